Background: an optimization exercise with open tools, aiming at small area and a short achievable clock period. Do not read the settings as production practice.
At most, simulation tests tie the RTL to the original design; equivalence was not proved.
Order is by start time. A run may have started before the one above it ended, and the first run may already hold edits.
The series may have gaps, and a smaller design here may also do less where the tests do not look.
For run 1, only the layout was checked, not whether the RTL still works.
Power is estimated from default activity; no workload was simulated.

### design/flow/run.sh
#!/bin/bash
# synth_recipe.tcl (not shown) runs the flow's synth.tcl, then flattens the netlist and writes it again
# the make line also repeats each setting of config.mk as NAME=value (left out here)
make -C /OpenROAD-flow-scripts/flow DESIGN_CONFIG=/design/flow/config.mk WORK_HOME=/design/flow/orfs CLKGATE_MAP_FILE= SYNTH_SCRIPT=/design/flow/synth_recipe.tcl finish
### design/flow/design.v
`timescale 1ns / 1ps
module ALU#(parameter OPERRATOR_WIDTH = 4)(
		input [OPERRATOR_WIDTH-1:0] OP,
		input [15:0] srcdata_a,
		input [15:0] srcdata_b,
		output [15:0] result
    );
	reg [15:0] temp_result ;
	parameter ADD = 4'b0000;
	parameter AND = 4'b0001;
	parameter OR = 4'b0010;
	parameter SLL = 4'b0011;
	parameter SRL = 4'b0100;
	parameter SRA = 4'b0101;
	parameter SUB = 4'b0110;
	parameter EQUAL = 4'b0111;
	parameter LESS = 4'b1000;
	parameter MOVE = 4'b1001;
	parameter EMPTY = 4'b1111;
	always  @(*)begin
		case(OP)
			ADD:begin
				temp_result[15:0] <= srcdata_a[15:0] + srcdata_b[15:0];
			end
			SUB:begin
				temp_result[15:0] <= srcdata_a[15:0] - srcdata_b[15:0];
			end
			AND:begin
				temp_result[15:0] <= srcdata_a[15:0] & srcdata_b[15:0];
			end
			OR:begin
				temp_result[15:0] <= srcdata_a[15:0] | srcdata_b[15:0];
			end
			SLL:begin
				temp_result[15:0] <= srcdata_a[15:0] << srcdata_b[15:0];
			end
			SRL:begin    
				temp_result[15:0] <= srcdata_a[15:0] >> srcdata_b[15:0];
			end
			SRA:begin    
				temp_result[15:0] <= ($signed(srcdata_a[15:0])) >>> srcdata_b[15:0];
			end
			EQUAL:begin    
				if(srcdata_a == srcdata_b)
					temp_result[15:0] <= 16'h0000;
				else
					temp_result[15:0] <= 16'h0001;
			end
			LESS:begin    
				if($signed(srcdata_a) < $signed(srcdata_b))
					temp_result[15:0] <= 16'h0001;
				else
					temp_result[15:0] <= 16'h0000;
			end
			MOVE:begin
				temp_result[15:0] <= srcdata_a[15:0];
			end
			default:begin   
				temp_result[15:0] <= 16'h0000;
			end 
		endcase
	end
	assign result[15:0] = temp_result[15:0];
endmodule
`timescale 1ns / 1ps
module ALUSrc#(parameter DATA_WID = 16)(
		input [2:0] ALU_SRC,
		input [DATA_WID-1:0] read_data_A,
		input [DATA_WID-1:0] read_data_B,
		input [DATA_WID-1:0] immediate,
		output reg [DATA_WID-1:0] srcdata_a,
		output reg [DATA_WID-1:0] srcdata_b,
		output [DATA_WID-1:0] memdata
    );
	parameter SRC_NULL = 3'b000;
	parameter r1_r2 = 3'b001;
	parameter r1_im = 3'b010;
	parameter r1_nu = 3'b011;
	parameter im_nu = 3'b100;
	parameter r2_r1 = 3'b101;
	always @(*) begin
		srcdata_a <= 16'h0000;
		srcdata_b <= 16'h0000;
		case(ALU_SRC)
			SRC_NULL:begin
				srcdata_a <= 16'h0000;
				srcdata_b <= 16'h0000;
			end
			r1_r2:begin
				srcdata_a <= read_data_A;
				srcdata_b <= read_data_B;
			end
			r1_im:begin
				srcdata_a <= read_data_A;
				srcdata_b <= immediate;
			end
			r1_nu:begin
				srcdata_a <= read_data_A;
				srcdata_b <= 16'h0000;
			end
			im_nu:begin
				srcdata_a <= immediate;
				srcdata_b <= 16'h0000;
			end
			r2_r1:begin
				srcdata_a <= read_data_B;
				srcdata_b <= read_data_A;
			end
		endcase
	end
	assign memdata = read_data_B;
endmodule
`timescale 1ns / 1ps
module RegisterHeap(
		input CLK,
		input RST,
		input [3:0] rdreg1_i, 
		input [3:0] rdreg2_i, 
		input regwrite_i,
		input [3:0] wrreg_i,
		input [15:0] wdata_i,        
		input [15:0] epc_i,
		output [15:0] rdata1_o,
		output [15:0] rdata2_o
    );
	reg [15:0] REG_Heaps[0:11];
	function [15:0] rd;
		input [3:0] a;
		begin
			if (a[3:2] == 2'b11)
				rd = 16'h0000;
			else if (regwrite_i && (wrreg_i == a))
				rd = wdata_i;
			else
				rd = REG_Heaps[a];
		end
	endfunction
	assign rdata1_o = rd(rdreg1_i);
	assign rdata2_o = rd(rdreg2_i);
	integer i;
	always@(posedge CLK or negedge RST) begin
		if (!RST) begin
			for (i = 0; i < 12; i = i + 1)
				REG_Heaps[i] <= 16'h0000;
		end else if (regwrite_i && (wrreg_i[3:2] != 2'b11)) begin
			REG_Heaps[wrreg_i] <= wdata_i;
		end
	end
endmodule
`timescale 1ns / 1ps
module decoder#(
		parameter ADDRESS_WIDTH = 16,
		parameter INSTR_WIDTH =16,
		parameter OPERRATOR_WIDTH = 4,
		parameter REG_WIDTH = 4)(
		input [ADDRESS_WIDTH-1:0] PC,
		input [INSTR_WIDTH-1:0] instruction,
		output reg [REG_WIDTH-1:0] r_reg_A, 
		output reg [REG_WIDTH-1:0] r_reg_B, 
		output reg [15:0] immediate,
		output reg [2:0] ALU_SRC,
		output reg [REG_WIDTH-1:0] regsrc_A,
		output reg [REG_WIDTH-1:0] regsrc_B,
		output reg [REG_WIDTH-1:0] regsrc_sw,
		output is_jump,
		output is_branch,
		output reg [1:0] eqz,
		output [OPERRATOR_WIDTH-1:0] ALU_OP,
		output mem_read,
		output mem_write,
		output REG_WRI,
		output reg [REG_WIDTH-1:0] w_reg,
		output MemToReg          
    );
	parameter SP = 4'b1000;
	parameter T = 4'b1001;
	parameter IH = 4'b1010;
	parameter RA = 4'b1011;
	parameter EPC = 4'b1100;
	parameter EMP_REG = 4'b1111;
	parameter ADD = 4'b0000;
	parameter AND = 4'b0001;
	parameter OR = 4'b0010;
	parameter SLL = 4'b0011;
	parameter SRL = 4'b0100;
	parameter SRA = 4'b0101;
	parameter SUB = 4'b0110;
	parameter EQUAL = 4'b0111;
	parameter LESS = 4'b1000;
	parameter MOVE = 4'b1001;
	parameter EMPTY = 4'b1111;
	parameter SRC_NULL = 3'b000;
	parameter r1_r2 = 3'b001;
	parameter r1_im = 3'b010;
	parameter r1_nu = 3'b011;
	parameter im_nu = 3'b100;
	parameter r2_r1 = 3'b101;
	parameter B_IMME = 2'b00;
	parameter EQU_ZERO = 2'b01;
	parameter NOT_EQU_ZERO = 2'b10;
	reg is_jump_temp ;
	reg is_branch_temp ;
	reg [OPERRATOR_WIDTH-1:0] ALU_OP_temp;
	reg mem_read_temp ;
	reg mem_write_temp ;
	reg REG_WRI_temp ;
	reg MemToReg_temp ;
	assign is_jump = is_jump_temp;
	assign is_branch = is_branch_temp;
	assign ALU_OP = ALU_OP_temp;
	assign mem_read = mem_read_temp;
	assign mem_write = mem_write_temp;
	assign REG_WRI = REG_WRI_temp;
	assign MemToReg = MemToReg_temp;
	always @(*) begin
		ALU_OP_temp <= EMPTY;
		r_reg_A <= EMP_REG;
		r_reg_B <= EMP_REG;
		immediate <= 16'h0000;
		ALU_SRC <= SRC_NULL;
		regsrc_A <= EMP_REG;
		regsrc_B <= EMP_REG;
		regsrc_sw <= EMP_REG;
		is_jump_temp <= 1'b0;
		is_branch_temp <= 1'b0;
		eqz <= B_IMME;
		mem_read_temp <= 1'b0;
		mem_write_temp <= 1'b0;
		REG_WRI_temp <= 1'b0;
		w_reg <= EMP_REG;
		MemToReg_temp <= 1'b0;
		case (instruction[15:11])
			5'b01001:begin 	 
				ALU_OP_temp <= ADD;
				r_reg_A <= {1'b0,instruction[10:8]};
				r_reg_B <= EMP_REG;
				case(instruction[7])
					1'b1:begin immediate[15:0] <= {8'b11111111,instruction[7:0]};end
					1'b0:begin immediate[15:0] <= {8'b00000000,instruction[7:0]};end
				endcase
				ALU_SRC <= r1_im;
				regsrc_A <= {1'b0,instruction[10:8]};
				regsrc_B <= EMP_REG;
				regsrc_sw <= EMP_REG;
				is_jump_temp <= 1'b0;
				is_branch_temp <= 1'b0;
				mem_read_temp <= 1'b0;
				mem_write_temp <= 1'b0;
				REG_WRI_temp <= 1'b1;
				w_reg <= {1'b0,instruction[10:8]};
				MemToReg_temp <= 1'b0;
			end
			5'b01000:begin 	 
				ALU_OP_temp <= ADD;
				r_reg_A <= {1'b0,instruction[10:8]};
				r_reg_B <= EMP_REG;
				case(instruction[3])
					1'b1:begin immediate[15:0] <= {12'b111111111111,instruction[3:0]};end
					1'b0:begin immediate[15:0] <= {12'b000000000000,instruction[3:0]};end
				endcase
				ALU_SRC <= r1_im;
				regsrc_A <= {1'b0,instruction[10:8]};
				regsrc_B <= EMP_REG;
				regsrc_sw <= EMP_REG;
				is_jump_temp <= 1'b0;
				is_branch_temp <= 1'b0;
				mem_read_temp <= 1'b0;
				mem_write_temp <= 1'b0;
				REG_WRI_temp <= 1'b1;
				w_reg <= {1'b0,instruction[7:5]};
				MemToReg_temp <= 1'b0;
			end
			5'b01100:begin 	 
				case(instruction[10:8])
					3'b011:begin	 
						ALU_OP_temp <= ADD;
						r_reg_A <= SP;
						r_reg_B <= EMP_REG;
						case(instruction[7])
							1'b1:begin immediate[15:0] <= {8'b11111111,instruction[7:0]};end
							1'b0:begin immediate[15:0] <= {8'b00000000,instruction[7:0]};end
						endcase
						ALU_SRC <= r1_im;
						regsrc_A <= SP;
						regsrc_B <= EMP_REG;
						regsrc_sw <= EMP_REG;
						is_jump_temp <= 1'b0;
						is_branch_temp <= 1'b0;
						mem_read_temp <= 1'b0;
						mem_write_temp <= 1'b0;
						REG_WRI_temp <= 1'b1;
						w_reg <= SP;
						MemToReg_temp <= 1'b0;
					end
					3'b000:begin	 
						ALU_OP_temp <= EMPTY;
						r_reg_A <= T;
						r_reg_B <= EMP_REG;
						case(instruction[7])
							1'b1:begin immediate[15:0] <= {8'b11111111,instruction[7:0]};end
							1'b0:begin immediate[15:0] <= {8'b00000000,instruction[7:0]};end
						endcase
						ALU_SRC <= SRC_NULL;
						regsrc_A <= EMP_REG;
						regsrc_B <= EMP_REG;
						regsrc_sw <= EMP_REG;
						is_jump_temp <= 1'b0;
						is_branch_temp <= 1'b1;
						eqz <= EQU_ZERO;
						mem_read_temp <= 1'b0;
						mem_write_temp <= 1'b0;
						REG_WRI_temp <= 1'b0;
						w_reg <= EMP_REG;
						MemToReg_temp <= 1'b0;
					end
					3'b100:begin	 
						ALU_OP_temp <= MOVE;
						r_reg_A <= {1'b0,instruction[7:5]};
						r_reg_B <= EMP_REG;
						immediate <= 16'h0000;
						ALU_SRC <= r1_nu;
						regsrc_A <= {1'b0,instruction[7:5]};
						regsrc_B <= EMP_REG;
						regsrc_sw <= EMP_REG;
						is_jump_temp <= 1'b0;
						is_branch_temp <= 1'b0;
						mem_read_temp <= 1'b0;
						mem_write_temp <= 1'b0;
						REG_WRI_temp <= 1'b1;
						w_reg <= SP;
						MemToReg_temp <= 1'b0;
					end
					3'b001:begin	 
						ALU_OP_temp <= EMPTY;
						r_reg_A <= T;
						r_reg_B <= EMP_REG;
						case(instruction[7])
							1'b1:begin immediate[15:0] <= {8'b11111111,instruction[7:0]};end
							1'b0:begin immediate[15:0] <= {8'b00000000,instruction[7:0]};end
						endcase
						ALU_SRC <= SRC_NULL;
						regsrc_A <= EMP_REG;
						regsrc_B <= EMP_REG;
						regsrc_sw <= EMP_REG;
						eqz <= NOT_EQU_ZERO;
						is_jump_temp <= 1'b0;
						is_branch_temp <= 1'b1;
						mem_read_temp <= 1'b0;
						mem_write_temp <= 1'b0;
						REG_WRI_temp <= 1'b0;
						w_reg <= EMP_REG;
						MemToReg_temp <= 1'b0;
					end
					3'b010:begin	 
						ALU_OP_temp <= ADD;
						r_reg_A <= SP;
						r_reg_B <= RA;
						case(instruction[7])
							1'b1:begin immediate[15:0] <= {8'b11111111,instruction[7:0]};end
							1'b0:begin immediate[15:0] <= {8'b00000000,instruction[7:0]};end
						endcase
						ALU_SRC <= r1_im;
						regsrc_A <= SP;
						regsrc_B <= EMP_REG;
						regsrc_sw <= RA;
						is_jump_temp <= 1'b0;
						is_branch_temp <= 1'b0;
						mem_read_temp <= 1'b0;
						mem_write_temp <= 1'b1;
						REG_WRI_temp <= 1'b0;
						w_reg <= EMP_REG;
						MemToReg_temp <= 1'b0;
					end
				endcase
			end
			5'b11100:begin		 
				case(instruction[1:0])
					2'b01:begin		 
						ALU_OP_temp <= ADD;
						r_reg_A <= {1'b0,instruction[10:8]};
						r_reg_B <= {1'b0,instruction[7:5]};
						immediate <= 16'h0000;
						ALU_SRC <= r1_r2;
						regsrc_A <= {1'b0,instruction[10:8]};
						regsrc_B <= {1'b0,instruction[7:5]};
						regsrc_sw <= EMP_REG;
						is_jump_temp <= 1'b0;
						is_branch_temp <= 1'b0;
						mem_read_temp <= 1'b0;
						mem_write_temp <= 1'b0;
						REG_WRI_temp <= 1'b1;
						w_reg <= {1'b0,instruction[4:2]};
						MemToReg_temp <= 1'b0;
					end
					2'b11:begin		 
						ALU_OP_temp <= SUB;
						r_reg_A <= {1'b0,instruction[10:8]};
						r_reg_B <= {1'b0,instruction[7:5]};
						immediate <= 16'h0000;
						ALU_SRC <= r1_r2;
						regsrc_A <= {1'b0,instruction[10:8]};
						regsrc_B <= {1'b0,instruction[7:5]};
						regsrc_sw <= EMP_REG;
						is_jump_temp <= 1'b0;
						is_branch_temp <= 1'b0;
						mem_read_temp <= 1'b0;
						mem_write_temp <= 1'b0;
						REG_WRI_temp <= 1'b1;
						w_reg <= {1'b0,instruction[4:2]};
						MemToReg_temp <= 1'b0;
					end
				endcase
			end
			5'b00010:begin		 
				ALU_OP_temp <= EMPTY;
				r_reg_A <= EMP_REG;
				r_reg_B <= EMP_REG;
				case(instruction[10])
					1'b1:begin immediate[15:0] <= {5'b11111,instruction[10:0]};end
					1'b0:begin immediate[15:0] <= {5'b00000,instruction[10:0]};end
				endcase
				ALU_SRC <= SRC_NULL;
				regsrc_A <= EMP_REG;
				regsrc_B <= EMP_REG;
				regsrc_sw <= EMP_REG;
				is_jump_temp <= 1'b0;
				is_branch_temp <= 1'b1;
				eqz <= B_IMME;
				mem_read_temp <= 1'b0;
				mem_write_temp <= 1'b0;
				REG_WRI_temp <= 1'b0;
				w_reg <= EMP_REG;
				MemToReg_temp <= 1'b0;
			end
			5'b00100:begin		 
				ALU_OP_temp <= EMPTY;
				r_reg_A <= {1'b0,instruction[10:8]};
				r_reg_B <= EMP_REG;
				case(instruction[7])
					1'b1:begin immediate[15:0] <= {8'b11111111,instruction[7:0]};end
					1'b0:begin immediate[15:0] <= {8'b00000000,instruction[7:0]};end
				endcase
				ALU_SRC <= SRC_NULL;
				regsrc_A <= EMP_REG;
				regsrc_B <= EMP_REG;
				regsrc_sw <= EMP_REG;
				is_jump_temp <= 1'b0;
				is_branch_temp <= 1'b1;
				eqz <= EQU_ZERO;
				mem_read_temp <= 1'b0;
				mem_write_temp <= 1'b0;
				REG_WRI_temp <= 1'b0;
				w_reg <= EMP_REG;
				MemToReg_temp <= 1'b0;
			end
			5'b00101:begin		 
				ALU_OP_temp <= EMPTY;
				r_reg_A <= {1'b0,instruction[10:8]};
				r_reg_B <= EMP_REG;
				case(instruction[7])
					1'b1:begin immediate[15:0] <= {8'b11111111,instruction[7:0]};end
					1'b0:begin immediate[15:0] <= {8'b00000000,instruction[7:0]};end
				endcase
				ALU_SRC <= SRC_NULL;
				regsrc_A <= EMP_REG;
				regsrc_B <= EMP_REG;
				regsrc_sw <= EMP_REG;
				is_jump_temp <= 1'b0;
				is_branch_temp <= 1'b1;
				eqz <= NOT_EQU_ZERO;
				mem_read_temp <= 1'b0;
				mem_write_temp <= 1'b0;
				REG_WRI_temp <= 1'b0;
				w_reg <= EMP_REG;
				MemToReg_temp <= 1'b0;
			end
			5'b11101:begin
				case(instruction[4:0])
					5'b01100:begin		 
						ALU_OP_temp <= AND;
						r_reg_A <= {1'b0,instruction[10:8]};
						r_reg_B <= {1'b0,instruction[7:5]};
						immediate <= 16'h0000;
						ALU_SRC <= r1_r2;
						regsrc_A <= {1'b0,instruction[10:8]};
						regsrc_B <= {1'b0,instruction[7:5]};
						regsrc_sw <= EMP_REG;
						is_jump_temp <= 1'b0;
						is_branch_temp <= 1'b0;
						mem_read_temp <= 1'b0;
						mem_write_temp <= 1'b0;
						REG_WRI_temp <= 1'b1;
						w_reg <= {1'b0,instruction[10:8]};
						MemToReg_temp <= 1'b0;
					end
					5'b01010:begin		 
						ALU_OP_temp <= EQUAL;
						r_reg_A <= {1'b0,instruction[10:8]};
						r_reg_B <= {1'b0,instruction[7:5]};
						immediate <= 16'h0000;
						ALU_SRC <= r1_r2;
						regsrc_A <= {1'b0,instruction[10:8]};
						regsrc_B <= {1'b0,instruction[7:5]};
						regsrc_sw <= EMP_REG;
						is_jump_temp <= 1'b0;
						is_branch_temp <= 1'b0;
						mem_read_temp <= 1'b0;
						mem_write_temp <= 1'b0;
						REG_WRI_temp <= 1'b1;
						w_reg <= T;
						MemToReg_temp <= 1'b0;
					end
					5'b00000:begin
						case(instruction[7:5])
							3'b000:begin		 
								ALU_OP_temp <= EMPTY;
								r_reg_A <= {1'b0,instruction[10:8]};
								r_reg_B <= EMP_REG;
								immediate <= 16'h0000;
								ALU_SRC <= SRC_NULL;
								regsrc_A <= EMP_REG;
								regsrc_B <= EMP_REG;
								regsrc_sw <= EMP_REG;
								is_jump_temp <= 1'b1;
								is_branch_temp <= 1'b0;
								mem_read_temp <= 1'b0;
								mem_write_temp <= 1'b0;
								REG_WRI_temp <= 1'b0;
								w_reg <= EMP_REG;
								MemToReg_temp <= 1'b0;
							end
							3'b010:begin		 
								ALU_OP_temp <= MOVE;
								r_reg_A <= EMP_REG;
								r_reg_B <= EMP_REG;
								immediate[15:0] <= PC[15:0];
								ALU_SRC <= im_nu;
								regsrc_A <= EMP_REG;
								regsrc_B <= EMP_REG;
								regsrc_sw <= EMP_REG;
								is_jump_temp <= 1'b0;
								is_branch_temp <= 1'b0;
								mem_read_temp <= 1'b0;
								mem_write_temp <= 1'b0;
								REG_WRI_temp <= 1'b1;
								w_reg <= {1'b0,instruction[10:8]};
								MemToReg_temp <= 1'b0;
							end
						endcase
					end
					5'b01101:begin		 
						ALU_OP_temp <= OR;
						r_reg_A <= {1'b0,instruction[10:8]};
						r_reg_B <= {1'b0,instruction[7:5]};
						immediate <= 16'h0000;
						ALU_SRC <= r1_r2;
						regsrc_A <= {1'b0,instruction[10:8]};
						regsrc_B <= {1'b0,instruction[7:5]};
						regsrc_sw <= EMP_REG;
						is_jump_temp <= 1'b0;
						is_branch_temp <= 1'b0;
						mem_read_temp <= 1'b0;
						mem_write_temp <= 1'b0;
						REG_WRI_temp <= 1'b1;
						w_reg <= {1'b0,instruction[10:8]};
						MemToReg_temp <= 1'b0;
					end
					5'b00010:begin		 
						ALU_OP_temp <= LESS;
						r_reg_A <= {1'b0,instruction[10:8]};
						r_reg_B <= {1'b0,instruction[7:5]};
						immediate <= 16'h0000;
						ALU_SRC <= r1_r2;
						regsrc_A <= {1'b0,instruction[10:8]};
						regsrc_B <= {1'b0,instruction[7:5]};
						regsrc_sw <= EMP_REG;
						is_jump_temp <= 1'b0;
						is_branch_temp <= 1'b0;
						mem_read_temp <= 1'b0;
						mem_write_temp <= 1'b0;
						REG_WRI_temp <= 1'b1;
						w_reg <= T;
						MemToReg_temp <= 1'b0;
					end
					5'b00111:begin		 
						ALU_OP_temp <= SRA;
						r_reg_A <= {1'b0,instruction[7:5]};
						r_reg_B <= {1'b0,instruction[10:8]};
						immediate <= 16'h0000;
						ALU_SRC <= r1_r2;
						regsrc_A <= {1'b0,instruction[7:5]};
						regsrc_B <= {1'b0,instruction[10:8]};
						regsrc_sw <= EMP_REG;
						is_jump_temp <= 1'b0;
						is_branch_temp <= 1'b0;
						mem_read_temp <= 1'b0;
						mem_write_temp <= 1'b0;
						REG_WRI_temp <= 1'b1;
						w_reg <= {1'b0,instruction[7:5]};
						MemToReg_temp <= 1'b0;
					end
				endcase
			end
			5'b01101:begin		 
				ALU_OP_temp <= MOVE;
				r_reg_A <= EMP_REG;
				r_reg_B <= EMP_REG;
				immediate[15:0] <= {8'b00000000,instruction[7:0]};
				ALU_SRC <= im_nu;
				regsrc_A <= EMP_REG;
				regsrc_B <= EMP_REG;
				regsrc_sw <= EMP_REG;
				is_jump_temp <= 1'b0;
				is_branch_temp <= 1'b0;
				mem_read_temp <= 1'b0;
				mem_write_temp <= 1'b0;
				REG_WRI_temp <= 1'b1;
				w_reg <= {1'b0,instruction[10:8]};
				MemToReg_temp <= 1'b0;
			end
			5'b10011:begin		 
				ALU_OP_temp <= ADD;
				r_reg_A <= {1'b0,instruction[10:8]};
				r_reg_B <= EMP_REG;
				case(instruction[4])
					1'b1:begin immediate[15:0] <= {11'b11111111111,instruction[4:0]};end
					1'b0:begin immediate[15:0] <= {11'b00000000000,instruction[4:0]};end
				endcase
				ALU_SRC <= r1_im;
				regsrc_A <= {1'b0,instruction[10:8]};
				regsrc_B <= EMP_REG;
				regsrc_sw <= EMP_REG;
				is_jump_temp <= 1'b0;
				is_branch_temp <= 1'b0;
				mem_read_temp <= 1'b1;
				mem_write_temp <= 1'b0;
				REG_WRI_temp <= 1'b1;
				w_reg <= {1'b0,instruction[7:5]};
				MemToReg_temp <= 1'b1;
			end
			5'b10010:begin		 
				ALU_OP_temp <= ADD;
				r_reg_A <= SP;
				r_reg_B <= EMP_REG;
				case(instruction[7])
					1'b1:begin immediate[15:0] <= {8'b11111111,instruction[7:0]};end
					1'b0:begin immediate[15:0] <= {8'b00000000,instruction[7:0]};end
				endcase
				ALU_SRC <= r1_im;
				regsrc_A <= SP;
				regsrc_B <= EMP_REG;
				regsrc_sw <= EMP_REG;
				is_jump_temp <= 1'b0;
				is_branch_temp <= 1'b0;
				mem_read_temp <= 1'b1;
				mem_write_temp <= 1'b0;
				REG_WRI_temp <= 1'b1;
				w_reg <= {1'b0,instruction[10:8]};
				MemToReg_temp <= 1'b1;
			end
			5'b11110:begin		 
				case(instruction[0])
					1'b0:begin		 
						ALU_OP_temp <= MOVE;
						r_reg_A <= IH;
						r_reg_B <= EMP_REG;
						immediate <= 16'h0000;
						ALU_SRC <= r1_nu;
						regsrc_A <= IH;
						regsrc_B <= EMP_REG;
						regsrc_sw <= EMP_REG;
						is_jump_temp <= 1'b0;
						is_branch_temp <= 1'b0;
						mem_read_temp <= 1'b0;
						mem_write_temp <= 1'b0;
						REG_WRI_temp <= 1'b1;
						w_reg <= {1'b0,instruction[10:8]};
						MemToReg_temp <= 1'b0;
					end
					1'b1:begin		 
						ALU_OP_temp <= MOVE;
						r_reg_A <= {1'b0,instruction[10:8]};
						r_reg_B <= EMP_REG;
						immediate <= 16'h0000;
						ALU_SRC <= r1_nu;
						regsrc_A <= {1'b0,instruction[10:8]};
						regsrc_B <= EMP_REG;
						regsrc_sw <= EMP_REG;
						is_jump_temp <= 1'b0;
						is_branch_temp <= 1'b0;
						mem_read_temp <= 1'b0;
						mem_write_temp <= 1'b0;
						REG_WRI_temp <= 1'b1;
						w_reg <= IH;
						MemToReg_temp <= 1'b0;
					end
				endcase
			end
			5'b00001:begin		 
				ALU_OP_temp <= EMPTY;
				r_reg_A <= EMP_REG;
				r_reg_B <= EMP_REG;
				immediate <= 16'h0000;
				ALU_SRC <= SRC_NULL;
				regsrc_A <= EMP_REG;
				regsrc_B <= EMP_REG;
				regsrc_sw <= EMP_REG;
				is_jump_temp <= 1'b0;
				is_branch_temp <= 1'b0;
				mem_read_temp <= 1'b0;
				mem_write_temp <= 1'b0;
				REG_WRI_temp <= 1'b0;
				w_reg <= EMP_REG;
				MemToReg_temp <= 1'b0;
			end
			5'b00110:begin
				case(instruction[1:0])
				2'b00:begin		 
					ALU_OP_temp <= SLL;
					r_reg_A <= {1'b0,instruction[7:5]};
					r_reg_B <= EMP_REG;
					if(instruction[4:2] == 3'b000)
					begin
						immediate[15:0] <= 16'b0000000000001000;
					end
					else
					begin
						immediate[15:0] <= {13'b0000000000000,instruction[4:2]};
					end
					ALU_SRC <= r1_im;
					regsrc_A <= {1'b0,instruction[7:5]};
					regsrc_B <= EMP_REG;
					regsrc_sw <= EMP_REG;
					is_jump_temp <= 1'b0;
					is_branch_temp <= 1'b0;
					mem_read_temp <= 1'b0;
					mem_write_temp <= 1'b0;
					REG_WRI_temp <= 1'b1;
					w_reg <= {1'b0,instruction[10:8]};
					MemToReg_temp <= 1'b0;
				end
				2'b11:begin		 
					ALU_OP_temp <= SRA;
					r_reg_A <= {1'b0,instruction[7:5]};
					r_reg_B <= EMP_REG;
					if(instruction[4:2] == 3'b000)
					begin
						immediate[15:0] <= 16'b0000000000001000;
					end
					else
					begin
						immediate[15:0] <= {13'b0000000000000,instruction[4:2]};
					end
					ALU_SRC <= r1_im;
					regsrc_A <= {1'b0,instruction[7:5]};
					regsrc_B <= EMP_REG;
					regsrc_sw <= EMP_REG;
					is_jump_temp <= 1'b0;
					is_branch_temp <= 1'b0;
					mem_read_temp <= 1'b0;
					mem_write_temp <= 1'b0;
					REG_WRI_temp <= 1'b1;
					w_reg <= {1'b0,instruction[10:8]};
					MemToReg_temp <= 1'b0;
				end
				endcase
			end
			5'b11011:begin		 
				ALU_OP_temp <= ADD;
				r_reg_A <= {1'b0,instruction[10:8]};
				r_reg_B <= {1'b0,instruction[7:5]};
				case(instruction[4])
					1'b1:begin immediate[15:0] <= {11'b11111111111,instruction[4:0]};end
					1'b0:begin immediate[15:0] <= {11'b00000000000,instruction[4:0]};end
				endcase
				ALU_SRC <= r1_im;
				regsrc_A <= {1'b0,instruction[10:8]};
				regsrc_B <= EMP_REG;
				regsrc_sw <= {1'b0,instruction[7:5]};
				is_jump_temp <= 1'b0;
				is_branch_temp <= 1'b0;
				mem_read_temp <= 1'b0;
				mem_write_temp <= 1'b1;
				REG_WRI_temp <= 1'b0;
				w_reg <= EMP_REG;
				MemToReg_temp <= 1'b0;
			end
			5'b11010:begin		 
				ALU_OP_temp <= ADD;
				r_reg_A <= SP;
				r_reg_B <= {1'b0,instruction[10:8]};
				case(instruction[7])
					1'b1:begin immediate[15:0] <= {8'b11111111,instruction[7:0]};end
					1'b0:begin immediate[15:0] <= {8'b00000000,instruction[7:0]};end
				endcase
				ALU_SRC <= r1_im;
				regsrc_A <= SP;
				regsrc_B <= EMP_REG;
				regsrc_sw <= {1'b0,instruction[10:8]};
				is_jump_temp <= 1'b0;
				is_branch_temp <= 1'b0;
				mem_read_temp <= 1'b0;
				mem_write_temp <= 1'b1;
				REG_WRI_temp <= 1'b0;
				w_reg <= EMP_REG;
				MemToReg_temp <= 1'b0;
			end
			5'b01110:begin		 
				ALU_OP_temp <= EQUAL;
				r_reg_A <= {1'b0,instruction[10:8]};
				r_reg_B <= EMP_REG;
				case(instruction[7])
					1'b1:begin immediate[15:0] <= {8'b11111111,instruction[7:0]};end
					1'b0:begin immediate[15:0] <= {8'b00000000,instruction[7:0]};end
				endcase
				ALU_SRC <= r1_im;
				regsrc_A <= {1'b0,instruction[10:8]};
				regsrc_B <= EMP_REG;
				regsrc_sw <= EMP_REG;
				is_jump_temp <= 1'b0;
				is_branch_temp <= 1'b0;
				mem_read_temp <= 1'b0;
				mem_write_temp <= 1'b0;
				REG_WRI_temp <= 1'b1;
				w_reg <= T;
				MemToReg_temp <= 1'b0;
			end
			5'b11111:begin		 
				ALU_OP_temp <= EMPTY;
				case(instruction[3:0])
				4'b1111:begin
					r_reg_A <= EPC;
				end
				4'b0000:begin
					r_reg_A <= IH;
				end
				endcase
				r_reg_B <= EMP_REG;
				immediate <= 16'h0000;
				ALU_SRC <= SRC_NULL;
				regsrc_A <= EMP_REG;
				regsrc_B <= EMP_REG;
				regsrc_sw <= EMP_REG;
				is_jump_temp <= 1'b1;
				is_branch_temp <= 1'b0;
				mem_read_temp <= 1'b0;
				mem_write_temp <= 1'b0;
				REG_WRI_temp <= 1'b0;
				w_reg <= EMP_REG;
				MemToReg_temp <= 1'b0;
			end
			default:begin		
				ALU_OP_temp <= EMPTY;
				r_reg_A <= EMP_REG;
				r_reg_B <= EMP_REG;
				immediate <= 16'h0000;
				ALU_SRC <= SRC_NULL;
				regsrc_A <= EMP_REG;
				regsrc_B <= EMP_REG;
				regsrc_sw <= EMP_REG;
				is_jump_temp <= 1'b0;
				is_branch_temp <= 1'b0;
				mem_read_temp <= 1'b0;
				mem_write_temp <= 1'b0;
				REG_WRI_temp <= 1'b0;
				w_reg <= EMP_REG;
				MemToReg_temp <= 1'b0;
			end
		endcase
	end
endmodule
`timescale 1ns / 1ps
module ex(
    input [3:0] aluop_i,
    input [15:0] alusrc1_i,
    input [15:0] alusrc2_i,
    input [3:0] regsrc1_i,
    input [3:0] regsrc2_i,
	input [3:0] regsrc_sw_i,
	input [15:0] memdata_i,
    input [3:0] exregdst_i,
    input exregwrite_i,
    input [15:0] exregdata_i,
    input [3:0] memregdst_i,
    input memregwrite_i,
    input [15:0] memregdata_i,
    output [15:0] alures_o,
	output [15:0] memdata_o
    );
	wire [15:0] alusrc1;
	wire [15:0] alusrc2;
	wire conflict_src1_ex;
	wire conflict_src2_ex;
	wire conflict_src1_mem;
	wire conflict_src2_mem;
	assign conflict_src1_ex = ((exregwrite_i) && (exregdst_i === regsrc1_i));
	assign conflict_src2_ex = ((exregwrite_i) && (exregdst_i === regsrc2_i));
	assign conflict_src_sw_ex = ((exregwrite_i) && (exregdst_i === regsrc_sw_i));
	assign conflict_src1_mem = ((memregwrite_i) && (memregdst_i === regsrc1_i));
	assign conflict_src2_mem = ((memregwrite_i) && (memregdst_i === regsrc2_i));
	assign conflict_src_sw_mem = ((memregwrite_i) && (memregdst_i === regsrc_sw_i));
	assign alusrc1 = ((conflict_src1_ex) ? (exregdata_i) : ((conflict_src1_mem) ? (memregdata_i) : (alusrc1_i)));
	assign alusrc2 = ((conflict_src2_ex) ? (exregdata_i) : ((conflict_src2_mem) ? (memregdata_i) : (alusrc2_i)));
	assign memdata_o = ((conflict_src_sw_ex) ? (exregdata_i) : ((conflict_src_sw_mem) ? (memregdata_i) : (memdata_i)));
	ALU _ALU(
		.OP(aluop_i),
		.srcdata_a(alusrc1),
		.srcdata_b(alusrc2),
		.result(alures_o)
	);
endmodule
`timescale 1ns / 1ps
module ex_mem(
	input CLK,
	input RST,
    input flush_ex_i,
    input regwrite_i,
    input memtoreg_i,
    input memread_i,
    input memwrite_i,
    input [15:0] memdata_i,
    input [3:0] regdst_i,
    input [15:0] alures_i,
    output regwrite_o,
    output memtoreg_o,
    output memread_o,
    output memwrite_o,
    output [15:0] memdata_o,
    output [3:0] regdst_o,
    output [15:0] alures_o
    );
    reg regwrite ;
    reg memtoreg ;
	reg memread ;
	reg memwrite ;
	reg [15:0] memdata ;
    reg [3:0] regdst ;
    reg [15:0] alures ;
	assign regwrite_o = regwrite;
	assign memtoreg_o = memtoreg;
	assign memread_o = memread;
	assign memwrite_o = memwrite;
	assign memdata_o = memdata;
	assign regdst_o = regdst;
	assign alures_o = alures;
	always@(posedge CLK or negedge RST) begin
		if (!RST) begin
			regwrite <= 1'b0;
			memtoreg <= 1'b0;
			memread <= 1'b0;
			memwrite <= 1'b0;
		end else begin
			memtoreg <= ((!flush_ex_i) & memtoreg_i);
			memread <= ((!flush_ex_i) & memread_i);
			memwrite <= ((!flush_ex_i) & memwrite_i);
			regwrite <= ((!flush_ex_i) & regwrite_i);
			memdata <= memdata_i;
			alures <= alures_i;
			regdst <= regdst_i;
		end
	end
endmodule
`timescale 1ns / 1ps
module hazard(
    input CLK,
    input interception_i,
    input ram2_conflict_i,
    input memtoreg_i,
    input memread_i,
    input [3:0] regsrc1_i,
    input [3:0] regsrc2_i,
    input [3:0] regsrc_sw_i,
    input [3:0] regdst_i,
    input memtoreg_mem_i,
    input memread_mem_i,
    input [3:0] regdst_mem_i,
    input [3:0] regsrc1_id_i,
    input isjump_i,
    output jr_o,
    input ifbranch_i,
    input isbranch_i,
    input prediction_i,
    output prewrong_o,
	output precorrc_o,
    output flush_if_o,
    output flush_id_o,
    output flush_ex_o,
    output isintzero_o,
    output stall_pc_o,
    output stall_if_o,
    input [15:0] epc_i,
    output [15:0] epc_o
    );
    wire conflictJRB;
	wire conflictLW;
    wire prewrong;
    wire precorrc;
	wire stall;      
    wire intercepted;
    assign intercepted = 1'b0;
    assign epc_o = 16'h0000;
    assign precorrc = (isbranch_i && (prediction_i === ifbranch_i));
	assign prewrong = ((isbranch_i && (prediction_i ^ ifbranch_i)) || (!isbranch_i && prediction_i));
	assign conflictLW = ((memtoreg_i && memread_i) && ((regsrc1_i === regdst_i) || (regsrc2_i === regdst_i) || (regsrc_sw_i === regdst_i)));
	assign conflictJRB = ((isbranch_i || isjump_i) && (memtoreg_mem_i && memread_mem_i) && (regsrc1_id_i === regdst_mem_i));
    assign stall = (conflictLW || ram2_conflict_i || conflictJRB);
	assign prewrong_o = (prewrong) && (!stall)  ;
	assign precorrc_o = (precorrc) && (!stall)  ;
    assign jr_o = isjump_i;
    assign isintzero_o = intercepted;
    assign flush_if_o = (prewrong || isjump_i);
    assign flush_id_o = (intercepted || stall);
    assign flush_ex_o = intercepted;
    assign stall_pc_o = stall;
    assign stall_if_o = stall;
endmodule
`timescale 1ns / 1ps
module id#(
		parameter ADDRESS_WIDTH = 16,
		parameter INSTR_WIDTH =16,
		parameter OPERRATOR_WIDTH = 4,
		parameter REG_WIDTH = 4)(
	input [INSTR_WIDTH-1:0] instr_i,
	input [ADDRESS_WIDTH-1:0] rdata1_i,
	input [ADDRESS_WIDTH-1:0] rdata2_i,
	input [INSTR_WIDTH-1:0] pcplus1_i,
	input [3:0] exregdst_i,
	input exregwrite_i,
	input [15:0] exregdata_i,
	input [3:0] memregdst_i,
	input memregwrite_i,
	input [15:0] memregdata_i,
	output [REG_WIDTH-1:0] readreg1_o,			 
	output [REG_WIDTH-1:0] readreg2_o,			 
	output regwrite_o,		 
	output memtoreg_o,								 
	output memread_o,								 
	output memwrite_o,								 
	output [ADDRESS_WIDTH-1:0] memdata_o,		 
	output [OPERRATOR_WIDTH-1:0] aluop_o,		 
	output [ADDRESS_WIDTH-1:0] alusrc1_o,		 
	output [ADDRESS_WIDTH-1:0] alusrc2_o,		 
	output [REG_WIDTH-1:0] regsrc1_o,  		 
	output [REG_WIDTH-1:0] regsrc2_o,			 
	output [REG_WIDTH-1:0] regsrc_sw_o,
	output [REG_WIDTH-1:0] regdst_o,			 
	output isjump_o,										 
	output isbranch_o,									 
	output reg ifbranch_o,								 
	output [ADDRESS_WIDTH-1:0] address_jr			 
    );
	parameter B_IMME = 2'b00;
	parameter EQU_ZERO = 2'b01;
	parameter NOT_EQU_ZERO = 2'b10;
	wire [2:0] ALU_src;
	wire [15:0] im_data;
	wire IS_JUMP;
	wire IS_BRANCH;
	wire [1:0] equal_zero;
	wire conflict_ex;
	wire conflict_mem;
	assign conflict_ex = (exregwrite_i) && (exregdst_i === readreg1_o);
	assign conflict_mem = (memregwrite_i) && (memregdst_i === readreg1_o);
	wire [15:0] forward_jr_bt;
	assign forward_jr_bt = (conflict_ex ? exregdata_i : (conflict_mem ? memregdata_i : rdata1_i));
	always @(*) begin
		ifbranch_o <= 1'b0;
		case(IS_BRANCH)
			1'b1:begin
				case(equal_zero)
					B_IMME:begin
						ifbranch_o <= 1'b1;
					end
					EQU_ZERO:begin
						case(forward_jr_bt)
						16'h0000:begin ifbranch_o <= 1'b1; end
						default:begin ifbranch_o <= 1'b0; end
						endcase
					end
					NOT_EQU_ZERO:begin
						case(forward_jr_bt)
							16'h0000:begin ifbranch_o <= 1'b0; end
							default:begin ifbranch_o <= 1'b1; end
						endcase
					end
				endcase
			end
			1'b0:begin
				ifbranch_o <= 1'b0;
			end
		endcase
	end
	decoder _decoder(
		.PC(pcplus1_i),
		.instruction(instr_i),
		.r_reg_A(readreg1_o), 
		.r_reg_B(readreg2_o), 
		.immediate(im_data),
		.ALU_SRC(ALU_src),
		.regsrc_A(regsrc1_o),
		.regsrc_B(regsrc2_o),
		.regsrc_sw(regsrc_sw_o),
		.is_jump(isjump_o),
		.is_branch(IS_BRANCH),
		.eqz(equal_zero),
		.ALU_OP(aluop_o),
		.mem_read(memread_o),
		.mem_write(memwrite_o),
		.REG_WRI(regwrite_o),
		.w_reg(regdst_o),
		.MemToReg(memtoreg_o)          
	);
	ALUSrc _alusrc(
		.ALU_SRC(ALU_src),
		.read_data_A(rdata1_i),
		.read_data_B(rdata2_i),
		.immediate(im_data),
		.srcdata_a(alusrc1_o),
		.srcdata_b(alusrc2_o),
		.memdata(memdata_o)
	);
	assign address_jr = forward_jr_bt;
	assign isbranch_o = IS_BRANCH;
endmodule
`timescale 1ns / 1ps
module id_ex(
	input CLK,
	input RST,
    input regwrite_i,
    input memtoreg_i,
    input memread_i,
    input memwrite_i,
    input [15:0] memdata_i,
    input [3:0] aluop_i,
    input [15:0] alusrc1_i,
    input [15:0] alusrc2_i,
    input [3:0] regsrc1_i,
    input [3:0] regsrc2_i,
    input [3:0] regsrc_sw_i,
    input [3:0] regdst_i,
    input [15:0] epc_i,
    input flush_id_i,
    output regwrite_o,
    output memtoreg_o,
    output memread_o,
    output memwrite_o,
    output [3:0] aluop_o,
    output [15:0] alusrc1_o,
    output [15:0] alusrc2_o,
    output [3:0] regsrc1_o,
    output [3:0] regsrc2_o,
    output [3:0] regsrc_sw_o,
    output [15:0] memdata_o,
    output [3:0] regdst_o,
    output [15:0] epc_o
    );
	reg regwrite ;
	reg memtoreg ;
	reg memread ;
	reg memwrite ;
	reg [15:0] memdata ;
	reg [3:0] aluop ;
	reg [15:0] alusrc1 ;
	reg [15:0] alusrc2 ;
	reg [3:0] regsrc1 ;
	reg [3:0] regsrc2 ;
	reg [3:0] regsrc_sw ;
	reg [3:0] regdst ;
	reg [15:0] epc ;
	assign regwrite_o = regwrite;
	assign memtoreg_o = memtoreg;
	assign memread_o = memread;
	assign memwrite_o = memwrite;
	assign memdata_o = memdata;
	assign aluop_o = aluop;
	assign alusrc1_o = alusrc1;
	assign alusrc2_o = alusrc2;
	assign regsrc1_o = regsrc1;
	assign regsrc2_o = regsrc2;
	assign regsrc_sw_o = regsrc_sw;
	assign regdst_o = regdst;
	assign epc_o = epc;
	always@(posedge CLK or negedge RST) begin
		if (!RST) begin
			regwrite <= 1'b0;
			memtoreg <= 1'b0;
			memread <= 1'b0;
			memwrite <= 1'b0;
		end else begin
			regwrite <= ((!flush_id_i) & regwrite_i);
			memtoreg <= ((!flush_id_i) & memtoreg_i);
			memread <= ((!flush_id_i) & memread_i);
			memwrite <= ((!flush_id_i) & memwrite_i);
			memdata <= memdata_i;
			aluop <= aluop_i;
			alusrc1 <= alusrc1_i;
			alusrc2 <= alusrc2_i;
			regsrc1 <= regsrc1_i;
			regsrc2 <= regsrc2_i;
			regsrc_sw <= regsrc_sw_i;
			regdst <= regdst_i;
			epc <= epc_i;
		end
	end
endmodule
`timescale 1ns / 1ps
module if_id(
	input CLK,
	input RST,
	input flush_if_i,
	input isintzero_i,
	input stall_if_i,
	input [15:0] epc_i,
	input [15:0] pcplus1_i,
	input [15:0] instr_i,
	output reg [15:0] epc_o,
	output reg [15:0] pcplus1_o,
	output reg [15:0] instr_o
    );
	always@(posedge CLK or negedge RST) begin
		if (!RST) begin
			instr_o <= 16'b0000100000000000;
			epc_o <= 16'h0000;
			pcplus1_o <= 16'h0000;
		end else begin
			if (isintzero_i) begin
				instr_o <= 16'b1111100000000000;		 
			end else if (!stall_if_i) begin
				if (flush_if_i) begin
					instr_o <= 16'b0000100000000000;		 
				end else begin
					epc_o <= epc_i;
					pcplus1_o <= pcplus1_i;
					instr_o <= instr_i;
				end
			end
		end
	end
endmodule
`timescale 1ns / 1ps
module ifetch(
    input CLK,
    input RST,
    input stall_pc_i,
    input jr_i,
    input [15:0] address_jr_i,
    input isbranch_i,
    input prewrong_i,
    input precorrc_i,
    output preresult_o,
    input [15:0] instr_i,
    output [15:0] pc_o,
    output [15:0] pcplus1_o,
    output [15:0] epc_o
    );
    reg reset;   
    reg [15:0] pc;
    reg [15:0] pc_lock;
    reg [15:0] pcplus1_lock;
    reg [15:0] pcplusimm_lock;
    reg [15:0] extendedimm;
    wire [15:0] pcplus1;
    wire [15:0] pcplusimm;
    wire [15:0] nextpc;
	reg  [255:0]pretable ;
	wire [255:0] pretable_next;
	assign pretable_next = prewrong_i ? (pretable ^ ({255'd0, 1'b1} << pc_lock[7:0])) : pretable;
    reg preresult_lock;
    wire preresult;
    assign preresult = pretable_next[pc[7:0]] ;
    assign preresult_o = preresult_lock;
	always@(posedge CLK or negedge RST) begin
        if (!RST) begin
            pretable <= 256'd0;
        end else begin
            pretable <= pretable_next;
        end
    end
    always@(*) begin
        if (instr_i[15:11] === 5'b00010) begin
            extendedimm <= {(instr_i[10] ? 5'b11111 : 5'b00000), instr_i[10:0]};
        end else begin
			extendedimm <= {(instr_i[7] ? 8'b11111111 : 8'b00000000), instr_i[7:0]};
        end
    end
    assign pcplus1 = pc + 16'h0001;
    assign pcplusimm = pc + 16'h0001 + extendedimm;
    assign nextpc = jr_i ? address_jr_i : (prewrong_i ? (preresult_lock ? pcplus1_lock : pcplusimm_lock) : ((preresult) ? pcplusimm : pcplus1));
    assign epc_o = (isbranch_i || jr_i) ? pc_lock : pc;
    assign pc_o = pc;
    assign pcplus1_o = pcplus1;
    always@(posedge CLK or negedge RST) begin
        if (!RST) begin
			pc <= 16'h0000;
            pc_lock <= 16'h0000;
            pcplus1_lock <= 16'h0000;
            pcplusimm_lock <= 16'h0000;
            preresult_lock <= 1'b0;
			reset <= 1'b1;
        end else begin
            if (!stall_pc_i) begin
				if (reset) begin
					reset <= 1'b0;
				end else begin
					pc_lock <= pc;
					pcplus1_lock <= pcplus1;
					pcplusimm_lock <= pcplusimm;
					pc <= nextpc;
                    preresult_lock <= preresult;
				end
            end
        end
    end
endmodule
`timescale 1ns / 1ps
module mem(
		input [15:0] alures_i,
		input [15:0] mem1_res_i,
		input [15:0] mem2_res_i,
		input memread_i,
		input memwrite_i,
		output is_RAM1_o,
		output is_UART_o,
		output is_RAM2_o,
		output [15:0] memres_o
    );
	reg [1:0] res_from;   
	reg is_RAM1 ;
	reg is_UART ;
	reg is_RAM2 ;
	assign memres_o = is_RAM2 ? mem2_res_i : mem1_res_i;
	assign is_RAM1_o = is_RAM1;
	assign is_UART_o = is_UART;
	assign is_RAM2_o = is_RAM2;
	always @(*) begin
		is_RAM1 <= 1'b0;
		is_UART <= 1'b0;
		is_RAM2 <= 1'b0;
		res_from <= 2'b00;
		if(alures_i <= 16'h7Fff & alures_i >= 16'h0000)begin			 
			is_RAM1 <= 1'b0;
			is_UART <= 1'b0;
			is_RAM2 <= (memread_i | memwrite_i);
			res_from <=2'b10;
		end
		else if(alures_i >= 16'h8000 & alures_i <= 16'hffff)begin  	 
			is_RAM2 <= 1'b0;
			case(alures_i)
				16'hbf01:begin
					is_RAM1 <= 1'b0;
					is_UART <= 1'b1;
					res_from <=2'b00;
				end
				16'hbf00:begin
					is_RAM1 <= 1'b0;
					is_UART <= 1'b1;
					res_from <=2'b00;
				end
				default:begin
					is_RAM1 <= 1'b1;
					is_UART <= 1'b0;
					res_from <= 2'b01;
				end
			endcase
		end
		else begin
			is_RAM2 <= 1'b0;
			is_RAM1 <= 1'b0;
			is_UART <= 1'b0;
		end
	end
endmodule
`timescale 1ns / 1ps
module mem_wb(
	input CLK,
	input RST,
    input memtoreg_i,
    input [3:0] regdst_i,
    input regwrite_i,
    input [15:0] alures_i,
    input [15:0] memres_i,
    output memtoreg_o,
    output [3:0] regdst_o,
    output regwrite_o,
    output [15:0] alures_o,
    output [15:0] memres_o
    );
    reg memtoreg;
    reg [3:0] regdst;
    reg regwrite;
    reg [15:0] alures;
    reg [15:0] memres;
	assign memtoreg_o = memtoreg;
	assign regdst_o = regdst;
	assign regwrite_o = regwrite;
	assign alures_o = alures;
	assign memres_o = memres;
	always@(posedge CLK or negedge RST) begin
		if (!RST) begin
			memtoreg <= 1'b0;
			regdst <= 4'b1111;
			regwrite <= 1'b0;
		end else begin
			memtoreg <= memtoreg_i;
			regdst <= regdst_i;
			regwrite <= regwrite_i;
			alures <= alures_i;
			memres <= memres_i;
		end
	end
endmodule
`timescale 1ns / 1ps
module ram1(
		input data_ready_i,
		input tbre_i,
		input tsre_i,
		output wrn_o,
		output rdn_o,
		output [17:0] Ram1Addr_o,
		input [15:0] Ram1Din_i,
		output [15:0] Ram1Dout_o,
		output Ram1Doe_o,
		output Ram1OE_o,
		output Ram1WE_o,
		output Ram1EN_o,
		input is_RAM1_i,
		input is_UART_i,
		input [17:0] addr_i,       
		input [15:0] data_i,
		input isread_i,
		input iswrite_i,
		output [15:0] ram1res_o,
		input clk
    );
reg is_uart_read;
reg is_uart_write;
reg is_ram_read;
wire read;
assign read = !iswrite_i;
assign rdn_o = !is_uart_read;
assign wrn_o = !is_uart_write;
reg en;
assign Ram1OE_o = !is_ram_read;
assign Ram1WE_o = is_ram_read;
assign Ram1EN_o = en;
assign Ram1Dout_o = data_i;
assign Ram1Doe_o = !read;
assign Ram1Addr_o = addr_i;
reg is_check;
wire [15:0] mem1res;
wire [15:0] uart_check;
assign uart_check = {14'b00000000000000,data_ready_i,(tbre_i & tsre_i)};
assign ram1res_o = is_check ? uart_check : mem1res;
always @(*) begin
	is_uart_read <= 1'b0;
	is_uart_write <= 1'b0;
	is_check <= 1'b0;
	case(is_UART_i)
		1'b0:begin
			is_uart_read <= 1'b0;
			is_uart_write <= 1'b0;
			is_check <= 1'b0;
		end
		1'b1:begin
			case(addr_i[15:0])
				16'hbf01:begin
					is_check <= 1'b1;
					is_uart_read <= 1'b0;
					is_uart_write <= 1'b0;
				end
				16'hbf00:begin
					is_check <= 1'b0;
					case({isread_i,iswrite_i})
						2'b01:begin							 
							is_uart_read <= 1'b0;
							is_uart_write <= 1'b1;
						end
						2'b10:begin							 
							is_uart_read <= 1'b1;
							is_uart_write <= 1'b0;
						end
						default:begin
							is_uart_read <= 1'b0;
							is_uart_write <= 1'b0;
						end
					endcase
				end
			endcase
		end
	endcase
	case(is_RAM1_i)
		1'b0:begin
			en <= 1'b1;
			is_ram_read <= 1'b1;
		end
		1'b1:begin
			case({isread_i,iswrite_i})
				2'b01:begin							 
					en <= 1'b0;
					is_ram_read <= 1'b0;
				end
				2'b10:begin							 
					en <= 1'b0;
					is_ram_read <= 1'b1;
				end
				default:begin
					en <= 1'b1;
					is_ram_read <= 1'b1;
				end
			endcase
		end
	endcase
end
assign mem1res = Ram1Din_i;
endmodule
`timescale 1ns / 1ps
module ram2(
		output [17:0] Ram2Addr_o,
		input [15:0] Ram2Din_i,
		output [15:0] Ram2Dout_o,
		output Ram2Doe_o,
		output Ram2OE_o,
		output Ram2WE_o,
		output Ram2EN_o,
		input is_RAM2_mem_i,
		input [17:0] addr_mem_i,
		input [15:0] data_mem_i,
		input isread_mem_i,
		input iswrite_mem_i,
		input [15:0] addr_if_i,
		output [15:0] ram2res_o,
		input clk
    );
assign ram2res_o = Ram2Din_i;
reg is_ram_read;
reg en;
assign Ram2OE_o = !is_ram_read;
assign Ram2WE_o = is_ram_read;
assign Ram2EN_o = en;
assign Ram2Dout_o = data_mem_i;
assign Ram2Doe_o = !is_ram_read;
assign Ram2Addr_o = is_RAM2_mem_i ? addr_mem_i : {2'b00,addr_if_i};
always @(*) begin
	case(is_RAM2_mem_i)
		1'b0:begin
			en <= 1'b0;
			is_ram_read <= 1'b1;
		end
		1'b1:begin
			case({isread_mem_i,iswrite_mem_i})
				2'b01:begin							 
					en <= 1'b0;
					is_ram_read <= 1'b0;
				end
				2'b10:begin							 
					en <= 1'b0;
					is_ram_read <= 1'b1;
				end
				default:begin
					en <= 1'b0;
					is_ram_read <= 1'b1;
				end
			endcase
		end
	endcase
end
endmodule
`timescale 1ns / 1ps
module wb(
    input memtoreg_i,
    input [15:0] alures_i,
    input [15:0] memres_i,
    output [15:0] res_o
    );
	assign res_o = (memtoreg_i) ? (memres_i) : (alures_i);
endmodule
`timescale 1ns / 1ps
module zzcpu(
	input clk,
	input rst,
	output [15:0] light,
	output [17:0] Ram1Addr,	 
	input [15:0] Ram1Din,
	output [15:0] Ram1Dout,
	output Ram1Doe,
	output Ram1OE,
	output Ram1WE,
	output Ram1EN,
	output [17:0] Ram2Addr,	 
	input [15:0] Ram2Din,
	output [15:0] Ram2Dout,
	output Ram2Doe,
	output Ram2OE,
	output Ram2WE,
	output Ram2EN,
	input data_ready,
	input tbre,
	input tsre,
	output wrn,
	output rdn
    );
wire clock;
assign clock = clk;
wire intercepted;
assign intercepted = 1'b0;
wire flush_id;
wire flush_ex;
wire flush_if;
wire stall_pc;
wire stall_if;
wire [15:0] pc_if_o;
wire ifjr_hdu_o;
wire prewrong_hdu_o;
wire precorrc_hdu_o;
wire preresult_if_o;
wire [15:0] ram2res_ram2_o;
wire [15:0] address_jr_id_o;
wire isbranch_id_o;	 
wire [15:0] epc_if_o;
wire [15:0] pcplus1_if_o;
ifetch _if(
	.CLK(clock),
	.RST(rst),
	.stall_pc_i(stall_pc),
	.jr_i(ifjr_hdu_o),
	.address_jr_i(address_jr_id_o),
	.isbranch_i(isbranch_id_o),
	.prewrong_i(prewrong_hdu_o),
	.precorrc_i(precorrc_hdu_o),
	.preresult_o(preresult_if_o),
	.instr_i(ram2res_ram2_o),
	.pc_o(pc_if_o),
	.pcplus1_o(pcplus1_if_o),
	.epc_o(epc_if_o)
);
wire isintzero;
wire [15:0] instr_ifid_o;
wire [15:0] epc_ifid_o;
wire [15:0] pcplus1_ifid_o;
assign light[15:8] = pc_if_o[7:0];
assign light[7:0] = instr_ifid_o[7:0];
if_id _if_id(
	.CLK(clock),
	.RST(rst),
	.flush_if_i(flush_if),
	.isintzero_i(isintzero),
	.stall_if_i(stall_if),
	.epc_i(epc_if_o),
	.pcplus1_i(pcplus1_if_o),
	.instr_i(ram2res_ram2_o),
	.epc_o(epc_ifid_o),
	.pcplus1_o(pcplus1_ifid_o),
	.instr_o(instr_ifid_o)
);
wire [15:0] regdata1_rh_o;
wire [15:0] regdata2_rh_o;
wire [3:0] readreg1_id_o;
wire [3:0] readreg2_id_o;
wire [15:0] alusrc1_id_o;
wire [15:0] alusrc2_id_o;
wire [3:0] regsrc1_id_o;			 
wire [3:0] regsrc2_id_o;
wire [3:0] regsrc_sw_id_o;
wire [3:0] regdst_id_o;				 
wire regwrite_id_o;					 
wire memtoreg_id_o;
wire memread_id_o;
wire memwrite_id_o;
wire [15:0] memdata_id_o;
wire [3:0] aluop_id_o;
wire isjump_id_o;
wire ifbranch_id_o;
wire [3:0] regdst_idex_o;
wire regwrite_idex_o;
wire [3:0] regdst_exmem_o;
wire regwrite_exmem_o;
wire [15:0] alures_exmem_o;
wire [15:0] alures_ex_o;
id _id(
	.instr_i(instr_ifid_o),
	.rdata1_i(regdata1_rh_o),
	.rdata2_i(regdata2_rh_o),
	.pcplus1_i(pcplus1_ifid_o),		 
	.exregdst_i(regdst_idex_o),			 
	.exregwrite_i(regwrite_idex_o),
	.exregdata_i(alures_ex_o),
	.memregdst_i(regdst_exmem_o),
	.memregwrite_i(regwrite_exmem_o),
	.memregdata_i(alures_exmem_o),
	.readreg1_o(readreg1_id_o),
	.readreg2_o(readreg2_id_o),
	.regwrite_o(regwrite_id_o),			 
	.memtoreg_o(memtoreg_id_o),
	.memread_o(memread_id_o),
	.memwrite_o(memwrite_id_o),
	.memdata_o(memdata_id_o),
	.aluop_o(aluop_id_o),				 
	.alusrc1_o(alusrc1_id_o),
	.alusrc2_o(alusrc2_id_o),
	.regsrc1_o(regsrc1_id_o),
	.regsrc2_o(regsrc2_id_o),
	.regsrc_sw_o(regsrc_sw_id_o),
	.regdst_o(regdst_id_o),
	.isjump_o(isjump_id_o),				 
	.ifbranch_o(ifbranch_id_o),
	.address_jr(address_jr_id_o),
	.isbranch_o(isbranch_id_o)
);
wire [15:0] epc_idex_o;
wire [3:0] aluop_idex_o;
wire [15:0] alusrc1_idex_o;
wire [15:0] alusrc2_idex_o;
wire [3:0] regsrc1_idex_o;
wire [3:0] regsrc2_idex_o;
wire [3:0] regsrc_sw_idex_o;
wire [15:0] memdata_idex_o;
wire memtoreg_idex_o;					 
wire memread_idex_o;
wire memwrite_idex_o;
id_ex _id_ex(
	.CLK(clock),
	.RST(rst),
	.regwrite_i(regwrite_id_o),			 
	.memtoreg_i(memtoreg_id_o),
	.memread_i(memread_id_o),
	.memwrite_i(memwrite_id_o),
	.memdata_i(memdata_id_o),
	.aluop_i(aluop_id_o),
	.alusrc1_i(alusrc1_id_o),
	.alusrc2_i(alusrc2_id_o),
	.regsrc1_i(regsrc1_id_o),
	.regsrc2_i(regsrc2_id_o),
	.regsrc_sw_i(regsrc_sw_id_o),
	.regdst_i(regdst_id_o),
	.epc_i(epc_ifid_o),
	.flush_id_i(flush_id),
	.regwrite_o(regwrite_idex_o),
	.memtoreg_o(memtoreg_idex_o),
	.memread_o(memread_idex_o),
	.memwrite_o(memwrite_idex_o),
	.aluop_o(aluop_idex_o),
	.alusrc1_o(alusrc1_idex_o),
	.alusrc2_o(alusrc2_idex_o),
	.regsrc1_o(regsrc1_idex_o),
	.regsrc2_o(regsrc2_idex_o),
	.regsrc_sw_o(regsrc_sw_idex_o),
	.memdata_o(memdata_idex_o),
	.regdst_o(regdst_idex_o),
	.epc_o(epc_idex_o)
);
wire [3:0] regdst_memwb_o;
wire regwrite_memwb_o;
wire [15:0] res_wb_o;
wire [15:0] memdata_ex_o;
ex _ex (
	.aluop_i(aluop_idex_o),					 
	.alusrc1_i(alusrc1_idex_o),
	.alusrc2_i(alusrc2_idex_o),
	.regsrc1_i(regsrc1_idex_o),
	.regsrc2_i(regsrc2_idex_o),
	.regsrc_sw_i(regsrc_sw_idex_o),
	.memdata_i(memdata_idex_o),
	.exregdst_i(regdst_exmem_o),			 
	.exregwrite_i(regwrite_exmem_o),
	.exregdata_i(alures_exmem_o),
	.memregdst_i(regdst_memwb_o),
	.memregwrite_i(regwrite_memwb_o),
	.memregdata_i(res_wb_o),
	.alures_o(alures_ex_o),
	.memdata_o(memdata_ex_o)
);
wire memread_exmem_o;
wire memwrite_exmem_o;
wire [15:0] memdata_exmem_o;
wire memtoreg_exmem_o;
ex_mem _ex_mem(
	.CLK(clock),
	.RST(rst),
	.flush_ex_i(flush_ex),					 
	.regwrite_i(regwrite_idex_o),
	.memtoreg_i(memtoreg_idex_o),
	.memread_i(memread_idex_o),
	.memwrite_i(memwrite_idex_o),
	.memdata_i(memdata_ex_o),
	.regdst_i(regdst_idex_o),
	.alures_i(alures_ex_o),
	.regwrite_o(regwrite_exmem_o),			 
	.memtoreg_o(memtoreg_exmem_o),
	.memread_o(memread_exmem_o),
	.memwrite_o(memwrite_exmem_o),
	.memdata_o(memdata_exmem_o),
	.regdst_o(regdst_exmem_o),
	.alures_o(alures_exmem_o)
);
wire [15:0] ram1res_ram1_o;
wire is_RAM2_mem_o;
wire is_RAM1_mem_o;
wire is_UART_mem_o;
wire [15:0] memres_mem_o;
mem _mem(
	.alures_i(alures_exmem_o),
	.mem1_res_i(ram1res_ram1_o),
	.mem2_res_i(ram2res_ram2_o),
	.memread_i(memread_exmem_o),
	.memwrite_i(memwrite_exmem_o),
	.is_RAM2_o(is_RAM2_mem_o),
	.is_RAM1_o(is_RAM1_mem_o),
	.is_UART_o(is_UART_mem_o),
	.memres_o(memres_mem_o)
);
ram1 _ram1(
	.data_ready_i(data_ready),
	.tbre_i(tbre),
	.tsre_i(tsre),
	.wrn_o(wrn),
	.rdn_o(rdn),
	.Ram1Addr_o(Ram1Addr),
	.Ram1Din_i(Ram1Din),
	.Ram1Dout_o(Ram1Dout),
	.Ram1Doe_o(Ram1Doe),
	.Ram1OE_o(Ram1OE),
	.Ram1WE_o(Ram1WE),
	.Ram1EN_o(Ram1EN),
	.is_RAM1_i(is_RAM1_mem_o),
	.is_UART_i(is_UART_mem_o),
	.addr_i({2'b00,alures_exmem_o}),
	.data_i(memdata_exmem_o),
	.isread_i(memread_exmem_o),
	.iswrite_i(memwrite_exmem_o),
	.ram1res_o(ram1res_ram1_o),
	.clk(clock)
);
ram2 _ram2(
	.Ram2Addr_o(Ram2Addr),
	.Ram2Din_i(Ram2Din),
	.Ram2Dout_o(Ram2Dout),
	.Ram2Doe_o(Ram2Doe),
	.Ram2OE_o(Ram2OE),
	.Ram2WE_o(Ram2WE),
	.Ram2EN_o(Ram2EN),
	.is_RAM2_mem_i(is_RAM2_mem_o),
	.addr_mem_i({2'b00,alures_exmem_o}),
	.data_mem_i(memdata_exmem_o),
	.isread_mem_i(memread_exmem_o),
	.iswrite_mem_i(memwrite_exmem_o),
	.addr_if_i(pc_if_o),
	.ram2res_o(ram2res_ram2_o),
	.clk(clock)
);
wire [15:0] alures_memwb_o;
wire [15:0] memres_memwb_o;
wire memtoreg_memwb_o;
mem_wb _mem_wb(
	.CLK(clock),
	.RST(rst),
	.memtoreg_i(memtoreg_exmem_o),
	.regdst_i(regdst_exmem_o),
	.regwrite_i(regwrite_exmem_o),
	.alures_i(alures_exmem_o),
	.memres_i(memres_mem_o),
	.memtoreg_o(memtoreg_memwb_o),
	.regdst_o(regdst_memwb_o),
	.regwrite_o(regwrite_memwb_o),
	.alures_o(alures_memwb_o),
	.memres_o(memres_memwb_o)
);
wb _wb(
	.memtoreg_i(memtoreg_memwb_o),
	.alures_i(alures_memwb_o),
	.memres_i(memres_memwb_o),
	.res_o(res_wb_o)
);
wire [15:0] epc_hdu_o;
RegisterHeap _regheap(
	.CLK(clock),
	.RST(rst),
	.rdreg1_i(readreg1_id_o),
	.rdreg2_i(readreg2_id_o),
	.regwrite_i(regwrite_memwb_o),
	.wrreg_i(regdst_memwb_o),
	.wdata_i(res_wb_o),
	.epc_i(epc_hdu_o),
	.rdata1_o(regdata1_rh_o),
	.rdata2_o(regdata2_rh_o)
);
hazard _hazard(
	.CLK(clock),
	.interception_i(intercepted),			 
	.ram2_conflict_i(is_RAM2_mem_o),			 
	.memtoreg_i(memtoreg_idex_o),			 
	.memread_i(memread_idex_o),
	.regsrc1_i(regsrc1_id_o),
	.regsrc2_i(regsrc2_id_o),
	.regsrc_sw_i(regsrc_sw_id_o),
	.regdst_i(regdst_idex_o),
	.memtoreg_mem_i(memtoreg_exmem_o),		 
	.memread_mem_i(memread_exmem_o),
	.regdst_mem_i(regdst_exmem_o),
	.regsrc1_id_i(readreg1_id_o),
	.isjump_i(isjump_id_o),					 
	.jr_o(ifjr_hdu_o),						 
	.isbranch_i(isbranch_id_o),				 
	.ifbranch_i(ifbranch_id_o),				 
	.prediction_i(preresult_if_o),			 
	.prewrong_o(prewrong_hdu_o),			 
	.precorrc_o(precorrc_hdu_o),			 
	.flush_if_o(flush_if),
	.flush_id_o(flush_id),
	.flush_ex_o(flush_ex),
	.isintzero_o(isintzero),
	.stall_pc_o(stall_pc),
	.stall_if_o(stall_if),
	.epc_i(epc_idex_o),
	.epc_o(epc_hdu_o)
);
endmodule
### design/flow/config.mk
export PLATFORM = sky130hd
export DESIGN_NAME = zzcpu
export DESIGN_NICKNAME = zzcpu
export VERILOG_FILES = /design/flow/design.v
export SDC_FILE = /design/flow/constraint.sdc
export NUM_CORES = 4
export LEC_CHECK = 0
export CAP_MARGIN = 20
export CORE_MARGIN = 2
export CORE_UTILIZATION = 40
export SLEW_MARGIN = 20
### design/flow/constraint.sdc
create_clock -name core_clock -period 11.0 [get_ports {clk}]
set_input_delay 2.2000 -clock core_clock [delete_from_list [all_inputs] [get_ports {clk}]]
set_output_delay 2.2000 -clock core_clock [all_outputs]
set_load 0.01 [all_outputs]
==> results of run 1 <==
==> layout make-up <==
cell class | instances | area share, %
diodes | 4 | 0.0198
clock buffers | 111 | 4.63
clock inverters | 36 | 1.00
inverters | 128 | 0.950
multi-input cells | 3952 | 48.6
flip-flops and latches | 686 | 35.3
well taps | 1488 | 3.68
repair buffers | 345 | 5.84
==> routing by layer <==
metal  GRT usage [%]  wire length, um
met5           0.638              154
met2            49.2            81900
met3            9.50            25400
met4            15.1             9930
met1            47.5            81100
==> where the power goes <==
part	switching [mW]	internal, mW
Clock	1.18	1.73
Sequential	0.993	3.55
Combinational	6.18	2.94
Total	8.36	8.23
==> worst max-delay path: cells and delay by family (launching register included) <==
| family | cells | cell delay (ns) |
|---|---|---|
| flops | 1 | 0.73 |
| simple gates | 9 | 3.33 |
| fa+ha+maj | 2 | 0.75 |
| buf+inv | 3 | 0.75 |
| xor+xnor | 1 | 0.24 |
| compound gates | 16 | 4.42 |
==> placed cells by master, fill, tap and decap left out, types with 36 or more instances in the layout <==
cell type                           n
sky130_fd_sc_hd__nand2_1          582
sky130_fd_sc_hd__dfrtp_1          539
sky130_fd_sc_hd__nor2_1           530
sky130_fd_sc_hd__a21oi_1          428
sky130_fd_sc_hd__o21ai_0          377
sky130_fd_sc_hd__buf_4            213
sky130_fd_sc_hd__xnor2_1          147
sky130_fd_sc_hd__nand3_1          143
sky130_fd_sc_hd__edfxtp_1         136
sky130_fd_sc_hd__xor2_1           134
sky130_fd_sc_hd__clkdlybuf4s50_1  124
sky130_fd_sc_hd__inv_1            121
sky130_fd_sc_hd__nor3_1           119
sky130_fd_sc_hd__a22oi_1           98
sky130_fd_sc_hd__clkbuf_16         83
sky130_fd_sc_hd__mux2i_1           78
sky130_fd_sc_hd__ha_1              73
sky130_fd_sc_hd__or3_1             71
sky130_fd_sc_hd__o22ai_1           62
sky130_fd_sc_hd__o211ai_1          61
sky130_fd_sc_hd__a211oi_1          59
sky130_fd_sc_hd__nand4_1           51
sky130_fd_sc_hd__o31ai_1           46
sky130_fd_sc_hd__a221oi_1          46
sky130_fd_sc_hd__nand2b_1          45
sky130_fd_sc_hd__and3_1            44
sky130_fd_sc_hd__mux2_2            40
sky130_fd_sc_hd__or2_2             36
==> through the flow <==
step | area, sq um | hold slack [ns] | instances
2_1_floorplan | 44400 | 0.331 | 5188
3_3_place_gp | 47700 | 0.334 | 6596
3_5_place_dp | 47700 | 0.336 | 6597
4_1_cts | 50600 | 0.353 | 6744
5_1_grt | 50600 | 0.372 | 6746
6_report | 50600 | 0.351 | 6750
==> path summary, 6_finish.rpt <==
path / end / cells after the start
setup / recovery: _if.pc[15] / 31
hold / removal: _ex_mem.memwrite / 0
setup reg to reg: _if.pc[15] / 31
hold reg to reg: _ex_mem.memwrite / 0
max in group asynchronous: _if.pc_lock[6] / 3
min in group asynchronous: _regheap.REG_Heaps[1][7] / 1
==> flip-flops by register name, indices dropped and copies added, names as in the netlist, 8 cells and up <==
signal	cells
_mem_wb.alures	16
_mem_wb.memres	16
_if.pcplus1_lock	16
_if_id.instr_o	16
_id_ex.memdata	16
_id_ex.alusrc1	16
_regheap.REG_Heaps	192
_if.pc	16
_if.pc_lock	8
_if.pcplusimm_lock	16
_if.pretable	256
_id_ex.alusrc2	16
_if_id.pcplus1_o	16
_ex_mem.alures	16
_ex_mem.memdata	16
==> logic make-up after synthesis <==
group / count (synthesis)
simple gates: 1818
compound gates: 1638
flops: 686
buf+inv: 550
xor+xnor: 281
mux: 134
fa+ha+maj: 76
other cells: 1
==> timing repair <==
action                                 4_1_cts  5_1_grt
resized for setup                            0        1
hold buffers                                 0        0
setup endpoints to repair                    0       17
endpoints found under the hold margin        0        0
==> impl_metrics.xml, run 1 <==
<?xml version="1.0" encoding="UTF-8"?>
<metrics>
  <group name="synth">
    <metric name="synth_cells" unit="">5184</metric>
    <metric name="synth.yosys.seq_area_share" unit="%">40.2</metric>
    <metric name="asyncSetResetFlopFracSynth" unit="%">80.2</metric>
    <metric name="commonest_cells_post_synth" unit="">sky130_fd_sc_hd__nand2_1 (582), sky130_fd_sc_hd__nor2_1 (548), sky130_fd_sc_hd__dfrtp_1 (544), sky130_fd_sc_hd__a21oi_1 (430), sky130_fd_sc_hd__o21ai_0 (379)</metric>
    <metric name="synth_top_family_by_area" unit="">compound AO/OA/AOI/OAI gates</metric>
    <metric name="synth_cell_type_count" unit="">113</metric>
    <metric name="synth_compound_gate_area_share" unit="%">24.6</metric>
    <metric name="yosys_warnings" unit="">16</metric>
    <metric name="synth.top_cell.area_share" unit="%">30.6</metric>
    <metric name="synthSimpleGateAreaFrac" unit="%">19.0</metric>
    <metric name="synthTopCellsByArea" unit="">sky130_fd_sc_hd__dfrtp_1 (31%), sky130_fd_sc_hd__edfxtp_1 (9.2%), sky130_fd_sc_hd__nand2_1 (4.9%), sky130_fd_sc_hd__a21oi_1 (4.8%), sky130_fd_sc_hd__nor2_1 (4.6%)</metric>
    <metric name="number_of_flops_mapped_to_enable_cells_by_yosys" unit="">136</metric>
    <metric name="ys_ff_latch" unit="">686</metric>
    <metric name="primary_ff_master_synth" unit="">sky130_fd_sc_hd__dfrtp_1</metric>
    <metric name="synth_top_cell_by_area" unit="">sky130_fd_sc_hd__dfrtp_1</metric>
    <metric name="synth_adder_area_share" unit="%">2.19</metric>
    <metric name="synth.avg_cell_area" unit="sq um">8.57</metric>
    <metric name="post_synth_instance_area" unit="sq mm">0.0444</metric>
    <metric name="muxShareOfSynthArea" unit="%">3.27</metric>
    <metric name="synth-xor-area-share" unit="%">5.54</metric>
    <metric name="synth.most_common_cell" unit="">sky130_fd_sc_hd__nand2_1</metric>
  </group>
  <group name="pwr">
    <metric name="report.power.total" unit="mW">16.6</metric>
    <metric name="max-vdd-ir-drop" unit="mV">0.199</metric>
    <metric name="power_density" unit="mW/mm^2">328</metric>
    <metric name="power.leakage" unit="nW">20.7</metric>
  </group>
  <group name="place">
    <metric name="place.port_buffers" unit="">125</metric>
    <metric name="globalplace.congestion" unit="">1.03</metric>
    <metric name="hpwl" unit="um">140000</metric>
    <metric name="place_worst_setup_slack" unit="ns">0.647</metric>
  </group>
  <group name="cells_and_area">
    <metric name="ff_latch_area" unit="sq mm">0.0179</metric>
    <metric name="fin_nets" unit="">5307</metric>
    <metric name="syn_to_final_growth" unit="%">13.9</metric>
    <metric name="final_layout_size_suffix_gt1_share" unit="%">11.0</metric>
    <metric name="filler_cell_count" unit="">10700</metric>
    <metric name="final_core_util" unit="%">45.8</metric>
    <metric name="multi_input_area" unit="sq mm">0.0246</metric>
  </group>
  <group name="setup_path">
    <metric name="critical_path.max_fanout" unit="">23</metric>
    <metric name="worstSetupStartpoint" unit="">_mem_wb.regdst[2]</metric>
    <metric name="arrival" unit="ns">10.95</metric>
    <metric name="cpPeakStageDelay" unit="ns">0.73</metric>
    <metric name="timing.setup.critical_path_class" unit="">reg2reg</metric>
    <metric name="required" unit="ns">11.48</metric>
    <metric name="reg2reg_slack" unit="ns">0.53</metric>
    <metric name="reg2reg_start" unit="">_mem_wb.regdst[2]</metric>
    <metric name="cp-start-kind" unit="">register</metric>
    <metric name="worstSetupEndpointType" unit="">register</metric>
    <metric name="timing.critical_path.slowest_stage_cell" unit="">sky130_fd_sc_hd__dfstp_2</metric>
  </group>
  <group name="global_route">
    <metric name="grt_start_max_net_pins" unit="">173</metric>
    <metric name="overall_global_routing_usage" unit="%">34.2</metric>
    <metric name="antenna_found_initial" unit="">5</metric>
    <metric name="grt_first_pass_wirelength" unit="um">288000</metric>
    <metric name="first_global_vias" unit="">41400</metric>
    <metric name="grt_total_ovfl" unit="">0</metric>
  </group>
  <group name="clocking">
    <metric name="ctsRootBufferMaster" unit="">sky130_fd_sc_hd__clkbuf_16</metric>
    <metric name="cts_max_level" unit="">3</metric>
    <metric name="clkTransAtPathRegs" unit="ns">0.06</metric>
    <metric name="cts.path.max_buffers" unit="">3</metric>
    <metric name="number_of_buffers_added_for_setup_after_cts" unit="">0</metric>
    <metric name="clock_tree_from_tritoncts" unit="">built</metric>
    <metric name="worstSkewPairLatency" unit="ns">0.67</metric>
    <metric name="cts.sinks" unit="">686</metric>
    <metric name="number_of_cts_inserted_buffers" unit="">81</metric>
  </group>
  <group name="routing">
    <metric name="routedWlPerCell" unit="um">29.4</metric>
    <metric name="dr.pass1.iters" unit="">7</metric>
    <metric name="drt_wl_total" unit="um">198000</metric>
    <metric name="routed-via-count" unit="">44100</metric>
    <metric name="route.detailed.vias_per_inst" unit="">6.54</metric>
    <metric name="ant_nets" unit="">0</metric>
    <metric name="drc" unit="">0</metric>
    <metric name="drt_iter0_markers" unit="">6540</metric>
  </group>
  <group name="worst_hold_path">
    <metric name="worstHoldPathType" unit="">reg2reg</metric>
    <metric name="holdCritStartpoint" unit="">_id_ex.memwrite</metric>
  </group>
  <group name="sta">
    <metric name="report.final.setup_viol" unit="">0</metric>
    <metric name="max_clock_freq" unit="MHz">95.5</metric>
    <metric name="timing.clock.skew" unit="ns">0.0248</metric>
    <metric name="period_share" unit="%">95.2</metric>
    <metric name="hold_viol_final" unit="">0</metric>
    <metric name="slew_violations" unit="">0</metric>
    <metric name="post-route-worst-setup-slack" unit="ns">0.531</metric>
    <metric name="worst_pin_slew" unit="ns">1.22</metric>
    <metric name="grt_setup_unrepaired" unit="">false</metric>
    <metric name="setup_total_negative_slack" unit="ns">0</metric>
    <metric name="final_period_minus_worst_setup_slack" unit="ns">10.47</metric>
    <metric name="slew_headroom" unit="%">18.3</metric>
  </group>
  <group name="run">
    <metric name="max_cap_violations" unit="">0</metric>
  </group>
  <group name="floorplan">
    <metric name="floorplan.die_area" unit="sq mm">0.114</metric>
    <metric name="fp.dieH" unit="um">337</metric>
    <metric name="floorplan.rows" unit="">122</metric>
    <metric name="io-pin-count" unit="">131</metric>
    <metric name="initial_standard_cell_utilization_of_the_core" unit="%">40.2</metric>
    <metric name="placeableCoreArea" unit="sq mm">0.110</metric>
    <metric name="die_width" unit="um">337</metric>
  </group>
  <group name="outcome">
    <metric name="status" unit="">timing/DRC/antenna clean</metric>
  </group>
</metrics>
==> run 2, diff against run 1 <==
==> design/flow/design.v (replaced) <==
`timescale 1ns / 1ps
module decoder#(
		parameter ADDRESS_WIDTH = 16,
		parameter INSTR_WIDTH =16,
		parameter OPERRATOR_WIDTH = 4,
		parameter REG_WIDTH = 4)(
		input [ADDRESS_WIDTH-1:0] PC,
		input [INSTR_WIDTH-1:0] instruction,
		output reg [REG_WIDTH-1:0] r_reg_A, 
		output reg [REG_WIDTH-1:0] r_reg_B, 
		output reg [15:0] immediate,
		output reg [2:0] ALU_SRC,
		output reg [REG_WIDTH-1:0] regsrc_A,
		output reg [REG_WIDTH-1:0] regsrc_B,
		output reg [REG_WIDTH-1:0] regsrc_sw,
		output is_jump,
		output is_branch,
		output reg [1:0] eqz,
		output [OPERRATOR_WIDTH-1:0] ALU_OP,
		output mem_read,
		output mem_write,
		output REG_WRI,
		output reg [REG_WIDTH-1:0] w_reg,
		output MemToReg          
    );
	parameter SP = 4'b1000;
	parameter T = 4'b1001;
	parameter IH = 4'b1010;
	parameter RA = 4'b1011;
	parameter EPC = 4'b1100;
	parameter EMP_REG = 4'b1111;
	parameter ADD = 4'b0000;
	parameter AND = 4'b0001;
	parameter OR = 4'b0010;
	parameter SLL = 4'b0011;
	parameter SRL = 4'b0100;
	parameter SRA = 4'b0101;
	parameter SUB = 4'b0110;
	parameter EQUAL = 4'b0111;
	parameter LESS = 4'b1000;
	parameter MOVE = 4'b1001;
	parameter EMPTY = 4'b1111;
	parameter SRC_NULL = 3'b000;
	parameter r1_r2 = 3'b001;
	parameter r1_im = 3'b010;
	parameter r1_nu = 3'b011;
	parameter im_nu = 3'b100;
	parameter r2_r1 = 3'b101;
	parameter B_IMME = 2'b00;
	parameter EQU_ZERO = 2'b01;
	parameter NOT_EQU_ZERO = 2'b10;
	reg is_jump_temp ;
	reg is_branch_temp ;
	reg [OPERRATOR_WIDTH-1:0] ALU_OP_temp;
	reg mem_read_temp ;
	reg mem_write_temp ;
	reg REG_WRI_temp ;
	reg MemToReg_temp ;
	assign is_jump = is_jump_temp;
	assign is_branch = is_branch_temp;
	assign ALU_OP = ALU_OP_temp;
	assign mem_read = mem_read_temp;
	assign mem_write = mem_write_temp;
	assign REG_WRI = REG_WRI_temp;
	assign MemToReg = MemToReg_temp;
	always @(*) begin
		ALU_OP_temp <= EMPTY;
		r_reg_A <= EMP_REG;
		r_reg_B <= EMP_REG;
		immediate <= 16'h0000;
		ALU_SRC <= SRC_NULL;
		regsrc_A <= EMP_REG;
		regsrc_B <= EMP_REG;
		regsrc_sw <= EMP_REG;
		is_jump_temp <= 1'b0;
		is_branch_temp <= 1'b0;
		eqz <= B_IMME;
		mem_read_temp <= 1'b0;
		mem_write_temp <= 1'b0;
		REG_WRI_temp <= 1'b0;
		w_reg <= EMP_REG;
		MemToReg_temp <= 1'b0;
		case (instruction[15:11])
			5'b01001:begin 	 
				ALU_OP_temp <= ADD;
				r_reg_A <= {1'b0,instruction[10:8]};
				r_reg_B <= EMP_REG;
				case(instruction[7])
					1'b1:begin immediate[15:0] <= {8'b11111111,instruction[7:0]};end
					1'b0:begin immediate[15:0] <= {8'b00000000,instruction[7:0]};end
				endcase
				ALU_SRC <= r1_im;
				regsrc_A <= {1'b0,instruction[10:8]};
				regsrc_B <= EMP_REG;
				regsrc_sw <= EMP_REG;
				is_jump_temp <= 1'b0;
				is_branch_temp <= 1'b0;
				mem_read_temp <= 1'b0;
				mem_write_temp <= 1'b0;
				REG_WRI_temp <= 1'b1;
				w_reg <= {1'b0,instruction[10:8]};
				MemToReg_temp <= 1'b0;
			end
			5'b01000:begin 	 
				ALU_OP_temp <= ADD;
				r_reg_A <= {1'b0,instruction[10:8]};
				r_reg_B <= EMP_REG;
				case(instruction[3])
					1'b1:begin immediate[15:0] <= {12'b111111111111,instruction[3:0]};end
					1'b0:begin immediate[15:0] <= {12'b000000000000,instruction[3:0]};end
				endcase
				ALU_SRC <= r1_im;
				regsrc_A <= {1'b0,instruction[10:8]};
				regsrc_B <= EMP_REG;
				regsrc_sw <= EMP_REG;
				is_jump_temp <= 1'b0;
				is_branch_temp <= 1'b0;
				mem_read_temp <= 1'b0;
				mem_write_temp <= 1'b0;
				REG_WRI_temp <= 1'b1;
				w_reg <= {1'b0,instruction[7:5]};
				MemToReg_temp <= 1'b0;
			end
			5'b01100:begin 	 
				case(instruction[10:8])
					3'b011:begin	 
						ALU_OP_temp <= ADD;
						r_reg_A <= SP;
						r_reg_B <= EMP_REG;
						case(instruction[7])
							1'b1:begin immediate[15:0] <= {8'b11111111,instruction[7:0]};end
							1'b0:begin immediate[15:0] <= {8'b00000000,instruction[7:0]};end
						endcase
						ALU_SRC <= r1_im;
						regsrc_A <= SP;
						regsrc_B <= EMP_REG;
						regsrc_sw <= EMP_REG;
						is_jump_temp <= 1'b0;
						is_branch_temp <= 1'b0;
						mem_read_temp <= 1'b0;
						mem_write_temp <= 1'b0;
						REG_WRI_temp <= 1'b1;
						w_reg <= SP;
						MemToReg_temp <= 1'b0;
					end
					3'b000:begin	 
						ALU_OP_temp <= EMPTY;
						r_reg_A <= T;
						r_reg_B <= EMP_REG;
						case(instruction[7])
							1'b1:begin immediate[15:0] <= {8'b11111111,instruction[7:0]};end
							1'b0:begin immediate[15:0] <= {8'b00000000,instruction[7:0]};end
						endcase
						ALU_SRC <= SRC_NULL;
						regsrc_A <= EMP_REG;
						regsrc_B <= EMP_REG;
						regsrc_sw <= EMP_REG;
						is_jump_temp <= 1'b0;
						is_branch_temp <= 1'b1;
						eqz <= EQU_ZERO;
						mem_read_temp <= 1'b0;
						mem_write_temp <= 1'b0;
						REG_WRI_temp <= 1'b0;
						w_reg <= EMP_REG;
						MemToReg_temp <= 1'b0;
					end
					3'b100:begin	 
						ALU_OP_temp <= MOVE;
						r_reg_A <= {1'b0,instruction[7:5]};
						r_reg_B <= EMP_REG;
						immediate <= 16'h0000;
						ALU_SRC <= r1_nu;
						regsrc_A <= {1'b0,instruction[7:5]};
						regsrc_B <= EMP_REG;
						regsrc_sw <= EMP_REG;
						is_jump_temp <= 1'b0;
						is_branch_temp <= 1'b0;
						mem_read_temp <= 1'b0;
						mem_write_temp <= 1'b0;
						REG_WRI_temp <= 1'b1;
						w_reg <= SP;
						MemToReg_temp <= 1'b0;
					end
					3'b001:begin	 
						ALU_OP_temp <= EMPTY;
						r_reg_A <= T;
						r_reg_B <= EMP_REG;
						case(instruction[7])
							1'b1:begin immediate[15:0] <= {8'b11111111,instruction[7:0]};end
							1'b0:begin immediate[15:0] <= {8'b00000000,instruction[7:0]};end
						endcase
						ALU_SRC <= SRC_NULL;
						regsrc_A <= EMP_REG;
						regsrc_B <= EMP_REG;
						regsrc_sw <= EMP_REG;
						eqz <= NOT_EQU_ZERO;
						is_jump_temp <= 1'b0;
						is_branch_temp <= 1'b1;
						mem_read_temp <= 1'b0;
						mem_write_temp <= 1'b0;
						REG_WRI_temp <= 1'b0;
						w_reg <= EMP_REG;
						MemToReg_temp <= 1'b0;
					end
					3'b010:begin	 
						ALU_OP_temp <= ADD;
						r_reg_A <= SP;
						r_reg_B <= RA;
						case(instruction[7])
							1'b1:begin immediate[15:0] <= {8'b11111111,instruction[7:0]};end
							1'b0:begin immediate[15:0] <= {8'b00000000,instruction[7:0]};end
						endcase
						ALU_SRC <= r1_im;
						regsrc_A <= SP;
						regsrc_B <= EMP_REG;
						regsrc_sw <= RA;
						is_jump_temp <= 1'b0;
						is_branch_temp <= 1'b0;
						mem_read_temp <= 1'b0;
						mem_write_temp <= 1'b1;
						REG_WRI_temp <= 1'b0;
						w_reg <= EMP_REG;
						MemToReg_temp <= 1'b0;
					end
				endcase
			end
			5'b11100:begin		 
				case(instruction[1:0])
					2'b01:begin		 
						ALU_OP_temp <= ADD;
						r_reg_A <= {1'b0,instruction[10:8]};
						r_reg_B <= {1'b0,instruction[7:5]};
						immediate <= 16'h0000;
						ALU_SRC <= r1_r2;
						regsrc_A <= {1'b0,instruction[10:8]};
						regsrc_B <= {1'b0,instruction[7:5]};
						regsrc_sw <= EMP_REG;
						is_jump_temp <= 1'b0;
						is_branch_temp <= 1'b0;
						mem_read_temp <= 1'b0;
						mem_write_temp <= 1'b0;
						REG_WRI_temp <= 1'b1;
						w_reg <= {1'b0,instruction[4:2]};
						MemToReg_temp <= 1'b0;
					end
					2'b11:begin		 
						ALU_OP_temp <= SUB;
						r_reg_A <= {1'b0,instruction[10:8]};
						r_reg_B <= {1'b0,instruction[7:5]};
						immediate <= 16'h0000;
						ALU_SRC <= r1_r2;
						regsrc_A <= {1'b0,instruction[10:8]};
						regsrc_B <= {1'b0,instruction[7:5]};
						regsrc_sw <= EMP_REG;
						is_jump_temp <= 1'b0;
						is_branch_temp <= 1'b0;
						mem_read_temp <= 1'b0;
						mem_write_temp <= 1'b0;
						REG_WRI_temp <= 1'b1;
						w_reg <= {1'b0,instruction[4:2]};
						MemToReg_temp <= 1'b0;
					end
				endcase
			end
			5'b00010:begin		 
				ALU_OP_temp <= EMPTY;
				r_reg_A <= EMP_REG;
				r_reg_B <= EMP_REG;
				case(instruction[10])
					1'b1:begin immediate[15:0] <= {5'b11111,instruction[10:0]};end
					1'b0:begin immediate[15:0] <= {5'b00000,instruction[10:0]};end
				endcase
				ALU_SRC <= SRC_NULL;
				regsrc_A <= EMP_REG;
				regsrc_B <= EMP_REG;
				regsrc_sw <= EMP_REG;
				is_jump_temp <= 1'b0;
				is_branch_temp <= 1'b1;
				eqz <= B_IMME;
				mem_read_temp <= 1'b0;
				mem_write_temp <= 1'b0;
				REG_WRI_temp <= 1'b0;
				w_reg <= EMP_REG;
				MemToReg_temp <= 1'b0;
			end
			5'b00100:begin		 
				ALU_OP_temp <= EMPTY;
				r_reg_A <= {1'b0,instruction[10:8]};
				r_reg_B <= EMP_REG;
				case(instruction[7])
					1'b1:begin immediate[15:0] <= {8'b11111111,instruction[7:0]};end
					1'b0:begin immediate[15:0] <= {8'b00000000,instruction[7:0]};end
				endcase
				ALU_SRC <= SRC_NULL;
				regsrc_A <= EMP_REG;
				regsrc_B <= EMP_REG;
				regsrc_sw <= EMP_REG;
				is_jump_temp <= 1'b0;
				is_branch_temp <= 1'b1;
				eqz <= EQU_ZERO;
				mem_read_temp <= 1'b0;
				mem_write_temp <= 1'b0;
				REG_WRI_temp <= 1'b0;
				w_reg <= EMP_REG;
				MemToReg_temp <= 1'b0;
			end
			5'b00101:begin		 
				ALU_OP_temp <= EMPTY;
				r_reg_A <= {1'b0,instruction[10:8]};
				r_reg_B <= EMP_REG;
				case(instruction[7])
					1'b1:begin immediate[15:0] <= {8'b11111111,instruction[7:0]};end
					1'b0:begin immediate[15:0] <= {8'b00000000,instruction[7:0]};end
				endcase
				ALU_SRC <= SRC_NULL;
				regsrc_A <= EMP_REG;
				regsrc_B <= EMP_REG;
				regsrc_sw <= EMP_REG;
				is_jump_temp <= 1'b0;
				is_branch_temp <= 1'b1;
				eqz <= NOT_EQU_ZERO;
				mem_read_temp <= 1'b0;
				mem_write_temp <= 1'b0;
				REG_WRI_temp <= 1'b0;
				w_reg <= EMP_REG;
				MemToReg_temp <= 1'b0;
			end
			5'b11101:begin
				case(instruction[4:0])
					5'b01100:begin		 
						ALU_OP_temp <= AND;
						r_reg_A <= {1'b0,instruction[10:8]};
						r_reg_B <= {1'b0,instruction[7:5]};
						immediate <= 16'h0000;
						ALU_SRC <= r1_r2;
						regsrc_A <= {1'b0,instruction[10:8]};
						regsrc_B <= {1'b0,instruction[7:5]};
						regsrc_sw <= EMP_REG;
						is_jump_temp <= 1'b0;
						is_branch_temp <= 1'b0;
						mem_read_temp <= 1'b0;
						mem_write_temp <= 1'b0;
						REG_WRI_temp <= 1'b1;
						w_reg <= {1'b0,instruction[10:8]};
						MemToReg_temp <= 1'b0;
					end
					5'b01010:begin		 
						ALU_OP_temp <= EQUAL;
						r_reg_A <= {1'b0,instruction[10:8]};
						r_reg_B <= {1'b0,instruction[7:5]};
						immediate <= 16'h0000;
						ALU_SRC <= r1_r2;
						regsrc_A <= {1'b0,instruction[10:8]};
						regsrc_B <= {1'b0,instruction[7:5]};
						regsrc_sw <= EMP_REG;
						is_jump_temp <= 1'b0;
						is_branch_temp <= 1'b0;
						mem_read_temp <= 1'b0;
						mem_write_temp <= 1'b0;
						REG_WRI_temp <= 1'b1;
						w_reg <= T;
						MemToReg_temp <= 1'b0;
					end
					5'b00000:begin
						case(instruction[7:5])
							3'b000:begin		 
								ALU_OP_temp <= EMPTY;
								r_reg_A <= {1'b0,instruction[10:8]};
								r_reg_B <= EMP_REG;
								immediate <= 16'h0000;
								ALU_SRC <= SRC_NULL;
								regsrc_A <= EMP_REG;
								regsrc_B <= EMP_REG;
								regsrc_sw <= EMP_REG;
								is_jump_temp <= 1'b1;
								is_branch_temp <= 1'b0;
								mem_read_temp <= 1'b0;
								mem_write_temp <= 1'b0;
								REG_WRI_temp <= 1'b0;
								w_reg <= EMP_REG;
								MemToReg_temp <= 1'b0;
							end
							3'b010:begin		 
								ALU_OP_temp <= MOVE;
								r_reg_A <= EMP_REG;
								r_reg_B <= EMP_REG;
								immediate[15:0] <= PC[15:0];
								ALU_SRC <= im_nu;
								regsrc_A <= EMP_REG;
								regsrc_B <= EMP_REG;
								regsrc_sw <= EMP_REG;
								is_jump_temp <= 1'b0;
								is_branch_temp <= 1'b0;
								mem_read_temp <= 1'b0;
								mem_write_temp <= 1'b0;
								REG_WRI_temp <= 1'b1;
								w_reg <= {1'b0,instruction[10:8]};
								MemToReg_temp <= 1'b0;
							end
						endcase
					end
					5'b01101:begin		 
						ALU_OP_temp <= OR;
						r_reg_A <= {1'b0,instruction[10:8]};
						r_reg_B <= {1'b0,instruction[7:5]};
						immediate <= 16'h0000;
						ALU_SRC <= r1_r2;
						regsrc_A <= {1'b0,instruction[10:8]};
						regsrc_B <= {1'b0,instruction[7:5]};
						regsrc_sw <= EMP_REG;
						is_jump_temp <= 1'b0;
						is_branch_temp <= 1'b0;
						mem_read_temp <= 1'b0;
						mem_write_temp <= 1'b0;
						REG_WRI_temp <= 1'b1;
						w_reg <= {1'b0,instruction[10:8]};
						MemToReg_temp <= 1'b0;
					end
					5'b00010:begin		 
						ALU_OP_temp <= LESS;
						r_reg_A <= {1'b0,instruction[10:8]};
						r_reg_B <= {1'b0,instruction[7:5]};
						immediate <= 16'h0000;
						ALU_SRC <= r1_r2;
						regsrc_A <= {1'b0,instruction[10:8]};
						regsrc_B <= {1'b0,instruction[7:5]};
						regsrc_sw <= EMP_REG;
						is_jump_temp <= 1'b0;
						is_branch_temp <= 1'b0;
						mem_read_temp <= 1'b0;
						mem_write_temp <= 1'b0;
						REG_WRI_temp <= 1'b1;
						w_reg <= T;
						MemToReg_temp <= 1'b0;
					end
					5'b00111:begin		 
						ALU_OP_temp <= SRA;
						r_reg_A <= {1'b0,instruction[7:5]};
						r_reg_B <= {1'b0,instruction[10:8]};
						immediate <= 16'h0000;
						ALU_SRC <= r1_r2;
						regsrc_A <= {1'b0,instruction[7:5]};
						regsrc_B <= {1'b0,instruction[10:8]};
						regsrc_sw <= EMP_REG;
						is_jump_temp <= 1'b0;
						is_branch_temp <= 1'b0;
						mem_read_temp <= 1'b0;
						mem_write_temp <= 1'b0;
						REG_WRI_temp <= 1'b1;
						w_reg <= {1'b0,instruction[7:5]};
						MemToReg_temp <= 1'b0;
					end
				endcase
			end
			5'b01101:begin		 
				ALU_OP_temp <= MOVE;
				r_reg_A <= EMP_REG;
				r_reg_B <= EMP_REG;
				immediate[15:0] <= {8'b00000000,instruction[7:0]};
				ALU_SRC <= im_nu;
				regsrc_A <= EMP_REG;
				regsrc_B <= EMP_REG;
				regsrc_sw <= EMP_REG;
				is_jump_temp <= 1'b0;
				is_branch_temp <= 1'b0;
				mem_read_temp <= 1'b0;
				mem_write_temp <= 1'b0;
				REG_WRI_temp <= 1'b1;
				w_reg <= {1'b0,instruction[10:8]};
				MemToReg_temp <= 1'b0;
			end
			5'b10011:begin		 
				ALU_OP_temp <= ADD;
				r_reg_A <= {1'b0,instruction[10:8]};
				r_reg_B <= EMP_REG;
				case(instruction[4])
					1'b1:begin immediate[15:0] <= {11'b11111111111,instruction[4:0]};end
					1'b0:begin immediate[15:0] <= {11'b00000000000,instruction[4:0]};end
				endcase
				ALU_SRC <= r1_im;
				regsrc_A <= {1'b0,instruction[10:8]};
				regsrc_B <= EMP_REG;
				regsrc_sw <= EMP_REG;
				is_jump_temp <= 1'b0;
				is_branch_temp <= 1'b0;
				mem_read_temp <= 1'b1;
				mem_write_temp <= 1'b0;
				REG_WRI_temp <= 1'b1;
				w_reg <= {1'b0,instruction[7:5]};
				MemToReg_temp <= 1'b1;
			end
			5'b10010:begin		 
				ALU_OP_temp <= ADD;
				r_reg_A <= SP;
				r_reg_B <= EMP_REG;
				case(instruction[7])
					1'b1:begin immediate[15:0] <= {8'b11111111,instruction[7:0]};end
					1'b0:begin immediate[15:0] <= {8'b00000000,instruction[7:0]};end
				endcase
				ALU_SRC <= r1_im;
				regsrc_A <= SP;
				regsrc_B <= EMP_REG;
				regsrc_sw <= EMP_REG;
				is_jump_temp <= 1'b0;
				is_branch_temp <= 1'b0;
				mem_read_temp <= 1'b1;
				mem_write_temp <= 1'b0;
				REG_WRI_temp <= 1'b1;
				w_reg <= {1'b0,instruction[10:8]};
				MemToReg_temp <= 1'b1;
			end
			5'b11110:begin		 
				case(instruction[0])
					1'b0:begin		 
						ALU_OP_temp <= MOVE;
						r_reg_A <= IH;
						r_reg_B <= EMP_REG;
						immediate <= 16'h0000;
						ALU_SRC <= r1_nu;
						regsrc_A <= IH;
						regsrc_B <= EMP_REG;
						regsrc_sw <= EMP_REG;
						is_jump_temp <= 1'b0;
						is_branch_temp <= 1'b0;
						mem_read_temp <= 1'b0;
						mem_write_temp <= 1'b0;
						REG_WRI_temp <= 1'b1;
						w_reg <= {1'b0,instruction[10:8]};
						MemToReg_temp <= 1'b0;
					end
					1'b1:begin		 
						ALU_OP_temp <= MOVE;
						r_reg_A <= {1'b0,instruction[10:8]};
						r_reg_B <= EMP_REG;
						immediate <= 16'h0000;
						ALU_SRC <= r1_nu;
						regsrc_A <= {1'b0,instruction[10:8]};
						regsrc_B <= EMP_REG;
						regsrc_sw <= EMP_REG;
						is_jump_temp <= 1'b0;
						is_branch_temp <= 1'b0;
						mem_read_temp <= 1'b0;
						mem_write_temp <= 1'b0;
						REG_WRI_temp <= 1'b1;
						w_reg <= IH;
						MemToReg_temp <= 1'b0;
					end
				endcase
			end
			5'b00001:begin		 
				ALU_OP_temp <= EMPTY;
				r_reg_A <= EMP_REG;
				r_reg_B <= EMP_REG;
				immediate <= 16'h0000;
				ALU_SRC <= SRC_NULL;
				regsrc_A <= EMP_REG;
				regsrc_B <= EMP_REG;
				regsrc_sw <= EMP_REG;
				is_jump_temp <= 1'b0;
				is_branch_temp <= 1'b0;
				mem_read_temp <= 1'b0;
				mem_write_temp <= 1'b0;
				REG_WRI_temp <= 1'b0;
				w_reg <= EMP_REG;
				MemToReg_temp <= 1'b0;
			end
			5'b00110:begin
				case(instruction[1:0])
				2'b00:begin		 
					ALU_OP_temp <= SLL;
					r_reg_A <= {1'b0,instruction[7:5]};
					r_reg_B <= EMP_REG;
					if(instruction[4:2] == 3'b000)
					begin
						immediate[15:0] <= 16'b0000000000001000;
					end
					else
					begin
						immediate[15:0] <= {13'b0000000000000,instruction[4:2]};
					end
					ALU_SRC <= r1_im;
					regsrc_A <= {1'b0,instruction[7:5]};
					regsrc_B <= EMP_REG;
					regsrc_sw <= EMP_REG;
					is_jump_temp <= 1'b0;
					is_branch_temp <= 1'b0;
					mem_read_temp <= 1'b0;
					mem_write_temp <= 1'b0;
					REG_WRI_temp <= 1'b1;
					w_reg <= {1'b0,instruction[10:8]};
					MemToReg_temp <= 1'b0;
				end
				2'b11:begin		 
					ALU_OP_temp <= SRA;
					r_reg_A <= {1'b0,instruction[7:5]};
					r_reg_B <= EMP_REG;
					if(instruction[4:2] == 3'b000)
					begin
						immediate[15:0] <= 16'b0000000000001000;
					end
					else
					begin
						immediate[15:0] <= {13'b0000000000000,instruction[4:2]};
					end
					ALU_SRC <= r1_im;
					regsrc_A <= {1'b0,instruction[7:5]};
					regsrc_B <= EMP_REG;
					regsrc_sw <= EMP_REG;
					is_jump_temp <= 1'b0;
					is_branch_temp <= 1'b0;
					mem_read_temp <= 1'b0;
					mem_write_temp <= 1'b0;
					REG_WRI_temp <= 1'b1;
					w_reg <= {1'b0,instruction[10:8]};
					MemToReg_temp <= 1'b0;
				end
				endcase
			end
			5'b11011:begin		 
				ALU_OP_temp <= ADD;
				r_reg_A <= {1'b0,instruction[10:8]};
				r_reg_B <= {1'b0,instruction[7:5]};
				case(instruction[4])
					1'b1:begin immediate[15:0] <= {11'b11111111111,instruction[4:0]};end
					1'b0:begin immediate[15:0] <= {11'b00000000000,instruction[4:0]};end
				endcase
				ALU_SRC <= r1_im;
				regsrc_A <= {1'b0,instruction[10:8]};
				regsrc_B <= EMP_REG;
				regsrc_sw <= {1'b0,instruction[7:5]};
				is_jump_temp <= 1'b0;
				is_branch_temp <= 1'b0;
				mem_read_temp <= 1'b0;
				mem_write_temp <= 1'b1;
				REG_WRI_temp <= 1'b0;
				w_reg <= EMP_REG;
				MemToReg_temp <= 1'b0;
			end
			5'b11010:begin		 
				ALU_OP_temp <= ADD;
				r_reg_A <= SP;
				r_reg_B <= {1'b0,instruction[10:8]};
				case(instruction[7])
					1'b1:begin immediate[15:0] <= {8'b11111111,instruction[7:0]};end
					1'b0:begin immediate[15:0] <= {8'b00000000,instruction[7:0]};end
				endcase
				ALU_SRC <= r1_im;
				regsrc_A <= SP;
				regsrc_B <= EMP_REG;
				regsrc_sw <= {1'b0,instruction[10:8]};
				is_jump_temp <= 1'b0;
				is_branch_temp <= 1'b0;
				mem_read_temp <= 1'b0;
				mem_write_temp <= 1'b1;
				REG_WRI_temp <= 1'b0;
				w_reg <= EMP_REG;
				MemToReg_temp <= 1'b0;
			end
			5'b01110:begin		 
				ALU_OP_temp <= EQUAL;
				r_reg_A <= {1'b0,instruction[10:8]};
				r_reg_B <= EMP_REG;
				case(instruction[7])
					1'b1:begin immediate[15:0] <= {8'b11111111,instruction[7:0]};end
					1'b0:begin immediate[15:0] <= {8'b00000000,instruction[7:0]};end
				endcase
				ALU_SRC <= r1_im;
				regsrc_A <= {1'b0,instruction[10:8]};
				regsrc_B <= EMP_REG;
				regsrc_sw <= EMP_REG;
				is_jump_temp <= 1'b0;
				is_branch_temp <= 1'b0;
				mem_read_temp <= 1'b0;
				mem_write_temp <= 1'b0;
				REG_WRI_temp <= 1'b1;
				w_reg <= T;
				MemToReg_temp <= 1'b0;
			end
			5'b11111:begin		 
				ALU_OP_temp <= EMPTY;
				case(instruction[3:0])
				4'b1111:begin
					r_reg_A <= EPC;
				end
				4'b0000:begin
					r_reg_A <= IH;
				end
				endcase
				r_reg_B <= EMP_REG;
				immediate <= 16'h0000;
				ALU_SRC <= SRC_NULL;
				regsrc_A <= EMP_REG;
				regsrc_B <= EMP_REG;
				regsrc_sw <= EMP_REG;
				is_jump_temp <= 1'b1;
				is_branch_temp <= 1'b0;
				mem_read_temp <= 1'b0;
				mem_write_temp <= 1'b0;
				REG_WRI_temp <= 1'b0;
				w_reg <= EMP_REG;
				MemToReg_temp <= 1'b0;
			end
			default:begin		
				ALU_OP_temp <= EMPTY;
				r_reg_A <= EMP_REG;
				r_reg_B <= EMP_REG;
				immediate <= 16'h0000;
				ALU_SRC <= SRC_NULL;
				regsrc_A <= EMP_REG;
				regsrc_B <= EMP_REG;
				regsrc_sw <= EMP_REG;
				is_jump_temp <= 1'b0;
				is_branch_temp <= 1'b0;
				mem_read_temp <= 1'b0;
				mem_write_temp <= 1'b0;
				REG_WRI_temp <= 1'b0;
				w_reg <= EMP_REG;
				MemToReg_temp <= 1'b0;
			end
		endcase
	end
endmodule
`timescale 1ns / 1ps
module zzcpu(
	input clk,
	input rst,
	output [15:0] light,
	output [17:0] Ram1Addr,
	input [15:0] Ram1Din,
	output [15:0] Ram1Dout,
	output Ram1Doe,
	output Ram1OE,
	output Ram1WE,
	output Ram1EN,
	output [17:0] Ram2Addr,
	input [15:0] Ram2Din,
	output [15:0] Ram2Dout,
	output Ram2Doe,
	output Ram2OE,
	output Ram2WE,
	output Ram2EN,
	input data_ready,
	input tbre,
	input tsre,
	output wrn,
	output rdn
    );
	localparam [15:0] NOP = 16'b0000100000000000;
	reg [15:0]  pc;
	reg         rflag;       
	reg [7:0]   pcl;         
	reg [15:0]  p1l;         
	reg [15:0]  pil;         
	reg         plock;       
	reg [255:0] pt;          
	reg [15:0]  ir;
	reg         e_we, e_ld, e_st;
	reg [3:0]   e_dst;
	reg [15:0]  e_a, e_b, e_m;
	reg         e_sub, e_and, e_or, e_sll, e_sra, e_eq, e_lt;
	reg         m_we, m_ld, m_st;
	reg [3:0]   m_dst;
	reg [15:0]  m_res, m_data;
	reg         m_z;
	reg         w_we;
	reg [3:0]   w_dst;
	reg [15:0]  w_res;
	reg [15:0]  rf [0:11];
	reg [11:0]  vld;
	wire [3:0]  rA, rB, regsrc_A, regsrc_B, regsrc_sw, wdst;
	wire [15:0] imm;
	wire [2:0]  alusrc;
	wire        isjump, isbranch, dec_ld, dec_st, dec_we, dec_m2r;
	wire [1:0]  eqz;
	wire [3:0]  aluop;
	decoder _decoder(
		.PC(p1l),
		.instruction(ir),
		.r_reg_A(rA),
		.r_reg_B(rB),
		.immediate(imm),
		.ALU_SRC(alusrc),
		.regsrc_A(regsrc_A),
		.regsrc_B(regsrc_B),
		.regsrc_sw(regsrc_sw),
		.is_jump(isjump),
		.is_branch(isbranch),
		.eqz(eqz),
		.ALU_OP(aluop),
		.mem_read(dec_ld),
		.mem_write(dec_st),
		.REG_WRI(dec_we),
		.w_reg(wdst),
		.MemToReg(dec_m2r)
	);
	wire [15:0] bx = e_b ^ {16{e_sub}};
	wire [15:0] sum = e_a + bx + {15'd0, e_sub};
	wire        ne = |(e_a ^ e_b);
	wire        lt = (e_a[15] ^ e_b[15]) ? e_a[15] : sum[15];
	wire [15:0] shl = e_a << e_b[3:0];
	wire [3:0]  sa = (|e_b[15:4]) ? 4'd15 : e_b[3:0];
	wire [15:0] shr = $signed(e_a) >>> sa;
	wire        other = e_and | e_or | e_sll | e_sra | e_eq | e_lt;
	wire [15:0] ores = ({16{e_and}} & (e_a & e_b))
	                 | ({16{e_or}}  & (e_a | e_b))
	                 | ({16{e_sll}} & shl)
	                 | ({16{e_sra}} & shr)
	                 | {15'd0, (e_eq & ne) | (e_lt & lt)};
	wire [15:0] alu = other ? ores : sum;
	wire [15:0] kp = e_a ^ bx;
	wire [15:0] kg = e_a | bx;
	wire        zsum = (kp == {kg[14:0], e_sub});
	wire        alu_z = other ? ~|ores : zsum;
	wire        m_acc   = m_ld | m_st;
	wire        is_ram2 = ~m_res[15] & m_acc;
	wire        u00     = (m_res == 16'hbf00);
	wire        u01     = (m_res == 16'hbf01);
	wire        is_ram1 = m_res[15] & ~u00 & ~u01;
	wire [15:0] memres  = is_ram2 ? Ram2Din :
	                      (u01 ? {14'd0, data_ready, tbre & tsre} : Ram1Din);
	wire [15:0] res_next = m_ld ? memres : m_res;
	assign rdn      = ~(u00 & m_ld);
	assign wrn      = ~(u00 & m_st);
	assign Ram1OE   = is_ram1 & m_st;
	assign Ram1WE   = ~(is_ram1 & m_st);
	assign Ram1EN   = ~(is_ram1 & m_acc);
	assign Ram1Doe  = m_st;
	assign Ram1Dout = m_data;
	assign Ram1Addr = {2'b00, m_res};
	assign Ram2OE   = is_ram2 & m_st;
	assign Ram2WE   = ~(is_ram2 & m_st);
	assign Ram2EN   = 1'b0;
	assign Ram2Doe  = is_ram2 & m_st;
	assign Ram2Dout = m_data;
	assign Ram2Addr = {2'b00, (is_ram2 ? m_res : pc)};
	function [15:0] rfrd;
		input [3:0] a;
		begin
			if (a[3:2] == 2'b11)
				rfrd = 16'h0000;
			else if (w_we && (w_dst == a))
				rfrd = w_res;
			else
				rfrd = vld[a] ? rf[a] : 16'h0000;
		end
	endfunction
	wire        fa_ex  = e_we && (e_dst == rA);
	wire        fa_mem = m_we && (m_dst == rA);
	wire        fb_ex  = e_we && (e_dst == rB);
	wire        fb_mem = m_we && (m_dst == rB);
	wire [15:0] rfa = rfrd(rA);
	wire [15:0] rfb = rfrd(rB);
	wire [15:0] valA = fa_ex ? alu : (fa_mem ? res_next : rfa);
	wire [15:0] valB = fb_ex ? alu : (fb_mem ? res_next : rfb);
	wire        zA = fa_ex ? alu_z : (fa_mem ? m_z : ~|rfa);
	wire conflictLW  = e_ld && ((regsrc_A == e_dst) || (regsrc_B == e_dst) || (regsrc_sw == e_dst));
	wire conflictJRB = (isbranch || isjump) && m_ld && (rA == m_dst);
	wire stall = conflictLW || is_ram2 || conflictJRB;
	wire ifbranch = isbranch && ((eqz == 2'b00) || ((eqz == 2'b01) && zA) || ((eqz == 2'b10) && !zA));
	wire prewrong = isbranch ? (plock ^ ifbranch) : plock;
	wire pw = prewrong && !stall;
	wire [15:0] ext = (Ram2Din[15:11] == 5'b00010) ? {{5{Ram2Din[10]}}, Ram2Din[10:0]}
	                                               : {{8{Ram2Din[7]}}, Ram2Din[7:0]};
	wire [15:0] pcplus1 = pc + 16'd1;
	wire [15:0] pcplusimm = pcplus1 + ext;
	wire        pt_raw = pt[pc[7:0]];
	wire        pres = pt_raw ^ (pw && (pcl == pc[7:0]));
	wire [15:0] nextpc = isjump ? valA :
	                     (pw ? (plock ? p1l : pil) : (pt_raw ? pcplusimm : pcplus1));
	assign light = {pc[7:0], ir[7:0]};
	always @(posedge clk or negedge rst) begin
		if (!rst) begin
			pc <= 16'h0000;
			rflag <= 1'b1;
			pcl <= 8'h00;
			p1l <= 16'h0001;
			pil <= 16'h0000;
			plock <= 1'b0;
		end else if (!stall) begin
			if (rflag) begin
				rflag <= 1'b0;
			end else begin
				pcl <= pc[7:0];
				p1l <= pcplus1;
				pil <= pcplusimm;
				pc <= nextpc;
				plock <= pres;
			end
		end
	end
	always @(posedge clk or negedge rst) begin
		if (!rst)
			pt <= 256'd0;
		else if (pw)
			pt <= pt ^ ({255'd0, 1'b1} << pcl);
	end
	always @(posedge clk or negedge rst) begin
		if (!rst)
			ir <= NOP;
		else if (!stall)
			ir <= (pw || isjump) ? NOP : Ram2Din;
	end
	always @(posedge clk or negedge rst) begin
		if (!rst) begin
			e_we <= 1'b0;
			e_ld <= 1'b0;
			e_st <= 1'b0;
			m_we <= 1'b0;
			m_ld <= 1'b0;
			m_st <= 1'b0;
			w_we <= 1'b0;
		end else begin
			e_we <= !stall && dec_we;
			e_ld <= !stall && dec_ld;
			e_st <= !stall && dec_st;
			m_we <= e_we;
			m_ld <= e_ld;
			m_st <= e_st;
			w_we <= m_we;
		end
	end
	always @(posedge clk) begin
		e_dst <= wdst;
		e_a <= valA;
		e_b <= (alusrc == 3'b001) ? valB : imm;
		e_m <= valB;
		e_sub <= (aluop == 4'b0110) || (aluop == 4'b1000);
		e_and <= (aluop == 4'b0001);
		e_or  <= (aluop == 4'b0010);
		e_sll <= (aluop == 4'b0011);
		e_sra <= (aluop == 4'b0101);
		e_eq  <= (aluop == 4'b0111);
		e_lt  <= (aluop == 4'b1000);
		m_dst <= e_dst;
		m_res <= alu;
		m_data <= e_m;
		m_z <= alu_z;
		w_dst <= m_dst;
		w_res <= res_next;
	end
	always @(posedge clk or negedge rst) begin
		if (!rst)
			vld <= 12'd0;
		else if (w_we && (w_dst[3:2] != 2'b11))
			vld[w_dst] <= 1'b1;
	end
	always @(posedge clk) begin
		if (w_we && (w_dst[3:2] != 2'b11))
			rf[w_dst] <= w_res;
	end
endmodule
==> run 2 against run 1 <==
  * Setup slack better by 2.2 ns
  * Largest cell class unchanged
  * Sequential power down 5.3%
  * Synthesized cell count down 25%
  * Register-to-register slack better by 2.2 ns
  * Critical path type unchanged
  * Fmax increased by 26%
  * Area after synthesis is 11% lower
  * Count of clock-buffer cells in the layout shrank 9
  * Sequential share of layout area grew 2.5 points
  * Global-route usage fell by 7.8 points
  * Wire length down 31%
  * Core utilization is 0.49 points lower
  * Clock skew up 0.0094 ns
==> impl_metrics.xml, run 2 <==
<?xml version="1.0" encoding="UTF-8"?>
<metrics>
  <group name="outcome">
    <metric name="status" unit="">timing/DRC/antenna clean</metric>
  </group>
  <group name="synth">
    <metric name="ys_ff_latch" unit="">657</metric>
    <metric name="synth.most_common_cell" unit="">sky130_fd_sc_hd__nand2_1</metric>
    <metric name="post_synth_instance_area" unit="sq mm">0.0395</metric>
    <metric name="synth.yosys.seq_area_share" unit="%">42.6</metric>
    <metric name="synth.top_cell.area_share" unit="%">21.9</metric>
    <metric name="primary_ff_master_synth" unit="">sky130_fd_sc_hd__dfrtp_1</metric>
    <metric name="synth.avg_cell_area" unit="sq um">10.1</metric>
    <metric name="commonest_cells_post_synth" unit="">sky130_fd_sc_hd__nand2_1 (453), sky130_fd_sc_hd__dfrtp_1 (346), sky130_fd_sc_hd__xor2_1 (299), sky130_fd_sc_hd__clkbuf_1 (247), sky130_fd_sc_hd__nor2_1 (226)</metric>
    <metric name="number_of_flops_mapped_to_enable_cells_by_yosys" unit="">192</metric>
    <metric name="yosys_warnings" unit="">2</metric>
    <metric name="synth_top_cell_by_area" unit="">sky130_fd_sc_hd__dfrtp_1</metric>
    <metric name="asyncSetResetFlopFracSynth" unit="%">53.1</metric>
    <metric name="synth_cell_type_count" unit="">96</metric>
    <metric name="synthTopCellsByArea" unit="">sky130_fd_sc_hd__dfrtp_1 (22%), sky130_fd_sc_hd__edfxtp_1 (15%), sky130_fd_sc_hd__xor2_1 (6.6%), sky130_fd_sc_hd__mux4_2 (5.9%), sky130_fd_sc_hd__dfxtp_1 (5.9%)</metric>
    <metric name="synth_cells" unit="">3907</metric>
  </group>
  <group name="worst_hold_path">
    <metric name="worst_hold_path.num_cells" unit="">0</metric>
    <metric name="timing.hold.worst_endpoint" unit="">m_data[3]</metric>
    <metric name="holdCritStartpoint" unit="">e_m[3]</metric>
    <metric name="worstHoldPathType" unit="">reg2reg</metric>
  </group>
  <group name="routing">
    <metric name="drc" unit="">0</metric>
    <metric name="ant_nets" unit="">0</metric>
    <metric name="drt_wl_total" unit="um">136000</metric>
    <metric name="routedWlPerCell" unit="um">26.2</metric>
    <metric name="routed-via-count" unit="">32000</metric>
    <metric name="drt_iter0_markers" unit="">3300</metric>
    <metric name="route.detailed.vias_per_inst" unit="">6.16</metric>
    <metric name="dr.pass1.iters" unit="">6</metric>
  </group>
  <group name="cells_and_area">
    <metric name="fin_nets" unit="">3971</metric>
    <metric name="layout_common_cells" unit="">sky130_fd_sc_hd__nand2_1 (453), sky130_fd_sc_hd__dfrtp_1 (343), sky130_fd_sc_hd__xor2_1 (299)</metric>
    <metric name="mostFrequentLayoutCell" unit="">sky130_fd_sc_hd__nand2_1</metric>
    <metric name="syn_to_final_growth" unit="%">12.6</metric>
    <metric name="final_core_util" unit="%">45.3</metric>
    <metric name="multi_input_area" unit="sq mm">0.0208</metric>
    <metric name="filler_cell_count" unit="">9161</metric>
    <metric name="ff_latch_area" unit="sq mm">0.0168</metric>
    <metric name="reg.largest.list" unit="">pt x256, rf x192</metric>
    <metric name="largest_reg_flops" unit="">256</metric>
    <metric name="regMostFlops" unit="">pt</metric>
    <metric name="final_layout_size_suffix_gt1_share" unit="%">11.1</metric>
    <metric name="layoutNonFillerInstCount" unit="">5194</metric>
    <metric name="fin_area" unit="sq mm">0.0445</metric>
  </group>
  <group name="floorplan">
    <metric name="initial_standard_cell_utilization_of_the_core" unit="%">40.3</metric>
    <metric name="floorplan.rows" unit="">115</metric>
    <metric name="placeableCoreArea" unit="sq mm">0.0981</metric>
    <metric name="fp.dieH" unit="um">318</metric>
    <metric name="die_width" unit="um">318</metric>
    <metric name="io-pin-count" unit="">131</metric>
    <metric name="floorplan.die_area" unit="sq mm">0.101</metric>
  </group>
  <group name="sta">
    <metric name="setup_total_negative_slack" unit="ns">0</metric>
    <metric name="period_share" unit="%">75.5</metric>
    <metric name="max_clock_freq" unit="MHz">120</metric>
    <metric name="grt_setup_unrepaired" unit="">false</metric>
    <metric name="final_period_minus_worst_setup_slack" unit="ns">8.30</metric>
    <metric name="report.final.setup_viol" unit="">0</metric>
    <metric name="slew_headroom" unit="%">17.2</metric>
    <metric name="slew_violations" unit="">0</metric>
    <metric name="post-route-worst-setup-slack" unit="ns">2.70</metric>
    <metric name="worst_pin_slew" unit="ns">1.23</metric>
    <metric name="worst_hold_slack" unit="ns">0.327</metric>
    <metric name="timing.clock.skew" unit="ns">0.0342</metric>
    <metric name="hold_viol_final" unit="">0</metric>
  </group>
  <group name="pwr">
    <metric name="power_density" unit="mW/mm^2">342</metric>
    <metric name="power.leakage" unit="nW">21.3</metric>
    <metric name="max-vdd-ir-drop" unit="mV">0.253</metric>
    <metric name="report.power.total" unit="mW">15.2</metric>
  </group>
  <group name="clocking">
    <metric name="ctsRootBufferMaster" unit="">sky130_fd_sc_hd__clkbuf_16</metric>
    <metric name="cts-resized-gates" unit="">0</metric>
    <metric name="clock_tree_from_tritoncts" unit="">built</metric>
    <metric name="number_of_buffers_added_for_setup_after_cts" unit="">0</metric>
    <metric name="number_of_cts_inserted_buffers" unit="">77</metric>
    <metric name="cts.sinks" unit="">657</metric>
    <metric name="cts_hold_repair.buffers" unit="">0</metric>
    <metric name="worstSkewPairLatency" unit="ns">0.67</metric>
    <metric name="cts_max_level" unit="">3</metric>
    <metric name="clkTransAtPathRegs" unit="ns">0.07</metric>
    <metric name="cts.path.max_buffers" unit="">3</metric>
  </group>
  <group name="global_route">
    <metric name="antenna_found_initial" unit="">4</metric>
    <metric name="grt_total_ovfl" unit="">0</metric>
    <metric name="grt_first_pass_wirelength" unit="um">204000</metric>
    <metric name="overall_global_routing_usage" unit="%">26.4</metric>
    <metric name="grt_start_max_net_pins" unit="">181</metric>
    <metric name="first_global_vias" unit="">30700</metric>
  </group>
  <group name="place">
    <metric name="detailed_place.area" unit="sq mm">0.0417</metric>
    <metric name="place.port_buffers" unit="">125</metric>
    <metric name="place_worst_setup_slack" unit="ns">2.79</metric>
    <metric name="hpwl" unit="um">91200</metric>
    <metric name="dp_cells" unit="">5051</metric>
    <metric name="globalplace.congestion" unit="">0.987</metric>
  </group>
  <group name="setup_path">
    <metric name="timing.setup.critical_path_class" unit="">reg2reg</metric>
    <metric name="crit_chain" unit="">inv_1 &gt; ha_1 &gt; or4b_1 &gt; or4_1 &gt; a31oi_1 &gt; o221ai_1 &gt; nor2_4 &gt; buf_4 &gt; a21oi_1 &gt; a211oi_2 &gt; o211ai_1 &gt; nand3_1 &gt; nor4b_4 &gt; o31ai_2 &gt; a211o_4 &gt; buf_4 &gt; o22ai_1 &gt; o32a_1</metric>
    <metric name="reg2reg_slack" unit="ns">2.70</metric>
    <metric name="worst_r2r_endpoint" unit="">pc[2]</metric>
    <metric name="timing.critical_path.slowest_stage_cell" unit="">sky130_fd_sc_hd__a211oi_2</metric>
    <metric name="required" unit="ns">11.53</metric>
    <metric name="cp-start-kind" unit="">register</metric>
    <metric name="reg2reg_start" unit="">ir[0]</metric>
    <metric name="r2r.worst_path.cells" unit="">18</metric>
    <metric name="arrival" unit="ns">8.84</metric>
    <metric name="worstSetupEndpointType" unit="">register</metric>
    <metric name="cpPeakStageDelay" unit="ns">0.91</metric>
    <metric name="critical_path.max_fanout" unit="">89</metric>
    <metric name="critical-path-top-cell-by-count" unit="">sky130_fd_sc_hd__buf_4</metric>
  </group>
  <group name="run">
    <metric name="max_cap_violations" unit="">0</metric>
  </group>
</metrics>
run 2: cell types whose count changed after synthesis, sizes merged, moves of 147 or more:
cell	previous run	this run
xor2	134	299
dfrtp	544	346
o21ai	386	147
a21oi	431	159
o211a	10	157
nor2	550	228
run 2: worst max path at each step:
stage | slack [ns] | end | start
detailed placement | 2.79 | pc[2] | ir[0]
CTS | 2.77 | pc[2] | ir[0]
floorplan | 5.20 | pt[206] | ir[0]
global placement | 2.96 | pc[2] | ir[0]
finish | 2.70 | pc[2] | ir[0]
global route | 2.25 | pc[2] | ir[13]
run 2: metal layers:
| metal | vias up | global-route usage [%] | routed length [um] |
|---|---|---|---|
| li1 | 14100 | - | - |
| met4 | 6 | 11.4 | 6370 |
| met2 | 1443 | 40.6 | 60700 |
| met1 | 16100 | 36.1 | 57700 |
| met5 | - | 0 | 34 |
| met3 | 324 | 5.15 | 11000 |
run 2: final cells by class:
cell class              count  share of cell area [%]
diodes                      1                 0.00562
multi-input cells        2764                    46.8
repair buffers            214                    4.38
well taps                1287                    3.62
inverters                 129                    1.09
clock buffers             102                    4.77
flip-flops and latches    657                    37.8
clock inverters            40                    1.49
run 2: power by group:
part / total [mW] / internal (mW) / switching [mW]
Combinational: 8.06 / 2.92 / 5.14
Sequential: 4.31 / 3.26 / 1.05
Clock: 2.83 / 1.73 / 1.10
run 2: worst max-delay path: cells and delay by family (launching register included):
family	cells	cell delay (ns)
DFF	1	0.56
buffers and inverters	3	1.62
AOI/OAI and AO/OA	9	3.43
adders and majority gates	1	0.30
and+or+nand+nor	5	2.19
run 2: kinds of logic after synthesis:
logic type	Yosys count	share of synthesized area, %
compound gates	972	18.3
xor+xnor	367	8.13
fa+ha+maj	91	2.92
buf+inv	490	5.22
flops	657	42.6
mux	276	10.4
other cells	1	0.00949
simple gates	1053	12.4
==> run 3, diff against run 2 <==
--- a/design/flow/design.v
+++ b/design/flow/design.v
@@ -748,57 +748,85 @@
 	localparam [15:0] NOP = 16'b0000100000000000;
 	reg [15:0]  pc;
 	reg         rflag;       
-	reg [7:0]   pcl;         
+	reg         nolock;      
 	reg [15:0]  p1l;         
-	reg [15:0]  pil;         
 	reg         plock;       
 	reg [255:0] pt;          
+	reg         pend_v;      
+	reg [7:0]   pend_idx;
 	reg [15:0]  ir;
+	reg [3:0]   d_rA, d_rB;  
+	reg         d_uA, d_uB, d_jump, d_branch;
+	reg [1:0]   d_eqz;
 	reg         e_we, e_ld, e_st;
 	reg [3:0]   e_dst;
 	reg [15:0]  e_a, e_b, e_m;
+	reg         e_sat;
 	reg         e_sub, e_and, e_or, e_sll, e_sra, e_eq, e_lt;
 	reg         m_we, m_ld, m_st;
 	reg [3:0]   m_dst;
 	reg [15:0]  m_res, m_data;
-	reg         m_z;
+	reg         m_z, m_ram2, m_u01;
+	reg         o_rdn, o_wrn, o_r1oe, o_r1we, o_r1en, o_r2oe, o_r2we;
 	reg         w_we;
 	reg [3:0]   w_dst;
 	reg [15:0]  w_res;
 	reg [15:0]  rf [0:11];
 	reg [11:0]  vld;
-	wire [3:0]  rA, rB, regsrc_A, regsrc_B, regsrc_sw, wdst;
+	wire [3:0]  f_rA, f_rB, f_sA, f_sB, f_sW;
+	wire        f_jump, f_branch;
+	wire [1:0]  f_eqz;
+	decoder _pdec(
+		.PC(16'h0000),
+		.instruction(Ram2Din),
+		.r_reg_A(f_rA),
+		.r_reg_B(f_rB),
+		.immediate(),
+		.ALU_SRC(),
+		.regsrc_A(f_sA),
+		.regsrc_B(f_sB),
+		.regsrc_sw(f_sW),
+		.is_jump(f_jump),
+		.is_branch(f_branch),
+		.eqz(f_eqz),
+		.ALU_OP(),
+		.mem_read(),
+		.mem_write(),
+		.REG_WRI(),
+		.w_reg(),
+		.MemToReg()
+	);
+	wire [3:0]  wdst;
 	wire [15:0] imm;
 	wire [2:0]  alusrc;
-	wire        isjump, isbranch, dec_ld, dec_st, dec_we, dec_m2r;
-	wire [1:0]  eqz;
+	wire        dec_ld, dec_st, dec_we;
 	wire [3:0]  aluop;
 	decoder _decoder(
 		.PC(p1l),
 		.instruction(ir),
-		.r_reg_A(rA),
-		.r_reg_B(rB),
+		.r_reg_A(),
+		.r_reg_B(),
 		.immediate(imm),
 		.ALU_SRC(alusrc),
-		.regsrc_A(regsrc_A),
-		.regsrc_B(regsrc_B),
-		.regsrc_sw(regsrc_sw),
-		.is_jump(isjump),
-		.is_branch(isbranch),
-		.eqz(eqz),
+		.regsrc_A(),
+		.regsrc_B(),
+		.regsrc_sw(),
+		.is_jump(),
+		.is_branch(),
+		.eqz(),
 		.ALU_OP(aluop),
 		.mem_read(dec_ld),
 		.mem_write(dec_st),
 		.REG_WRI(dec_we),
 		.w_reg(wdst),
-		.MemToReg(dec_m2r)
+		.MemToReg()
 	);
 	wire [15:0] bx = e_b ^ {16{e_sub}};
 	wire [15:0] sum = e_a + bx + {15'd0, e_sub};
 	wire        ne = |(e_a ^ e_b);
 	wire        lt = (e_a[15] ^ e_b[15]) ? e_a[15] : sum[15];
 	wire [15:0] shl = e_a << e_b[3:0];
-	wire [3:0]  sa = (|e_b[15:4]) ? 4'd15 : e_b[3:0];
+	wire [3:0]  sa = e_sat ? 4'd15 : e_b[3:0];
 	wire [15:0] shr = $signed(e_a) >>> sa;
 	wire        other = e_and | e_or | e_sll | e_sra | e_eq | e_lt;
 	wire [15:0] ores = ({16{e_and}} & (e_a & e_b))
@@ -811,28 +839,28 @@
 	wire [15:0] kg = e_a | bx;
 	wire        zsum = (kp == {kg[14:0], e_sub});
 	wire        alu_z = other ? ~|ores : zsum;
-	wire        m_acc   = m_ld | m_st;
-	wire        is_ram2 = ~m_res[15] & m_acc;
-	wire        u00     = (m_res == 16'hbf00);
-	wire        u01     = (m_res == 16'hbf01);
-	wire        is_ram1 = m_res[15] & ~u00 & ~u01;
-	wire [15:0] memres  = is_ram2 ? Ram2Din :
-	                      (u01 ? {14'd0, data_ready, tbre & tsre} : Ram1Din);
+	wire        x_acc  = e_ld | e_st;
+	wire        x_u00  = (alu == 16'hbf00);
+	wire        x_u01  = (alu == 16'hbf01);
+	wire        x_ram2 = ~alu[15] & x_acc;
+	wire        x_ram1 = alu[15] & ~x_u00 & ~x_u01;
+	wire [15:0] memres = m_ram2 ? Ram2Din :
+	                     (m_u01 ? {14'd0, data_ready, tbre & tsre} : Ram1Din);
 	wire [15:0] res_next = m_ld ? memres : m_res;
-	assign rdn      = ~(u00 & m_ld);
-	assign wrn      = ~(u00 & m_st);
-	assign Ram1OE   = is_ram1 & m_st;
-	assign Ram1WE   = ~(is_ram1 & m_st);
-	assign Ram1EN   = ~(is_ram1 & m_acc);
+	assign rdn      = o_rdn;
+	assign wrn      = o_wrn;
+	assign Ram1OE   = o_r1oe;
+	assign Ram1WE   = o_r1we;
+	assign Ram1EN   = o_r1en;
 	assign Ram1Doe  = m_st;
 	assign Ram1Dout = m_data;
 	assign Ram1Addr = {2'b00, m_res};
-	assign Ram2OE   = is_ram2 & m_st;
-	assign Ram2WE   = ~(is_ram2 & m_st);
+	assign Ram2OE   = o_r2oe;
+	assign Ram2WE   = o_r2we;
 	assign Ram2EN   = 1'b0;
-	assign Ram2Doe  = is_ram2 & m_st;
+	assign Ram2Doe  = o_r2oe;
 	assign Ram2Dout = m_data;
-	assign Ram2Addr = {2'b00, (is_ram2 ? m_res : pc)};
+	assign Ram2Addr = {2'b00, (m_ram2 ? m_res : pc)};
 	function [15:0] rfrd;
 		input [3:0] a;
 		begin
@@ -844,61 +872,106 @@
 				rfrd = vld[a] ? rf[a] : 16'h0000;
 		end
 	endfunction
-	wire        fa_ex  = e_we && (e_dst == rA);
-	wire        fa_mem = m_we && (m_dst == rA);
-	wire        fb_ex  = e_we && (e_dst == rB);
-	wire        fb_mem = m_we && (m_dst == rB);
-	wire [15:0] rfa = rfrd(rA);
-	wire [15:0] rfb = rfrd(rB);
-	wire [15:0] valA = fa_ex ? alu : (fa_mem ? res_next : rfa);
-	wire [15:0] valB = fb_ex ? alu : (fb_mem ? res_next : rfb);
+	wire        fa_ex  = e_we && (e_dst == d_rA);
+	wire        fa_mem = m_we && (m_dst == d_rA);
+	wire        fb_ex  = e_we && (e_dst == d_rB);
+	wire        fb_mem = m_we && (m_dst == d_rB);
+	wire [15:0] rfa = rfrd(d_rA);
+	wire [15:0] rfb = rfrd(d_rB);
+	wire [15:0] jrA  = fa_ex ? alu : (fa_mem ? m_res : rfa);
+	wire [15:0] valA = (fa_mem && !fa_ex && m_ld) ? memres : jrA;
+	wire [15:0] valB = (fb_mem && !fb_ex && m_ld) ? memres :
+	                   (fb_ex ? alu : (fb_mem ? m_res : rfb));
 	wire        zA = fa_ex ? alu_z : (fa_mem ? m_z : ~|rfa);
-	wire conflictLW  = e_ld && ((regsrc_A == e_dst) || (regsrc_B == e_dst) || (regsrc_sw == e_dst));
-	wire conflictJRB = (isbranch || isjump) && m_ld && (rA == m_dst);
-	wire stall = conflictLW || is_ram2 || conflictJRB;
-	wire ifbranch = isbranch && ((eqz == 2'b00) || ((eqz == 2'b01) && zA) || ((eqz == 2'b10) && !zA));
-	wire prewrong = isbranch ? (plock ^ ifbranch) : plock;
+	wire conflictLW  = e_ld && ((d_uA && (d_rA == e_dst)) || (d_uB && (d_rB == e_dst)));
+	wire conflictJRB = (d_branch || d_jump) && m_ld && (d_rA == m_dst);
+	wire stall = conflictLW || m_ram2 || conflictJRB;
+	wire ifbranch = d_branch && ((d_eqz == 2'b00) || ((d_eqz == 2'b01) && zA) || ((d_eqz == 2'b10) && !zA));
+	wire prewrong = d_branch ? (plock ^ ifbranch) : plock;
 	wire pw = prewrong && !stall;
-	wire [15:0] ext = (Ram2Din[15:11] == 5'b00010) ? {{5{Ram2Din[10]}}, Ram2Din[10:0]}
-	                                               : {{8{Ram2Din[7]}}, Ram2Din[7:0]};
 	wire [15:0] pcplus1 = pc + 16'd1;
-	wire [15:0] pcplusimm = pcplus1 + ext;
-	wire        pt_raw = pt[pc[7:0]];
-	wire        pres = pt_raw ^ (pw && (pcl == pc[7:0]));
-	wire [15:0] nextpc = isjump ? valA :
-	                     (pw ? (plock ? p1l : pil) : (pt_raw ? pcplusimm : pcplus1));
+	wire        f_isB = (Ram2Din[15:11] == 5'b00010);
+	wire [8:0]  lo = {1'b0, pcplus1[7:0]} + {1'b0, Ram2Din[7:0]};
+	wire [7:0]  h = pcplus1[15:8];
+	wire [7:0]  hm1 = h - 8'd1;
+	wire [7:0]  hp1 = h + 8'd1;
+	wire [7:0]  hi8 = Ram2Din[7] ? (lo[8] ? h : hm1) : (lo[8] ? hp1 : h);
+	wire [7:0]  e3 = {{5{Ram2Din[10]}}, Ram2Din[10:8]};
+	wire [7:0]  hB0 = h + e3;
+	wire [8:0]  hB1 = {h, 1'b1} + {e3, 1'b1};
+	wire [7:0]  hiB = lo[8] ? hB1[8:1] : hB0;
+	wire [15:0] pcplusimm = {(f_isB ? hiB : hi8), lo[7:0]};
+	wire [15:0] iext = (ir[15:11] == 5'b00010) ? {{5{ir[10]}}, ir[10:0]}
+	                                          : {{8{ir[7]}}, ir[7:0]};
+	wire [15:0] pil = nolock ? 16'h0000 : (p1l + iext);
+	wire        pt_raw = pt[pc[7:0]] ^ (pend_v && (pend_idx == pc[7:0]));
+	wire        pres = pt_raw ^ (pw && (p1l[7:0] == pcplus1[7:0]));
+	wire [15:0] pc_other = d_jump ? jrA : (pw ? (plock ? p1l : pil) : pcplus1);
+	wire        sel_imm = !d_jump && !pw && pt_raw;
+	wire [15:0] nextpc = sel_imm ? pcplusimm : pc_other;
 	assign light = {pc[7:0], ir[7:0]};
 	always @(posedge clk or negedge rst) begin
 		if (!rst) begin
 			pc <= 16'h0000;
 			rflag <= 1'b1;
-			pcl <= 8'h00;
+			nolock <= 1'b1;
 			p1l <= 16'h0001;
-			pil <= 16'h0000;
 			plock <= 1'b0;
 		end else if (!stall) begin
 			if (rflag) begin
 				rflag <= 1'b0;
 			end else begin
-				pcl <= pc[7:0];
+				nolock <= 1'b0;
 				p1l <= pcplus1;
-				pil <= pcplusimm;
 				pc <= nextpc;
 				plock <= pres;
 			end
 		end
 	end
 	always @(posedge clk or negedge rst) begin
-		if (!rst)
+		if (!rst) begin
 			pt <= 256'd0;
-		else if (pw)
-			pt <= pt ^ ({255'd0, 1'b1} << pcl);
+			pend_v <= 1'b0;
+		end else begin
+			if (pend_v)
+				pt <= pt ^ ({255'd0, 1'b1} << pend_idx);
+			pend_v <= pw;
+		end
+	end
+	always @(posedge clk) begin
+		pend_idx <= p1l[7:0] - 8'd1;
 	end
 	always @(posedge clk or negedge rst) begin
-		if (!rst)
+		if (!rst) begin
 			ir <= NOP;
-		else if (!stall)
-			ir <= (pw || isjump) ? NOP : Ram2Din;
+			d_rA <= 4'hF;
+			d_rB <= 4'hF;
+			d_uA <= 1'b0;
+			d_uB <= 1'b0;
+			d_jump <= 1'b0;
+			d_branch <= 1'b0;
+			d_eqz <= 2'b00;
+		end else if (!stall) begin
+			if (pw || d_jump) begin
+				ir <= NOP;
+				d_rA <= 4'hF;
+				d_rB <= 4'hF;
+				d_uA <= 1'b0;
+				d_uB <= 1'b0;
+				d_jump <= 1'b0;
+				d_branch <= 1'b0;
+				d_eqz <= 2'b00;
+			end else begin
+				ir <= Ram2Din;
+				d_rA <= f_rA;
+				d_rB <= f_rB;
+				d_uA <= (f_sA != 4'hF);
+				d_uB <= (f_sB != 4'hF) || (f_sW != 4'hF);
+				d_jump <= f_jump;
+				d_branch <= f_branch;
+				d_eqz <= f_eqz;
+			end
+		end
 	end
 	always @(posedge clk or negedge rst) begin
 		if (!rst) begin
@@ -908,6 +981,14 @@
 			m_we <= 1'b0;
 			m_ld <= 1'b0;
 			m_st <= 1'b0;
+			m_ram2 <= 1'b0;
+			o_rdn <= 1'b1;
+			o_wrn <= 1'b1;
+			o_r1oe <= 1'b0;
+			o_r1we <= 1'b1;
+			o_r1en <= 1'b1;
+			o_r2oe <= 1'b0;
+			o_r2we <= 1'b1;
 			w_we <= 1'b0;
 		end else begin
 			e_we <= !stall && dec_we;
@@ -916,13 +997,23 @@
 			m_we <= e_we;
 			m_ld <= e_ld;
 			m_st <= e_st;
+			m_ram2 <= x_ram2;
+			o_rdn <= !(x_u00 && e_ld);
+			o_wrn <= !(x_u00 && e_st);
+			o_r1oe <= x_ram1 && e_st;
+			o_r1we <= !(x_ram1 && e_st);
+			o_r1en <= !(x_ram1 && x_acc);
+			o_r2oe <= x_ram2 && e_st;
+			o_r2we <= !(x_ram2 && e_st);
 			w_we <= m_we;
 		end
 	end
+	wire [15:0] bsel = (alusrc == 3'b001) ? valB : imm;
 	always @(posedge clk) begin
 		e_dst <= wdst;
 		e_a <= valA;
-		e_b <= (alusrc == 3'b001) ? valB : imm;
+		e_b <= bsel;
+		e_sat <= |bsel[15:4];
 		e_m <= valB;
 		e_sub <= (aluop == 4'b0110) || (aluop == 4'b1000);
 		e_and <= (aluop == 4'b0001);
@@ -935,6 +1026,7 @@
 		m_res <= alu;
 		m_data <= e_m;
 		m_z <= alu_z;
+		m_u01 <= x_u01;
 		w_dst <= m_dst;
 		w_res <= res_next;
 	end
--- a/design/flow/config.mk
+++ b/design/flow/config.mk
@@ -7,5 +7,7 @@
 export LEC_CHECK = 0
 export CAP_MARGIN = 20
 export CORE_MARGIN = 2
-export CORE_UTILIZATION = 40
+export CORE_UTILIZATION = 65
+export CTS_BUF_LIST = sky130_fd_sc_hd__clkbuf_4 sky130_fd_sc_hd__clkbuf_8
+export SETUP_SLACK_MARGIN = 5
 export SLEW_MARGIN = 20
==> run 3 against run 2 <==
  * Worst hold slack worse by 0.0071 ns
  * Count of clock-buffer cells in the layout rose by 61
  * Still clean
  * Register-to-register slack better by 2.5 ns
  * Critical endpoint is now d_jump
  * Wire length down 3.5%
  * Clock power fell by 19%
==> impl_metrics.xml, run 3 <==
<?xml version="1.0" encoding="UTF-8"?>
<metrics>
  <group name="outcome">
    <metric name="status" unit="">timing/DRC/antenna clean</metric>
  </group>
  <group name="setup_path">
    <metric name="critical_path.max_fanout" unit="">54</metric>
    <metric name="reg2reg_start" unit="">d_rA[1]</metric>
    <metric name="timing.setup.critical_path_class" unit="">reg2reg</metric>
    <metric name="required" unit="ns">11.61</metric>
    <metric name="cp-start-kind" unit="">register</metric>
    <metric name="worstSetupEndpointType" unit="">register</metric>
    <metric name="arrival" unit="ns">6.39</metric>
    <metric name="worstSetupStartpoint" unit="">d_rA[1]</metric>
  </group>
  <group name="routing">
    <metric name="ant_nets" unit="">0</metric>
    <metric name="drt_iter0_markers" unit="">4805</metric>
    <metric name="drc" unit="">0</metric>
    <metric name="route.detailed.vias_per_inst" unit="">6.98</metric>
    <metric name="dr.pass1.iters" unit="">8</metric>
    <metric name="routedWlPerCell" unit="um">28.8</metric>
    <metric name="drt_wl_total" unit="um">131000</metric>
    <metric name="routed-via-count" unit="">31800</metric>
  </group>
  <group name="pwr">
    <metric name="report.power.total" unit="mW">12.2</metric>
    <metric name="max-vdd-ir-drop" unit="mV">0.175</metric>
    <metric name="p_comb_share" unit="%">45.7</metric>
    <metric name="power_density" unit="mW/mm^2">285</metric>
    <metric name="internal_power" unit="mW">6.81</metric>
    <metric name="power.leakage" unit="nW">18.2</metric>
    <metric name="net_switching_power" unit="mW">5.43</metric>
    <metric name="seqPwrFrac" unit="%">35.5</metric>
    <metric name="power_frac_clock" unit="%">18.8</metric>
    <metric name="power.switching_fraction" unit="%">44.4</metric>
  </group>
  <group name="cells_and_area">
    <metric name="reg.largest.list" unit="">pt x256, rf x192</metric>
    <metric name="largest_reg_flops" unit="">256</metric>
    <metric name="layout_common_cells" unit="">sky130_fd_sc_hd__nor2_1 (388), sky130_fd_sc_hd__nand2_1 (364), sky130_fd_sc_hd__dfrtp_1 (329)</metric>
    <metric name="final_layout_size_suffix_gt1_share" unit="%">15.1</metric>
    <metric name="mostFrequentLayoutCell" unit="">sky130_fd_sc_hd__nor2_1</metric>
    <metric name="fin_nets" unit="">3851</metric>
    <metric name="multi_input_area" unit="sq mm">0.0203</metric>
    <metric name="syn_to_final_growth" unit="%">10.0</metric>
    <metric name="regMostFlops" unit="">pt</metric>
    <metric name="ff_latch_area" unit="sq mm">0.0171</metric>
    <metric name="fin_area" unit="sq mm">0.0429</metric>
    <metric name="filler_cell_count" unit="">3954</metric>
  </group>
  <group name="synth">
    <metric name="post_synth_instance_area" unit="sq mm">0.0390</metric>
    <metric name="synth_cells" unit="">3665</metric>
    <metric name="synth.top_cell.area_share" unit="%">21.3</metric>
    <metric name="synth.avg_cell_area" unit="sq um">10.6</metric>
    <metric name="yosys_warnings" unit="">2</metric>
    <metric name="number_of_flops_mapped_to_enable_cells_by_yosys" unit="">192</metric>
    <metric name="synth.yosys.seq_area_share" unit="%">43.7</metric>
    <metric name="primary_ff_master_synth" unit="">sky130_fd_sc_hd__dfrtp_1</metric>
    <metric name="synth_top_cell_by_area" unit="">sky130_fd_sc_hd__dfrtp_1</metric>
    <metric name="asyncSetResetFlopFracSynth" unit="%">52.3</metric>
    <metric name="ys_ff_latch" unit="">667</metric>
    <metric name="synth.most_common_cell" unit="">sky130_fd_sc_hd__nor2_1</metric>
    <metric name="commonest_cells_post_synth" unit="">sky130_fd_sc_hd__nor2_1 (388), sky130_fd_sc_hd__nand2_1 (366), sky130_fd_sc_hd__dfrtp_1 (332), sky130_fd_sc_hd__xor2_1 (234), sky130_fd_sc_hd__mux4_2 (195)</metric>
    <metric name="synth_cell_type_count" unit="">103</metric>
    <metric name="synthTopCellsByArea" unit="">sky130_fd_sc_hd__dfrtp_1 (21%), sky130_fd_sc_hd__edfxtp_1 (15%), sky130_fd_sc_hd__mux4_2 (11%), sky130_fd_sc_hd__dfxtp_1 (6.5%), sky130_fd_sc_hd__xor2_1 (5.3%)</metric>
  </group>
  <group name="sta">
    <metric name="hold_viol_final" unit="">0</metric>
    <metric name="max_clock_freq" unit="MHz">173</metric>
    <metric name="slew_headroom" unit="%">19.0</metric>
    <metric name="worst_pin_slew" unit="ns">1.21</metric>
    <metric name="grt_setup_unrepaired" unit="">false</metric>
    <metric name="period_share" unit="%">52.5</metric>
    <metric name="timing.clock.skew" unit="ns">0.0533</metric>
    <metric name="slew_violations" unit="">0</metric>
    <metric name="final_period_minus_worst_setup_slack" unit="ns">5.78</metric>
    <metric name="setup_total_negative_slack" unit="ns">0</metric>
    <metric name="report.final.setup_viol" unit="">0</metric>
  </group>
  <group name="clocking">
    <metric name="ctsRootBufferMaster" unit="">sky130_fd_sc_hd__clkbuf_8</metric>
    <metric name="cts.sinks" unit="">667</metric>
    <metric name="clkTransAtPathRegs" unit="ns">0.06</metric>
    <metric name="clock_tree_from_tritoncts" unit="">built</metric>
    <metric name="cts_hold_repair.buffers" unit="">0</metric>
    <metric name="worstSkewPairLatency" unit="ns">0.77</metric>
    <metric name="cts_max_level" unit="">3</metric>
    <metric name="number_of_cts_inserted_buffers" unit="">103</metric>
    <metric name="cts.path.max_buffers" unit="">3</metric>
  </group>
  <group name="global_route">
    <metric name="grt_first_pass_wirelength" unit="um">198000</metric>
    <metric name="overall_global_routing_usage" unit="%">42.1</metric>
    <metric name="grt_start_max_net_pins" unit="">163</metric>
    <metric name="first_global_vias" unit="">31600</metric>
    <metric name="grt_total_ovfl" unit="">0</metric>
    <metric name="antenna_found_initial" unit="">8</metric>
  </group>
  <group name="place">
    <metric name="detailed_place.area" unit="sq mm">0.0405</metric>
    <metric name="place.port_buffers" unit="">125</metric>
    <metric name="globalplace.congestion" unit="">1.04</metric>
    <metric name="hpwl" unit="um">90500</metric>
  </group>
  <group name="floorplan">
    <metric name="fp.dieH" unit="um">249</metric>
    <metric name="placeableCoreArea" unit="sq mm">0.0591</metric>
    <metric name="io-pin-count" unit="">131</metric>
    <metric name="floorplan.die_area" unit="sq mm">0.0619</metric>
    <metric name="floorplan.rows" unit="">89</metric>
    <metric name="die_width" unit="um">249</metric>
    <metric name="initial_standard_cell_utilization_of_the_core" unit="%">65.9</metric>
  </group>
  <group name="worst_hold_path">
    <metric name="worstHoldPathType" unit="">reg2reg</metric>
    <metric name="holdCritStartpoint" unit="">e_m[10]</metric>
  </group>
  <group name="run">
    <metric name="max_cap_violations" unit="">0</metric>
  </group>
</metrics>
[run 3: cell types whose count changed after synthesis, moves of 21 or more]
cell,before,now
sky130_fd_sc_hd__o211a_1,157,3
sky130_fd_sc_hd__xnor2_1,68,154
sky130_fd_sc_hd__mux2i_1,125,85
sky130_fd_sc_hd__a211oi_1,146,17
sky130_fd_sc_hd__ha_1,89,111
sky130_fd_sc_hd__mux4_2,104,195
sky130_fd_sc_hd__nor3_1,44,65
sky130_fd_sc_hd__and2_1,45,20
sky130_fd_sc_hd__nand2_1,453,366
sky130_fd_sc_hd__xor2_1,299,234
sky130_fd_sc_hd__nor2_1,226,388
sky130_fd_sc_hd__o31ai_1,13,37
sky130_fd_sc_hd__clkbuf_1,247,161
[run 3: path summary, 6_finish.rpt]
path                       slack [ns]  cells past startpoint         end
setup / recovery                 5.22                     13      d_jump
max in group asynchronous        7.02                      3       pc[1]
hold / removal                   0.32                      0  m_data[10]
setup reg to reg                 5.22                     13      d_jump
hold reg to reg                  0.32                      0  m_data[10]
min in group asynchronous        1.44                      1        m_st
[run 3: logic make-up after synthesis]
family | count (synthesis) | share of synthesized area (%)
DFF | 667 | 43.7
buffers and inverters | 386 | 4.40
and+or+nand+nor | 1109 | 12.7
muxes | 319 | 14.7
adders and majority gates | 116 | 3.82
other | 1 | 0.00962
xor gates and xnor gates | 391 | 8.87
AOI/OAI and AO/OA | 676 | 11.7
[run 3: power by group through the flow]
stage | sequential [mW] | clock, mW | combinational [mW]
2_1_floorplan | 3.72 | 0 | 4.06
3_3_place_gp | 4.27 | 0 | 5.23
3_5_place_dp | 4.33 | 0 | 5.35
4_1_cts | 4.27 | 2.31 | 5.43
5_1_grt | 4.38 | 2.42 | 5.92
6_report | 4.34 | 2.30 | 5.59
[run 3: metal layers]
| metal | routed length, um | GRT usage [%] | vias to the layer above |
|---|---|---|---|
| met1 | 47700 | 55.5 | 15600 |
| met4 | 8100 | 23.5 | 6 |
| met2 | 59600 | 65.1 | 2349 |
| met3 | 15700 | 9.57 | 552 |
| li1 | - | - | 13300 |
| met5 | 42 | 0 | - |
[run 3: layout make-up]
cell class,count,share of cell area (%)
diodes,5,0.0292
clock inverters,27,0.674
clock buffers,163,4.71
repair buffers,189,4.12
inverters,121,1.06
multi-input cells,2616,47.4
flip-flops and latches,667,39.8
well taps,773,2.26
[run 3: per-stage QoR]
stage          setup slack (ns)  hold slack (ns)  std cells  util, %
3_5_place_dp               4.43            0.312       4365     68.5
3_3_place_gp               4.43            0.310       4365     68.5
6_report                   5.22            0.319       4561     72.5
2_1_floorplan              6.07            0.310       3669        -
5_1_grt                    5.06            0.329       4559     72.5
4_1_cts                    5.00            0.321       4556     72.5
[run 3: critical path: stages, from the launching register on]
cell and delay, ns:
sky130_fd_sc_hd__dfstp_2 0.53, sky130_fd_sc_hd__buf_4 0.67, sky130_fd_sc_hd__mux4_2 0.45, sky130_fd_sc_hd__a22oi_1 0.34, sky130_fd_sc_hd__nand4_1 0.23, sky130_fd_sc_hd__nor4_1 0.44
sky130_fd_sc_hd__a41oi_1 0.28, sky130_fd_sc_hd__nor4_1 0.54, sky130_fd_sc_hd__a311o_1 0.43, sky130_fd_sc_hd__a21boi_2 0.28, sky130_fd_sc_hd__nor2_4 0.39, sky130_fd_sc_hd__xnor2_2 0.23
sky130_fd_sc_hd__nand2_2 0.42, sky130_fd_sc_hd__o31ai_1 0.37
[run 3: what timing repair did]
action                                  in CTS  in global routing
endpoints found under the setup margin      22                 22
setup buffers                                1                  0
gates resized for setup                      1                  3
==> run 4, diff against run 3 <==
==> design/flow/design.v (replaced) <==
`timescale 1ns / 1ps
module zzcpu(
	input clk,
	input rst,
	output [15:0] light,
	output [17:0] Ram1Addr,
	input [15:0] Ram1Din,
	output [15:0] Ram1Dout,
	output Ram1Doe,
	output Ram1OE,
	output Ram1WE,
	output Ram1EN,
	output [17:0] Ram2Addr,
	input [15:0] Ram2Din,
	output [15:0] Ram2Dout,
	output Ram2Doe,
	output Ram2OE,
	output Ram2WE,
	output Ram2EN,
	input data_ready,
	input tbre,
	input tsre,
	output wrn,
	output rdn
    );
	localparam [15:0] NOP = 16'b0000100000000000;
	reg [15:0]  pc;
	reg         rflag;       
	reg         nolock;      
	reg [15:0]  p1l;         
	reg         plock;       
	reg [255:0] pt;          
	reg         pend_v;      
	reg [7:0]   pend_idx;
	reg [15:0]  ir;
	reg [3:0]   d_rA, d_rB;  
	reg         d_uA, d_uB, d_jump, d_branch;
	reg [1:0]   d_eqz;
	reg         e_we, e_ld, e_st;
	reg [3:0]   e_dst;
	reg [15:0]  e_a, e_b, e_m;
	reg         e_sat;
	reg         e_sub, e_and, e_or, e_sll, e_sra, e_eq, e_lt;
	reg         m_we, m_ld, m_st;
	reg [3:0]   m_dst;
	reg [15:0]  m_res, m_data;
	reg         m_z, m_ram2, m_u01;
	reg         m_ram2n;     
	reg         o_rdn, o_wrn, o_r1oe, o_r1we, o_r1en, o_r2oe, o_r2we;
	reg         w_we;
	reg [3:0]   w_dst;
	reg [15:0]  w_res;
	reg [15:0]  rf [0:11];
	reg [11:0]  zf;          
	reg [11:0]  vld;
	localparam SP = 4'b1000;
	localparam T = 4'b1001;
	localparam IH = 4'b1010;
	localparam RA = 4'b1011;
	localparam EPC = 4'b1100;
	localparam EMP_REG = 4'b1111;
	localparam ADD = 4'b0000;
	localparam AND = 4'b0001;
	localparam OR = 4'b0010;
	localparam SLL = 4'b0011;
	localparam SRL = 4'b0100;
	localparam SRA = 4'b0101;
	localparam SUB = 4'b0110;
	localparam EQUAL = 4'b0111;
	localparam LESS = 4'b1000;
	localparam MOVE = 4'b1001;
	localparam EMPTY = 4'b1111;
	localparam SRC_NULL = 3'b000;
	localparam r1_r2 = 3'b001;
	localparam r1_im = 3'b010;
	localparam r1_nu = 3'b011;
	localparam im_nu = 3'b100;
	localparam r2_r1 = 3'b101;
	localparam B_IMME = 2'b00;
	localparam EQU_ZERO = 2'b01;
	localparam NOT_EQU_ZERO = 2'b10;
	function [54:0] decf;
		input [15:0] PC;
		input [15:0] instruction;
		reg [3:0] ALU_OP_temp;
		reg [3:0] r_reg_A;
		reg [3:0] r_reg_B;
		reg [15:0] immediate;
		reg [2:0] ALU_SRC;
		reg [3:0] regsrc_A;
		reg [3:0] regsrc_B;
		reg [3:0] regsrc_sw;
		reg is_jump_temp;
		reg is_branch_temp;
		reg [1:0] eqz;
		reg mem_read_temp;
		reg mem_write_temp;
		reg REG_WRI_temp;
		reg [3:0] w_reg;
		reg MemToReg_temp;
	begin
		ALU_OP_temp = EMPTY;
		r_reg_A = EMP_REG;
		r_reg_B = EMP_REG;
		immediate = 16'h0000;
		ALU_SRC = SRC_NULL;
		regsrc_A = EMP_REG;
		regsrc_B = EMP_REG;
		regsrc_sw = EMP_REG;
		is_jump_temp = 1'b0;
		is_branch_temp = 1'b0;
		eqz = B_IMME;
		mem_read_temp = 1'b0;
		mem_write_temp = 1'b0;
		REG_WRI_temp = 1'b0;
		w_reg = EMP_REG;
		MemToReg_temp = 1'b0;
		case (instruction[15:11])
			5'b01001:begin 	 
				ALU_OP_temp = ADD;
				r_reg_A = {1'b0,instruction[10:8]};
				r_reg_B = EMP_REG;
				case(instruction[7])
					1'b1:begin immediate[15:0] = {8'b11111111,instruction[7:0]};end
					1'b0:begin immediate[15:0] = {8'b00000000,instruction[7:0]};end
				endcase
				ALU_SRC = r1_im;
				regsrc_A = {1'b0,instruction[10:8]};
				regsrc_B = EMP_REG;
				regsrc_sw = EMP_REG;
				is_jump_temp = 1'b0;
				is_branch_temp = 1'b0;
				mem_read_temp = 1'b0;
				mem_write_temp = 1'b0;
				REG_WRI_temp = 1'b1;
				w_reg = {1'b0,instruction[10:8]};
				MemToReg_temp = 1'b0;
			end
			5'b01000:begin 	 
				ALU_OP_temp = ADD;
				r_reg_A = {1'b0,instruction[10:8]};
				r_reg_B = EMP_REG;
				case(instruction[3])
					1'b1:begin immediate[15:0] = {12'b111111111111,instruction[3:0]};end
					1'b0:begin immediate[15:0] = {12'b000000000000,instruction[3:0]};end
				endcase
				ALU_SRC = r1_im;
				regsrc_A = {1'b0,instruction[10:8]};
				regsrc_B = EMP_REG;
				regsrc_sw = EMP_REG;
				is_jump_temp = 1'b0;
				is_branch_temp = 1'b0;
				mem_read_temp = 1'b0;
				mem_write_temp = 1'b0;
				REG_WRI_temp = 1'b1;
				w_reg = {1'b0,instruction[7:5]};
				MemToReg_temp = 1'b0;
			end
			5'b01100:begin 	 
				case(instruction[10:8])
					3'b011:begin	 
						ALU_OP_temp = ADD;
						r_reg_A = SP;
						r_reg_B = EMP_REG;
						case(instruction[7])
							1'b1:begin immediate[15:0] = {8'b11111111,instruction[7:0]};end
							1'b0:begin immediate[15:0] = {8'b00000000,instruction[7:0]};end
						endcase
						ALU_SRC = r1_im;
						regsrc_A = SP;
						regsrc_B = EMP_REG;
						regsrc_sw = EMP_REG;
						is_jump_temp = 1'b0;
						is_branch_temp = 1'b0;
						mem_read_temp = 1'b0;
						mem_write_temp = 1'b0;
						REG_WRI_temp = 1'b1;
						w_reg = SP;
						MemToReg_temp = 1'b0;
					end
					3'b000:begin	 
						ALU_OP_temp = EMPTY;
						r_reg_A = T;
						r_reg_B = EMP_REG;
						case(instruction[7])
							1'b1:begin immediate[15:0] = {8'b11111111,instruction[7:0]};end
							1'b0:begin immediate[15:0] = {8'b00000000,instruction[7:0]};end
						endcase
						ALU_SRC = SRC_NULL;
						regsrc_A = EMP_REG;
						regsrc_B = EMP_REG;
						regsrc_sw = EMP_REG;
						is_jump_temp = 1'b0;
						is_branch_temp = 1'b1;
						eqz = EQU_ZERO;
						mem_read_temp = 1'b0;
						mem_write_temp = 1'b0;
						REG_WRI_temp = 1'b0;
						w_reg = EMP_REG;
						MemToReg_temp = 1'b0;
					end
					3'b100:begin	 
						ALU_OP_temp = MOVE;
						r_reg_A = {1'b0,instruction[7:5]};
						r_reg_B = EMP_REG;
						immediate = 16'h0000;
						ALU_SRC = r1_nu;
						regsrc_A = {1'b0,instruction[7:5]};
						regsrc_B = EMP_REG;
						regsrc_sw = EMP_REG;
						is_jump_temp = 1'b0;
						is_branch_temp = 1'b0;
						mem_read_temp = 1'b0;
						mem_write_temp = 1'b0;
						REG_WRI_temp = 1'b1;
						w_reg = SP;
						MemToReg_temp = 1'b0;
					end
					3'b001:begin	 
						ALU_OP_temp = EMPTY;
						r_reg_A = T;
						r_reg_B = EMP_REG;
						case(instruction[7])
							1'b1:begin immediate[15:0] = {8'b11111111,instruction[7:0]};end
							1'b0:begin immediate[15:0] = {8'b00000000,instruction[7:0]};end
						endcase
						ALU_SRC = SRC_NULL;
						regsrc_A = EMP_REG;
						regsrc_B = EMP_REG;
						regsrc_sw = EMP_REG;
						eqz = NOT_EQU_ZERO;
						is_jump_temp = 1'b0;
						is_branch_temp = 1'b1;
						mem_read_temp = 1'b0;
						mem_write_temp = 1'b0;
						REG_WRI_temp = 1'b0;
						w_reg = EMP_REG;
						MemToReg_temp = 1'b0;
					end
					3'b010:begin	 
						ALU_OP_temp = ADD;
						r_reg_A = SP;
						r_reg_B = RA;
						case(instruction[7])
							1'b1:begin immediate[15:0] = {8'b11111111,instruction[7:0]};end
							1'b0:begin immediate[15:0] = {8'b00000000,instruction[7:0]};end
						endcase
						ALU_SRC = r1_im;
						regsrc_A = SP;
						regsrc_B = EMP_REG;
						regsrc_sw = RA;
						is_jump_temp = 1'b0;
						is_branch_temp = 1'b0;
						mem_read_temp = 1'b0;
						mem_write_temp = 1'b1;
						REG_WRI_temp = 1'b0;
						w_reg = EMP_REG;
						MemToReg_temp = 1'b0;
					end
				endcase
			end
			5'b11100:begin		 
				case(instruction[1:0])
					2'b01:begin		 
						ALU_OP_temp = ADD;
						r_reg_A = {1'b0,instruction[10:8]};
						r_reg_B = {1'b0,instruction[7:5]};
						immediate = 16'h0000;
						ALU_SRC = r1_r2;
						regsrc_A = {1'b0,instruction[10:8]};
						regsrc_B = {1'b0,instruction[7:5]};
						regsrc_sw = EMP_REG;
						is_jump_temp = 1'b0;
						is_branch_temp = 1'b0;
						mem_read_temp = 1'b0;
						mem_write_temp = 1'b0;
						REG_WRI_temp = 1'b1;
						w_reg = {1'b0,instruction[4:2]};
						MemToReg_temp = 1'b0;
					end
					2'b11:begin		 
						ALU_OP_temp = SUB;
						r_reg_A = {1'b0,instruction[10:8]};
						r_reg_B = {1'b0,instruction[7:5]};
						immediate = 16'h0000;
						ALU_SRC = r1_r2;
						regsrc_A = {1'b0,instruction[10:8]};
						regsrc_B = {1'b0,instruction[7:5]};
						regsrc_sw = EMP_REG;
						is_jump_temp = 1'b0;
						is_branch_temp = 1'b0;
						mem_read_temp = 1'b0;
						mem_write_temp = 1'b0;
						REG_WRI_temp = 1'b1;
						w_reg = {1'b0,instruction[4:2]};
						MemToReg_temp = 1'b0;
					end
				endcase
			end
			5'b00010:begin		 
				ALU_OP_temp = EMPTY;
				r_reg_A = EMP_REG;
				r_reg_B = EMP_REG;
				case(instruction[10])
					1'b1:begin immediate[15:0] = {5'b11111,instruction[10:0]};end
					1'b0:begin immediate[15:0] = {5'b00000,instruction[10:0]};end
				endcase
				ALU_SRC = SRC_NULL;
				regsrc_A = EMP_REG;
				regsrc_B = EMP_REG;
				regsrc_sw = EMP_REG;
				is_jump_temp = 1'b0;
				is_branch_temp = 1'b1;
				eqz = B_IMME;
				mem_read_temp = 1'b0;
				mem_write_temp = 1'b0;
				REG_WRI_temp = 1'b0;
				w_reg = EMP_REG;
				MemToReg_temp = 1'b0;
			end
			5'b00100:begin		 
				ALU_OP_temp = EMPTY;
				r_reg_A = {1'b0,instruction[10:8]};
				r_reg_B = EMP_REG;
				case(instruction[7])
					1'b1:begin immediate[15:0] = {8'b11111111,instruction[7:0]};end
					1'b0:begin immediate[15:0] = {8'b00000000,instruction[7:0]};end
				endcase
				ALU_SRC = SRC_NULL;
				regsrc_A = EMP_REG;
				regsrc_B = EMP_REG;
				regsrc_sw = EMP_REG;
				is_jump_temp = 1'b0;
				is_branch_temp = 1'b1;
				eqz = EQU_ZERO;
				mem_read_temp = 1'b0;
				mem_write_temp = 1'b0;
				REG_WRI_temp = 1'b0;
				w_reg = EMP_REG;
				MemToReg_temp = 1'b0;
			end
			5'b00101:begin		 
				ALU_OP_temp = EMPTY;
				r_reg_A = {1'b0,instruction[10:8]};
				r_reg_B = EMP_REG;
				case(instruction[7])
					1'b1:begin immediate[15:0] = {8'b11111111,instruction[7:0]};end
					1'b0:begin immediate[15:0] = {8'b00000000,instruction[7:0]};end
				endcase
				ALU_SRC = SRC_NULL;
				regsrc_A = EMP_REG;
				regsrc_B = EMP_REG;
				regsrc_sw = EMP_REG;
				is_jump_temp = 1'b0;
				is_branch_temp = 1'b1;
				eqz = NOT_EQU_ZERO;
				mem_read_temp = 1'b0;
				mem_write_temp = 1'b0;
				REG_WRI_temp = 1'b0;
				w_reg = EMP_REG;
				MemToReg_temp = 1'b0;
			end
			5'b11101:begin
				case(instruction[4:0])
					5'b01100:begin		 
						ALU_OP_temp = AND;
						r_reg_A = {1'b0,instruction[10:8]};
						r_reg_B = {1'b0,instruction[7:5]};
						immediate = 16'h0000;
						ALU_SRC = r1_r2;
						regsrc_A = {1'b0,instruction[10:8]};
						regsrc_B = {1'b0,instruction[7:5]};
						regsrc_sw = EMP_REG;
						is_jump_temp = 1'b0;
						is_branch_temp = 1'b0;
						mem_read_temp = 1'b0;
						mem_write_temp = 1'b0;
						REG_WRI_temp = 1'b1;
						w_reg = {1'b0,instruction[10:8]};
						MemToReg_temp = 1'b0;
					end
					5'b01010:begin		 
						ALU_OP_temp = EQUAL;
						r_reg_A = {1'b0,instruction[10:8]};
						r_reg_B = {1'b0,instruction[7:5]};
						immediate = 16'h0000;
						ALU_SRC = r1_r2;
						regsrc_A = {1'b0,instruction[10:8]};
						regsrc_B = {1'b0,instruction[7:5]};
						regsrc_sw = EMP_REG;
						is_jump_temp = 1'b0;
						is_branch_temp = 1'b0;
						mem_read_temp = 1'b0;
						mem_write_temp = 1'b0;
						REG_WRI_temp = 1'b1;
						w_reg = T;
						MemToReg_temp = 1'b0;
					end
					5'b00000:begin
						case(instruction[7:5])
							3'b000:begin		 
								ALU_OP_temp = EMPTY;
								r_reg_A = {1'b0,instruction[10:8]};
								r_reg_B = EMP_REG;
								immediate = 16'h0000;
								ALU_SRC = SRC_NULL;
								regsrc_A = EMP_REG;
								regsrc_B = EMP_REG;
								regsrc_sw = EMP_REG;
								is_jump_temp = 1'b1;
								is_branch_temp = 1'b0;
								mem_read_temp = 1'b0;
								mem_write_temp = 1'b0;
								REG_WRI_temp = 1'b0;
								w_reg = EMP_REG;
								MemToReg_temp = 1'b0;
							end
							3'b010:begin		 
								ALU_OP_temp = MOVE;
								r_reg_A = EMP_REG;
								r_reg_B = EMP_REG;
								immediate[15:0] = PC[15:0];
								ALU_SRC = im_nu;
								regsrc_A = EMP_REG;
								regsrc_B = EMP_REG;
								regsrc_sw = EMP_REG;
								is_jump_temp = 1'b0;
								is_branch_temp = 1'b0;
								mem_read_temp = 1'b0;
								mem_write_temp = 1'b0;
								REG_WRI_temp = 1'b1;
								w_reg = {1'b0,instruction[10:8]};
								MemToReg_temp = 1'b0;
							end
						endcase
					end
					5'b01101:begin		 
						ALU_OP_temp = OR;
						r_reg_A = {1'b0,instruction[10:8]};
						r_reg_B = {1'b0,instruction[7:5]};
						immediate = 16'h0000;
						ALU_SRC = r1_r2;
						regsrc_A = {1'b0,instruction[10:8]};
						regsrc_B = {1'b0,instruction[7:5]};
						regsrc_sw = EMP_REG;
						is_jump_temp = 1'b0;
						is_branch_temp = 1'b0;
						mem_read_temp = 1'b0;
						mem_write_temp = 1'b0;
						REG_WRI_temp = 1'b1;
						w_reg = {1'b0,instruction[10:8]};
						MemToReg_temp = 1'b0;
					end
					5'b00010:begin		 
						ALU_OP_temp = LESS;
						r_reg_A = {1'b0,instruction[10:8]};
						r_reg_B = {1'b0,instruction[7:5]};
						immediate = 16'h0000;
						ALU_SRC = r1_r2;
						regsrc_A = {1'b0,instruction[10:8]};
						regsrc_B = {1'b0,instruction[7:5]};
						regsrc_sw = EMP_REG;
						is_jump_temp = 1'b0;
						is_branch_temp = 1'b0;
						mem_read_temp = 1'b0;
						mem_write_temp = 1'b0;
						REG_WRI_temp = 1'b1;
						w_reg = T;
						MemToReg_temp = 1'b0;
					end
					5'b00111:begin		 
						ALU_OP_temp = SRA;
						r_reg_A = {1'b0,instruction[7:5]};
						r_reg_B = {1'b0,instruction[10:8]};
						immediate = 16'h0000;
						ALU_SRC = r1_r2;
						regsrc_A = {1'b0,instruction[7:5]};
						regsrc_B = {1'b0,instruction[10:8]};
						regsrc_sw = EMP_REG;
						is_jump_temp = 1'b0;
						is_branch_temp = 1'b0;
						mem_read_temp = 1'b0;
						mem_write_temp = 1'b0;
						REG_WRI_temp = 1'b1;
						w_reg = {1'b0,instruction[7:5]};
						MemToReg_temp = 1'b0;
					end
				endcase
			end
			5'b01101:begin		 
				ALU_OP_temp = MOVE;
				r_reg_A = EMP_REG;
				r_reg_B = EMP_REG;
				immediate[15:0] = {8'b00000000,instruction[7:0]};
				ALU_SRC = im_nu;
				regsrc_A = EMP_REG;
				regsrc_B = EMP_REG;
				regsrc_sw = EMP_REG;
				is_jump_temp = 1'b0;
				is_branch_temp = 1'b0;
				mem_read_temp = 1'b0;
				mem_write_temp = 1'b0;
				REG_WRI_temp = 1'b1;
				w_reg = {1'b0,instruction[10:8]};
				MemToReg_temp = 1'b0;
			end
			5'b10011:begin		 
				ALU_OP_temp = ADD;
				r_reg_A = {1'b0,instruction[10:8]};
				r_reg_B = EMP_REG;
				case(instruction[4])
					1'b1:begin immediate[15:0] = {11'b11111111111,instruction[4:0]};end
					1'b0:begin immediate[15:0] = {11'b00000000000,instruction[4:0]};end
				endcase
				ALU_SRC = r1_im;
				regsrc_A = {1'b0,instruction[10:8]};
				regsrc_B = EMP_REG;
				regsrc_sw = EMP_REG;
				is_jump_temp = 1'b0;
				is_branch_temp = 1'b0;
				mem_read_temp = 1'b1;
				mem_write_temp = 1'b0;
				REG_WRI_temp = 1'b1;
				w_reg = {1'b0,instruction[7:5]};
				MemToReg_temp = 1'b1;
			end
			5'b10010:begin		 
				ALU_OP_temp = ADD;
				r_reg_A = SP;
				r_reg_B = EMP_REG;
				case(instruction[7])
					1'b1:begin immediate[15:0] = {8'b11111111,instruction[7:0]};end
					1'b0:begin immediate[15:0] = {8'b00000000,instruction[7:0]};end
				endcase
				ALU_SRC = r1_im;
				regsrc_A = SP;
				regsrc_B = EMP_REG;
				regsrc_sw = EMP_REG;
				is_jump_temp = 1'b0;
				is_branch_temp = 1'b0;
				mem_read_temp = 1'b1;
				mem_write_temp = 1'b0;
				REG_WRI_temp = 1'b1;
				w_reg = {1'b0,instruction[10:8]};
				MemToReg_temp = 1'b1;
			end
			5'b11110:begin		 
				case(instruction[0])
					1'b0:begin		 
						ALU_OP_temp = MOVE;
						r_reg_A = IH;
						r_reg_B = EMP_REG;
						immediate = 16'h0000;
						ALU_SRC = r1_nu;
						regsrc_A = IH;
						regsrc_B = EMP_REG;
						regsrc_sw = EMP_REG;
						is_jump_temp = 1'b0;
						is_branch_temp = 1'b0;
						mem_read_temp = 1'b0;
						mem_write_temp = 1'b0;
						REG_WRI_temp = 1'b1;
						w_reg = {1'b0,instruction[10:8]};
						MemToReg_temp = 1'b0;
					end
					1'b1:begin		 
						ALU_OP_temp = MOVE;
						r_reg_A = {1'b0,instruction[10:8]};
						r_reg_B = EMP_REG;
						immediate = 16'h0000;
						ALU_SRC = r1_nu;
						regsrc_A = {1'b0,instruction[10:8]};
						regsrc_B = EMP_REG;
						regsrc_sw = EMP_REG;
						is_jump_temp = 1'b0;
						is_branch_temp = 1'b0;
						mem_read_temp = 1'b0;
						mem_write_temp = 1'b0;
						REG_WRI_temp = 1'b1;
						w_reg = IH;
						MemToReg_temp = 1'b0;
					end
				endcase
			end
			5'b00001:begin		 
				ALU_OP_temp = EMPTY;
				r_reg_A = EMP_REG;
				r_reg_B = EMP_REG;
				immediate = 16'h0000;
				ALU_SRC = SRC_NULL;
				regsrc_A = EMP_REG;
				regsrc_B = EMP_REG;
				regsrc_sw = EMP_REG;
				is_jump_temp = 1'b0;
				is_branch_temp = 1'b0;
				mem_read_temp = 1'b0;
				mem_write_temp = 1'b0;
				REG_WRI_temp = 1'b0;
				w_reg = EMP_REG;
				MemToReg_temp = 1'b0;
			end
			5'b00110:begin
				case(instruction[1:0])
				2'b00:begin		 
					ALU_OP_temp = SLL;
					r_reg_A = {1'b0,instruction[7:5]};
					r_reg_B = EMP_REG;
					if(instruction[4:2] == 3'b000)
					begin
						immediate[15:0] = 16'b0000000000001000;
					end
					else
					begin
						immediate[15:0] = {13'b0000000000000,instruction[4:2]};
					end
					ALU_SRC = r1_im;
					regsrc_A = {1'b0,instruction[7:5]};
					regsrc_B = EMP_REG;
					regsrc_sw = EMP_REG;
					is_jump_temp = 1'b0;
					is_branch_temp = 1'b0;
					mem_read_temp = 1'b0;
					mem_write_temp = 1'b0;
					REG_WRI_temp = 1'b1;
					w_reg = {1'b0,instruction[10:8]};
					MemToReg_temp = 1'b0;
				end
				2'b11:begin		 
					ALU_OP_temp = SRA;
					r_reg_A = {1'b0,instruction[7:5]};
					r_reg_B = EMP_REG;
					if(instruction[4:2] == 3'b000)
					begin
						immediate[15:0] = 16'b0000000000001000;
					end
					else
					begin
						immediate[15:0] = {13'b0000000000000,instruction[4:2]};
					end
					ALU_SRC = r1_im;
					regsrc_A = {1'b0,instruction[7:5]};
					regsrc_B = EMP_REG;
					regsrc_sw = EMP_REG;
					is_jump_temp = 1'b0;
					is_branch_temp = 1'b0;
					mem_read_temp = 1'b0;
					mem_write_temp = 1'b0;
					REG_WRI_temp = 1'b1;
					w_reg = {1'b0,instruction[10:8]};
					MemToReg_temp = 1'b0;
				end
				endcase
			end
			5'b11011:begin		 
				ALU_OP_temp = ADD;
				r_reg_A = {1'b0,instruction[10:8]};
				r_reg_B = {1'b0,instruction[7:5]};
				case(instruction[4])
					1'b1:begin immediate[15:0] = {11'b11111111111,instruction[4:0]};end
					1'b0:begin immediate[15:0] = {11'b00000000000,instruction[4:0]};end
				endcase
				ALU_SRC = r1_im;
				regsrc_A = {1'b0,instruction[10:8]};
				regsrc_B = EMP_REG;
				regsrc_sw = {1'b0,instruction[7:5]};
				is_jump_temp = 1'b0;
				is_branch_temp = 1'b0;
				mem_read_temp = 1'b0;
				mem_write_temp = 1'b1;
				REG_WRI_temp = 1'b0;
				w_reg = EMP_REG;
				MemToReg_temp = 1'b0;
			end
			5'b11010:begin		 
				ALU_OP_temp = ADD;
				r_reg_A = SP;
				r_reg_B = {1'b0,instruction[10:8]};
				case(instruction[7])
					1'b1:begin immediate[15:0] = {8'b11111111,instruction[7:0]};end
					1'b0:begin immediate[15:0] = {8'b00000000,instruction[7:0]};end
				endcase
				ALU_SRC = r1_im;
				regsrc_A = SP;
				regsrc_B = EMP_REG;
				regsrc_sw = {1'b0,instruction[10:8]};
				is_jump_temp = 1'b0;
				is_branch_temp = 1'b0;
				mem_read_temp = 1'b0;
				mem_write_temp = 1'b1;
				REG_WRI_temp = 1'b0;
				w_reg = EMP_REG;
				MemToReg_temp = 1'b0;
			end
			5'b01110:begin		 
				ALU_OP_temp = EQUAL;
				r_reg_A = {1'b0,instruction[10:8]};
				r_reg_B = EMP_REG;
				case(instruction[7])
					1'b1:begin immediate[15:0] = {8'b11111111,instruction[7:0]};end
					1'b0:begin immediate[15:0] = {8'b00000000,instruction[7:0]};end
				endcase
				ALU_SRC = r1_im;
				regsrc_A = {1'b0,instruction[10:8]};
				regsrc_B = EMP_REG;
				regsrc_sw = EMP_REG;
				is_jump_temp = 1'b0;
				is_branch_temp = 1'b0;
				mem_read_temp = 1'b0;
				mem_write_temp = 1'b0;
				REG_WRI_temp = 1'b1;
				w_reg = T;
				MemToReg_temp = 1'b0;
			end
			5'b11111:begin		 
				ALU_OP_temp = EMPTY;
				case(instruction[3:0])
				4'b1111:begin
					r_reg_A = EPC;
				end
				4'b0000:begin
					r_reg_A = IH;
				end
				endcase
				r_reg_B = EMP_REG;
				immediate = 16'h0000;
				ALU_SRC = SRC_NULL;
				regsrc_A = EMP_REG;
				regsrc_B = EMP_REG;
				regsrc_sw = EMP_REG;
				is_jump_temp = 1'b1;
				is_branch_temp = 1'b0;
				mem_read_temp = 1'b0;
				mem_write_temp = 1'b0;
				REG_WRI_temp = 1'b0;
				w_reg = EMP_REG;
				MemToReg_temp = 1'b0;
			end
			default:begin		
				ALU_OP_temp = EMPTY;
				r_reg_A = EMP_REG;
				r_reg_B = EMP_REG;
				immediate = 16'h0000;
				ALU_SRC = SRC_NULL;
				regsrc_A = EMP_REG;
				regsrc_B = EMP_REG;
				regsrc_sw = EMP_REG;
				is_jump_temp = 1'b0;
				is_branch_temp = 1'b0;
				mem_read_temp = 1'b0;
				mem_write_temp = 1'b0;
				REG_WRI_temp = 1'b0;
				w_reg = EMP_REG;
				MemToReg_temp = 1'b0;
			end
		endcase
		decf = {ALU_OP_temp, r_reg_A, r_reg_B, immediate, ALU_SRC, regsrc_A, regsrc_B, regsrc_sw, is_jump_temp, is_branch_temp, eqz, mem_read_temp, mem_write_temp, REG_WRI_temp, w_reg, MemToReg_temp};
	end
	endfunction
	wire [3:0]  f_rA, f_rB, f_sA, f_sB, f_sW;
	wire        f_jump, f_branch;
	wire [1:0]  f_eqz;
	wire [54:0] fdec = decf(16'h0000, Ram2Din);
	assign f_rA = fdec[50:47];
	assign f_rB = fdec[46:43];
	assign f_sA = fdec[23:20];
	assign f_sB = fdec[19:16];
	assign f_sW = fdec[15:12];
	assign f_jump = fdec[11];
	assign f_branch = fdec[10];
	assign f_eqz = fdec[9:8];
	wire [3:0]  wdst;
	wire [15:0] imm;
	wire [2:0]  alusrc;
	wire        dec_ld, dec_st, dec_we;
	wire [3:0]  aluop;
	wire [54:0] ddec = decf(p1l, ir);
	assign aluop = ddec[54:51];
	assign imm = ddec[42:27];
	assign alusrc = ddec[26:24];
	assign dec_ld = ddec[7];
	assign dec_st = ddec[6];
	assign dec_we = ddec[5];
	assign wdst = ddec[4:1];
	wire [15:0] bx = e_b ^ {16{e_sub}};
	wire [16:0] sum1 = {e_a, 1'b1} + {bx, e_sub};
	wire [15:0] sum = sum1[16:1];
	wire        ne = |(e_a ^ e_b);
	wire        lt = (e_a[15] ^ e_b[15]) ? e_a[15] : sum[15];
	wire [15:0] shl = e_a << e_b[3:0];
	wire [3:0]  sa = e_sat ? 4'd15 : e_b[3:0];
	wire [15:0] shr = $signed(e_a) >>> sa;
	wire        other = e_and | e_or | e_sll | e_sra | e_eq | e_lt;
	wire [15:0] ores = ({16{e_and}} & (e_a & e_b))
	                 | ({16{e_or}}  & (e_a | e_b))
	                 | ({16{e_sll}} & shl)
	                 | ({16{e_sra}} & shr)
	                 | {15'd0, (e_eq & ne) | (e_lt & lt)};
	wire [15:0] alu = other ? ores : sum;
	wire [15:0] kp = e_a ^ bx;
	wire [15:0] kg = e_a | bx;
	wire        zsum = (kp == {kg[14:0], e_sub});
	wire [15:0] mask_l = 16'hFFFF >> e_b[3:0];
	wire [15:0] mask_r = 16'hFFFF << sa;
	wire        alu_z = (e_and & ~|(e_a & e_b))
	                  | (e_or  & ~|(e_a | e_b))
	                  | (e_sll & ~|(e_a & mask_l))
	                  | (e_sra & ~|(e_a & mask_r))
	                  | (e_eq  & ~ne)
	                  | (e_lt  & ~lt)
	                  | (~other & zsum);
	wire        x_acc  = e_ld | e_st;
	function eqk;
		input [15:0] k;
		reg [15:0] c;
		begin
			c = k ^ kp;      
			eqk = (c == {e_a[14:0] & bx[14:0] | (kp[14:0] & c[14:0]), e_sub});
		end
	endfunction
	wire        x_u00  = eqk(16'hbf00);
	wire        x_u01  = eqk(16'hbf01);
	wire        x_ram2 = ~sum[15] & x_acc;
	wire        x_ram1 = sum[15] & ~x_u00 & ~x_u01;
	wire [15:0] memres = m_ram2 ? Ram2Din :
	                     (m_u01 ? {14'd0, data_ready, tbre & tsre} : Ram1Din);
	wire [15:0] res_next = m_ld ? memres : m_res;
	assign rdn      = o_rdn;
	assign wrn      = o_wrn;
	assign Ram1OE   = o_r1oe;
	assign Ram1WE   = o_r1we;
	assign Ram1EN   = o_r1en;
	assign Ram1Doe  = m_st;
	assign Ram1Dout = m_data;
	assign Ram1Addr = {2'b00, m_res};
	assign Ram2OE   = o_r2oe;
	assign Ram2WE   = o_r2we;
	assign Ram2EN   = 1'b0;
	assign Ram2Doe  = o_r2oe;
	assign Ram2Dout = m_data;
	assign Ram2Addr = {2'b00, (m_ram2n ? pc : m_res)};
	function [15:0] rfrd;
		input [3:0] a;
		begin
			if (a[3:2] == 2'b11)
				rfrd = 16'h0000;
			else if (w_we && (w_dst == a))
				rfrd = w_res;
			else
				rfrd = vld[a] ? rf[a] : 16'h0000;
		end
	endfunction
	wire        fa_ex  = e_we && (e_dst == d_rA);
	wire        fa_mem = m_we && (m_dst == d_rA);
	wire        fb_ex  = e_we && (e_dst == d_rB);
	wire        fb_mem = m_we && (m_dst == d_rB);
	wire [15:0] rfa = rfrd(d_rA);
	wire [15:0] rfb = rfrd(d_rB);
	wire [15:0] jrA  = fa_ex ? alu : (fa_mem ? m_res : rfa);
	wire [15:0] valA = (fa_mem && !fa_ex && m_ld) ? memres : jrA;
	wire [15:0] valB = (fb_mem && !fb_ex && m_ld) ? memres :
	                   (fb_ex ? alu : (fb_mem ? m_res : rfb));
	wire        memres_hi = m_ram2 ? |Ram2Din[15:4] : (!m_u01 && |Ram1Din[15:4]);
	wire        hiB_or = (fb_mem && !fb_ex && m_ld) ? memres_hi :
	                     (fb_ex ? |alu[15:4] : (fb_mem ? |m_res[15:4] : |rfb[15:4]));
	wire        w_z = ~|w_res;
	wire        zrfa = (d_rA[3:2] == 2'b11) ? 1'b1 :
	                   ((w_we && (w_dst == d_rA)) ? w_z : (~vld[d_rA] | zf[d_rA]));
	wire        zrest = fa_mem ? m_z : zrfa;
	wire conflictLW  = e_ld && ((d_uA && (d_rA == e_dst)) || (d_uB && (d_rB == e_dst)));
	wire conflictJRB = (d_branch || d_jump) && m_ld && (d_rA == m_dst);
	wire stall = conflictLW || m_ram2 || conflictJRB;
	wire ifb1 = (d_eqz == 2'b00) || (d_eqz == 2'b01);
	wire ifb0 = (d_eqz == 2'b00) || (d_eqz == 2'b10);
	wire pw1 = !stall && (d_branch ? (plock ^ ifb1) : plock);
	wire pw0 = !stall && (d_branch ? (plock ^ ifb0) : plock);
	wire pwr = zrest ? pw1 : pw0;
	wire pw = fa_ex ? (alu_z ? pw1 : pw0) : pwr;
	wire [15:0] pcplus1 = pc + 16'd1;
	wire [15:0] iext = (ir[15:11] == 5'b00010) ? {{5{ir[10]}}, ir[10:0]}
	                                          : {{8{ir[7]}}, ir[7:0]};
	wire [15:0] pil = nolock ? 16'h0000 : (p1l + iext);
	wire        pt_raw = pt[pc[7:0]] ^ (pend_v && (pend_idx == pc[7:0]));
	wire        pres = pt_raw ^ (pw && (p1l[7:0] == pcplus1[7:0]));
	wire        pc_en = !stall && !rflag;
	wire [15:0] pc_other = !pc_en ? pc : (d_jump ? jrA : (pw ? (plock ? p1l : pil) : pcplus1));
	wire        sel_imm = pc_en && !d_jump && !pw && pt_raw;
	wire [15:0] pc_d;
	zz_ifnext _ifnext(.d(Ram2Din), .p1(pcplus1), .other(pc_other), .sel(sel_imm), .pc_d(pc_d));
	assign light = {pc[7:0], ir[7:0]};
	always @(posedge clk or negedge rst) begin
		if (!rst)
			pc <= 16'h0000;
		else
			pc <= pc_d;
	end
	always @(posedge clk or negedge rst) begin
		if (!rst) begin
			rflag <= 1'b1;
			nolock <= 1'b1;
			p1l <= 16'h0001;
			plock <= 1'b0;
		end else if (!stall) begin
			if (rflag) begin
				rflag <= 1'b0;
			end else begin
				nolock <= 1'b0;
				p1l <= pcplus1;
				plock <= pres;
			end
		end
	end
	always @(posedge clk or negedge rst) begin
		if (!rst) begin
			pt <= 256'd0;
			pend_v <= 1'b0;
		end else begin
			if (pend_v)
				pt <= pt ^ ({255'd0, 1'b1} << pend_idx);
			pend_v <= pw;
		end
	end
	always @(posedge clk) begin
		pend_idx <= p1l[7:0] - 8'd1;
	end
	always @(posedge clk or negedge rst) begin
		if (!rst) begin
			ir <= NOP;
			d_rA <= 4'hF;
			d_rB <= 4'hF;
			d_uA <= 1'b0;
			d_uB <= 1'b0;
			d_jump <= 1'b0;
			d_branch <= 1'b0;
			d_eqz <= 2'b00;
		end else if (!stall) begin
			if (pw || d_jump) begin
				ir <= NOP;
				d_rA <= 4'hF;
				d_rB <= 4'hF;
				d_uA <= 1'b0;
				d_uB <= 1'b0;
				d_jump <= 1'b0;
				d_branch <= 1'b0;
				d_eqz <= 2'b00;
			end else begin
				ir <= Ram2Din;
				d_rA <= f_rA;
				d_rB <= f_rB;
				d_uA <= (f_sA != 4'hF);
				d_uB <= (f_sB != 4'hF) || (f_sW != 4'hF);
				d_jump <= f_jump;
				d_branch <= f_branch;
				d_eqz <= f_eqz;
			end
		end
	end
	always @(posedge clk or negedge rst) begin
		if (!rst) begin
			e_we <= 1'b0;
			e_ld <= 1'b0;
			e_st <= 1'b0;
			m_we <= 1'b0;
			m_ld <= 1'b0;
			m_st <= 1'b0;
			m_ram2 <= 1'b0;
			m_ram2n <= 1'b1;
			o_rdn <= 1'b1;
			o_wrn <= 1'b1;
			o_r1oe <= 1'b0;
			o_r1we <= 1'b1;
			o_r1en <= 1'b1;
			o_r2oe <= 1'b0;
			o_r2we <= 1'b1;
			w_we <= 1'b0;
		end else begin
			e_we <= !stall && dec_we;
			e_ld <= !stall && dec_ld;
			e_st <= !stall && dec_st;
			m_we <= e_we;
			m_ld <= e_ld;
			m_st <= e_st;
			m_ram2 <= x_ram2;
			m_ram2n <= !x_ram2;
			o_rdn <= !(x_u00 && e_ld);
			o_wrn <= !(x_u00 && e_st);
			o_r1oe <= x_ram1 && e_st;
			o_r1we <= !(x_ram1 && e_st);
			o_r1en <= !(x_ram1 && x_acc);
			o_r2oe <= x_ram2 && e_st;
			o_r2we <= !(x_ram2 && e_st);
			w_we <= m_we;
		end
	end
	wire [15:0] bsel = (alusrc == 3'b001) ? valB : imm;
	always @(posedge clk) begin
		e_dst <= wdst;
		e_a <= valA;
		e_b <= bsel;
		e_sat <= (alusrc == 3'b001) ? hiB_or : |imm[15:4];
		e_m <= valB;
		e_sub <= (aluop == 4'b0110) || (aluop == 4'b1000);
		e_and <= (aluop == 4'b0001);
		e_or  <= (aluop == 4'b0010);
		e_sll <= (aluop == 4'b0011);
		e_sra <= (aluop == 4'b0101);
		e_eq  <= (aluop == 4'b0111);
		e_lt  <= (aluop == 4'b1000);
		m_dst <= e_dst;
		m_res <= alu;
		m_data <= e_m;
		m_z <= alu_z;
		m_u01 <= x_u01;
		w_dst <= m_dst;
		w_res <= res_next;
	end
	always @(posedge clk or negedge rst) begin
		if (!rst)
			vld <= 12'd0;
		else if (w_we && (w_dst[3:2] != 2'b11))
			vld[w_dst] <= 1'b1;
	end
	always @(posedge clk) begin
		if (w_we && (w_dst[3:2] != 2'b11)) begin
			rf[w_dst] <= w_res;
			zf[w_dst] <= w_z;
		end
	end
endmodule
module zz_ifnext(
	input  [15:0] d,         
	input  [15:0] p1,        
	input  [15:0] other,     
	input         sel,
	output [15:0] pc_d
    );
	function [8:0] ks8;
		input [7:0] a, b;
		input ci;
		reg [7:0] g, p, gg, pp;
		integer i, st;
		begin
			g = a & b;
			p = a ^ b;
			g[0] = g[0] | (p[0] & ci);
			gg = g;
			pp = p;
			for (st = 1; st < 8; st = st * 2)
				for (i = 7; i >= st; i = i - 1) begin
					gg[i] = gg[i] | (pp[i] & gg[i - st]);
					pp[i] = pp[i] & pp[i - st];
				end
			ks8 = {gg[7], p ^ {gg[6:0], ci}};
		end
	endfunction
	wire        f_isB = (d[15:11] == 5'b00010);
	wire [8:0]  lo = ks8(p1[7:0], d[7:0], 1'b0);
	wire [7:0]  h = p1[15:8];
	wire [7:0]  hm1 = h - 8'd1;
	wire [7:0]  hp1 = h + 8'd1;
	wire [7:0]  e3 = {{5{d[10]}}, d[10:8]};
	wire [8:0]  hB0 = ks8(h, e3, 1'b0);
	wire [8:0]  hB1 = ks8(h, e3, 1'b1);
	wire [7:0]  hic1 = f_isB ? hB1[7:0] : (d[7] ? h : hp1);
	wire [7:0]  hic0 = f_isB ? hB0[7:0] : (d[7] ? hm1 : h);
	assign pc_d = sel ? {(lo[8] ? hic1 : hic0), lo[7:0]} : other;
endmodule
==> design/flow/flow/run.sh (new file) <==
#!/bin/bash
set -euo pipefail
bash standard.sh SETUP_SLACK_MARGIN=7.5 'BUFFER_PORTS_ARGS=-buffer_cell sky130_fd_sc_hd__buf_2' finish > standard_flow.log 2>&1
==> design/flow/standard.sh (new file) <==
#!/bin/bash
# synth_recipe.tcl (not shown) runs the flow's synth.tcl, then flattens the netlist and writes it again
# the make line also repeats each setting of config.mk as NAME=value (left out here)
make -C /OpenROAD-flow-scripts/flow DESIGN_CONFIG=/design/flow/config.mk WORK_HOME=/design/flow/orfs CLKGATE_MAP_FILE= SYNTH_SCRIPT=/design/flow/synth_recipe.tcl "${@:-finish}"
--- a/design/flow/config.mk
+++ b/design/flow/config.mk
@@ -8,6 +8,8 @@
 export CAP_MARGIN = 20
 export CORE_MARGIN = 2
 export CORE_UTILIZATION = 65
-export CTS_BUF_LIST = sky130_fd_sc_hd__clkbuf_4 sky130_fd_sc_hd__clkbuf_8
-export SETUP_SLACK_MARGIN = 5
+export CTS_BUF_LIST = sky130_fd_sc_hd__clkbuf_8 sky130_fd_sc_hd__clkbuf_16
+export CTS_CLUSTER_DIAMETER = 60
+export CTS_CLUSTER_SIZE = 20
 export SLEW_MARGIN = 20
+export SYNTH_HIERARCHICAL = 1
removed: design/flow/run.sh
==> run 4 against run 3 <==
  * Die area rose by 2.6%
  * Via count increased by 7.0%
  * Register-to-register slack better by 1.6 ns
  * Sequential cell count rose by 13
  * Area after synthesis is 2.7% higher
  * Clock skew fell by 0.020 ns
  * Fmax is 38% higher
  * Critical endpoint is now d_rA[3]
  * Largest cell class unchanged
  * Largest power group unchanged
==> impl_metrics.xml, run 4 <==
<?xml version="1.0" encoding="UTF-8"?>
<metrics>
  <group name="outcome">
    <metric name="status" unit="">timing/DRC/antenna clean</metric>
  </group>
  <group name="global_route">
    <metric name="grt_start_max_net_pins" unit="">146</metric>
    <metric name="grt_first_pass_wirelength" unit="um">212000</metric>
    <metric name="antenna_found_initial" unit="">9</metric>
    <metric name="grt_total_ovfl" unit="">0</metric>
    <metric name="first_global_vias" unit="">33400</metric>
    <metric name="overall_global_routing_usage" unit="%">44.7</metric>
  </group>
  <group name="cells_and_area">
    <metric name="syn_to_final_growth" unit="%">16.2</metric>
    <metric name="regMostFlops" unit="">pt</metric>
    <metric name="largest_reg_flops" unit="">256</metric>
    <metric name="ff_latch_area" unit="sq mm">0.0175</metric>
    <metric name="layout_common_cells" unit="">sky130_fd_sc_hd__nor2_1 (393), sky130_fd_sc_hd__nand2_1 (382), sky130_fd_sc_hd__dfrtp_1 (314)</metric>
    <metric name="mostFrequentLayoutCell" unit="">sky130_fd_sc_hd__nor2_1</metric>
    <metric name="reg.largest.list" unit="">pt x256, rf x192</metric>
    <metric name="final_layout_size_suffix_gt1_share" unit="%">23.5</metric>
    <metric name="multi_input_area" unit="sq mm">0.0226</metric>
    <metric name="fin_nets" unit="">4117</metric>
    <metric name="filler_cell_count" unit="">3857</metric>
  </group>
  <group name="sta">
    <metric name="period_share" unit="%">38.0</metric>
    <metric name="slew_headroom" unit="%">20.2</metric>
    <metric name="timing.clock.skew" unit="ns">0.0336</metric>
    <metric name="slew_violations" unit="">0</metric>
    <metric name="final_period_minus_worst_setup_slack" unit="ns">4.18</metric>
    <metric name="grt_setup_unrepaired" unit="">true</metric>
    <metric name="worst_pin_slew" unit="ns">1.19</metric>
    <metric name="post-route-worst-setup-slack" unit="ns">6.82</metric>
    <metric name="report.final.setup_viol" unit="">0</metric>
    <metric name="hold_viol_final" unit="">0</metric>
    <metric name="setup_total_negative_slack" unit="ns">0</metric>
    <metric name="max_clock_freq" unit="MHz">239</metric>
  </group>
  <group name="clocking">
    <metric name="cts.path.max_buffers" unit="">3</metric>
    <metric name="number_of_cts_inserted_buffers" unit="">49</metric>
    <metric name="ctsRootBufferMaster" unit="">sky130_fd_sc_hd__clkbuf_16</metric>
    <metric name="clock_tree_from_tritoncts" unit="">built</metric>
    <metric name="cts_max_level" unit="">2</metric>
    <metric name="clkTransAtPathRegs" unit="ns">0.08</metric>
    <metric name="worstSkewPairLatency" unit="ns">0.64</metric>
    <metric name="cts.sinks" unit="">680</metric>
  </group>
  <group name="setup_path">
    <metric name="critical_path.max_fanout" unit="">6</metric>
    <metric name="worstSetupEndpointType" unit="">register</metric>
    <metric name="worstSetupEndpoint" unit="">d_rA[3]</metric>
    <metric name="reg2reg_slack" unit="ns">6.82</metric>
    <metric name="reg2reg_start" unit="">e_a[0]</metric>
    <metric name="worst_r2r_endpoint" unit="">d_rA[3]</metric>
    <metric name="required" unit="ns">11.57</metric>
    <metric name="arrival" unit="ns">4.76</metric>
    <metric name="cp-start-kind" unit="">register</metric>
    <metric name="r2r.worst_path.cells" unit="">15</metric>
    <metric name="timing.setup.critical_path_class" unit="">reg2reg</metric>
    <metric name="worstSetupStartpoint" unit="">e_a[0]</metric>
  </group>
  <group name="routing">
    <metric name="dr.pass1.iters" unit="">9</metric>
    <metric name="routedWlPerCell" unit="um">30.1</metric>
    <metric name="drc" unit="">0</metric>
    <metric name="drt_wl_total" unit="um">144000</metric>
    <metric name="ant_nets" unit="">0</metric>
    <metric name="drt_iter0_markers" unit="">5101</metric>
    <metric name="route.detailed.vias_per_inst" unit="">7.13</metric>
    <metric name="routed-via-count" unit="">34100</metric>
  </group>
  <group name="floorplan">
    <metric name="floorplan.die_area" unit="sq mm">0.0636</metric>
    <metric name="fp.dieH" unit="um">252</metric>
    <metric name="placeableCoreArea" unit="sq mm">0.0606</metric>
    <metric name="die_width" unit="um">252</metric>
    <metric name="io-pin-count" unit="">131</metric>
    <metric name="initial_standard_cell_utilization_of_the_core" unit="%">66.1</metric>
    <metric name="floorplan.rows" unit="">90</metric>
  </group>
  <group name="synth">
    <metric name="synth_top_cell_by_area" unit="">sky130_fd_sc_hd__dfrtp_1</metric>
    <metric name="synth_cell_type_count" unit="">95</metric>
    <metric name="synthTopCellsByArea" unit="">sky130_fd_sc_hd__dfrtp_1 (21%), sky130_fd_sc_hd__edfxtp_1 (15%), sky130_fd_sc_hd__mux4_2 (9.4%), sky130_fd_sc_hd__dfxtp_1 (6.3%), sky130_fd_sc_hd__xor2_1 (5.7%)</metric>
    <metric name="synth.top_cell.area_share" unit="%">20.8</metric>
    <metric name="primary_ff_master_synth" unit="">sky130_fd_sc_hd__dfrtp_1</metric>
    <metric name="number_of_flops_mapped_to_enable_cells_by_yosys" unit="">204</metric>
    <metric name="yosys_warnings" unit="">8</metric>
    <metric name="synth_cells" unit="">3837</metric>
    <metric name="synth.most_common_cell" unit="">sky130_fd_sc_hd__nor2_1</metric>
    <metric name="asyncSetResetFlopFracSynth" unit="%">51.5</metric>
    <metric name="synth.yosys.seq_area_share" unit="%">43.6</metric>
    <metric name="commonest_cells_post_synth" unit="">sky130_fd_sc_hd__nor2_1 (408), sky130_fd_sc_hd__nand2_1 (390), sky130_fd_sc_hd__dfrtp_1 (332), sky130_fd_sc_hd__xor2_1 (259), sky130_fd_sc_hd__edfxtp_1 (204)</metric>
    <metric name="post_synth_instance_area" unit="sq mm">0.0400</metric>
    <metric name="ys_ff_latch" unit="">680</metric>
    <metric name="synth.avg_cell_area" unit="sq um">10.4</metric>
  </group>
  <group name="worst_hold_path">
    <metric name="worstHoldPathType" unit="">reg2reg</metric>
  </group>
  <group name="pwr">
    <metric name="power.leakage" unit="nW">19.8</metric>
    <metric name="power_density" unit="mW/mm^2">328</metric>
    <metric name="max-vdd-ir-drop" unit="mV">0.225</metric>
  </group>
  <group name="place">
    <metric name="place_worst_setup_slack" unit="ns">5.33</metric>
    <metric name="hpwl" unit="um">96800</metric>
    <metric name="globalplace.congestion" unit="">1.02</metric>
    <metric name="place.port_buffers" unit="">125</metric>
  </group>
  <group name="run">
    <metric name="max_cap_violations" unit="">0</metric>
  </group>
</metrics>
## run 4: metal layers
| metal | GRT usage, % | up-vias | part of all wire, % |
|---|---|---|---|
| met5 | 0 | - | 0.075 |
| met4 | 29.2 | 12 | 8.0 |
| met2 | 68.5 | 2687 | 45 |
| met3 | 11.4 | 687 | 12 |
| met1 | 56.6 | 16700 | 35 |
| li1 | - | 14000 | - |
## run 4: logic make-up after synthesis
| family | share of synthesized area [%] |
|---|---|
| simple gates | 13.1 |
| fa+ha+maj | 4.20 |
| compound gates | 12.2 |
| mux | 13.9 |
| other cells | 0.00937 |
| flops | 43.6 |
| buf+inv | 4.29 |
| xor+xnor | 8.73 |
## run 4: worst min path at each step
stage             from         end  slack (ns)  cells past startpoint
2_1_floorplan   e_m[0]   m_data[0]        0.31                      0
3_3_place_gp   e_m[14]  m_data[14]        0.31                      0
3_5_place_dp    e_m[2]   m_data[2]        0.31                      0
4_1_cts         e_m[2]   m_data[2]        0.33                      0
5_1_grt         e_m[9]   m_data[9]        0.33                      0
6_report        e_m[8]   m_data[8]        0.33                      0
## run 4: area by class of cell
cell class | count | area share [%]
Sequential cell | 680 | 37.7
Clock inverter | 35 | 0.638
Multi-Input combinational cell | 2763 | 48.6
Clock buffer | 52 | 2.75
Antenna cell | 6 | 0.0323
Tap cell | 782 | 2.10
Timing Repair Buffer | 342 | 7.16
Inverter | 117 | 1.01
## run 4: repair_timing
item	CTS	global route
hold buffers	0	0
setup buffers	108	43
pin swaps	81	60
resized for setup	360	117
endpoints found under the setup margin	240	199
cloned	13	4
## run 4: per-stage QoR
stage | utilization, % | instances | instance area [sq um] | total power, mW | hold slack [ns]
3_3_place_gp | 67.8 | 4516 | 41000 | 11.1 | 0.310
3_5_place_dp | 67.8 | 4516 | 41000 | 11.2 | 0.312
2_1_floorplan | - | 3841 | 40500 | 9.05 | 0.310
6_report | 76.8 | 4777 | 46500 | 15.3 | 0.332
5_1_grt | 76.7 | 4772 | 46500 | 15.8 | 0.334
4_1_cts | 75.0 | 4724 | 45500 | 14.3 | 0.331
## run 4: worst max-delay path, cell delays in order (launching register included)
cell and delay, ns:
sky130_fd_sc_hd__dfxtp_2 0.53, sky130_fd_sc_hd__inv_1 0.29, sky130_fd_sc_hd__ha_1 0.40, sky130_fd_sc_hd__nor4_2 0.43
sky130_fd_sc_hd__and4_1 0.31, sky130_fd_sc_hd__nand2_1 0.07, sky130_fd_sc_hd__o211ai_1 0.12, sky130_fd_sc_hd__a31oi_2 0.08
sky130_fd_sc_hd__o2111ai_4 0.17, sky130_fd_sc_hd__nor2_4 0.07, sky130_fd_sc_hd__a222oi_1 0.33, sky130_fd_sc_hd__buf_4 0.20
sky130_fd_sc_hd__buf_6 0.10, sky130_fd_sc_hd__o221ai_4 0.17, sky130_fd_sc_hd__or4_4 0.56, sky130_fd_sc_hd__o32a_1 0.30
## run 4: per-module statistics from Yosys (local to each module, per instance)
module | times used | cell area [sq um]
zz_ifnext | 1 | 1400
zzcpu | 1 | 38600
## run 4: report_power, final
part / switching, mW / internal, mW / leakage, nW
sequential: 1.17 / 3.43 / 7.55
clock: 0.989 / 0.877 / 0.814
combinational: 4.93 / 3.88 / 11.5
==> run 5, diff against run 4 <==
--- a/design/flow/design.v
+++ b/design/flow/design.v
@@ -46,6 +46,7 @@
 	reg [15:0]  m_res, m_data;
 	reg         m_z, m_ram2, m_u01;
 	reg         m_ram2n;     
+	reg         m_ram2h;     
 	reg         o_rdn, o_wrn, o_r1oe, o_r1we, o_r1en, o_r2oe, o_r2we;
 	reg         w_we;
 	reg [3:0]   w_dst;
@@ -837,7 +838,7 @@
 	assign Ram2EN   = 1'b0;
 	assign Ram2Doe  = o_r2oe;
 	assign Ram2Dout = m_data;
-	assign Ram2Addr = {2'b00, (m_ram2n ? pc : m_res)};
+	assign Ram2Addr = {2'b00, (m_ram2h ? pc[15:8] : m_res[15:8]), (m_ram2n ? pc[7:0] : m_res[7:0])};
 	function [15:0] rfrd;
 		input [3:0] a;
 		begin
@@ -871,8 +872,8 @@
 	wire stall = conflictLW || m_ram2 || conflictJRB;
 	wire ifb1 = (d_eqz == 2'b00) || (d_eqz == 2'b01);
 	wire ifb0 = (d_eqz == 2'b00) || (d_eqz == 2'b10);
-	wire pw1 = !stall && (d_branch ? (plock ^ ifb1) : plock);
-	wire pw0 = !stall && (d_branch ? (plock ^ ifb0) : plock);
+	wire pw1 = !stall && !rflag && (d_branch ? (plock ^ ifb1) : plock);
+	wire pw0 = !stall && !rflag && (d_branch ? (plock ^ ifb0) : plock);
 	wire pwr = zrest ? pw1 : pw0;
 	wire pw = fa_ex ? (alu_z ? pw1 : pw0) : pwr;
 	wire [15:0] pcplus1 = pc + 16'd1;
@@ -882,10 +883,12 @@
 	wire        pt_raw = pt[pc[7:0]] ^ (pend_v && (pend_idx == pc[7:0]));
 	wire        pres = pt_raw ^ (pw && (p1l[7:0] == pcplus1[7:0]));
 	wire        pc_en = !stall && !rflag;
-	wire [15:0] pc_other = !pc_en ? pc : (d_jump ? jrA : (pw ? (plock ? p1l : pil) : pcplus1));
-	wire        sel_imm = pc_en && !d_jump && !pw && pt_raw;
-	wire [15:0] pc_d;
-	zz_ifnext _ifnext(.d(Ram2Din), .p1(pcplus1), .other(pc_other), .sel(sel_imm), .pc_d(pc_d));
+	wire [15:0] pc_other = !pc_en ? pc : (d_jump ? jrA : pcplus1);
+	wire        sel_imm = pc_en && !d_jump && pt_raw;
+	wire [15:0] pc_nopw;
+	zz_ifnext _ifnext(.d(Ram2Din), .p1(pcplus1), .other(pc_other), .sel(sel_imm), .pc_d(pc_nopw));
+	wire [15:0] pc_pw = d_jump ? jrA : (plock ? p1l : pil);
+	wire [15:0] pc_d = pw ? pc_pw : pc_nopw;
 	assign light = {pc[7:0], ir[7:0]};
 	always @(posedge clk or negedge rst) begin
 		if (!rst)
@@ -932,8 +935,17 @@
 			d_jump <= 1'b0;
 			d_branch <= 1'b0;
 			d_eqz <= 2'b00;
+		end else if (pw) begin
+			ir <= NOP;
+			d_rA <= 4'hF;
+			d_rB <= 4'hF;
+			d_uA <= 1'b0;
+			d_uB <= 1'b0;
+			d_jump <= 1'b0;
+			d_branch <= 1'b0;
+			d_eqz <= 2'b00;
 		end else if (!stall) begin
-			if (pw || d_jump) begin
+			if (d_jump) begin
 				ir <= NOP;
 				d_rA <= 4'hF;
 				d_rB <= 4'hF;
@@ -964,6 +976,7 @@
 			m_st <= 1'b0;
 			m_ram2 <= 1'b0;
 			m_ram2n <= 1'b1;
+			m_ram2h <= 1'b1;
 			o_rdn <= 1'b1;
 			o_wrn <= 1'b1;
 			o_r1oe <= 1'b0;
@@ -981,6 +994,7 @@
 			m_st <= e_st;
 			m_ram2 <= x_ram2;
 			m_ram2n <= !x_ram2;
+			m_ram2h <= sum[15] | !x_acc;
 			o_rdn <= !(x_u00 && e_ld);
 			o_wrn <= !(x_u00 && e_st);
 			o_r1oe <= x_ram1 && e_st;
==> design/flow/flow/run.sh (replaced) <==
#!/bin/bash
set -euo pipefail
bash standard.sh SETUP_SLACK_MARGIN=7.0 'BUFFER_PORTS_ARGS=-buffer_cell sky130_fd_sc_hd__buf_2' finish > standard_flow.log 2>&1
==> run 5 against run 4 <==
  * Sequential cell count unchanged
  * Core utilization decreased by 1.9 points
  * Combinational power decreased by 7.5%
  * Global-route usage increased by 0.37 points
  * Clock power increased by 3%
  * Via count increased by 3.8%
  * Register-to-register slack improved by 0.05 ns
  * Wire length increased by 2.7%
  * Still clean on timing, DRC and antenna
==> impl_metrics.xml, run 5 <==
<?xml version="1.0" encoding="UTF-8"?>
<metrics>
  <group name="clocking">
    <metric name="clock_tree_from_tritoncts" unit="">built</metric>
    <metric name="cts.sinks" unit="">680</metric>
    <metric name="number_of_cts_inserted_buffers" unit="">49</metric>
    <metric name="clkTransAtPathRegs" unit="ns">0.09</metric>
    <metric name="ctsRootBufferMaster" unit="">sky130_fd_sc_hd__clkbuf_16</metric>
    <metric name="cts.path.max_buffers" unit="">3</metric>
    <metric name="cts_max_level" unit="">2</metric>
    <metric name="worstSkewPairLatency" unit="ns">0.65</metric>
    <metric name="cts_hold_repair.buffers" unit="">0</metric>
  </group>
  <group name="cells_and_area">
    <metric name="mostFrequentLayoutCell" unit="">sky130_fd_sc_hd__nand2_1</metric>
    <metric name="final_layout_size_suffix_gt1_share" unit="%">20.9</metric>
    <metric name="reg.largest.list" unit="">pt x256, rf x192</metric>
    <metric name="regMostFlops" unit="">pt</metric>
    <metric name="largest_reg_flops" unit="">256</metric>
    <metric name="syn_to_final_growth" unit="%">13.4</metric>
    <metric name="layout_common_cells" unit="">sky130_fd_sc_hd__nand2_1 (433), sky130_fd_sc_hd__nor2_1 (355), sky130_fd_sc_hd__dfrtp_1 (322)</metric>
    <metric name="filler_cell_count" unit="">4185</metric>
    <metric name="fin_nets" unit="">4233</metric>
  </group>
  <group name="synth">
    <metric name="post_synth_instance_area" unit="sq mm">0.0409</metric>
    <metric name="asyncSetResetFlopFracSynth" unit="%">51.5</metric>
    <metric name="ys_ff_latch" unit="">680</metric>
    <metric name="synthTopCellsByArea" unit="">sky130_fd_sc_hd__dfrtp_1 (20%), sky130_fd_sc_hd__edfxtp_1 (15%), sky130_fd_sc_hd__mux4_2 (9.0%), sky130_fd_sc_hd__dfxtp_1 (6.2%), sky130_fd_sc_hd__xor2_1 (4.5%)</metric>
    <metric name="synth_top_cell_by_area" unit="">sky130_fd_sc_hd__dfrtp_1</metric>
    <metric name="synth_cells" unit="">3999</metric>
    <metric name="number_of_flops_mapped_to_enable_cells_by_yosys" unit="">204</metric>
    <metric name="synth.avg_cell_area" unit="sq um">10.2</metric>
    <metric name="yosys_warnings" unit="">8</metric>
    <metric name="synth.yosys.seq_area_share" unit="%">42.7</metric>
    <metric name="synth.top_cell.area_share" unit="%">20.3</metric>
    <metric name="commonest_cells_post_synth" unit="">sky130_fd_sc_hd__nand2_1 (435), sky130_fd_sc_hd__nor2_1 (367), sky130_fd_sc_hd__dfrtp_1 (332), sky130_fd_sc_hd__xor2_1 (208), sky130_fd_sc_hd__o21ai_0 (207)</metric>
    <metric name="primary_ff_master_synth" unit="">sky130_fd_sc_hd__dfrtp_1</metric>
    <metric name="synth_cell_type_count" unit="">98</metric>
    <metric name="synth.most_common_cell" unit="">sky130_fd_sc_hd__nand2_1</metric>
  </group>
  <group name="setup_path">
    <metric name="timing.critical_path.slowest_stage_cell" unit="">sky130_fd_sc_hd__dfstp_4</metric>
    <metric name="arrival" unit="ns">1.98</metric>
    <metric name="crit_chain" unit="">buf_12 &gt; mux2_4 &gt; buf_6</metric>
    <metric name="path_buf_inv" unit="">2</metric>
    <metric name="crit_family" unit="">flip-flops</metric>
    <metric name="cpPeakStageDelay" unit="ns">0.69</metric>
    <metric name="r2r.worst_path.cells" unit="">18</metric>
    <metric name="required" unit="ns">8.80</metric>
    <metric name="critical_path.max_fanout" unit="">5</metric>
    <metric name="reg2reg_slack" unit="ns">6.87</metric>
    <metric name="worstSetupEndpointType" unit="">primary output</metric>
    <metric name="cp-start-kind" unit="">register</metric>
    <metric name="reg2reg_start" unit="">e_b[0]</metric>
    <metric name="worst_r2r_endpoint" unit="">pc[14]</metric>
    <metric name="timing.setup.critical_path_class" unit="">reg2out</metric>
  </group>
  <group name="floorplan">
    <metric name="placeableCoreArea" unit="sq mm">0.0619</metric>
    <metric name="io-pin-count" unit="">131</metric>
    <metric name="floorplan.die_area" unit="sq mm">0.0649</metric>
    <metric name="initial_standard_cell_utilization_of_the_core" unit="%">66.0</metric>
    <metric name="die_width" unit="um">255</metric>
    <metric name="fp.dieH" unit="um">255</metric>
    <metric name="floorplan.rows" unit="">91</metric>
  </group>
  <group name="sta">
    <metric name="max_clock_freq" unit="MHz">239</metric>
    <metric name="grt_setup_unrepaired" unit="">true</metric>
    <metric name="setup_total_negative_slack" unit="ns">0</metric>
    <metric name="final_period_minus_worst_setup_slack" unit="ns">4.18</metric>
    <metric name="hold_viol_final" unit="">0</metric>
    <metric name="worst_pin_slew" unit="ns">1.14</metric>
    <metric name="post-route-worst-setup-slack" unit="ns">6.82</metric>
    <metric name="slew_violations" unit="">0</metric>
    <metric name="period_share" unit="%">38.0</metric>
    <metric name="timing.clock.skew" unit="ns">0.0411</metric>
    <metric name="slew_headroom" unit="%">23.7</metric>
    <metric name="report.final.setup_viol" unit="">0</metric>
  </group>
  <group name="routing">
    <metric name="route.layer.met1.wl" unit="um">50200</metric>
    <metric name="total_length_of_routed_met3_wires" unit="um">18900</metric>
    <metric name="route.detailed.vias_per_inst" unit="">7.14</metric>
    <metric name="ant_nets" unit="">0</metric>
    <metric name="drt_iter0_markers" unit="">5252</metric>
    <metric name="routed-via-count" unit="">35300</metric>
    <metric name="drt_wl_total" unit="um">148000</metric>
    <metric name="dr.pass1.iters" unit="">10</metric>
    <metric name="routedWlPerCell" unit="um">29.8</metric>
    <metric name="drc" unit="">0</metric>
    <metric name="top_layer" unit="">met5</metric>
    <metric name="met2WireLength" unit="um">66100</metric>
  </group>
  <group name="place">
    <metric name="place.port_buffers" unit="">125</metric>
    <metric name="hpwl" unit="um">99000</metric>
    <metric name="globalplace.congestion" unit="">1.02</metric>
    <metric name="place_worst_setup_slack" unit="ns">5.55</metric>
  </group>
  <group name="run">
    <metric name="max_cap_violations" unit="">0</metric>
  </group>
  <group name="global_route">
    <metric name="grt_first_pass_wirelength" unit="um">217000</metric>
    <metric name="grt_start_max_net_pins" unit="">87</metric>
    <metric name="overall_global_routing_usage" unit="%">45.0</metric>
    <metric name="grt_total_ovfl" unit="">0</metric>
    <metric name="first_global_vias" unit="">34300</metric>
    <metric name="antenna_found_initial" unit="">9</metric>
  </group>
  <group name="worst_hold_path">
    <metric name="worstHoldPathType" unit="">reg2reg</metric>
    <metric name="worst_hold_path.num_cells" unit="">0</metric>
    <metric name="timing.hold.worst_endpoint" unit="">m_data[1]</metric>
    <metric name="holdCritStartpoint" unit="">e_m[1]</metric>
  </group>
  <group name="pwr">
    <metric name="max-vdd-ir-drop" unit="mV">0.219</metric>
    <metric name="power_density" unit="mW/mm^2">313</metric>
    <metric name="power.leakage" unit="nW">19.7</metric>
  </group>
  <group name="outcome">
    <metric name="status" unit="">timing/DRC/antenna clean</metric>
  </group>
</metrics>
==> run 5: cell families after synthesis <==
kind of cell | synth area share (%)
simple gates | 13.7
compound gates | 13.0
flops | 42.7
buf+inv | 4.54
xor+xnor | 8.57
mux | 13.4
fa+ha+maj | 4.12
other cells | 0.00918
==> run 5: worst max path at each step <==
stage | cells past startpoint | start | slack (ns) | to
floorplan | 9 | Ram2Din[0] | 6.45 | pc[12]
global placement | 11 | pc[0] | 5.61 | pc[1]
detailed placement | 11 | pc[0] | 5.55 | pc[1]
CTS | 3 | m_ram2n | 6.83 | Ram2Addr[1]
global route | 18 | e_sub | 6.81 | pc[14]
finish | 3 | m_ram2n | 6.82 | Ram2Addr[1]
==> run 5: where the power goes <==
group	switching, mW	internal (mW)
clock	0.980	0.950
combinational	4.67	3.49
sequential	1.08	3.35
total	6.73	7.79
==> run 5: stage by stage <==
step / instance area, sq um / hold slack, ns / utilization [%] / cells / power, mW
5_1_grt: 46300 / 0.328 / 74.8 / 4946 / 15.0
3_3_place_gp: 41900 / 0.310 / 67.7 / 4729 / 10.8
4_1_cts: 45300 / 0.326 / 73.2 / 4883 / 13.7
3_5_place_dp: 41900 / 0.312 / 67.7 / 4729 / 10.9
2_1_floorplan: 41100 / 0.310 / - / 4003 / 8.77
6_report: 46300 / 0.327 / 74.8 / 4950 / 14.5
==> run 5: metal layers <==
layer | global-route usage, % | vias up
li1 | - | 14500
met1 | 56.3 | 17000
met2 | 69.3 | 3032
met3 | 11.5 | 737
met4 | 30.5 | 6
met5 | 0 | -
==> run 5: layout make-up <==
class / instances / area [sq um] / area share (%)
antenna: 6 / 15.0 / 0.0324
clock buffer: 54 / 1310 / 2.82
clock inverter: 36 / 350 / 0.756
inverter: 130 / 504 / 1.09
multi-input combinational: 2893 / 22800 / 49.2
sequential: 680 / 17500 / 37.8
tap: 837 / 1050 / 2.26
timing repair buffer: 314 / 2810 / 6.06
==> run 5: per-module statistics from Yosys (local to each module, per instance) <==
module / copies in the design / area [sq um]
zz_ifnext: 1 / 1400
zzcpu: 1 / 39500
==> run 5: worst register-to-register path, delay by kind of cell (launching register included) <==
kind / cells / cell delay, ns
buffers and inverters: 3 / 0.43
XOR/XNOR: 1 / 0.19
flip-flops: 1 / 0.41
multiplexers: 3 / 0.78
AND/OR/NAND/NOR: 1 / 0.11
AO/OA/AOI/OAI: 8 / 1.63
adder cells (fa/ha/maj): 2 / 0.54
==> run 5: timing repair <==
| action | in CTS | in global routing |
|---|---|---|
| gates cloned | 14 | 1 |
| buffers inserted | 50 | 59 |
| endpoints found under the setup margin | 89 | 60 |
| gates resized for setup | 208 | 110 |
| pin swaps | 27 | 38 |
==> run 6, diff against run 5 <==
--- a/design/flow/design.v
+++ b/design/flow/design.v
@@ -38,7 +38,8 @@
 	reg [1:0]   d_eqz;
 	reg         e_we, e_ld, e_st;
 	reg [3:0]   e_dst;
-	reg [15:0]  e_a, e_b, e_m;
+	reg [15:0]  e_a, e_m;
+	reg [15:0]  e_b;         
 	reg         e_sat;
 	reg         e_sub, e_and, e_or, e_sll, e_sra, e_eq, e_lt;
 	reg         m_we, m_ld, m_st;
@@ -782,11 +783,11 @@
 	assign dec_st = ddec[6];
 	assign dec_we = ddec[5];
 	assign wdst = ddec[4:1];
-	wire [15:0] bx = e_b ^ {16{e_sub}};
+	wire [15:0] bx = e_b;
 	wire [16:0] sum1 = {e_a, 1'b1} + {bx, e_sub};
 	wire [15:0] sum = sum1[16:1];
 	wire        ne = |(e_a ^ e_b);
-	wire        lt = (e_a[15] ^ e_b[15]) ? e_a[15] : sum[15];
+	wire        lt = (e_a[15] == e_b[15]) ? e_a[15] : sum[15];
 	wire [15:0] shl = e_a << e_b[3:0];
 	wire [3:0]  sa = e_sat ? 4'd15 : e_b[3:0];
 	wire [15:0] shr = $signed(e_a) >>> sa;
@@ -1009,7 +1010,7 @@
 	always @(posedge clk) begin
 		e_dst <= wdst;
 		e_a <= valA;
-		e_b <= bsel;
+		e_b <= bsel ^ {16{(aluop == 4'b0110) || (aluop == 4'b1000)}};
 		e_sat <= (alusrc == 3'b001) ? hiB_or : |imm[15:4];
 		e_m <= valB;
 		e_sub <= (aluop == 4'b0110) || (aluop == 4'b1000);
==> run 6 against run 5 <==
  * Largest cell class unchanged
  * Critical path type unchanged
  * Highest routed layer unchanged
  * Worst hold slack gained 0.0037 ns
  * Sequential cell count is the same
  * Register-to-register slack gained 0.06 ns
  * Critical endpoint is now Ram2Addr[15]
  * Via count shrank 3.7%
  * Still clean on timing, DRC and antenna
==> impl_metrics.xml, run 6 <==
<?xml version="1.0" encoding="UTF-8"?>
<metrics>
  <group name="sta">
    <metric name="grt_setup_unrepaired" unit="">true</metric>
    <metric name="max_clock_freq" unit="MHz">243</metric>
    <metric name="period_share" unit="%">37.4</metric>
    <metric name="slew_violations" unit="">0</metric>
    <metric name="hold_viol_final" unit="">0</metric>
    <metric name="timing.clock.skew" unit="ns">0.0540</metric>
    <metric name="report.final.setup_viol" unit="">0</metric>
    <metric name="final_period_minus_worst_setup_slack" unit="ns">4.12</metric>
    <metric name="worst_pin_slew" unit="ns">1.22</metric>
    <metric name="slew_headroom" unit="%">18.4</metric>
    <metric name="setup_total_negative_slack" unit="ns">0</metric>
  </group>
  <group name="setup_path">
    <metric name="timing.critical_path.slowest_stage_cell" unit="">sky130_fd_sc_hd__dfstp_4</metric>
    <metric name="critical_path.max_fanout" unit="">7</metric>
    <metric name="worstSetupStartpoint" unit="">m_ram2n</metric>
    <metric name="worstSetupEndpointType" unit="">primary output</metric>
    <metric name="path_buf_inv" unit="">2</metric>
    <metric name="cpPeakStageDelay" unit="ns">0.67</metric>
    <metric name="arrival" unit="ns">1.92</metric>
    <metric name="crit_chain" unit="">buf_12 &gt; mux2_4 &gt; buf_6</metric>
    <metric name="reg2reg_start" unit="">e_a[11]</metric>
    <metric name="timing.setup.critical_path_class" unit="">reg2out</metric>
    <metric name="cp-start-kind" unit="">register</metric>
    <metric name="required" unit="ns">8.80</metric>
    <metric name="crit_family" unit="">flip-flops</metric>
  </group>
  <group name="synth">
    <metric name="synth_top_cell_by_area" unit="">sky130_fd_sc_hd__dfrtp_1</metric>
    <metric name="synth_top_family_by_area" unit="">multiplexers</metric>
    <metric name="synth-xor-area-share" unit="%">8.62</metric>
    <metric name="synth.top_cell.area_share" unit="%">20.5</metric>
    <metric name="synth_compound_gate_area_share" unit="%">12.3</metric>
    <metric name="synth.yosys.seq_area_share" unit="%">43.1</metric>
    <metric name="yosys_warnings" unit="">8</metric>
    <metric name="synthSimpleGateAreaFrac" unit="%">13.6</metric>
    <metric name="synth_adder_area_share" unit="%">3.43</metric>
    <metric name="commonest_cells_post_synth" unit="">sky130_fd_sc_hd__nand2_1 (457), sky130_fd_sc_hd__nor2_1 (386), sky130_fd_sc_hd__dfrtp_1 (332), sky130_fd_sc_hd__edfxtp_1 (204), sky130_fd_sc_hd__xor2_1 (201)</metric>
    <metric name="number_of_flops_mapped_to_enable_cells_by_yosys" unit="">204</metric>
    <metric name="ys_ff_latch" unit="">680</metric>
    <metric name="synth_cells" unit="">3925</metric>
    <metric name="synth.avg_cell_area" unit="sq um">10.3</metric>
    <metric name="post_synth_instance_area" unit="sq mm">0.0405</metric>
    <metric name="primary_ff_master_synth" unit="">sky130_fd_sc_hd__dfrtp_1</metric>
    <metric name="synth.most_common_cell" unit="">sky130_fd_sc_hd__nand2_1</metric>
    <metric name="muxShareOfSynthArea" unit="%">14.3</metric>
    <metric name="synth_cell_type_count" unit="">103</metric>
    <metric name="asyncSetResetFlopFracSynth" unit="%">51.5</metric>
    <metric name="synthTopCellsByArea" unit="">sky130_fd_sc_hd__dfrtp_1 (21%), sky130_fd_sc_hd__edfxtp_1 (15%), sky130_fd_sc_hd__mux4_2 (9.6%), sky130_fd_sc_hd__dfxtp_1 (6.2%), sky130_fd_sc_hd__xor2_1 (4.4%)</metric>
  </group>
  <group name="global_route">
    <metric name="overall_global_routing_usage" unit="%">43.4</metric>
    <metric name="antenna_found_initial" unit="">11</metric>
    <metric name="grt_start_max_net_pins" unit="">128</metric>
    <metric name="grt_total_ovfl" unit="">0</metric>
    <metric name="first_global_vias" unit="">33100</metric>
    <metric name="grt_first_pass_wirelength" unit="um">208000</metric>
  </group>
  <group name="routing">
    <metric name="route.detailed.vias_per_inst" unit="">7.01</metric>
    <metric name="drc" unit="">0</metric>
    <metric name="drt_wl_total" unit="um">143000</metric>
    <metric name="ant_nets" unit="">0</metric>
    <metric name="routedWlPerCell" unit="um">29.4</metric>
    <metric name="drt_iter0_markers" unit="">4962</metric>
    <metric name="dr.pass1.iters" unit="">6</metric>
    <metric name="total_length_of_routed_met3_wires" unit="um">17300</metric>
    <metric name="met2WireLength" unit="um">64400</metric>
    <metric name="route.layer.met1.wl" unit="um">49800</metric>
    <metric name="top_layer" unit="">met5</metric>
    <metric name="routed-via-count" unit="">34000</metric>
  </group>
  <group name="pwr">
    <metric name="power_density" unit="mW/mm^2">317</metric>
    <metric name="seqPwrFrac" unit="%">31.4</metric>
    <metric name="internal_power" unit="mW">7.63</metric>
    <metric name="net_switching_power" unit="mW">6.71</metric>
    <metric name="max-vdd-ir-drop" unit="mV">0.209</metric>
    <metric name="power.leakage" unit="nW">19.1</metric>
    <metric name="power.switching_fraction" unit="%">46.8</metric>
    <metric name="power_frac_clock" unit="%">12.9</metric>
    <metric name="report.power.total" unit="mW">14.3</metric>
    <metric name="p_comb_share" unit="%">55.6</metric>
  </group>
  <group name="floorplan">
    <metric name="placeableCoreArea" unit="sq mm">0.0616</metric>
    <metric name="die_width" unit="um">253</metric>
    <metric name="fp.dieH" unit="um">253</metric>
    <metric name="floorplan.die_area" unit="sq mm">0.0642</metric>
    <metric name="initial_standard_cell_utilization_of_the_core" unit="%">65.7</metric>
    <metric name="floorplan.rows" unit="">91</metric>
    <metric name="io-pin-count" unit="">131</metric>
  </group>
  <group name="cells_and_area">
    <metric name="mostFrequentLayoutCell" unit="">sky130_fd_sc_hd__nand2_1</metric>
    <metric name="filler_cell_count" unit="">4280</metric>
    <metric name="syn_to_final_growth" unit="%">11.9</metric>
    <metric name="regMostFlops" unit="">pt</metric>
    <metric name="layout_common_cells" unit="">sky130_fd_sc_hd__nand2_1 (443), sky130_fd_sc_hd__nor2_1 (378), sky130_fd_sc_hd__dfrtp_1 (324)</metric>
    <metric name="fin_nets" unit="">4116</metric>
    <metric name="reg.largest.list" unit="">pt x256, rf x192</metric>
    <metric name="final_layout_size_suffix_gt1_share" unit="%">20.4</metric>
    <metric name="largest_reg_flops" unit="">256</metric>
  </group>
  <group name="clocking">
    <metric name="ctsRootBufferMaster" unit="">sky130_fd_sc_hd__clkbuf_16</metric>
    <metric name="worstSkewPairLatency" unit="ns">0.65</metric>
    <metric name="number_of_cts_inserted_buffers" unit="">49</metric>
    <metric name="cts_max_level" unit="">2</metric>
    <metric name="cts.path.max_buffers" unit="">3</metric>
    <metric name="clkTransAtPathRegs" unit="ns">0.07</metric>
    <metric name="cts.sinks" unit="">680</metric>
    <metric name="cts_hold_repair.buffers" unit="">0</metric>
    <metric name="clock_tree_from_tritoncts" unit="">built</metric>
  </group>
  <group name="worst_hold_path">
    <metric name="holdCritStartpoint" unit="">e_m[1]</metric>
    <metric name="worstHoldPathType" unit="">reg2reg</metric>
  </group>
  <group name="place">
    <metric name="place.port_buffers" unit="">125</metric>
    <metric name="globalplace.congestion" unit="">1.03</metric>
    <metric name="hpwl" unit="um">95800</metric>
  </group>
  <group name="outcome">
    <metric name="status" unit="">timing/DRC/antenna clean</metric>
  </group>
  <group name="run">
    <metric name="max_cap_violations" unit="">0</metric>
  </group>
</metrics>
run 6: power by group through the flow:
stage	clock network, mW	logic (mW)	registers, mW
floorplan	0	5.09	3.89
global placement	0	6.49	4.52
detailed placement	0	6.60	4.57
CTS	1.85	7.34	4.45
global route	1.94	8.38	4.56
finish	1.86	7.97	4.51
run 6: per-stage QoR:
step / instances / area (sq um) / utilization [%] / worst slack [ns] / hold WS (ns)
after global placement: 4643 / 41300 / 67.0 / 5.42 / 0.312
after global routing: 4853 / 45300 / 73.5 / 6.84 / 0.337
final: 4857 / 45300 / 73.5 / 6.88 / 0.331
after CTS: 4808 / 44300 / 71.9 / 6.89 / 0.330
after floorplan: 3929 / 40500 / - / 6.53 / 0.310
after detailed placement: 4644 / 41300 / 67.0 / 5.32 / 0.312
run 6: repair_timing:
item	in CTS	in global routing
resized for setup	200	118
gates cloned	7	5
pin swaps	21	19
buffers inserted	67	38
endpoints found under the setup margin	108	71
endpoints found under the hold margin	0	0
run 6: cells by family after synthesis:
kind of cell / Yosys count
and+or+nand+nor: 1224
AOI/OAI and AO/OA: 738
DFF: 680
buffers and inverters: 424
xor gates and xnor gates: 398
muxes: 356
adders and majority gates: 104
other: 1
run 6: layer usage:
layer	global-route usage, %	vias up
li1	-	14200
met1	55.1	16600
met2	67.8	2570
met3	10.3	626
met4	26.7	18
met5	0	-
run 6: area by class of cell:
| cell class | instances | area, sq um | share of cell area [%] |
|---|---|---|---|
| Timing Repair Buffer | 291 | 2550 | 5.63 |
| Antenna cell | 5 | 12.5 | 0.0276 |
| Clock buffer | 52 | 1280 | 2.83 |
| Tap cell | 837 | 1050 | 2.31 |
| Sequential cell | 680 | 17500 | 38.7 |
| Clock inverter | 38 | 307 | 0.677 |
| Multi-Input combinational cell | 2827 | 22000 | 48.7 |
| Inverter | 127 | 504 | 1.11 |
run 6: Yosys stat by module (local to each module, per instance):
module     area [sq um]  flops+latches  copies in the design  cells inside
zzcpu             39000            680                     1          3739
zz_ifnext          1400              0                     1           186
run 6: final timing paths:
check                      slack (ns)           end  depth (start not counted)
min in group asynchronous        1.67        pt[89]                          1
min reg2reg                      0.33     m_data[1]                          0
max                              6.88  Ram2Addr[15]                          3
max reg2reg                      6.93        pc[12]                         14
min                              0.33     m_data[1]                          0
max in group asynchronous        7.63        ir[15]                          2

-- static timing again, ports no longer ideal --
No port has a modelled driver above. Below, the same layouts with a new extraction and two added sets of constraints. Step 1 sets driving cells, clkbuf_16 on the clock port and buf_2 on the other inputs (assumed; they add their load-dependent delay and slew). Step 2 times the ports against the registers' clock, not the clock port: input delays grow and output delays shrink by t, the midpoint of the rising clock arrivals with the driver on. a / b / c = no drivers / after step 1 / after step 2; a / b = the first two.
run | t (ns) | slack for setup (ns) | latest minus earliest clock arrival (ns) | cell pins on the clock port's net
run 1 | 0.738 | 0.531 / 0.531 / 0.531 | 0.025 / 0.026 | 1
run 2 | 0.732 | 2.697 / 2.697 / 2.697 | 0.034 / 0.034 | 1
run 3 | 0.809 | 5.222 / 5.222 / 4.761 | 0.054 / 0.054 | 1
run 4 | 0.693 | 6.815 / 6.751 / 6.303 | 0.034 / 0.034 | 1
run 5 | 0.693 | 6.820 / 6.753 / 6.176 | 0.042 / 0.042 | 1
run 6 | 0.692 | 6.882 / 6.816 / 6.217 | 0.056 / 0.056 | 1
After both steps setup and hold are still met in every run listed. The setup slack of run 6, which loses most, moves by -0.066 ns with the drivers and by -0.665 ns with both steps.
